What follows belongs to an exercise in optimizing a design on an open flow for small area, a short achievable clock period and few clock cycles; a production flow would make more cautious choices. Function was checked by simulation only, so behaviour that the tests miss may differ from the original. Runs are listed by start time; runs that overlapped did not see each other's results, and the first one shown may already differ from the original design. The series may have gaps, and a smaller design here may also do less where the tests do not look. No activity file was given, so power comes from the tool's default toggle rates.

## design/flow/constraint.sdc

```tcl
create_clock -name core_clock -period 12.0 [get_ports {CLK}]
set_input_delay 2.4000 -clock core_clock [delete_from_list [all_inputs] [get_ports {CLK}]]
set_output_delay 2.4000 -clock core_clock [all_outputs]
set_load 0.01 [all_outputs]
```

## design/flow/config.mk

```make
export PLATFORM = sky130hd
export DESIGN_NAME = pipeline
export DESIGN_NICKNAME = pipeline
export VERILOG_FILES = /design/flow/design.v
export SDC_FILE = /design/flow/constraint.sdc
export NUM_CORES = 4
export LEC_CHECK = 0
export CAP_MARGIN = 20
export CORE_MARGIN = 2
export CORE_UTILIZATION = 40
export PLACE_DENSITY = 0.6
export SLEW_MARGIN = 20
```

## design/flow/run.sh

```bash
#!/bin/bash
# synth_recipe.tcl (not shown) runs the flow's synth.tcl, then flattens the netlist and writes it again
# the make line also repeats each setting of config.mk as NAME=value (left out here)
make -C /OpenROAD-flow-scripts/flow DESIGN_CONFIG=/design/flow/config.mk WORK_HOME=/design/flow/orfs CLKGATE_MAP_FILE= SYNTH_SCRIPT=/design/flow/synth_recipe.tcl finish
```

## design/flow/design.v

```verilog
package cpu_types_pkg;
  parameter WORD_W    = 32;
  parameter WBYTES    = WORD_W/8;
  parameter OP_W      = 6;
  parameter REG_W     = 5;
  parameter SHAM_W    = REG_W;
  parameter FUNC_W    = OP_W;
  parameter IMM_W     = 16;
  parameter ADDR_W    = 26;
  parameter AOP_W     = 4;
  parameter ITAG_W    = 26;
  parameter IIDX_W    = 4;
  parameter IBLK_W    = 0;  
  parameter IBYT_W    = 2;
  parameter DTAG_W    = 26;
  parameter DIDX_W    = 3;
  parameter DBLK_W    = 1;
  parameter DBYT_W    = 2;
  parameter DWAY_ASS  = 2;
  typedef enum logic [OP_W-1:0] {
    RTYPE   = 6'b000000,
    J       = 6'b000010,
    JAL     = 6'b000011,
    BEQ     = 6'b000100,
    BNE     = 6'b000101,
    ADDI    = 6'b001000,
    ADDIU   = 6'b001001,
    SLTI    = 6'b001010,
    SLTIU   = 6'b001011,
    ANDI    = 6'b001100,
    ORI     = 6'b001101,
    XORI    = 6'b001110,
    LUI     = 6'b001111,
    LW      = 6'b100011,
    LBU     = 6'b100100,
    LHU     = 6'b100101,
    SB      = 6'b101000,
    SH      = 6'b101001,
    SW      = 6'b101011,
    LL      = 6'b110000,
    SC      = 6'b111000,
    HALT    = 6'b111111
  } opcode_t;
  typedef enum logic [FUNC_W-1:0] {
    SLLV    = 6'b000100,
    SRLV    = 6'b000110,
    JR      = 6'b001000,
    ADD     = 6'b100000,
    ADDU    = 6'b100001,
    SUB     = 6'b100010,
    SUBU    = 6'b100011,
    AND     = 6'b100100,
    OR      = 6'b100101,
    XOR     = 6'b100110,
    NOR     = 6'b100111,
    SLT     = 6'b101010,
    SLTU    = 6'b101011
  } funct_t;
  typedef enum logic [AOP_W-1:0] {
    ALU_SLL     = 4'b0000,
    ALU_SRL     = 4'b0001,
    ALU_ADD     = 4'b0010,
    ALU_SUB     = 4'b0011,
    ALU_AND     = 4'b0100,
    ALU_OR      = 4'b0101,
    ALU_XOR     = 4'b0110,
    ALU_NOR     = 4'b0111,
    ALU_SLT     = 4'b1010,
    ALU_SLTU    = 4'b1011
  } aluop_t;
  typedef logic [REG_W-1:0] regbits_t;
  typedef struct packed {
    opcode_t            opcode;
    logic [ADDR_W-1:0]  addr;
  } j_t;
  typedef struct packed {
    opcode_t            opcode;
    regbits_t           rs;
    regbits_t           rt;
    logic [IMM_W-1:0]   imm;
  } i_t;
  typedef struct packed {
    opcode_t            opcode;
    regbits_t           rs;
    regbits_t           rt;
    regbits_t           rd;
    logic [SHAM_W-1:0]  shamt;
    funct_t             funct;
  } r_t;
  typedef struct packed {
    logic [ITAG_W-1:0]  tag;
    logic [IIDX_W-1:0]  idx;
    logic [IBYT_W-1:0]  bytoff;
  } icachef_t;
  typedef struct packed {
    logic [DTAG_W-1:0]  tag;
    logic [DIDX_W-1:0]  idx;
    logic [DBLK_W-1:0]  blkoff;
    logic [DBYT_W-1:0]  bytoff;
  } dcachef_t;
  typedef logic [WORD_W-1:0] word_t;
  typedef enum logic [1:0] {
    FREE,
    BUSY,
    ACCESS,
    ERROR
  } ramstate_t;
  typedef struct packed {
	logic valid;
	logic dirty;
	logic [DTAG_W - 1:0] tag;
	word_t [1:0] data;
  } dcache_frame;
  typedef struct packed {
	logic valid;
	logic [ITAG_W - 1:0] tag;
	word_t data;
  } icache_frame;
endpackage
module alu (
  input logic [31:0] aluif_port_a,
  input logic [31:0] aluif_port_b,
  input logic [3:0] aluif_aluop,
  output logic [31:0] aluif_port_o,
  output logic aluif_zero,
  output logic aluif_ov,
  output logic aluif_neg
);
  always_comb begin
    aluif_zero = '0;
    aluif_ov = '0;
    aluif_neg = '0;
    aluif_port_o = '0;
    casez(aluif_aluop)
      cpu_types_pkg::ALU_SLL:begin
        aluif_port_o = aluif_port_b << aluif_port_a[4:0];
      end
      cpu_types_pkg::ALU_SRL:begin
        aluif_port_o = aluif_port_b >> aluif_port_a[4:0];
      end
      cpu_types_pkg::ALU_ADD:begin
        aluif_port_o = $signed(aluif_port_a) + $signed(aluif_port_b);
        if((aluif_port_o[31] ^ aluif_port_a[31]) && (aluif_port_a[31] ~^ aluif_port_b[31]))begin
          aluif_ov = 1'b1;
        end
      end
      cpu_types_pkg::ALU_SUB:begin
        aluif_port_o = $signed(aluif_port_a) - $signed(aluif_port_b);
        if(aluif_port_a[31] == 1'b1 && aluif_port_o[31] == 1'b0 || aluif_port_a[31] == 1'b0 && aluif_port_o[31] == 1'b1) begin
          aluif_ov = 1'b1;
        end
      end
      cpu_types_pkg::ALU_AND:begin
        aluif_port_o = aluif_port_a & aluif_port_b;
      end
      cpu_types_pkg::ALU_OR:begin
        aluif_port_o = aluif_port_a | aluif_port_b;
      end
      cpu_types_pkg::ALU_XOR:begin
        aluif_port_o = aluif_port_a ^ aluif_port_b;
      end
      cpu_types_pkg::ALU_NOR:begin
        aluif_port_o = ~(aluif_port_a | aluif_port_b);
      end
      cpu_types_pkg::ALU_SLT:begin
        aluif_port_o = $signed(aluif_port_a) < $signed(aluif_port_b);
      end
      cpu_types_pkg::ALU_SLTU:begin
        aluif_port_o = aluif_port_a < aluif_port_b;
      end
      default:begin
        aluif_port_o = '0;
      end
    endcase
    if(aluif_port_o == 0)begin
      aluif_zero = 1'b1;
    end
    if(aluif_port_o[31] == 1'b1)begin
      aluif_neg = 1'b1;
    end
  end
endmodule
module control_unit (
  input logic [31:0] cuif_instr,
  output logic cuif_brn,
  output logic cuif_bne,
  output logic cuif_jmp,
  output logic cuif_jr,
  output logic [25:0] cuif_jmpaddr,
  output logic [3:0] cuif_aluop,
  output logic cuif_WEN,
  output logic [4:0] cuif_wsel,
  output logic [4:0] cuif_rsel1,
  output logic [4:0] cuif_rsel2,
  output logic cuif_luipad,
  output logic cuif_extsel,
  output logic [1:0] cuif_memreg,
  output logic cuif_rdat2sel,
  output logic cuif_dWEN,
  output logic cuif_dREN,
  output logic cuif_halt,
  output logic [15:0] cuif_imm16,
  output logic [5:0] cuif_opcode
);
cpu_types_pkg::r_t rtype;
cpu_types_pkg::i_t itype;
cpu_types_pkg::j_t jtype;
assign rtype = cuif_instr;
assign itype = cuif_instr;
assign jtype = cuif_instr;
always_comb begin
  cuif_brn = '0;
  cuif_bne = '0;
  cuif_jmp = '0;
  cuif_jr = '0;
  cuif_jmpaddr = '0;
  cuif_aluop = cpu_types_pkg::ALU_ADD;
  cuif_WEN = '0;
  cuif_wsel = '0;
  cuif_rsel1 = '0;
  cuif_rsel2 = '0;
  cuif_luipad = '0;
  cuif_extsel = '0;
  cuif_memreg = '0;
  cuif_rdat2sel = '0;
  cuif_dWEN = '0;
  cuif_dREN = '0;
  cuif_halt = '0;
  cuif_imm16 = '0;
  cuif_opcode = itype.opcode;
  casez(itype.opcode)
    cpu_types_pkg::BEQ:begin
      cuif_aluop = cpu_types_pkg::ALU_SUB;
      cuif_brn = 1;
      cuif_rsel1 = itype.rs;
      cuif_rsel2 = itype.rt;
      cuif_imm16 = itype.imm;
      cuif_extsel = 1;
    end
    cpu_types_pkg::BNE:begin
      cuif_aluop = cpu_types_pkg::ALU_SUB;
      cuif_bne = 1;
      cuif_rsel1 = itype.rs;
      cuif_rsel2 = itype.rt;
      cuif_imm16 = itype.imm;
      cuif_extsel = 1;
    end
    cpu_types_pkg::ADDI:begin
      cuif_aluop = cpu_types_pkg::ALU_ADD;
      cuif_rsel1 = itype.rs;
      cuif_wsel = itype.rt;
      cuif_rdat2sel = 1;  
      cuif_imm16 = itype.imm;
      cuif_WEN = 1;
      cuif_extsel = 1;  
    end
    cpu_types_pkg::ADDIU:begin
      cuif_aluop = cpu_types_pkg::ALU_ADD;
      cuif_rsel1 = itype.rs;
      cuif_wsel = itype.rt;
      cuif_rdat2sel = 1;  
      cuif_imm16 = itype.imm;
      cuif_WEN = 1;
      cuif_extsel = 1;  
    end
    cpu_types_pkg::SLTI:begin
      cuif_aluop = cpu_types_pkg::ALU_SLT;
      cuif_rsel1 = itype.rs;
      cuif_wsel = itype.rt;
      cuif_rdat2sel = 1;  
      cuif_imm16 = itype.imm;
      cuif_WEN = 1;
      cuif_extsel = 1;  
    end
    cpu_types_pkg::SLTIU:begin
      cuif_aluop = cpu_types_pkg::ALU_SLTU;
      cuif_rsel1 = itype.rs;
      cuif_wsel = itype.rt;
      cuif_rdat2sel = 1;  
      cuif_imm16 = itype.imm;
      cuif_WEN = 1;
    end
    cpu_types_pkg::ANDI:begin
      cuif_aluop = cpu_types_pkg::ALU_AND;
      cuif_rsel1 = itype.rs;
      cuif_wsel = itype.rt;
      cuif_rdat2sel = 1;  
      cuif_imm16 = itype.imm;
      cuif_WEN = 1;
    end
    cpu_types_pkg::ORI:begin
      cuif_aluop = cpu_types_pkg::ALU_OR;
      cuif_rsel1 = itype.rs;
      cuif_wsel = itype.rt;
      cuif_rdat2sel = 1;  
      cuif_imm16 = itype.imm;
      cuif_WEN = 1;
    end
    cpu_types_pkg::XORI:begin
      cuif_aluop = cpu_types_pkg::ALU_XOR;
      cuif_rsel1 = itype.rs;
      cuif_wsel = itype.rt;
      cuif_rdat2sel = 1;  
      cuif_imm16 = itype.imm;
      cuif_WEN = 1;
    end
    cpu_types_pkg::LUI:begin
      cuif_aluop = cpu_types_pkg::ALU_OR;
      cuif_rsel1 = '0;  
      cuif_wsel = itype.rt;
      cuif_rdat2sel = 1;  
      cuif_imm16 = itype.imm;
      cuif_WEN = 1;
      cuif_luipad = 1;  
    end
    cpu_types_pkg::LW:begin
      cuif_aluop = cpu_types_pkg::ALU_ADD;
      cuif_rsel1 = itype.rs;
      cuif_wsel = itype.rt;
      cuif_memreg = 1;  
      cuif_rdat2sel = 1;  
      cuif_imm16 = itype.imm;
      cuif_WEN = 1;
      cuif_extsel = 1;  
      cuif_dREN = 1;  
    end
    cpu_types_pkg::SW:begin
      cuif_aluop = cpu_types_pkg::ALU_ADD;
      cuif_rsel1 = itype.rs;
      cuif_rsel2 = itype.rt;
      cuif_rdat2sel = 1;  
      cuif_imm16 = itype.imm;
      cuif_extsel = 1;  
      cuif_dWEN = 1;  
    end
    cpu_types_pkg::HALT:begin
      cuif_halt = 1;
    end
    cpu_types_pkg::J:begin
      cuif_jmp = 1;
      cuif_aluop = cpu_types_pkg::ALU_ADD;
      cuif_jmpaddr = jtype.addr;
    end
    cpu_types_pkg::JAL:begin
      cuif_jmp = 1;
      cuif_aluop = cpu_types_pkg::ALU_ADD;
      cuif_memreg = 2;  
      cuif_wsel = 31;  
      cuif_WEN = 1;  
      cuif_jmpaddr = jtype.addr;
    end
    cpu_types_pkg::RTYPE:begin
      cuif_brn = '0;
      cuif_bne = '0;
      cuif_jmp = '0;
      cuif_jr = '0;
      cuif_jmpaddr = '0;
      cuif_aluop = cpu_types_pkg::ALU_ADD;
      cuif_WEN = '0;
      cuif_wsel = '0;
      cuif_rsel1 = '0;
      cuif_rsel2 = '0;
      cuif_luipad = '0;
      cuif_extsel = '0;
      cuif_memreg = '0;
      cuif_rdat2sel = '0;
      cuif_dWEN = '0;
      cuif_dREN = '0;
      cuif_halt = '0;
      cuif_imm16 = '0;
      cuif_opcode = itype.opcode;
      casez(rtype.funct)
        cpu_types_pkg::SLLV:begin
          cuif_aluop = cpu_types_pkg::ALU_SLL;
          cuif_WEN = 1;
          cuif_rdat2sel = 0;  
          cuif_rsel1 = rtype.rs;
          cuif_rsel2 = rtype.rt;
          cuif_wsel = rtype.rd;
        end
        cpu_types_pkg::SRLV:begin
          cuif_aluop = cpu_types_pkg::ALU_SRL;
          cuif_WEN = 1;
          cuif_rdat2sel = 0;  
          cuif_rsel1 = rtype.rs;
          cuif_rsel2 = rtype.rt;
          cuif_wsel = rtype.rd;
        end
        cpu_types_pkg::JR:begin
          cuif_jr = 1;
          cuif_rsel1 = rtype.rs;
          cuif_rsel2 = 0;  
          cuif_wsel = rtype.rd;
          cuif_aluop = cpu_types_pkg::ALU_OR;
        end
        cpu_types_pkg::ADD:begin
          cuif_aluop = cpu_types_pkg::ALU_ADD;
          cuif_WEN = 1;
          cuif_rsel1 = rtype.rs;
          cuif_rsel2 = rtype.rt;
          cuif_wsel = rtype.rd;
        end
        cpu_types_pkg::ADDU:begin
          cuif_aluop = cpu_types_pkg::ALU_ADD;
          cuif_WEN = 1;
          cuif_rsel1 = rtype.rs;
          cuif_rsel2 = rtype.rt;
          cuif_wsel = rtype.rd;
        end
        cpu_types_pkg::SUB:begin
          cuif_aluop = cpu_types_pkg::ALU_SUB;
          cuif_WEN = 1;
          cuif_rsel1 = rtype.rs;
          cuif_rsel2 = rtype.rt;
          cuif_wsel = rtype.rd;
        end
        cpu_types_pkg::SUBU:begin
          cuif_aluop = cpu_types_pkg::ALU_SUB;
          cuif_WEN = 1;
          cuif_rsel1 = rtype.rs;
          cuif_rsel2 = rtype.rt;
          cuif_wsel = rtype.rd;
        end
        cpu_types_pkg::AND:begin
          cuif_aluop = cpu_types_pkg::ALU_AND;
          cuif_WEN = 1;
          cuif_rsel1 = rtype.rs;
          cuif_rsel2 = rtype.rt;
          cuif_wsel = rtype.rd;
        end
        cpu_types_pkg::OR:begin
          cuif_aluop = cpu_types_pkg::ALU_OR;
          cuif_WEN = 1;
          cuif_rsel1 = rtype.rs;
          cuif_rsel2 = rtype.rt;
          cuif_wsel = rtype.rd;
        end
        cpu_types_pkg::XOR:begin
          cuif_aluop = cpu_types_pkg::ALU_XOR;
          cuif_WEN = 1;
          cuif_rsel1 = rtype.rs;
          cuif_rsel2 = rtype.rt;
          cuif_wsel = rtype.rd;
        end
        cpu_types_pkg::NOR:begin
          cuif_aluop = cpu_types_pkg::ALU_NOR;
          cuif_WEN = 1;
          cuif_rsel1 = rtype.rs;
          cuif_rsel2 = rtype.rt;
          cuif_wsel = rtype.rd;
        end
        cpu_types_pkg::SLT:begin
          cuif_aluop = cpu_types_pkg::ALU_SLT;
          cuif_WEN = 1;
          cuif_rsel1 = rtype.rs;
          cuif_rsel2 = rtype.rt;
          cuif_wsel = rtype.rd;
        end
        cpu_types_pkg::SLTU:begin
          cuif_aluop = cpu_types_pkg::ALU_SLTU;
          cuif_WEN = 1;
          cuif_rsel1 = rtype.rs;
          cuif_rsel2 = rtype.rt;
          cuif_wsel = rtype.rd;
        end
      endcase
    end
  endcase
end
endmodule
module register_file (
  input logic CLK,
  input logic nRST,
  input logic rfif_WEN,
  input logic [4:0] rfif_wsel,
  input logic [4:0] rfif_rsel1,
  input logic [4:0] rfif_rsel2,
  input logic [31:0] rfif_wdat,
  output logic [31:0] rfif_rdat1,
  output logic [31:0] rfif_rdat2
);
    cpu_types_pkg::word_t [31:0] val;
    always_ff @ (negedge CLK, negedge nRST) begin
        if(nRST == 1'b0)begin
            val[31:0] <= '0;
        end
        else if(rfif_WEN == 1'b1 && rfif_wsel != '0)begin
            val[rfif_wsel] <= rfif_wdat;
        end
    end
    always_comb begin
        rfif_rdat1 = val[rfif_rsel1];
        rfif_rdat2 = val[rfif_rsel2];
    end
endmodule
module forward_unit (
  input logic [4:0] fuif_memwsel,
  input logic [4:0] fuif_wbwsel,
  input logic fuif_memWEN,
  input logic fuif_wbWEN,
  input logic [4:0] fuif_rs,
  input logic [4:0] fuif_rt,
  input logic [31:0] fuif_exinstr,
  output logic [1:0] fuif_forwardb,
  output logic [1:0] fuif_forwarda
);
	cpu_types_pkg::r_t rtype;
	cpu_types_pkg::i_t itype;
	assign rtype = fuif_exinstr;
	assign itype = fuif_exinstr;
	always_comb begin
		fuif_forwarda = 0;
		fuif_forwardb = 0;
		if(fuif_memWEN && (fuif_memwsel != 0) && (fuif_memwsel == fuif_rs))begin
			fuif_forwarda = 2'b10;
		end
		else if(fuif_wbWEN && (fuif_wbwsel != 0) && fuif_wbwsel == fuif_rs)begin
			fuif_forwarda = 2'b01;
		end
		if(fuif_memWEN && (fuif_memwsel != 0) && (fuif_memwsel == fuif_rt))begin
			if(fuif_memwsel == fuif_rt && (itype.opcode == cpu_types_pkg::SW || itype.opcode == cpu_types_pkg::BEQ || itype.opcode == cpu_types_pkg::BNE || rtype.opcode == cpu_types_pkg::RTYPE))begin
				fuif_forwardb = 2'b10;
			end
		end
		else if(fuif_wbWEN && (fuif_wbwsel != 0) && fuif_wbwsel == fuif_rt)begin
			if(fuif_wbwsel == fuif_rt && (itype.opcode == cpu_types_pkg::SW || itype.opcode == cpu_types_pkg::BEQ || itype.opcode == cpu_types_pkg::BNE || rtype.opcode == cpu_types_pkg::RTYPE))begin
				fuif_forwardb = 2'b01;
			end
		end
	end
endmodule  
module hazard_unit (
  input logic huif_exbrn,
  input logic huif_exbne,
  input logic huif_exzero,
  input logic huif_exjmp,
  input logic huif_exjr,
  input logic huif_dhit,
  input logic huif_exWEN,
  input logic huif_memWEN,
  input logic huif_wbWEN,
  input logic [4:0] huif_exwsel,
  input logic [4:0] huif_memwsel,
  input logic [4:0] huif_wbwsel,
  input logic [4:0] huif_rs,
  input logic [4:0] huif_rt,
  input logic [31:0] huif_exinstr,
  output logic huif_ifidfreeze,
  output logic huif_idexfreeze,
  output logic huif_exmemfreeze,
  output logic huif_memwbfreeze,
  output logic huif_ifidflush,
  output logic huif_idexflush,
  output logic huif_exmemflush,
  output logic huif_memwbflush,
  output logic huif_stall
);
	cpu_types_pkg::r_t rtype;
	assign rtype = huif_exinstr;
	always_comb begin
		huif_stall = 0;
		huif_ifidfreeze = 0;
		huif_idexfreeze = 0;
		huif_exmemfreeze = 0;
		huif_memwbfreeze = 0;
		huif_ifidflush = 0;
		huif_idexflush = 0;
		huif_exmemflush = 0;
		huif_memwbflush = 0;
		if(huif_exbrn && huif_exzero || huif_exbne && ~huif_exzero || huif_exjmp || huif_exjr)begin
			huif_ifidflush = 1;
			huif_idexflush = 1;
		end
		else if(rtype.opcode == cpu_types_pkg::LW && (huif_exwsel == huif_rs || huif_exwsel == huif_rt) && huif_exwsel != 0 && huif_exWEN == 1) begin
			huif_ifidfreeze = 1;
			huif_idexflush = 1;
			huif_stall = 1;
		end
	end
endmodule  
module if_id (
  input logic CLK,
  input logic nRST,
  input logic [31:0] iiif_imemload_in,
  input logic [31:0] iiif_npc_in,
  input logic iiif_ihit,
  input logic iiif_flush,
  input logic iiif_freeze,
  output logic [31:0] iiif_imemload_out,
  output logic [31:0] iiif_npc_out
);
	always_ff @(posedge CLK, negedge nRST)
	begin
		if(!nRST)
		begin
			iiif_imemload_out <= 0;
			iiif_npc_out <= 0;
		end
	    else if (iiif_ihit && ~iiif_freeze) begin
	    	if(iiif_flush)begin
				iiif_imemload_out <= 0;
				iiif_npc_out <= 0;
			end
    		else begin
				iiif_imemload_out <= iiif_imemload_in;
				iiif_npc_out <= iiif_npc_in;
    		end  
	    end  
	end
endmodule
module id_ex (
  input logic CLK,
  input logic nRST,
  input logic ieif_ihit,
  input logic ieif_dREN_in,
  input logic [1:0] ieif_memreg_in,
  input logic ieif_halt_in,
  input logic ieif_dWEN_in,
  input logic ieif_luipad_in,
  input logic ieif_jr_in,
  input logic ieif_jmp_in,
  input logic ieif_brn_in,
  input logic ieif_bne_in,
  input logic ieif_rdat2sel_in,
  input logic ieif_WEN_in,
  input logic ieif_extsel_in,
  input logic [25:0] ieif_jmpaddr_in,
  input logic [4:0] ieif_rs_in,
  input logic [4:0] ieif_rt_in,
  input logic [4:0] ieif_wsel_in,
  input logic [15:0] ieif_imm16_in,
  input logic [31:0] ieif_rdat1_in,
  input logic [31:0] ieif_rdat2_in,
  input logic [31:0] ieif_npc_in,
  input logic [3:0] ieif_aluop_in,
  input logic ieif_freeze,
  input logic ieif_flush,
  input logic [31:0] ieif_instr_in,
  output logic ieif_dREN_out,
  output logic [1:0] ieif_memreg_out,
  output logic ieif_halt_out,
  output logic ieif_dWEN_out,
  output logic ieif_luipad_out,
  output logic ieif_jr_out,
  output logic ieif_jmp_out,
  output logic ieif_brn_out,
  output logic ieif_bne_out,
  output logic ieif_rdat2sel_out,
  output logic ieif_WEN_out,
  output logic ieif_extsel_out,
  output logic [25:0] ieif_jmpaddr_out,
  output logic [4:0] ieif_rs_out,
  output logic [4:0] ieif_rt_out,
  output logic [4:0] ieif_wsel_out,
  output logic [15:0] ieif_imm16_out,
  output logic [31:0] ieif_rdat1_out,
  output logic [31:0] ieif_rdat2_out,
  output logic [31:0] ieif_npc_out,
  output logic [3:0] ieif_aluop_out,
  output logic [31:0] ieif_instr_out
);
always_ff @(posedge CLK, negedge nRST) 
begin
	if(!nRST) begin
		ieif_dREN_out <= 0;
		ieif_memreg_out<=0;
		ieif_halt_out<=0;
		ieif_dWEN_out<=0;
		ieif_luipad_out<=0; 
		ieif_jr_out<=0;
		ieif_jmp_out<=0;
		ieif_brn_out<=0;
		ieif_bne_out<=0;
		ieif_rdat2sel_out<=0;
		ieif_WEN_out<=0;
		ieif_extsel_out<=0;
		ieif_jmpaddr_out<=0;
		ieif_rs_out<=0;
		ieif_rt_out<=0;
		ieif_wsel_out<=0;
		ieif_imm16_out<=0;
		ieif_rdat1_out<=0;
		ieif_rdat2_out<=0;
		ieif_npc_out<=0;
		ieif_aluop_out<=0;
		ieif_instr_out<='0;
	end 
	else if(ieif_ihit && ~ieif_freeze)begin
		if(ieif_flush)begin
			ieif_dREN_out <= 0;
			ieif_memreg_out<=0;
			ieif_halt_out<=0;
			ieif_dWEN_out<=0;
			ieif_luipad_out<=0; 
			ieif_jr_out<=0;
			ieif_jmp_out<=0;
			ieif_brn_out<=0;
			ieif_bne_out<=0;
			ieif_rdat2sel_out<=0;
			ieif_WEN_out<=0;
			ieif_extsel_out<=0;
			ieif_jmpaddr_out<=0;
			ieif_rs_out<=0;
			ieif_rt_out<=0;
			ieif_wsel_out<=0;
			ieif_imm16_out<=0;
			ieif_rdat1_out<=0;
			ieif_rdat2_out<=0;
			ieif_npc_out<=0;
			ieif_aluop_out<=0;
			ieif_instr_out<=0;
		end
		else begin
			ieif_dREN_out <= ieif_dREN_in;
			ieif_memreg_out<= ieif_memreg_in;
			ieif_halt_out <= ieif_halt_in;
			ieif_dWEN_out<= ieif_dWEN_in;
			ieif_luipad_out<= ieif_luipad_in;
			ieif_jr_out<=ieif_jr_in;
			ieif_jmp_out<=ieif_jmp_in;
			ieif_brn_out<=ieif_brn_in;
			ieif_bne_out<=ieif_bne_in;
			ieif_rdat2sel_out<=ieif_rdat2sel_in;
			ieif_WEN_out<=ieif_WEN_in;
			ieif_extsel_out<=ieif_extsel_in;
			ieif_jmpaddr_out<=ieif_jmpaddr_in;
			ieif_rs_out<=ieif_rs_in;
			ieif_rt_out<=ieif_rt_in;
			ieif_wsel_out<=ieif_wsel_in;
			ieif_imm16_out<=ieif_imm16_in;
			ieif_rdat1_out<=ieif_rdat1_in;
			ieif_rdat2_out<=ieif_rdat2_in;
			ieif_npc_out<=ieif_npc_in;
			ieif_aluop_out<=ieif_aluop_in;
			ieif_instr_out<=ieif_instr_in;
		end  
	end
end
endmodule
module ex_mem (
  input logic CLK,
  input logic nRST,
  input logic emif_ihit,
  input logic emif_dhit,
  input logic emif_jmp_in,
  input logic emif_brn_in,
  input logic emif_bne_in,
  input logic emif_jr_in,
  input logic emif_halt_in,
  input logic [1:0] emif_memreg_in,
  input logic emif_WEN_in,
  input logic emif_dREN_in,
  input logic emif_dWEN_in,
  input logic [25:0] emif_jmpaddr_in,
  input logic [31:0] emif_jraddr_in,
  input logic [31:0] emif_brnaddr_in,
  input logic [31:0] emif_npc_in,
  input logic [31:0] emif_rdat2_in,
  input logic [4:0] emif_wsel_in,
  input logic [31:0] emif_port_o_in,
  input logic emif_zero_in,
  input logic emif_ov_in,
  input logic emif_neg_in,
  input logic emif_freeze,
  input logic emif_flush,
  input logic [31:0] emif_instr_in,
  input logic [31:0] emif_dmemload_in,
  output logic emif_jmp_out,
  output logic emif_brn_out,
  output logic emif_bne_out,
  output logic emif_jr_out,
  output logic emif_halt_out,
  output logic [1:0] emif_memreg_out,
  output logic emif_WEN_out,
  output logic emif_dREN_out,
  output logic emif_dWEN_out,
  output logic [25:0] emif_jmpaddr_out,
  output logic [31:0] emif_jraddr_out,
  output logic [31:0] emif_brnaddr_out,
  output logic [31:0] emif_npc_out,
  output logic [31:0] emif_rdat2_out,
  output logic [4:0] emif_wsel_out,
  output logic [31:0] emif_port_o_out,
  output logic emif_zero_out,
  output logic emif_ov_out,
  output logic emif_neg_out,
  output logic [31:0] emif_instr_out,
  output logic [31:0] emif_dmemload_out
);
	always_ff @(posedge CLK, negedge nRST)begin
		if(~nRST)begin
			emif_jmp_out <= '0;
			emif_brn_out <= '0;
			emif_bne_out <= '0;
			emif_jr_out <= '0;
			emif_memreg_out <= '0;
			emif_halt_out <= '0;
			emif_WEN_out <= '0;
			emif_dREN_out <= '0;
			emif_dWEN_out <= '0;
			emif_jmpaddr_out <= '0;
			emif_npc_out <= '0;
			emif_jraddr_out <= '0;
			emif_brnaddr_out <= '0;
			emif_wsel_out <= '0;
			emif_rdat2_out <= '0;
			emif_port_o_out <= '0;
			emif_zero_out <= '0;
			emif_ov_out <= '0;
			emif_neg_out <= '0;
			emif_instr_out <= '0;
		end
		else if((emif_ihit) && ~emif_freeze)begin
			if(emif_flush)begin
				emif_jmp_out <= '0;
				emif_brn_out <= '0;
				emif_bne_out <= '0;
				emif_jr_out <= '0;
				emif_memreg_out <= '0;
				emif_halt_out <= '0;
				emif_WEN_out <= '0;
				emif_dREN_out <= '0;
				emif_dWEN_out <= '0;
				emif_jmpaddr_out <= '0;
				emif_npc_out <= '0;
				emif_jraddr_out <= '0;
				emif_brnaddr_out <= '0;
				emif_wsel_out <= '0;
				emif_rdat2_out <= '0;
				emif_port_o_out <= '0;
				emif_zero_out <= '0;
				emif_ov_out <= '0;
				emif_neg_out <= '0;
				emif_instr_out <= '0;
				emif_dmemload_out <= 0;
			end
			else begin
				emif_jmp_out <= emif_jmp_in;
				emif_brn_out <= emif_brn_in;
				emif_bne_out <= emif_bne_in;
				emif_jr_out <= emif_jr_in;
				emif_memreg_out <= emif_memreg_in;
				emif_halt_out <= emif_halt_in;
				emif_WEN_out <= emif_WEN_in;
				emif_dREN_out <= emif_dREN_in;
				emif_dWEN_out <= emif_dWEN_in;
				emif_jmpaddr_out <= emif_jmp_in;
				emif_npc_out <= emif_npc_in;
				emif_jraddr_out <= emif_jraddr_in;
				emif_brnaddr_out <= emif_brnaddr_in;
				emif_wsel_out <= emif_wsel_in;
				emif_rdat2_out <= emif_rdat2_in;
				emif_port_o_out <= emif_port_o_in;
				emif_zero_out <= emif_zero_in;
				emif_ov_out <= emif_ov_in;
				emif_neg_out <= emif_neg_in;
				emif_instr_out <= emif_instr_in;
				emif_dmemload_out <= emif_dmemload_in;
			end  
		end
		else if(emif_dhit)begin  
			emif_dREN_out <= '0;
			emif_dWEN_out <= '0;
			emif_dmemload_out <= emif_dmemload_in;
		end
	end
endmodule
module mem_wb (
  input logic CLK,
  input logic nRST,
  input logic [31:0] mwif_dmemload_in,
  input logic [31:0] mwif_jraddr_in,
  input logic [31:0] mwif_brnaddr_in,
  input logic [31:0] mwif_npc_in,
  input logic [31:0] mwif_port_o_in,
  input logic mwif_ihit,
  input logic mwif_dhit,
  input logic mwif_halt_in,
  input logic [25:0] mwif_jmpaddr_in,
  input logic mwif_zero_in,
  input logic mwif_neg_in,
  input logic mwif_ov_in,
  input logic mwif_WEN_in,
  input logic [1:0] mwif_memreg_in,
  input logic mwif_brn_in,
  input logic mwif_bne_in,
  input logic mwif_jmp_in,
  input logic mwif_jr_in,
  input logic [4:0] mwif_wsel_in,
  input logic mwif_freeze,
  input logic mwif_flush,
  output logic [31:0] mwif_dmemload_out,
  output logic [31:0] mwif_jraddr_out,
  output logic [31:0] mwif_brnaddr_out,
  output logic [31:0] mwif_npc_out,
  output logic [31:0] mwif_port_o_out,
  output logic mwif_halt_out,
  output logic [25:0] mwif_jmpaddr_out,
  output logic mwif_zero_out,
  output logic mwif_neg_out,
  output logic mwif_ov_out,
  output logic mwif_WEN_out,
  output logic [1:0] mwif_memreg_out,
  output logic mwif_brn_out,
  output logic mwif_bne_out,
  output logic mwif_jmp_out,
  output logic mwif_jr_out,
  output logic [4:0] mwif_wsel_out
);
always_ff @(posedge CLK, negedge nRST) begin
	if(~nRST) begin
		mwif_dmemload_out <= '0;
		mwif_jraddr_out <= '0;
		mwif_brnaddr_out <= '0;
		mwif_npc_out <= '0;
		mwif_port_o_out <= '0;
		mwif_halt_out <= '0;
		mwif_jmpaddr_out <= '0;
		mwif_zero_out <= '0;
		mwif_neg_out <= '0;
		mwif_ov_out <= '0;
		mwif_WEN_out <= '0;
		mwif_memreg_out <= '0;
		mwif_brn_out <= '0;
		mwif_bne_out <= '0;
		mwif_jmp_out <= '0;
		mwif_jr_out <= '0;
		mwif_wsel_out <= '0;
	end 
	else if((mwif_ihit) && ~mwif_freeze)begin
		if(mwif_flush)begin
			mwif_dmemload_out <= '0;
			mwif_jraddr_out <= '0;
			mwif_brnaddr_out <= '0;
			mwif_npc_out <= '0;
			mwif_port_o_out <= '0;
			mwif_halt_out <= '0;
			mwif_jmpaddr_out <= '0;
			mwif_zero_out <= '0;
			mwif_neg_out <= '0;
			mwif_ov_out <= '0;
			mwif_WEN_out <= '0;
			mwif_memreg_out <= '0;
			mwif_brn_out <= '0;
			mwif_bne_out <= '0;
			mwif_jmp_out <= '0;
			mwif_jr_out <= '0;
			mwif_wsel_out <= '0;
		end  
		else begin
			mwif_dmemload_out <= mwif_dmemload_in;
			mwif_jraddr_out <= mwif_jraddr_in;
			mwif_brnaddr_out <= mwif_brnaddr_in;
			mwif_npc_out <= mwif_npc_in;
			mwif_port_o_out <= mwif_port_o_in;
			mwif_halt_out <= mwif_halt_in;
			mwif_jmpaddr_out <= mwif_jmpaddr_in;
			mwif_zero_out <= mwif_zero_in;
			mwif_neg_out <= mwif_neg_in;
			mwif_ov_out <= mwif_ov_in;
			mwif_WEN_out <= mwif_WEN_in;
			mwif_memreg_out <= mwif_memreg_in;
			mwif_brn_out <= mwif_brn_in;
			mwif_bne_out <= mwif_bne_in;
			mwif_jmp_out <= mwif_jmp_in;
			mwif_jr_out <= mwif_jr_in;
			mwif_wsel_out <= mwif_wsel_in;
		end
	end
end
endmodule
module datapath (
  input logic CLK,
  input logic nRST,
  input logic dpif_ihit,
  input logic [31:0] dpif_imemload,
  input logic dpif_dhit,
  input logic [31:0] dpif_dmemload,
  output logic dpif_halt,
  output logic dpif_imemREN,
  output logic [31:0] dpif_imemaddr,
  output logic dpif_dmemREN,
  output logic dpif_dmemWEN,
  output logic dpif_datomic,
  output logic [31:0] dpif_dmemstore,
  output logic [31:0] dpif_dmemaddr
);
  parameter PC_INIT = 0;
  logic rfif_WEN;
  logic [4:0] rfif_wsel;
  logic [4:0] rfif_rsel1;
  logic [4:0] rfif_rsel2;
  logic [31:0] rfif_wdat;
  logic [31:0] rfif_rdat1;
  logic [31:0] rfif_rdat2;
  logic [31:0] aluif_port_a;
  logic [31:0] aluif_port_b;
  logic [31:0] aluif_port_o;
  logic aluif_zero;
  logic aluif_ov;
  logic aluif_neg;
  logic [3:0] aluif_aluop;
  logic cuif_brn;
  logic cuif_bne;
  logic cuif_jmp;
  logic cuif_jr;
  logic [25:0] cuif_jmpaddr;
  logic [3:0] cuif_aluop;
  logic [5:0] cuif_opcode;
  logic cuif_WEN;
  logic [4:0] cuif_wsel;
  logic [4:0] cuif_rsel1;
  logic [4:0] cuif_rsel2;
  logic cuif_extsel;
  logic cuif_luipad;
  logic [1:0] cuif_memreg;
  logic cuif_rdat2sel;
  logic [15:0] cuif_imm16;
  logic cuif_dWEN;
  logic cuif_dREN;
  logic cuif_halt;
  logic [31:0] cuif_instr;
  logic [31:0] iiif_imemload_in;
  logic [31:0] iiif_npc_in;
  logic [31:0] iiif_imemload_out;
  logic [31:0] iiif_npc_out;
  logic iiif_ihit;
  logic iiif_flush;
  logic iiif_freeze;
  logic ieif_ihit;
  logic ieif_dREN_in;
  logic ieif_halt_in;
  logic ieif_dWEN_in;
  logic ieif_luipad_in;
  logic ieif_jr_in;
  logic ieif_jmp_in;
  logic ieif_brn_in;
  logic ieif_bne_in;
  logic ieif_rdat2sel_in;
  logic ieif_WEN_in;
  logic ieif_extsel_in;
  logic [1:0] ieif_memreg_in;
  logic [25:0] ieif_jmpaddr_in;
  logic [31:0] ieif_rdat1_in;
  logic [31:0] ieif_rdat2_in;
  logic [31:0] ieif_npc_in;
  logic [3:0] ieif_aluop_in;
  logic [4:0] ieif_rs_in;
  logic [4:0] ieif_rt_in;
  logic [4:0] ieif_wsel_in;
  logic [15:0] ieif_imm16_in;
  logic ieif_flush;
  logic ieif_freeze;
  logic [31:0] ieif_instr_in;
  logic ieif_dREN_out;
  logic ieif_halt_out;
  logic ieif_dWEN_out;
  logic ieif_luipad_out;
  logic ieif_jr_out;
  logic ieif_jmp_out;
  logic ieif_brn_out;
  logic ieif_bne_out;
  logic ieif_rdat2sel_out;
  logic ieif_WEN_out;
  logic ieif_extsel_out;
  logic [1:0] ieif_memreg_out;
  logic [25:0] ieif_jmpaddr_out;
  logic [31:0] ieif_rdat1_out;
  logic [31:0] ieif_rdat2_out;
  logic [31:0] ieif_npc_out;
  logic [3:0] ieif_aluop_out;
  logic [4:0] ieif_rs_out;
  logic [4:0] ieif_rt_out;
  logic [4:0] ieif_wsel_out;
  logic [15:0] ieif_imm16_out;
  logic [31:0] ieif_instr_out;
  logic emif_ihit;
  logic emif_dhit;
  logic [1:0] emif_memreg_in;
  logic emif_jmp_in;
  logic emif_brn_in;
  logic emif_bne_in;
  logic emif_jr_in;
  logic emif_halt_in;
  logic emif_WEN_in;
  logic emif_dREN_in;
  logic emif_dWEN_in;
  logic [25:0] emif_jmpaddr_in;
  logic [31:0] emif_npc_in;
  logic [31:0] emif_jraddr_in;
  logic [31:0] emif_brnaddr_in;
  logic [4:0] emif_wsel_in;
  logic [31:0] emif_rdat2_in;
  logic [31:0] emif_port_o_in;
  logic emif_zero_in;
  logic emif_ov_in;
  logic emif_neg_in;
  logic emif_freeze;
  logic emif_flush;
  logic [31:0] emif_instr_in;
  logic [31:0] emif_dmemload_in;
  logic emif_jmp_out;
  logic emif_brn_out;
  logic emif_bne_out;
  logic emif_jr_out;
  logic [1:0] emif_memreg_out;
  logic emif_halt_out;
  logic emif_WEN_out;
  logic emif_dREN_out;
  logic emif_dWEN_out;
  logic [25:0] emif_jmpaddr_out;
  logic [31:0] emif_npc_out;
  logic [31:0] emif_jraddr_out;
  logic [31:0] emif_brnaddr_out;
  logic [4:0] emif_wsel_out;
  logic [31:0] emif_rdat2_out;
  logic [31:0] emif_port_o_out;
  logic emif_zero_out;
  logic emif_ov_out;
  logic emif_neg_out;
  logic [31:0] emif_instr_out;
  logic [31:0] emif_dmemload_out;
  logic [31:0] mwif_dmemload_in;
  logic [31:0] mwif_jraddr_in;
  logic [31:0] mwif_brnaddr_in;
  logic [31:0] mwif_npc_in;
  logic [31:0] mwif_port_o_in;
  logic mwif_ihit;
  logic mwif_dhit;
  logic mwif_halt_in;
  logic [25:0] mwif_jmpaddr_in;
  logic mwif_zero_in;
  logic mwif_neg_in;
  logic mwif_ov_in;
  logic mwif_WEN_in;
  logic [1:0] mwif_memreg_in;
  logic mwif_brn_in;
  logic mwif_bne_in;
  logic mwif_jmp_in;
  logic mwif_jr_in;
  logic [4:0] mwif_wsel_in;
  logic mwif_freeze;
  logic mwif_flush;
  logic [31:0] mwif_dmemload_out;
  logic [31:0] mwif_jraddr_out;
  logic [31:0] mwif_brnaddr_out;
  logic [31:0] mwif_npc_out;
  logic [31:0] mwif_port_o_out;
  logic mwif_halt_out;
  logic [25:0] mwif_jmpaddr_out;
  logic mwif_zero_out;
  logic mwif_neg_out;
  logic mwif_ov_out;
  logic mwif_WEN_out;
  logic [1:0] mwif_memreg_out;
  logic mwif_brn_out;
  logic mwif_bne_out;
  logic mwif_jmp_out;
  logic mwif_jr_out;
  logic [4:0] mwif_wsel_out;
  logic huif_exWEN;
  logic huif_memWEN;
  logic huif_wbWEN;
  logic huif_exbrn;
  logic huif_exbne;
  logic huif_exzero;
  logic huif_exjmp;
  logic huif_exjr;
  logic huif_dhit;
  logic [4:0] huif_exwsel;
  logic [4:0] huif_memwsel;
  logic [4:0] huif_wbwsel;
  logic [4:0] huif_rs;
  logic [4:0] huif_rt;
  logic [31:0] huif_exinstr;
  logic huif_stall;
  logic huif_ifidfreeze;
  logic huif_idexfreeze;
  logic huif_exmemfreeze;
  logic huif_memwbfreeze;
  logic huif_ifidflush;
  logic huif_idexflush;
  logic huif_exmemflush;
  logic huif_memwbflush;
  logic [4:0] fuif_rs;
  logic [4:0] fuif_rt;
  logic [4:0] fuif_memwsel;
  logic [4:0] fuif_wbwsel;
  logic fuif_memWEN;
  logic fuif_wbWEN;
  logic [31:0] fuif_exinstr;
  logic [1:0] fuif_forwarda;
  logic [1:0] fuif_forwardb;
  register_file RF (
    .CLK(CLK),
    .nRST(nRST),
    .rfif_WEN(rfif_WEN),
    .rfif_wsel(rfif_wsel),
    .rfif_rsel1(rfif_rsel1),
    .rfif_rsel2(rfif_rsel2),
    .rfif_wdat(rfif_wdat),
    .rfif_rdat1(rfif_rdat1),
    .rfif_rdat2(rfif_rdat2)
  );
  alu ALU (
    .aluif_port_a(aluif_port_a),
    .aluif_port_b(aluif_port_b),
    .aluif_aluop(aluif_aluop),
    .aluif_port_o(aluif_port_o),
    .aluif_zero(aluif_zero),
    .aluif_ov(aluif_ov),
    .aluif_neg(aluif_neg)
  );
  control_unit CU (
    .cuif_instr(cuif_instr),
    .cuif_brn(cuif_brn),
    .cuif_bne(cuif_bne),
    .cuif_jmp(cuif_jmp),
    .cuif_jr(cuif_jr),
    .cuif_jmpaddr(cuif_jmpaddr),
    .cuif_aluop(cuif_aluop),
    .cuif_WEN(cuif_WEN),
    .cuif_wsel(cuif_wsel),
    .cuif_rsel1(cuif_rsel1),
    .cuif_rsel2(cuif_rsel2),
    .cuif_luipad(cuif_luipad),
    .cuif_extsel(cuif_extsel),
    .cuif_memreg(cuif_memreg),
    .cuif_rdat2sel(cuif_rdat2sel),
    .cuif_dWEN(cuif_dWEN),
    .cuif_dREN(cuif_dREN),
    .cuif_halt(cuif_halt),
    .cuif_imm16(cuif_imm16),
    .cuif_opcode(cuif_opcode)
  );
  if_id IFID (
    .CLK(CLK),
    .nRST(nRST),
    .iiif_imemload_in(iiif_imemload_in),
    .iiif_npc_in(iiif_npc_in),
    .iiif_ihit(iiif_ihit),
    .iiif_flush(iiif_flush),
    .iiif_freeze(iiif_freeze),
    .iiif_imemload_out(iiif_imemload_out),
    .iiif_npc_out(iiif_npc_out)
  );
  id_ex IDEX (
    .CLK(CLK),
    .nRST(nRST),
    .ieif_ihit(ieif_ihit),
    .ieif_dREN_in(ieif_dREN_in),
    .ieif_memreg_in(ieif_memreg_in),
    .ieif_halt_in(ieif_halt_in),
    .ieif_dWEN_in(ieif_dWEN_in),
    .ieif_luipad_in(ieif_luipad_in),
    .ieif_jr_in(ieif_jr_in),
    .ieif_jmp_in(ieif_jmp_in),
    .ieif_brn_in(ieif_brn_in),
    .ieif_bne_in(ieif_bne_in),
    .ieif_rdat2sel_in(ieif_rdat2sel_in),
    .ieif_WEN_in(ieif_WEN_in),
    .ieif_extsel_in(ieif_extsel_in),
    .ieif_jmpaddr_in(ieif_jmpaddr_in),
    .ieif_rs_in(ieif_rs_in),
    .ieif_rt_in(ieif_rt_in),
    .ieif_wsel_in(ieif_wsel_in),
    .ieif_imm16_in(ieif_imm16_in),
    .ieif_rdat1_in(ieif_rdat1_in),
    .ieif_rdat2_in(ieif_rdat2_in),
    .ieif_npc_in(ieif_npc_in),
    .ieif_aluop_in(ieif_aluop_in),
    .ieif_freeze(ieif_freeze),
    .ieif_flush(ieif_flush),
    .ieif_instr_in(ieif_instr_in),
    .ieif_dREN_out(ieif_dREN_out),
    .ieif_memreg_out(ieif_memreg_out),
    .ieif_halt_out(ieif_halt_out),
    .ieif_dWEN_out(ieif_dWEN_out),
    .ieif_luipad_out(ieif_luipad_out),
    .ieif_jr_out(ieif_jr_out),
    .ieif_jmp_out(ieif_jmp_out),
    .ieif_brn_out(ieif_brn_out),
    .ieif_bne_out(ieif_bne_out),
    .ieif_rdat2sel_out(ieif_rdat2sel_out),
    .ieif_WEN_out(ieif_WEN_out),
    .ieif_extsel_out(ieif_extsel_out),
    .ieif_jmpaddr_out(ieif_jmpaddr_out),
    .ieif_rs_out(ieif_rs_out),
    .ieif_rt_out(ieif_rt_out),
    .ieif_wsel_out(ieif_wsel_out),
    .ieif_imm16_out(ieif_imm16_out),
    .ieif_rdat1_out(ieif_rdat1_out),
    .ieif_rdat2_out(ieif_rdat2_out),
    .ieif_npc_out(ieif_npc_out),
    .ieif_aluop_out(ieif_aluop_out),
    .ieif_instr_out(ieif_instr_out)
  );
  ex_mem EXMEM (
    .CLK(CLK),
    .nRST(nRST),
    .emif_ihit(emif_ihit),
    .emif_dhit(emif_dhit),
    .emif_jmp_in(emif_jmp_in),
    .emif_brn_in(emif_brn_in),
    .emif_bne_in(emif_bne_in),
    .emif_jr_in(emif_jr_in),
    .emif_halt_in(emif_halt_in),
    .emif_memreg_in(emif_memreg_in),
    .emif_WEN_in(emif_WEN_in),
    .emif_dREN_in(emif_dREN_in),
    .emif_dWEN_in(emif_dWEN_in),
    .emif_jmpaddr_in(emif_jmpaddr_in),
    .emif_jraddr_in(emif_jraddr_in),
    .emif_brnaddr_in(emif_brnaddr_in),
    .emif_npc_in(emif_npc_in),
    .emif_rdat2_in(emif_rdat2_in),
    .emif_wsel_in(emif_wsel_in),
    .emif_port_o_in(emif_port_o_in),
    .emif_zero_in(emif_zero_in),
    .emif_ov_in(emif_ov_in),
    .emif_neg_in(emif_neg_in),
    .emif_freeze(emif_freeze),
    .emif_flush(emif_flush),
    .emif_instr_in(emif_instr_in),
    .emif_dmemload_in(emif_dmemload_in),
    .emif_jmp_out(emif_jmp_out),
    .emif_brn_out(emif_brn_out),
    .emif_bne_out(emif_bne_out),
    .emif_jr_out(emif_jr_out),
    .emif_halt_out(emif_halt_out),
    .emif_memreg_out(emif_memreg_out),
    .emif_WEN_out(emif_WEN_out),
    .emif_dREN_out(emif_dREN_out),
    .emif_dWEN_out(emif_dWEN_out),
    .emif_jmpaddr_out(emif_jmpaddr_out),
    .emif_jraddr_out(emif_jraddr_out),
    .emif_brnaddr_out(emif_brnaddr_out),
    .emif_npc_out(emif_npc_out),
    .emif_rdat2_out(emif_rdat2_out),
    .emif_wsel_out(emif_wsel_out),
    .emif_port_o_out(emif_port_o_out),
    .emif_zero_out(emif_zero_out),
    .emif_ov_out(emif_ov_out),
    .emif_neg_out(emif_neg_out),
    .emif_instr_out(emif_instr_out),
    .emif_dmemload_out(emif_dmemload_out)
  );
  mem_wb MEMWB (
    .CLK(CLK),
    .nRST(nRST),
    .mwif_dmemload_in(mwif_dmemload_in),
    .mwif_jraddr_in(mwif_jraddr_in),
    .mwif_brnaddr_in(mwif_brnaddr_in),
    .mwif_npc_in(mwif_npc_in),
    .mwif_port_o_in(mwif_port_o_in),
    .mwif_ihit(mwif_ihit),
    .mwif_dhit(mwif_dhit),
    .mwif_halt_in(mwif_halt_in),
    .mwif_jmpaddr_in(mwif_jmpaddr_in),
    .mwif_zero_in(mwif_zero_in),
    .mwif_neg_in(mwif_neg_in),
    .mwif_ov_in(mwif_ov_in),
    .mwif_WEN_in(mwif_WEN_in),
    .mwif_memreg_in(mwif_memreg_in),
    .mwif_brn_in(mwif_brn_in),
    .mwif_bne_in(mwif_bne_in),
    .mwif_jmp_in(mwif_jmp_in),
    .mwif_jr_in(mwif_jr_in),
    .mwif_wsel_in(mwif_wsel_in),
    .mwif_freeze(mwif_freeze),
    .mwif_flush(mwif_flush),
    .mwif_dmemload_out(mwif_dmemload_out),
    .mwif_jraddr_out(mwif_jraddr_out),
    .mwif_brnaddr_out(mwif_brnaddr_out),
    .mwif_npc_out(mwif_npc_out),
    .mwif_port_o_out(mwif_port_o_out),
    .mwif_halt_out(mwif_halt_out),
    .mwif_jmpaddr_out(mwif_jmpaddr_out),
    .mwif_zero_out(mwif_zero_out),
    .mwif_neg_out(mwif_neg_out),
    .mwif_ov_out(mwif_ov_out),
    .mwif_WEN_out(mwif_WEN_out),
    .mwif_memreg_out(mwif_memreg_out),
    .mwif_brn_out(mwif_brn_out),
    .mwif_bne_out(mwif_bne_out),
    .mwif_jmp_out(mwif_jmp_out),
    .mwif_jr_out(mwif_jr_out),
    .mwif_wsel_out(mwif_wsel_out)
  );
  hazard_unit HU (
    .huif_exbrn(huif_exbrn),
    .huif_exbne(huif_exbne),
    .huif_exzero(huif_exzero),
    .huif_exjmp(huif_exjmp),
    .huif_exjr(huif_exjr),
    .huif_dhit(huif_dhit),
    .huif_exWEN(huif_exWEN),
    .huif_memWEN(huif_memWEN),
    .huif_wbWEN(huif_wbWEN),
    .huif_exwsel(huif_exwsel),
    .huif_memwsel(huif_memwsel),
    .huif_wbwsel(huif_wbwsel),
    .huif_rs(huif_rs),
    .huif_rt(huif_rt),
    .huif_exinstr(huif_exinstr),
    .huif_ifidfreeze(huif_ifidfreeze),
    .huif_idexfreeze(huif_idexfreeze),
    .huif_exmemfreeze(huif_exmemfreeze),
    .huif_memwbfreeze(huif_memwbfreeze),
    .huif_ifidflush(huif_ifidflush),
    .huif_idexflush(huif_idexflush),
    .huif_exmemflush(huif_exmemflush),
    .huif_memwbflush(huif_memwbflush),
    .huif_stall(huif_stall)
  );
  forward_unit FU (
    .fuif_memwsel(fuif_memwsel),
    .fuif_wbwsel(fuif_wbwsel),
    .fuif_memWEN(fuif_memWEN),
    .fuif_wbWEN(fuif_wbWEN),
    .fuif_rs(fuif_rs),
    .fuif_rt(fuif_rt),
    .fuif_exinstr(fuif_exinstr),
    .fuif_forwardb(fuif_forwardb),
    .fuif_forwarda(fuif_forwarda)
  );
  cpu_types_pkg::word_t imm32, lui32, brnaddr, wdat;
  cpu_types_pkg::word_t cpcr, npcr, pcradd;
  always_ff @ (posedge CLK, negedge nRST) begin
    if(!nRST)
      cpcr <= '0;
    else
      if(dpif_ihit && ~huif_stall)
        cpcr <= npcr;
      else
        cpcr <= cpcr;
  end
  assign pcradd = cpcr + 4;
  always_comb begin
    if(ieif_brn_out && aluif_zero || ieif_bne_out && ~aluif_zero)begin
      npcr = brnaddr;
    end  
    else if(ieif_jmp_out)begin
      npcr = {pcradd[31:28], ieif_jmpaddr_out, 2'b0};
    end  
    else if(ieif_jr_out)begin
      npcr = aluif_port_o;  
    end  
    else begin
      npcr = pcradd;
    end
  end  
  assign iiif_freeze = huif_ifidfreeze;
  assign ieif_freeze = huif_idexfreeze;
  assign iiif_flush = huif_ifidflush;
  assign ieif_flush = huif_idexflush;
  assign emif_freeze = huif_exmemfreeze;
  assign emif_flush = huif_exmemflush;
  assign mwif_freeze = huif_memwbfreeze;
  assign mwif_flush = huif_memwbflush;
  assign huif_rs = cuif_rsel1;
  assign huif_rt = cuif_rsel2;
  assign huif_dhit = dpif_dhit;
  assign huif_exinstr = ieif_instr_out;
  assign huif_exwsel = ieif_wsel_out;
  assign huif_exWEN = ieif_WEN_out;
  assign huif_memwsel = emif_wsel_out;
  assign huif_memWEN = emif_WEN_out;
  assign huif_wbwsel = mwif_wsel_out;
  assign huif_wbWEN = mwif_WEN_out;
  assign huif_exbrn = ieif_brn_out;
  assign huif_exbne = ieif_bne_out;
  assign huif_exjmp = ieif_jmp_out;
  assign huif_exjr = ieif_jr_out;
  assign huif_exzero = aluif_zero;
  assign fuif_rs = ieif_rs_out;
  assign fuif_rt = ieif_rt_out;
  assign fuif_exinstr = ieif_instr_out;
  assign fuif_memwsel = emif_wsel_out;
  assign fuif_wbwsel = mwif_wsel_out;
  assign fuif_memWEN = emif_WEN_out;
  assign fuif_wbWEN = mwif_WEN_out;
  assign iiif_ihit = dpif_ihit;
  assign iiif_npc_in = npcr;
  assign iiif_imemload_in = dpif_imemload;
  assign cuif_instr = iiif_imemload_out;
  assign rfif_rsel1 = cuif_rsel1;
  assign rfif_rsel2 = cuif_rsel2;
  assign ieif_ihit = dpif_ihit;
  assign ieif_npc_in = iiif_npc_out;
  assign ieif_brn_in = cuif_brn;
  assign ieif_bne_in = cuif_bne;
  assign ieif_jmpaddr_in = cuif_jmpaddr;
  assign ieif_jmp_in = cuif_jmp;
  assign ieif_jr_in = cuif_jr;
  assign ieif_dREN_in = cuif_dREN;
  assign ieif_dWEN_in = cuif_dWEN;
  assign ieif_WEN_in = cuif_WEN;
  assign ieif_memreg_in = cuif_memreg;
  assign ieif_halt_in = cuif_halt;
  assign ieif_wsel_in = cuif_wsel;
  assign ieif_aluop_in = cuif_aluop;
  assign ieif_rdat2sel_in = cuif_rdat2sel;
  assign ieif_luipad_in = cuif_luipad;
  assign ieif_extsel_in = cuif_extsel;
  assign ieif_rdat1_in = rfif_rdat1;
  assign ieif_rdat2_in = rfif_rdat2;
  assign ieif_imm16_in = cuif_imm16;
  assign ieif_rs_in = cuif_rsel1;
  assign ieif_rt_in = cuif_rsel2;
  assign ieif_instr_in = cuif_instr;
  always_comb begin 
    lui32 = '0;
    imm32 = {16'h0, ieif_imm16_out};
    if(ieif_luipad_out)begin
      lui32 = {ieif_imm16_out, 16'h0};
    end  
    else if(ieif_extsel_out)begin
      imm32 = (ieif_imm16_out[15] == 0) ? {16'h0, ieif_imm16_out} : {16'hffff, ieif_imm16_out};
    end  
    else begin
      imm32 = {16'h0, ieif_imm16_out};
    end  
  end  
  always_comb begin
    if(ieif_luipad_out)begin
      aluif_port_b = lui32;
    end  
    else if(ieif_rdat2sel_out)begin
      aluif_port_b = imm32;
    end  
    else begin
      if(fuif_forwardb == 2'b00)begin
        aluif_port_b = ieif_rdat2_out;
      end
      else if(fuif_forwardb == 2'b01)begin
        aluif_port_b = wdat;
      end
      else begin
        aluif_port_b = emif_port_o_out;
      end  
    end  
  end  
  always_comb begin
    if(fuif_forwarda == 2'b00)begin
      aluif_port_a = ieif_rdat1_out;
    end
    else if(fuif_forwarda == 2'b01)begin
      aluif_port_a = wdat;
    end
    else begin
      aluif_port_a = emif_port_o_out;
    end  
  end  
  assign brnaddr = ieif_npc_out + {imm32[29:0], 2'b00};
  assign emif_ihit = dpif_ihit;
  assign emif_dhit = dpif_dhit;
  assign emif_npc_in = ieif_npc_out;
  assign emif_brnaddr_in = brnaddr;
  assign emif_brn_in = ieif_brn_out;
  assign emif_bne_in = ieif_bne_out;
  assign emif_jmpaddr_in = ieif_jmpaddr_out;
  assign emif_jmp_in = ieif_jmp_out;
  assign emif_jraddr_in = aluif_port_o;
  assign emif_jr_in = ieif_jr_out;
  assign emif_dREN_in = ieif_dREN_out;
  assign emif_dWEN_in = ieif_dWEN_out;
  assign emif_WEN_in = ieif_WEN_out;
  assign emif_memreg_in = ieif_memreg_out;
  assign emif_halt_in = ieif_halt_out;
  assign emif_wsel_in = ieif_wsel_out;
  always_comb begin
      if(fuif_forwardb == 2'b00)begin
        emif_rdat2_in = ieif_rdat2_out;
      end
      else if(fuif_forwardb == 2'b01)begin
        emif_rdat2_in = wdat;
      end
      else begin
        emif_rdat2_in = emif_port_o_out;
      end  
  end
  assign emif_port_o_in = aluif_port_o;
  assign emif_zero_in = aluif_zero;
  assign emif_ov_in = aluif_ov;
  assign emif_neg_in = aluif_neg;
  assign aluif_aluop = ieif_aluop_out;
  assign dpif_dmemstore = emif_rdat2_out;
  assign emif_instr_in = ieif_instr_out;
  assign emif_dmemload_in = dpif_dmemload;
  assign dpif_imemREN = 1'b1;
  assign dpif_dmemREN = emif_dREN_out;
  assign dpif_dmemWEN = emif_dWEN_out;
  assign dpif_dmemaddr = emif_port_o_out;
  assign dpif_imemaddr = cpcr;
  assign mwif_ihit = dpif_ihit;
  assign mwif_dhit = dpif_dhit;
  assign mwif_npc_in = emif_npc_out;
  assign mwif_brnaddr_in = emif_brnaddr_out;
  assign mwif_brn_in = emif_brn_out;
  assign mwif_bne_in = emif_bne_out;
  assign mwif_jmpaddr_in = emif_jmpaddr_out;
  assign mwif_jmp_in = emif_jmp_out;
  assign mwif_jraddr_in = emif_jraddr_out;
  assign mwif_jr_in = emif_jr_out;
  assign mwif_WEN_in = emif_WEN_out;
  assign mwif_memreg_in = emif_memreg_out;
  assign mwif_halt_in = emif_halt_out;
  assign mwif_wsel_in = emif_wsel_out;
  assign mwif_port_o_in = emif_port_o_out;
  assign mwif_dmemload_in = emif_dmemload_out;
  assign mwif_zero_in = emif_zero_out;
  assign mwif_ov_in = emif_ov_out;
  assign mwif_neg_in = emif_neg_out;
  assign rfif_WEN = mwif_WEN_out;
  assign rfif_wsel = mwif_wsel_out;
  assign rfif_wdat = wdat;
  always_comb begin
    if(mwif_memreg_out == 2)begin
      wdat = mwif_npc_out;
    end  
    else if(mwif_memreg_out == 1)begin
      wdat = mwif_dmemload_out;
    end
    else begin
      wdat = mwif_port_o_out;
    end
  end
  always_ff @(posedge CLK ,negedge nRST) begin
    if(!nRST) begin
       dpif_halt <= 0;
    end else if(mwif_halt_out)begin
      dpif_halt <= 1;
    end
    else begin
      dpif_halt <= dpif_halt;
    end
  end
endmodule
module caches (
  input logic CLK, nRST,
  input  logic        dcif_halt, dcif_imemREN, dcif_dmemREN, dcif_dmemWEN,
  input  logic [31:0] dcif_dmemstore, dcif_dmemaddr, dcif_imemaddr,
  output logic        dcif_ihit, dcif_dhit, dcif_flushed,
  output logic [31:0] dcif_imemload, dcif_dmemload,
  input  logic        cif_iwait, cif_dwait,
  input  logic [31:0] cif_iload, cif_dload,
  output logic        cif_iREN, cif_dREN, cif_dWEN,
  output logic [31:0] cif_dstore, cif_iaddr, cif_daddr
);
  assign dcif_flushed = dcif_halt;
  assign dcif_ihit = (dcif_imemREN) ? ~cif_iwait : 0;
  assign dcif_dhit = (dcif_dmemREN|dcif_dmemWEN) ? ~cif_dwait : 0;
  assign dcif_imemload = cif_iload;
  assign dcif_dmemload = cif_dload;
  assign cif_iREN = dcif_imemREN;
  assign cif_dREN = dcif_dmemREN;
  assign cif_dWEN = dcif_dmemWEN;
  assign cif_dstore = dcif_dmemstore;
  assign cif_iaddr = dcif_imemaddr;
  assign cif_daddr = dcif_dmemaddr;
endmodule
module memory_control (
  input logic CLK, nRST,
  input  logic        ccif_iREN, ccif_dREN, ccif_dWEN,
  input  logic [31:0] ccif_dstore, ccif_iaddr, ccif_daddr,
  output logic        ccif_iwait, ccif_dwait,
  output logic [31:0] ccif_iload, ccif_dload,
  input  logic [31:0] ccif_ramload,
  input  logic [1:0]  ccif_ramstate,
  output logic        ccif_ramREN, ccif_ramWEN,
  output logic [31:0] ccif_ramaddr, ccif_ramstore
);
  parameter CPUS = 1;
  assign ccif_iload = ccif_ramload;
  assign ccif_dload = ccif_ramload;
  assign ccif_ramstore = ccif_dstore;
  assign ccif_ramWEN = ccif_dWEN;
  assign ccif_ramREN = ccif_dREN != 1'b0 ? ccif_dREN : ccif_iREN;
  assign ccif_ramaddr = (ccif_dREN || ccif_dWEN) ? ccif_daddr : ccif_iaddr;
  always_comb begin
    ccif_iwait = 1'b1;
    ccif_dwait = 1'b1;
    casez(ccif_ramstate)
      cpu_types_pkg::FREE,
      cpu_types_pkg::BUSY,
      cpu_types_pkg::ERROR:begin
        ccif_iwait = 1'b1;
        ccif_dwait = 1'b1;
      end
      cpu_types_pkg::ACCESS:begin
        if(ccif_dREN || ccif_dWEN)begin
          ccif_dwait = 1'b0;
          ccif_iwait = 1'b1;
        end
        else if(ccif_iREN)begin
          ccif_dwait = 1'b1;
          ccif_iwait = 1'b0;
        end
      end
    endcase
  end
endmodule
module pipeline (
  input  logic        CLK, nRST,
  output logic        halt,
  input  logic [1:0]  ramstate,
  input  logic [31:0] ramload,
  output logic [31:0] memaddr,
  output logic        memREN,
  output logic        memWEN,
  output logic [31:0] memstore
);
parameter PC0 = 0;
  logic        dcif_halt, dcif_ihit, dcif_imemREN, dcif_dhit, dcif_datomic;
  logic        dcif_dmemREN, dcif_dmemWEN, dcif_flushed;
  logic [31:0] dcif_imemload, dcif_imemaddr, dcif_dmemload, dcif_dmemstore, dcif_dmemaddr;
  logic        cif0_iwait, cif0_dwait, cif0_iREN, cif0_dREN, cif0_dWEN;
  logic [31:0] cif0_iload, cif0_dload, cif0_dstore, cif0_iaddr, cif0_daddr;
  datapath #(.PC_INIT(PC0)) DP (
    .CLK(CLK), .nRST(nRST),
    .dpif_ihit(dcif_ihit), .dpif_imemload(dcif_imemload),
    .dpif_dhit(dcif_dhit), .dpif_dmemload(dcif_dmemload),
    .dpif_halt(dcif_halt), .dpif_imemREN(dcif_imemREN), .dpif_imemaddr(dcif_imemaddr),
    .dpif_dmemREN(dcif_dmemREN), .dpif_dmemWEN(dcif_dmemWEN), .dpif_datomic(dcif_datomic),
    .dpif_dmemstore(dcif_dmemstore), .dpif_dmemaddr(dcif_dmemaddr)
  );
  caches CM (
    .CLK(CLK), .nRST(nRST),
    .dcif_halt(dcif_halt), .dcif_imemREN(dcif_imemREN), .dcif_dmemREN(dcif_dmemREN),
    .dcif_dmemWEN(dcif_dmemWEN), .dcif_dmemstore(dcif_dmemstore), .dcif_dmemaddr(dcif_dmemaddr),
    .dcif_imemaddr(dcif_imemaddr), .dcif_ihit(dcif_ihit), .dcif_dhit(dcif_dhit),
    .dcif_flushed(dcif_flushed), .dcif_imemload(dcif_imemload), .dcif_dmemload(dcif_dmemload),
    .cif_iwait(cif0_iwait), .cif_dwait(cif0_dwait), .cif_iload(cif0_iload), .cif_dload(cif0_dload),
    .cif_iREN(cif0_iREN), .cif_dREN(cif0_dREN), .cif_dWEN(cif0_dWEN),
    .cif_dstore(cif0_dstore), .cif_iaddr(cif0_iaddr), .cif_daddr(cif0_daddr)
  );
  memory_control CC (
    .CLK(CLK), .nRST(nRST),
    .ccif_iREN(cif0_iREN), .ccif_dREN(cif0_dREN), .ccif_dWEN(cif0_dWEN),
    .ccif_dstore(cif0_dstore), .ccif_iaddr(cif0_iaddr), .ccif_daddr(cif0_daddr),
    .ccif_iwait(cif0_iwait), .ccif_dwait(cif0_dwait), .ccif_iload(cif0_iload), .ccif_dload(cif0_dload),
    .ccif_ramload(ramload), .ccif_ramstate(ramstate),
    .ccif_ramREN(memREN), .ccif_ramWEN(memWEN), .ccif_ramaddr(memaddr), .ccif_ramstore(memstore)
  );
  assign halt = dcif_flushed;
endmodule
```

==> results of run 1 <==
## stage by stage
stage	area [um2]	setup slack, ns
6_report	98400	1.47
5_1_grt	98300	1.27
4_1_cts	98300	1.64
3_5_place_dp	92000	1.76
3_3_place_gp	91800	1.89
2_1_floorplan	87600	3.22
## routing by layer
metal | track usage | vias up | wire (um)
met1 | 0.456 | 40400 | 153000
li1 | - | 32900 | -
met2 | 0.511 | 5673 | 170000
met4 | 0.229 | 8 | 31400
met3 | 0.104 | 1389 | 47300
met5 | 0 | - | 53
## critical path, cell delays in order (launching register included)
cell and delay [ns]:
dfrtp_1 0.63, inv_1 0.19, ha_1 0.30, nor3b_1 0.18, ha_1 0.22, nor2b_1 0.35
nand2_1 0.17, nor2_1 0.73, nand3_2 0.70, buf_4 0.51, a22o_1 0.24
## final cells by class
type	instances	share of cell area
antenna	19	0.000483
clock buffer	242	0.0516
clock inverter	83	0.0120
inverter	209	0.00797
multi-input combinational	6231	0.459
sequential	1541	0.394
tap	2854	0.0363
timing repair buffer	417	0.0387
## cell families after synthesis
logic type | Yosys count | synth area share
AOI/OAI and AO/OA | 3045 | 0.258
and+or+nand+nor | 2363 | 0.113
DFF | 1541 | 0.442
buffers and inverters | 1120 | 0.0497
muxes | 574 | 0.107
adders and majority gates | 144 | 0.0208
xor gates and xnor gates | 104 | 0.0104
other | 1 | 0.0000428
## worst paths after layout
path,endpoint,slack [ns],cells after the start,startpoint
worst min-delay path,DP.RF.val[19],0.34,0,DP.RF.val[19]
max in group asynchronous,DP.RF.val[683],3.17,2,nRST
worst max-delay path,DP.RF.val[52],1.47,10,DP.MEMWB.mwif_wsel_out[0]
worst max register to register,DP.RF.val[52],1.47,10,DP.MEMWB.mwif_wsel_out[0]
worst min register to register,DP.RF.val[19],0.34,0,DP.RF.val[19]
min in group asynchronous,DP.EXMEM.emif_npc_out[9],1.43,1,nRST
## sequential cells by signal (all words and copies together), names as in the netlist, 5 cells and up
signal                      flops
DP.RF.val                    1024
DP.EXMEM.emif_dmemload_out     32
DP.EXMEM.emif_npc_out          32
DP.EXMEM.emif_port_o_out       32
DP.EXMEM.emif_rdat2_out        32
DP.IDEX.ieif_npc_out           32
DP.IDEX.ieif_rdat1_out         32
DP.IDEX.ieif_rdat2_out         32
DP.IFID.iiif_imemload_out      32
DP.IFID.iiif_npc_out           32
DP.MEMWB.mwif_dmemload_out     32
DP.MEMWB.mwif_npc_out          32
DP.MEMWB.mwif_port_o_out       32
DP.cpcr                        32
DP.IDEX.ieif_jmpaddr_out       26
DP.IDEX.ieif_imm16_out         16
DP.IDEX.ieif_instr_out          6
DP.EXMEM.emif_wsel_out          5
DP.IDEX.ieif_rs_out             5
DP.IDEX.ieif_rt_out             5
DP.IDEX.ieif_wsel_out           5
DP.MEMWB.mwif_wsel_out          5
## power by group through the flow
stage | clock (uW) | combinational [uW] | sequential (uW)
3_5_place_dp | 0 | 6510 | 6160
2_1_floorplan | 0 | 3550 | 5920
3_3_place_gp | 0 | 6490 | 6150
6_report | 5850 | 6820 | 6090
4_1_cts | 5870 | 6540 | 6080
5_1_grt | 6100 | 7010 | 6120
## cells in the mapped netlist (22+ instances only)
cell type / n
dfrtp_1: 485
a22o_1: 843
nor3_1: 176
o21ai_0: 646
ha_1: 141
o22ai_1: 57
clkbuf_1: 755
nand4_1: 25
and2_1: 22
a222oi_1: 131
nor2_1: 354
o21a_1: 22
inv_1: 205
mux2i_1: 133
mux2_4: 28
o311ai_0: 73
buf_2: 45
and3_1: 27
a31oi_1: 88
a21oi_1: 282
nand3_1: 106
edfxtp_1: 32
a32oi_1: 28
nand2_1: 1505
buf_1: 95
a221oi_1: 282
o21ai_1: 25
dfrtn_1: 1024
xnor2_1: 75
o211ai_1: 131
mux4_2: 260
mux2_2: 149
o221ai_1: 47
o31ai_1: 24
xor2_1: 29
a21o_1: 38
nand2b_1: 30
o2bb2ai_1: 32
a211oi_1: 134
==> flow_summary_export.csv, run 1 <==
group,metric,value,unit
run_status,status,"complete, no violations",
yosys,synthArstFlopShare,0.979,
yosys,synth_area_leaders,"dfrtn_1, dfrtp_1, a22o_1, mux4_2, nand2_1",
place,place_inst,11300,
finish,fin_util,0.453,
worst_setup_path,critPathMaxFanout,18,
finish,multi_input_area,0.0452,mm2
yosys,synth_largest_area_cell,"dfrtn_1",
global_route,grt_pass1_vias,77300,
timing,rsz0062_at_grt,"no",
floorplan,initial_core_util,0.403,
clock_tree,post_cts_buffers,0,
pwr,power.density,191,mW/mm2
clock_tree,cts_hold_buf,0,
clock_tree,cts_resized,0,
finish,fin_cells,11600,
finish,drive_gt1_frac,0.139,
pwr,comb_power_share,0.364,
clock_tree,cts_htree_levels,4,
floorplan,num_rows,171,
yosys,synth_top_area_share,0.293,
place,dp_hpwl,263000,um
worst_setup_path,cp_data_arrival_time,5.14,ns
yosys,ys_warn_count,11,
clock_tree,cts_tree,"done",
floorplan,die_w,472,um
finish,layout_commonest_cell,"nand2_1",
floorplan,die_y,472,um
drt,antenna_left,0,
drt,via_per_inst,6.93,
pwr,p_sw,7800,uW
worst_setup_path,criticalPathCategory,"reg2reg",
finish,final_cell_mix,"nand2_1, dfrtn_1, a22o_1",
global_route,grt_usage,0.352,
place,gp_congestion,1.04,
pwr,swShare,0.416,
timing,slew_violations,0,
yosys,avgSynthCellArea,9.85,um2
yosys,synth_cells,8892,
clock_tree,clock_sinks,1541,
timing,slew_headroom,0.108,
timing,setup_viol,0,
drt,vias,80300,
yosys,syn-cell-area,0.0876,mm2
drt,first_pass_iters,10,
clock_tree,clk_pin_slew,0.06,ns
timing,whs,0.339,ns
worst_setup_path,required,6.61,ns
yosys,ys_seq_elements,1541,
drt,totalWireLength,401000,um
timing,hold_viol,0,
hold_path,hp-class,"reg2reg",
pwr,p_leak,0.0419,uW
clock_tree,cts-root-buf,"clkbuf_16",
pwr,clkPwrFrac,0.312,
clock_tree,clkLatencyLatePin,0.86,ns
timing,worst_slew_pin_slew,1.34,ns
finish,fillers,20300,
clock_tree,clock_path_buffers,3,
pwr,power,18800,uW
yosys,synth_cell_type_count,102,
drt,remaining_drc_errors,0,
yosys,synth_ff_type,"dfrtn_1",
global_route,antenna_found_initial,22,
finish,seqCellArea,0.0387,mm2
drt,drtIter0Drc,11900,
finish,syn_to_final_growth,12.3,%
worst_setup_path,start_kind,"flip-flop",
place,portBuffers,101,
clock_tree,cts_made_buffers,173,
floorplan,core_area,0.217,mm2
floorplan,die_area,0.223,mm2
global_route,overflow,0,
global_route,grt_max_degree,238,
pwr,seqPwrFrac,0.325,
finish,num-nets-final,8753,
yosys,synth-edff-count,32,
floorplan,ios,103,
yosys,ys_seq_area_frac,0.442,
flow_run,cap_violations,0,
worst_setup_path,worstSetupEndpointType,"flip-flop",
timing,fin_setup_tns,0,ns
timing,fin_skew,0.115,ns
pwr,internal-power,11000,uW
drt,avgRoutedWirePerCell,34.6,um
pwr,ir_worst_vdd,0.151,mV
global_route,grt_pass1_wl,574000,um
Testbench counts, summed over its fixed seeds: cycles 122,512.
==> run 2, diff against run 1 <==
==> design/flow/design.v (replaced) <==
module pipeline (
  input  logic        CLK, nRST,
  output logic        halt,
  input  logic [1:0]  ramstate,
  input  logic [31:0] ramload,
  output logic [31:0] memaddr,
  output logic        memREN,
  output logic        memWEN,
  output logic [31:0] memstore
);
  logic [31:2] npc;        
  logic [31:0] ir;
  logic        dv;         
  logic        dph;        
  logic        dm;         
  logic        dwr;        
  logic [15:2] daddr;
  logic [31:0] a, b;
  logic        ev;         
  logic [3:0]  eop;
  logic [4:0]  ewsel;
  logic        halt_r;
  logic [31:0] rf [1:31];
  logic [31:1] rvalid;
  logic [5:0]  op, fn;
  logic [4:0]  rs, rt, rd;
  logic [15:0] imm;
  assign op  = ir[31:26];
  assign fn  = ir[5:0];
  assign rs  = ir[25:21];
  assign rt  = ir[20:16];
  assign rd  = ir[15:11];
  assign imm = ir[15:0];
  localparam logic [3:0] A_ADD = 4'd0, A_SUB = 4'd1, A_SLT = 4'd2, A_SLTU = 4'd3,
                         A_AND = 4'd4, A_OR = 4'd5, A_XOR = 4'd6, A_NOR = 4'd7,
                         A_SLL = 4'd8, A_SRL = 4'd9, A_PASSB = 4'd10;
  logic is_r, is_jr, is_j, is_jal, is_beq, is_bne, is_br, is_immop, is_lui,
        is_lw, is_sw, is_halt, r_alu;
  logic [3:0] r_op;
  always_comb begin
    is_r     = (op == 6'b000000);
    is_jr    = is_r && (fn == 6'b001000);
    is_j     = (op == 6'b000010);
    is_jal   = (op == 6'b000011);
    is_beq   = (op == 6'b000100);
    is_bne   = (op == 6'b000101);
    is_br    = is_beq || is_bne;
    is_immop = (op[5:3] == 3'b001) && (op[2:0] != 3'b111);
    is_lui   = (op == 6'b001111);
    is_lw    = (op == 6'b100011);
    is_sw    = (op == 6'b101011);
    is_halt  = (op == 6'b111111);
    r_alu    = 1'b1;
    case (fn)
      6'b100000, 6'b100001: r_op = A_ADD;
      6'b100010, 6'b100011: r_op = A_SUB;
      6'b100100:            r_op = A_AND;
      6'b100101:            r_op = A_OR;
      6'b100110:            r_op = A_XOR;
      6'b100111:            r_op = A_NOR;
      6'b101010:            r_op = A_SLT;
      6'b101011:            r_op = A_SLTU;
      6'b000100:            r_op = A_SLL;
      6'b000110:            r_op = A_SRL;
      default: begin        r_op = A_ADD; r_alu = 1'b0; end
    endcase
    r_alu = r_alu && is_r;
  end
  logic [3:0] i_op;
  always_comb
    case (op[2:0])
      3'b010:  i_op = A_SLT;
      3'b011:  i_op = A_SLTU;
      3'b100:  i_op = A_AND;
      3'b101:  i_op = A_OR;
      3'b110:  i_op = A_XOR;
      default: i_op = A_ADD;
    endcase
  logic        sext;
  logic [31:0] immx;
  assign sext = ~op[2] & ~(op[1] & op[0]);
  assign immx = {{16{sext & imm[15]}}, imm};
  logic two;
  assign two = r_alu || is_br || is_sw;
  logic rd_now;
  assign rd_now = dph ? 1'b1 : (is_r || is_br || is_immop || is_lw || is_sw);
  logic [4:0]  raddr;
  logic [31:0] rdata;
  assign raddr = dph ? rt : rs;
  logic [31:0] rfa [0:31];
  logic [31:0] rva;
  always_comb begin
    rfa[0] = '0;
    for (int i = 1; i < 32; i++) rfa[i] = rf[i];
  end
  assign rva   = {rvalid, 1'b0};
  assign rdata = rva[raddr] ? rfa[raddr] : 32'd0;
  logic stall_rd;
  assign stall_rd = rd_now && ev && (ewsel != 5'd0) && (ewsel == raddr);
  logic dstep;     
  assign dstep = dv && !dm && !halt_r && !stall_rd;
  logic last;      
  assign last = dph || !two;
  logic taken;
  assign taken = is_br && ((a == rdata) ^ is_bne);
  logic redirect;
  assign redirect = dstep && ((!dph && (is_j || is_jal || is_jr)) || (dph && taken));
  logic [31:2] target;
  always_comb begin
    if (dph)           target = npc + {{14{imm[15]}}, imm};
    else if (is_jr)    target = rdata[31:2];
    else               target = {npc[31:28], ir[25:0]};
  end
  logic fetch_en, acc, fdone, daccept;
  assign fetch_en = !halt_r && !(dv && is_halt);
  assign acc      = ramstate[1];                  
  assign fdone    = acc && !dm && fetch_en;
  assign daccept  = !dv || (dstep && last);
  assign memaddr  = {16'h0, dm ? daddr : npc[15:2], 2'b00};
  assign memREN   = dm ? !dwr : fetch_en;
  assign memWEN   = dm && dwr;
  assign memstore = b;
  assign halt     = halt_r;
  logic        sub;
  logic [31:0] bx, res;
  logic [32:0] sum;
  logic        slt, sltu;
  logic        left;
  logic [31:0] shin, shr, sh;
  assign sub  = (eop == A_SUB) || (eop == A_SLT) || (eop == A_SLTU);
  assign bx   = sub ? ~b : b;
  assign sum  = {1'b0, a} + {1'b0, bx} + {32'd0, sub};
  assign sltu = ~sum[32];
  assign slt  = (a[31] ^ b[31]) ? a[31] : sum[31];
  assign left = (eop == A_SLL);
  always_comb
    for (int i = 0; i < 32; i++) shin[i] = left ? b[31-i] : b[i];
  assign shr = shin >> a[4:0];
  always_comb
    for (int i = 0; i < 32; i++) sh[i] = left ? shr[31-i] : shr[i];
  always_comb
    case (eop)
      A_ADD, A_SUB: res = sum[31:0];
      A_SLT:        res = {31'd0, slt};
      A_SLTU:       res = {31'd0, sltu};
      A_AND:        res = a & b;
      A_OR:         res = a | b;
      A_XOR:        res = a ^ b;
      A_NOR:        res = ~(a | b);
      A_SLL, A_SRL: res = sh;
      default:      res = b;
    endcase
  always_ff @(posedge CLK)
    for (int i = 1; i < 32; i++)
      if (ev && ewsel == 5'(i)) rf[i] <= res;
  always_ff @(posedge CLK, negedge nRST)
    if (!nRST) rvalid <= '0;
    else
      for (int i = 1; i < 32; i++)
        if (ev && ewsel == 5'(i)) rvalid[i] <= 1'b1;
  always_ff @(posedge CLK, negedge nRST) begin
    if (!nRST) begin
      npc    <= '0;
      dv     <= 1'b0;
      dph    <= 1'b0;
      dm     <= 1'b0;
      ev     <= 1'b0;
      halt_r <= 1'b0;
    end else begin
      if (redirect)
        npc <= target;
      else if (fdone && daccept)
        npc <= npc + 30'd1;
      if (daccept)
        dv <= fdone && !redirect;
      if (dstep)
        dph <= two && !dph;
      if (dm) begin
        if (acc) dm <= 1'b0;
      end else if (dstep && ((is_lw && !dph) || (is_sw && dph)))
        dm <= 1'b1;
      ev <= (dm && !dwr && acc) ||
            (dstep && last && ((r_alu && dph) || (!dph && (is_immop || is_lui || is_jal))));
      if (dstep && is_halt)
        halt_r <= 1'b1;
    end
  end
  always_ff @(posedge CLK) begin
    if (fdone && daccept)
      ir <= ramload;
    if (dstep && !dph) begin
      daddr <= rdata[15:2] + imm[15:2];
      dwr   <= is_sw;
    end
    if (dstep && !dph)
      a <= rdata;
    if (dm && !dwr)
      b <= ramload;
    else if (dstep) begin
      if (dph)          b <= rdata;
      else if (is_lui)  b <= {imm, 16'h0};
      else if (is_jal)  b <= {npc, 2'b00};
      else              b <= immx;
    end
    if (dstep && last) begin
      if (dph)          begin eop <= r_op;    ewsel <= rd;     end
      else if (is_jal)  begin eop <= A_PASSB; ewsel <= 5'd31;  end
      else if (is_lui)  begin eop <= A_PASSB; ewsel <= rt;     end
      else if (is_lw)   begin eop <= A_PASSB; ewsel <= rt;     end
      else              begin eop <= i_op;    ewsel <= rt;     end
    end
  end
endmodule
==> run 2 against run 1 <==
  * Largest cell class is now sequential cells
  * Setup slack better by 2.4 ns
  * Critical endpoint is now daddr[15]
  * Largest power group unchanged
  * Final cell count down 43%
  * Die area decreased by 35%
  * Global-route usage shrank 3.1 points
==> flow_summary_export.csv, run 2 <==
group,metric,value,unit
run_status,status,"complete, no violations",
global_route,antenna_found_initial,12,
clock_tree,cts_hold_buf,0,
clock_tree,cts_made_buffers,118,
floorplan,die_y,381,um
timing,setup_viol,0,
floorplan,die_area,0.145,mm2
global_route,overflow,0,
pwr,ir_worst_vdd,0.192,mV
finish,top_register,"rf",
drt,vias,44900,
timing,fin_skew,0.0902,ns
clock_tree,clk_pin_slew,0.06,ns
yosys,avgSynthCellArea,12.6,um2
clock_tree,cts_htree_levels,3,
clock_tree,cts_tree,"done",
yosys,synth_cell_type_count,105,
yosys,synth_ff_type,"edfxtp_1",
yosys,synth-edff-count,1112,
floorplan,core_area,0.141,mm2
drt,first_pass_iters,6,
finish,layout_commonest_cell,"edfxtp_1",
floorplan,initial_core_util,0.402,
drt,drtIter0Drc,7309,
timing,hold_viol,0,
finish,fillers,12600,
global_route,grt_max_degree,91,
clock_tree,clkLatencyLatePin,0.79,ns
global_route,grt_pass1_vias,41200,
finish,drive_gt1_frac,0.135,
yosys,synthArstFlopShare,0.0560,
yosys,syn-cell-area,0.0569,mm2
finish,num-nets-final,4818,
worst_setup_path,cp_slowest_stage_delay,0.91,ns
timing,fin_setup_tns,0,ns
drt,remaining_drc_errors,0,
yosys,synthTopCellsByCount,"edfxtp_1, a21oi_1, nand2_1, nor2_1, a22oi_1",
yosys,ys_seq_elements,1178,
yosys,synth_top_area_share,0.587,
worst_setup_path,cpMostUsedCell,"a21oi_1",
clock_tree,post_cts_buffers,0,
yosys,synth_area_leaders,"edfxtp_1, a22oi_1, a21oi_1, ha_1, dfrtp_1",
timing,slew_headroom,0.0878,
worst_setup_path,cp_data_arrival_time,8.64,ns
worst_setup_path,required,12.49,ns
hold_path,hp-class,"reg2reg",
worst_setup_path,criticalPathCategory,"reg2reg",
clock_tree,cts_resized,0,
clock_tree,clock_path_buffers,3,
yosys,yosysMostFrequentCell,"edfxtp_1",
global_route,grt_pass1_wl,329000,um
timing,fin_crit,8.15,ns
worst_setup_path,start_kind,"flip-flop",
timing,final.period_utilization,0.679,
clock_tree,clock_sinks,1178,
floorplan,num_rows,138,
place,portBuffers,83,
drt,avgRoutedWirePerCell,36.2,um
drt,totalWireLength,241000,um
yosys,synth_cells,4526,
finish,syn_to_final_growth,14.5,%
timing,fmax,123,MHz
finish,final_cell_mix,"edfxtp_1, a21oi_1, nand2_1",
drt,antenna_left,0,
place,dp_hpwl,147000,um
finish,seqCellArea,0.0350,mm2
finish,largest_register_ffs,992,
pwr,p_leak,0.0222,uW
yosys,synth_largest_area_cell,"edfxtp_1",
place,place_inst,6411,
pwr,power.density,322,mW/mm2
floorplan,ios,103,
finish,fin_cells,6640,
yosys,ys_warn_count,3,
worst_setup_path,worstSetupEndpointType,"flip-flop",
drt,via_per_inst,6.77,
worst_setup_path,slowest_stage,"o22a_1",
yosys,ys_seq_area_frac,0.616,
place,gp_congestion,0.938,
clock_tree,cts-root-buf,"clkbuf_16",
timing,slew_violations,0,
worst_setup_path,crit_chain,"buf_4 -> and3_2 -> buf_4 -> o22a_1 -> buf_4 -> a22oi_1 -> and4_1 -> nand4_1 -> and2_1 -> ha_1 -> a21oi_1 -> o21bai_1 -> a21oi_1 -> o21bai_1 -> a21oi_1 -> nor2b_1 -> o21a_1 -> o21ai_0 -> nand2b_1 -> a21oi_1 -> o21ai_0 -> xnor2_1",
global_route,grt_usage,0.321,
timing,worst_slew_pin_slew,1.36,ns
finish,multi_input_area,0.0206,mm2
floorplan,die_w,381,um
flow_run,cap_violations,0,
timing,rsz0062_at_grt,"no",
worst_setup_path,critPathMaxFanout,78,
-- run 2: cell count changes after synthesis, sizes merged, moves of 419 or more --
cell    previous run  this run
a22o             843        50
clkbuf           756       204
dfrtn           1024         0
dfrtp            485        66
edfxtp            32      1112
nand2           1505       261
o21ai            672       224
-- run 2: path summary, 6_finish.rpt --
kind                            start         end  slack [ns]  cells past startpoint
max                               dph   daddr[15]        3.85                     22
min                        rvalid[16]  rvalid[16]        0.46                      1
max reg2reg                       dph   daddr[15]        3.85                     22
min reg2reg                rvalid[16]  rvalid[16]        0.46                      1
max in group asynchronous        nRST         dph        9.08                      2
min in group asynchronous        nRST     npc[24]        1.61                      1
-- run 2: through the flow --
step,util,total power (uW),hold slack [ns],cell area [um2],setup WS [ns]
CTS,0.461,20600,0.462,65100,4.25
detailed placement,0.431,16600,0.445,61000,4.22
floorplan,-,12300,0.432,56900,6.56
global route,0.461,21600,0.472,65100,3.76
finish,0.461,21000,0.460,65200,3.85
global placement,0.431,16500,0.442,60900,4.19
-- run 2: final cells by class --
type,instances,share of cell area
clock buffers,156,0.0498
flip-flops and latches,1178,0.538
diodes,8,0.000307
clock inverters,65,0.0140
well taps,1890,0.0363
inverters,114,0.00657
multi-input cells,2922,0.317
repair buffers,307,0.0385
-- run 2: critical path, delay by kind of cell (launching register included) --
family	cells	cell delay [ns]
flops	1	0.79
simple gates	6	2.03
compound gates	11	2.69
buf+inv	3	1.82
fa+ha+maj	1	0.34
xor+xnor	1	0.16
-- run 2: routing by layer --
metal	global-route usage	vias up	wire (um)
met5	0	-	83
met4	0.194	12	17400
met3	0.0870	769	31500
met2	0.472	3562	102000
met1	0.424	22500	89300
li1	-	18100	-
-- run 2: cells by family after synthesis --
kind of cell / share of synthesized area
compound gates: 0.180
mux: 0.0243
buf+inv: 0.0330
other cells: 0.0000659
fa+ha+maj: 0.0314
xor+xnor: 0.0243
flops: 0.616
simple gates: 0.0910
-- run 2: power breakdown --
group | total (uW) | switching, uW | internal, uW | leakage, uW
clock | 3970 | 1670 | 2300 | 0.00200
sequential | 6990 | 566 | 6420 | 0.0110
combinational | 10000 | 7090 | 2900 | 0.00918
total | 21000 | 9330 | 11600 | 0.0222
Testbench counts for the RTL of run 2, summed over its fixed seeds: cycles 110,112.
==> run 3, diff against run 2 <==
==> design/flow/design.v (replaced) <==
module pipeline (
  input  logic        CLK, nRST,
  output logic        halt,
  input  logic [1:0]  ramstate,
  input  logic [31:0] ramload,
  output logic [31:0] memaddr,
  output logic        memREN,
  output logic        memWEN,
  output logic [31:0] memstore
);
  logic [31:2] npc;        
  logic [31:0] ir;
  logic        dv;         
  logic        dph;        
  logic [4:0]  raddr;      
  logic [31:1] rse;        
  logic [15:2] daddr;      
  logic        dm;         
  logic [4:0]  lrt;        
  logic        halt_r;
  logic        ev;
  logic [4:0]  ewsel;
  logic [31:0] a, b;       
  logic [4:0]  sa;         
  logic        e_sub, e_left;
  logic        e_sum, e_slt, e_sltu, e_and, e_or, e_xor, e_nor, e_sh, e_b;
  logic [31:0] rf [1:31];
  logic [31:1] rvalid;
  logic [5:0]  op, fn;
  logic [4:0]  rs, rt, rd;
  logic [15:0] imm;
  assign op  = ir[31:26];
  assign fn  = ir[5:0];
  assign rs  = ir[25:21];
  assign rt  = ir[20:16];
  assign rd  = ir[15:11];
  assign imm = ir[15:0];
  logic is_r, is_jr, is_jal, is_beq, is_bne, is_br, is_immop, is_lui,
        is_lw, is_sw, is_halt, r_alu;
  logic f_add, f_sub, f_and, f_or, f_xor, f_nor, f_slt, f_sltu, f_sll, f_srl;
  always_comb begin
    is_r     = (op == 6'b000000);
    is_jr    = is_r && (fn == 6'b001000);
    is_jal   = (op == 6'b000011);
    is_beq   = (op == 6'b000100);
    is_bne   = (op == 6'b000101);
    is_br    = is_beq || is_bne;
    is_immop = (op[5:3] == 3'b001);           
    is_lui   = (op == 6'b001111);
    is_lw    = (op == 6'b100011);
    is_sw    = (op == 6'b101011);
    is_halt  = (op == 6'b111111);
    if (is_r) begin
      f_add  = (fn[5:1] == 5'b10000);
      f_sub  = (fn[5:1] == 5'b10001);
      f_and  = (fn == 6'b100100);
      f_or   = (fn == 6'b100101);
      f_xor  = (fn == 6'b100110);
      f_nor  = (fn == 6'b100111);
      f_slt  = (fn == 6'b101010);
      f_sltu = (fn == 6'b101011);
      f_sll  = (fn == 6'b000100);
      f_srl  = (fn == 6'b000110);
    end else begin
      f_add  = is_immop && (op[2:1] == 2'b00);
      f_sub  = 1'b0;
      f_and  = is_immop && (op[2:0] == 3'b100);
      f_or   = is_immop && (op[2:0] == 3'b101);
      f_xor  = is_immop && (op[2:0] == 3'b110);
      f_nor  = 1'b0;
      f_slt  = is_immop && (op[2:0] == 3'b010);
      f_sltu = is_immop && (op[2:0] == 3'b011);
      f_sll  = 1'b0;
      f_srl  = 1'b0;
    end
    r_alu = is_r && (f_add || f_sub || f_and || f_or || f_xor || f_nor ||
                     f_slt || f_sltu || f_sll || f_srl);
  end
  logic        sext;
  logic [31:0] immy;
  assign sext = ~op[2] & ~(op[1] & op[0]);
  assign immy = is_lui ? {imm, 16'h0} : {{16{sext & imm[15]}}, imm};
  logic two;
  assign two = r_alu || (is_br && rt != 5'd0) || is_sw;
  logic [31:0] rdata;
  always_comb begin
    rdata = '0;
    for (int i = 1; i < 32; i++)
      rdata = rdata | ({32{rse[i]}} & rf[i]);
  end
  logic acc, st, fetch_en, fdone;
  logic rq_d, rq_w, rq_f;
  assign acc      = ramstate[1];                  
  assign st       = rq_w;                         
  assign fetch_en = rq_f;                         
  assign fdone    = acc && !rq_d && fetch_en;
  assign memaddr  = {16'h0, rq_d ? daddr : npc[15:2], 2'b00};
  assign memREN   = rq_d ? !rq_w : rq_f;
  assign memWEN   = rq_w;
  assign memstore = rdata;
  assign halt     = halt_r;
  logic rd_now, stall, dstep, last, leave, taken, redirect;
  assign rd_now = dph || is_r || is_br || is_immop || is_lw || is_sw;
  assign stall  = rd_now && ev && (ewsel == raddr);
  assign dstep  = dv && !dm && !halt_r && !stall;
  assign last   = dph || !two;
  assign leave  = dstep && last && !(st && !acc);
  assign taken  = is_br && (((dph ? b : 32'd0) == rdata) ^ is_bne);
  assign redirect = dstep && last && (is_jal || is_jr || taken);
  logic [31:2] target;
  always_comb begin
    if (is_br)      target = npc + {{14{imm[15]}}, imm};
    else if (is_jr) target = rdata[31:2];
    else            target = {npc[31:28], ir[25:0]};
  end
  logic daccept;
  assign daccept = !dv || leave;
  logic [31:2] npc1;
  logic        fj;
  assign npc1 = npc + 30'd1;
  assign fj   = (ramload[31:26] == 6'b000010);
  logic [4:0] fra;
  logic       f_rt;
  assign f_rt = (ramload[31:26] == 6'b000000 && ramload[5:0] != 6'b001000) ||
                (ramload[31:27] == 5'b00010 && ramload[20:16] != 5'd0);
  assign fra  = f_rt ? ramload[20:16] : ramload[25:21];
  logic [4:0] sra;
  assign sra = is_sw ? rt : rs;
  logic [4:0] raddr_n;
  logic       raddr_ld;
  always_comb begin
    raddr_ld = 1'b1;
    raddr_n  = fra;
    if (fdone && daccept) raddr_n = fra;
    else if (dstep && !dph && two) raddr_n = sra;
    else raddr_ld = 1'b0;
  end
  logic [31:0] brev;
  always_comb
    for (int i = 0; i < 32; i++) brev[i] = b[31-i];
  logic [32:0] sum;
  logic        slt, sltu;
  logic [31:0] shr, sh, res;
  assign sum  = {1'b0, a} + {1'b0, b} + {32'd0, e_sub};
  assign sltu = ~sum[32];
  assign slt  = (a[31] ^ b[31] ^ e_sub) ? a[31] : sum[31];
  assign shr  = b >> sa;
  always_comb
    for (int i = 0; i < 32; i++) sh[i] = e_left ? shr[31-i] : shr[i];
  assign res = ({32{e_sum}}  & sum[31:0]) |
               ({32{e_slt}}  & {31'd0, slt}) |
               ({32{e_sltu}} & {31'd0, sltu}) |
               ({32{e_and}}  & (a & b)) |
               ({32{e_or}}   & (a | b)) |
               ({32{e_xor}}  & (a ^ b)) |
               ({32{e_nor}}  & ~(a | b)) |
               ({32{e_sh}}   & sh) |
               ({32{e_b}}    & b);
  logic        wen;
  logic [4:0]  wsel;
  logic [31:0] wdata;
  assign wen   = dm ? acc : ev;
  assign wsel  = dm ? lrt : ewsel;
  assign wdata = dm ? ramload : res;
  always_ff @(posedge CLK)
    for (int i = 1; i < 32; i++)
      if (wen && wsel == 5'(i)) rf[i] <= wdata;
  logic [31:1] rvalid_n;
  always_comb
    for (int i = 1; i < 32; i++)
      rvalid_n[i] = rvalid[i] || (wen && wsel == 5'(i));
  always_ff @(posedge CLK, negedge nRST)
    if (!nRST) rvalid <= '0;
    else       rvalid <= rvalid_n;
  logic [4:0] raddr_nx;
  assign raddr_nx = raddr_ld ? raddr_n : raddr;
  always_ff @(posedge CLK) begin
    raddr <= raddr_nx;
    for (int i = 1; i < 32; i++) rse[i] <= (raddr_nx == 5'(i)) && rvalid_n[i];
  end
  logic dm_nx, st_nx, halt_nx, dv_nx, halt_ir_nx;
  assign dm_nx      = dm ? !acc : (dstep && !dph && is_lw);
  assign st_nx      = (dstep && !dph && is_sw) || (st && !acc);
  assign halt_nx    = halt_r || (dstep && is_halt);
  assign dv_nx      = daccept ? (fdone && !redirect && !fj) : dv;
  assign halt_ir_nx = (fdone && daccept) ? (ramload[31:26] == 6'b111111) : is_halt;
  logic e_go;    
  assign e_go = dstep && ((dph && r_alu) || (!dph && (is_immop || is_jal)));
  always_ff @(posedge CLK, negedge nRST) begin
    if (!nRST) begin
      npc    <= '0;
      dv     <= 1'b0;
      dph    <= 1'b0;
      dm     <= 1'b0;
      ev     <= 1'b0;
      halt_r <= 1'b0;
      rq_d   <= 1'b0;
      rq_w   <= 1'b0;
      rq_f   <= 1'b1;
    end else begin
      if (redirect)
        npc <= target;
      else if (fdone && daccept)
        npc <= fj ? {npc1[31:28], ramload[25:0]} : npc1;
      if (daccept)
        dv <= fdone && !redirect && !fj;
      if (leave)
        dph <= 1'b0;
      else if (dstep && !dph && two)
        dph <= 1'b1;
      if (dm) begin
        if (acc) dm <= 1'b0;
      end else if (dstep && !dph && is_lw)
        dm <= 1'b1;
      ev <= e_go;
      rq_d <= dm_nx || st_nx;
      rq_w <= st_nx;
      rq_f <= !halt_nx && !(dv_nx && halt_ir_nx);
      if (dstep && is_halt)
        halt_r <= 1'b1;
    end
  end
  always_ff @(posedge CLK) begin
    if (fdone && daccept)
      ir <= ramload;
    if (dstep && !dph) begin
      daddr <= rdata[15:2] + imm[15:2];
      lrt   <= rt;
    end
    if (dstep) begin
      a  <= rdata;
      sa <= rdata[4:0];
      if (dph)
        b <= {32{f_sub | f_slt | f_sltu}} ^ (f_sll ? brev : b);
      else if (two)
        b <= rdata;                        
      else if (is_jal)
        b <= {npc, 2'b00};
      else
        b <= {32{f_slt | f_sltu}} ^ immy;
    end
    if (e_go) begin
      ewsel  <= dph ? rd : (is_jal ? 5'd31 : rt);
      e_sub  <= f_sub | f_slt | f_sltu;
      e_left <= f_sll;
      e_sum  <= f_add | f_sub;
      e_slt  <= f_slt;
      e_sltu <= f_sltu;
      e_and  <= f_and;
      e_or   <= f_or;
      e_xor  <= f_xor;
      e_nor  <= f_nor;
      e_sh   <= f_sll | f_srl;
      e_b    <= is_jal || is_lui;
    end
  end
endmodule
--- a/design/flow/config.mk
+++ b/design/flow/config.mk
@@ -5,8 +5,9 @@
 export SDC_FILE = /design/flow/constraint.sdc
 export NUM_CORES = 4
 export LEC_CHECK = 0
-export CAP_MARGIN = 20
+export CAP_MARGIN = 50
 export CORE_MARGIN = 2
 export CORE_UTILIZATION = 40
 export PLACE_DENSITY = 0.6
-export SLEW_MARGIN = 20
+export SETUP_SLACK_MARGIN = 5
+export SLEW_MARGIN = 70
==> run 3 against run 2 <==
  * Synthesized cell count is 6.8% lower
  * Register-to-register slack better by 3.1 ns
  * Utilization increased by 2.0 points
  * Flip-flop and latch count up 50
  * Largest cell class unchanged
  * Largest power group unchanged
  * Highest routed layer unchanged
==> flow_summary_export.csv, run 3 <==
group,metric,value,unit
floorplan,initial_core_util,0.403,
yosys,ys_warn_count,2,
yosys,synth_cells,4218,
drt,drtIter0Drc,6666,
clock_tree,cts_resized,0,
clock_tree,cts_made_buffers,131,
floorplan,die_w,376,um
pwr,seqPwrFrac,0.366,
drt,totalWireLength,218000,um
finish,final_cell_mix,"edfxtp_1, a22oi_1, nand2_1",
yosys,synth-edff-count,1123,
yosys,synth_top_area_share,0.610,
floorplan,core_area,0.137,mm2
worst_setup_path,slowest_stage,"or4_2",
yosys,synthTopCellsByCount,"edfxtp_1, a22oi_1, nand2_1, a21oi_1, nor2_1",
clock_tree,clock_sinks,1228,
floorplan,num_rows,136,
floorplan,ios,103,
clock_tree,cts_htree_levels,4,
run_status,status,"complete, no violations",
yosys,avgSynthCellArea,13.1,um2
place,dp_hpwl,140000,um
worst_setup_path,rrSetupSlack,6.97,ns
finish,top_register,"rf",
timing,hold_viol,0,
pwr,p_sw,6760,uW
drt,via_per_inst,6.59,
finish,syn_to_final_growth,19.4,%
drt,antenna_left,0,
timing,final.period_utilization,0.516,
timing,slew_violations,0,
yosys,synth_ff_type,"edfxtp_1",
global_route,grt_pass1_vias,38600,
finish,drive_gt1_frac,0.166,
place,portBuffers,83,
timing,fin_skew,0.0466,ns
timing,rsz0062_at_grt,"no",
hold_path,whs_path_depth,1,
pwr,ir_worst_vdd,0.148,mV
clock_tree,post_cts_buffers,0,
place,gp_congestion,0.990,
timing,worst_slack,5.81,ns
pwr,comb_power_share,0.400,
worst_setup_path,criticalPathCategory,"reg2out",
worst_setup_path,worst_r2r_path_depth,17,
global_route,grt_usage,0.301,
yosys,synthArstFlopShare,0.0562,
global_route,antenna_found_initial,9,
yosys,ys_seq_area_frac,0.654,
drt,vias,41900,
timing,setup_viol,0,
clock_tree,clk_pin_slew,0.06,ns
pwr,swShare,0.391,
global_route,grt_pass1_wl,300000,um
finish,layout_commonest_cell,"edfxtp_1",
floorplan,die_area,0.141,mm2
worst_setup_path,critPathMaxFanout,16,
finish,fillers,11800,
pwr,clkPwrFrac,0.235,
clock_tree,cts-root-buf,"clkbuf_16",
drt,remaining_drc_errors,0,
worst_setup_path,cp_slowest_stage_delay,0.95,ns
hold_path,hp-class,"reg2reg",
finish,num-nets-final,4600,
pwr,p_leak,0.0225,uW
timing,worst_slew_pin_slew,0.533,ns
yosys,syn-cell-area,0.0553,mm2
worst_setup_path,required,9.60,ns
yosys,yosysMostFrequentCell,"edfxtp_1",
place,place_ws,6.38,ns
yosys,synth_cell_type_count,91,
worst_setup_path,worstSetupEndpointType,"output pin",
floorplan,die_y,376,um
flow_run,cap_violations,0,
drt,avgRoutedWirePerCell,34.2,um
global_route,overflow,0,
timing,fin_crit,6.19,ns
drt,wl_met3,25900,um
worst_setup_path,crit_chain,"buf_6 -> buf_12 -> a222oi_1 -> nand3_1 -> or4_2 -> clkdlybuf4s50_1",
clock_tree,clock_path_buffers,3,
drt,wl_met2,98500,um
pwr,power.density,262,mW/mm2
clock_tree,cts_hold_buf,0,
finish,largest_register_ffs,992,
worst_setup_path,start_kind,"flip-flop",
drt,routedLengthMet1,81200,um
clock_tree,clkLatencyLatePin,0.79,ns
timing,whs,0.450,ns
drt,first_pass_iters,6,
clock_tree,cts_tree,"done",
timing,slew_headroom,0.640,
worst_setup_path,cp_data_arrival_time,3.79,ns
timing,fin_setup_tns,0,ns
timing,fmax,161,MHz
yosys,ys_seq_elements,1228,
yosys,synth_largest_area_cell,"edfxtp_1",
yosys,synth_area_leaders,"edfxtp_1, a22oi_1, dfrtp_1, ha_1, a21oi_1",
pwr,internal-power,10500,uW
drt,top_layer_used,"met5",
global_route,grt_max_degree,61,
run 3: cell count changes after synthesis, sizes merged, moves of 33 or more:
cell / previous run / this run
a21oi: 367 / 256
a221oi: 45 / 88
a22oi: 255 / 358
dfxtp: 0 / 36
nand3: 70 / 107
nand4: 45 / 80
nor3: 68 / 35
o21ai: 224 / 161
o221ai: 91 / 10
run 3: final cells by class:
| type | instances | area [um2] | area share |
|---|---|---|---|
| Sequential cell | 1228 | 36200 | 0.549 |
| Multi-Input combinational cell | 2599 | 18500 | 0.280 |
| Timing Repair Buffer | 361 | 4260 | 0.0644 |
| Clock buffer | 167 | 3510 | 0.0531 |
| Tap cell | 1794 | 2240 | 0.0340 |
| Clock inverter | 71 | 792 | 0.0120 |
| Inverter | 132 | 499 | 0.00756 |
| Antenna cell | 3 | 7.51 | 0.000114 |
run 3: layer usage:
metal | up-vias | global-route usage
li1 | 17100 | -
met1 | 21200 | 0.402
met2 | 3059 | 0.472
met3 | 529 | 0.0609
met4 | 2 | 0.143
met5 | - | 0
run 3: cell families after synthesis:
family                     synth area share
AOI/OAI and AO/OA                     0.159
muxes                                0.0243
xor gates and xnor gates             0.0187
and+or+nand+nor                      0.0882
DFF                                   0.654
adders and majority gates            0.0257
other                             0.0000678
buffers and inverters                0.0302
run 3: critical path, delay by kind of cell (launching register included):
| family | cells | cell delay [ns] |
|---|---|---|
| buffers and inverters | 3 | 1.10 |
| AND/OR/NAND/NOR | 2 | 1.06 |
| flip-flops | 1 | 0.42 |
| AO/OA/AOI/OAI | 1 | 0.38 |
run 3: metrics by stage:
step	cell area [um2]	std cells	utilization	power [uW]
after floorplan	55400	4235	-	10100
after global placement	58800	5983	0.429	12600
after detailed placement	61500	6104	0.448	13000
after CTS	65800	6342	0.479	17000
after global routing	66100	6352	0.481	17900
final	66100	6355	0.481	17300
run 3: final timing paths:
kind                             from            to
max reg2reg                      b[0]     rf[7][28]
max in group asynchronous        nRST            dm
min in group asynchronous        nRST        npc[5]
min                        rvalid[20]    rvalid[20]
max                           rse[11]  memstore[19]
min reg2reg                rvalid[20]    rvalid[20]
run 3: power by group through the flow:
stage	Clock (uW)	Combinational, uW	Sequential (uW)
after floorplan	0	3810	6280
after global placement	0	6090	6530
after detailed placement	0	6600	6400
after CTS	4090	6630	6320
after global routing	4250	7290	6350
final	4060	6910	6320
Testbench counts for the RTL of run 3, summed over its fixed seeds: cycles 106,576.
==> run 4, diff against run 3 <==
--- a/design/flow/design.v
+++ b/design/flow/design.v
@@ -97,14 +97,14 @@
   assign memaddr  = {16'h0, rq_d ? daddr : npc[15:2], 2'b00};
   assign memREN   = rq_d ? !rq_w : rq_f;
   assign memWEN   = rq_w;
-  assign memstore = rdata;
+  assign memstore = b;
   assign halt     = halt_r;
   logic rd_now, stall, dstep, last, leave, taken, redirect;
   assign rd_now = dph || is_r || is_br || is_immop || is_lw || is_sw;
   assign stall  = rd_now && ev && (ewsel == raddr);
   assign dstep  = dv && !dm && !halt_r && !stall;
   assign last   = dph || !two;
-  assign leave  = dstep && last && !(st && !acc);
+  assign leave  = dstep && last && !(is_sw && !(st && acc));
   assign taken  = is_br && (((dph ? b : 32'd0) == rdata) ^ is_bne);
   assign redirect = dstep && last && (is_jal || is_jr || taken);
   logic [31:2] target;
@@ -180,7 +180,7 @@
   end
   logic dm_nx, st_nx, halt_nx, dv_nx, halt_ir_nx;
   assign dm_nx      = dm ? !acc : (dstep && !dph && is_lw);
-  assign st_nx      = (dstep && !dph && is_sw) || (st && !acc);
+  assign st_nx      = (dstep && dph && is_sw && !st) || (st && !acc);
   assign halt_nx    = halt_r || (dstep && is_halt);
   assign dv_nx      = daccept ? (fdone && !redirect && !fj) : dv;
   assign halt_ir_nx = (fdone && daccept) ? (ramload[31:26] == 6'b111111) : is_halt;
@@ -230,7 +230,9 @@
     if (dstep) begin
       a  <= rdata;
       sa <= rdata[4:0];
-      if (dph)
+      if (dph && is_sw) begin
+        if (!st) b <= rdata;               
+      end else if (dph)
         b <= {32{f_sub | f_slt | f_sltu}} ^ (f_sll ? brev : b);
       else if (two)
         b <= rdata;                        
--- a/design/flow/config.mk
+++ b/design/flow/config.mk
@@ -7,7 +7,7 @@
 export LEC_CHECK = 0
 export CAP_MARGIN = 50
 export CORE_MARGIN = 2
-export CORE_UTILIZATION = 40
-export PLACE_DENSITY = 0.6
+export CORE_UTILIZATION = 55
+export PLACE_DENSITY = 0.7
 export SETUP_SLACK_MARGIN = 5
 export SLEW_MARGIN = 70
==> run 4 against run 3 <==
  * Worst hold slack worse by 0.0026 ns
  * Critical path depth is 12 higher
  * Via count rose by 0.37%
  * Sequential share of layout area grew 1.2 points
  * Non-clock buffer count down 5
  * Sequential power grew 2%
  * Critical endpoint is now daddr[15]
  * Largest cell class unchanged
  * Largest power group unchanged
==> flow_summary_export.csv, run 4 <==
group,metric,value,unit
yosys,syn-cell-area,0.0555,mm2
timing,fin_crit,5.41,ns
hold_path,whs_endpoint,"rvalid[18]",
finish,largest_register_ffs,992,
yosys,synth-edff-count,1123,
drt,antenna_left,0,
pwr,p_leak,0.0222,uW
worst_setup_path,worstSetupEndpointType,"flip-flop",
timing,worst_slew_pin_slew,0.501,ns
global_route,grt_pass1_wl,289000,um
finish,layout_commonest_cell,"edfxtp_1",
global_route,grt_util_met3,0.0957,
hold_path,whs_path_depth,1,
timing,fin_setup_tns,0,ns
drt,totalWireLength,207000,um
global_route,grt_use_met2,0.599,
global_route,grt_pass1_vias,39200,
clock_tree,post_cts_buffers,0,
timing,slew_violations,0,
worst_setup_path,reg2reg_from,"rse[19]",
timing,fmax,185,MHz
place,gp_congestion,0.997,
worst_setup_path,required,12.45,ns
global_route,antenna_found_initial,4,
yosys,synth_ff_type,"edfxtp_1",
worst_setup_path,worst_r2r_path_depth,18,
timing,setup_viol,0,
yosys,avgSynthCellArea,13.1,um2
flow_run,cap_violations,0,
yosys,synth_cells,4250,
finish,syn_to_final_growth,16.4,%
worst_setup_path,criticalPathCategory,"reg2reg",
clock_tree,cts_resized,0,
worst_setup_path,r2r_end,"daddr[15]",
worst_setup_path,rrSetupSlack,6.59,ns
finish,fillers,7216,
yosys,ys_warn_count,2,
hold_path,hp-class,"reg2reg",
finish,final_cell_mix,"edfxtp_1, a22oi_1, nand2_1",
worst_setup_path,slowest_stage,"or4_2",
hold_path,min-delay-start,"rvalid[18]",
clock_tree,clock_path_buffers,3,
clock_tree,clkLatencyLatePin,0.75,ns
clock_tree,cts_htree_levels,3,
timing,fin_skew,0.0702,ns
global_route,grt_max_degree,65,
yosys,yosysMostFrequentCell,"edfxtp_1",
timing,whs,0.448,ns
timing,hold_viol,0,
pwr,ir_worst_vdd,0.195,mV
global_route,grt_usage,0.396,
yosys,synth_top_area_share,0.607,
floorplan,die_area,0.104,mm2
drt,avgRoutedWirePerCell,35.4,um
timing,final.period_utilization,0.451,
clock_tree,cts-root-buf,"clkbuf_16",
floorplan,initial_core_util,0.555,
place,dp_hpwl,130000,um
drt,drtIter0Drc,6971,
drt,remaining_drc_errors,0,
worst_setup_path,cp_slowest_stage_delay,0.95,ns
worst_setup_path,critPathMaxFanout,19,
worst_setup_path,cp_data_arrival_time,5.87,ns
clock_tree,cts_hold_buf,0,
finish,top_register,"rf",
yosys,synth_area_leaders,"edfxtp_1, a22oi_1, dfrtp_1, ha_1, a21oi_1",
clock_tree,clk_pin_slew,0.06,ns
drt,first_pass_iters,7,
run_status,status,"complete, no violations",
finish,num-nets-final,4593,
floorplan,die_w,322,um
global_route,met1_usage,0.518,
worst_setup_path,cpMostUsedCell,"a21oi_1",
yosys,ys_seq_area_frac,0.651,
place,portBuffers,83,
floorplan,num_rows,116,
drt,via_per_inst,7.19,
clock_tree,cts_made_buffers,119,
clock_tree,cts_tree,"done",
yosys,ys_seq_elements,1228,
clock_tree,clock_sinks,1228,
worst_setup_path,start_kind,"flip-flop",
finish,drive_gt1_frac,0.163,
timing,slew_headroom,0.664,
yosys,synth_cell_type_count,84,
floorplan,die_y,322,um
global_route,grt.busiest_layer,"met2",
worst_setup_path,crit_chain,"buf_4 -> buf_4 -> a222oi_1 -> nand3_1 -> or4_2 -> ha_1 -> a21o_1 -> a21oi_1 -> o21ai_0 -> a21oi_1 -> o21ai_0 -> a21oi_1 -> nand2b_1 -> a21boi_0 -> or4_1 -> a31o_2 -> a21oi_1 -> xnor2_1",
yosys,synth_largest_area_cell,"edfxtp_1",
drt,vias,42000,
floorplan,ios,103,
yosys,synthTopCellsByCount,"edfxtp_1, a22oi_1, a21oi_1, nand2_1, nor2_1",
pwr,power.density,273,mW/mm2
yosys,synthArstFlopShare,0.0562,
global_route,overflow,0,
floorplan,core_area,0.100,mm2
timing,rsz0062_at_grt,"no",
## run 4: cell count changes after synthesis, sizes merged, moves of 16 or more
cell    change
o21a       +16
a211oi     +31
o211ai     -18
mux2i      -16
nand2      -30
xnor2      +19
a221oi     +22
## run 4: power breakdown
part	switching (uW)	internal [uW]	total, uW	leakage (uW)
registers	434	6010	6450	0.0112
logic	4860	2460	7320	0.00908
clock network	1660	2240	3900	0.00197
## run 4: how the worst max path moves through the flow
stage                startpoint         to  slack [ns]  cells after the start
floorplan           ramstate[1]    npc[14]        7.01                     11
finish                  rse[19]  daddr[15]        6.59                     18
global route            rse[19]  daddr[15]        6.31                     18
detailed placement  ramload[28]    rse[17]        6.41                     11
CTS                     rse[19]  daddr[15]        6.67                     18
global placement     ramload[3]    rse[19]        6.15                     11
## run 4: per-stage QoR
| step | cell area [um2] | std cells | util | setup slack (ns) | total power (uW) |
|---|---|---|---|---|---|
| finish | 64600 | 5850 | 0.646 | 6.59 | 17700 |
| global route | 64600 | 5848 | 0.645 | 6.31 | 18300 |
| CTS | 64400 | 5837 | 0.643 | 6.67 | 17400 |
| detailed placement | 60300 | 5612 | 0.603 | 6.41 | 13500 |
| global placement | 58300 | 5488 | 0.582 | 6.15 | 13000 |
| floorplan | 55600 | 4267 | - | 7.01 | 10500 |
## run 4: cells by family after synthesis
group           Yosys count  share of synthesized area
compound gates         1295                      0.163
simple gates            962                     0.0854
flops                  1228                      0.651
fa+ha+maj               111                     0.0255
mux                      93                     0.0216
buf+inv                 427                     0.0316
xor+xnor                133                     0.0210
other cells               1                  0.0000675
## run 4: per-layer routing
| metal | vias to the layer above | wire, um |
|---|---|---|
| met5 | - | 26 |
| met4 | 4 | 16000 |
| met3 | 785 | 28600 |
| met2 | 3565 | 90900 |
| met1 | 20600 | 71500 |
| li1 | 17100 | - |
## run 4: final cells by class
class	instances	area, um2	area share
Antenna cell	2	5.00	0.0000774
Clock inverter	81	960	0.0148
Tap cell	1298	1620	0.0251
Sequential cell	1228	36300	0.561
Multi-Input combinational cell	2612	18700	0.289
Inverter	129	485	0.00751
Clock buffer	144	3100	0.0480
Timing Repair Buffer	356	3500	0.0541
## run 4: critical path, delay by kind of cell, from the launching register on
family | cells | cell delay, ns
compound gates | 10 | 2.12
simple gates | 4 | 1.66
buf+inv | 2 | 0.57
fa+ha+maj | 1 | 0.33
flops | 1 | 0.31
xor+xnor | 1 | 0.08
Testbench counts for the RTL of run 4, summed over its fixed seeds: cycles 110,240.
==> run 5, diff against run 4 <==
--- a/design/flow/design.v
+++ b/design/flow/design.v
@@ -1,3 +1,30 @@
+module ksadd #(parameter int W = 32, parameter int L = 5) (   
+  input  logic [W-1:0] x, y,
+  input  logic         cin,
+  output logic [W-1:0] s,
+  output logic         cout
+);
+  logic [W-1:0] p;
+  logic [W-1:0] g [0:L];
+  logic [W-1:0] q [0:L];
+  assign p = x ^ y;
+  always_comb begin
+    g[0] = x & y;
+    g[0][0] = g[0][0] | (p[0] & cin);
+    q[0] = p;
+    for (int k = 0; k < L; k++)
+      for (int i = 0; i < W; i++)
+        if (i >= (1 << k)) begin
+          g[k+1][i] = g[k][i] | (q[k][i] & g[k][i - (1 << k)]);
+          q[k+1][i] = q[k][i] & q[k][i - (1 << k)];
+        end else begin
+          g[k+1][i] = g[k][i];
+          q[k+1][i] = q[k][i];
+        end
+  end
+  assign s    = p ^ {g[L][W-2:0], cin};
+  assign cout = g[L][W-1];
+endmodule
 module pipeline (
   input  logic        CLK, nRST,
   output logic        halt,
@@ -104,7 +131,7 @@
   assign stall  = rd_now && ev && (ewsel == raddr);
   assign dstep  = dv && !dm && !halt_r && !stall;
   assign last   = dph || !two;
-  assign leave  = dstep && last && !(is_sw && !(st && acc));
+  assign leave  = dstep && last;
   assign taken  = is_br && (((dph ? b : 32'd0) == rdata) ^ is_bne);
   assign redirect = dstep && last && (is_jal || is_jr || taken);
   logic [31:2] target;
@@ -113,6 +140,9 @@
     else if (is_jr) target = rdata[31:2];
     else            target = {npc[31:28], ir[25:0]};
   end
+  logic [15:2] dsum;
+  logic        dsum_co;
+  ksadd #(.W(14), .L(4)) u_dadd (.x(rdata[15:2]), .y(imm[15:2]), .cin(1'b0), .s(dsum), .cout(dsum_co));
   logic daccept;
   assign daccept = !dv || leave;
   logic [31:2] npc1;
@@ -141,7 +171,7 @@
   logic [32:0] sum;
   logic        slt, sltu;
   logic [31:0] shr, sh, res;
-  assign sum  = {1'b0, a} + {1'b0, b} + {32'd0, e_sub};
+  ksadd #(.W(32), .L(5)) u_add (.x(a), .y(b), .cin(e_sub), .s(sum[31:0]), .cout(sum[32]));
   assign sltu = ~sum[32];
   assign slt  = (a[31] ^ b[31] ^ e_sub) ? a[31] : sum[31];
   assign shr  = b >> sa;
@@ -159,7 +189,7 @@
   logic        wen;
   logic [4:0]  wsel;
   logic [31:0] wdata;
-  assign wen   = dm ? acc : ev;
+  assign wen   = dm ? (acc && !st) : ev;
   assign wsel  = dm ? lrt : ewsel;
   assign wdata = dm ? ramload : res;
   always_ff @(posedge CLK)
@@ -174,13 +204,22 @@
     else       rvalid <= rvalid_n;
   logic [4:0] raddr_nx;
   assign raddr_nx = raddr_ld ? raddr_n : raddr;
+  logic [31:1] rsel_nx;
+  always_comb
+    for (int i = 1; i < 32; i++)
+      if (fdone && daccept)
+        rsel_nx[i] = f_rt ? (ramload[20:16] == 5'(i)) : (ramload[25:21] == 5'(i));
+      else if (dstep && !dph && two)
+        rsel_nx[i] = (sra == 5'(i));
+      else
+        rsel_nx[i] = (raddr == 5'(i));
   always_ff @(posedge CLK) begin
     raddr <= raddr_nx;
-    for (int i = 1; i < 32; i++) rse[i] <= (raddr_nx == 5'(i)) && rvalid_n[i];
+    for (int i = 1; i < 32; i++) rse[i] <= rsel_nx[i] && rvalid_n[i];
   end
   logic dm_nx, st_nx, halt_nx, dv_nx, halt_ir_nx;
-  assign dm_nx      = dm ? !acc : (dstep && !dph && is_lw);
-  assign st_nx      = (dstep && dph && is_sw && !st) || (st && !acc);
+  assign dm_nx      = dm ? !acc : (dstep && ((!dph && is_lw) || (dph && is_sw)));
+  assign st_nx      = dm ? (st && !acc) : (dstep && dph && is_sw);
   assign halt_nx    = halt_r || (dstep && is_halt);
   assign dv_nx      = daccept ? (fdone && !redirect && !fj) : dv;
   assign halt_ir_nx = (fdone && daccept) ? (ramload[31:26] == 6'b111111) : is_halt;
@@ -208,10 +247,7 @@
         dph <= 1'b0;
       else if (dstep && !dph && two)
         dph <= 1'b1;
-      if (dm) begin
-        if (acc) dm <= 1'b0;
-      end else if (dstep && !dph && is_lw)
-        dm <= 1'b1;
+      dm <= dm_nx;
       ev <= e_go;
       rq_d <= dm_nx || st_nx;
       rq_w <= st_nx;
@@ -224,15 +260,15 @@
     if (fdone && daccept)
       ir <= ramload;
     if (dstep && !dph) begin
-      daddr <= rdata[15:2] + imm[15:2];
+      daddr <= dsum;
       lrt   <= rt;
     end
     if (dstep) begin
       a  <= rdata;
       sa <= rdata[4:0];
-      if (dph && is_sw) begin
-        if (!st) b <= rdata;               
-      end else if (dph)
+      if (dph && is_sw)
+        b <= rdata;                        
+      else if (dph)
         b <= {32{f_sub | f_slt | f_sltu}} ^ (f_sll ? brev : b);
       else if (two)
         b <= rdata;                        
--- a/design/flow/config.mk
+++ b/design/flow/config.mk
@@ -8,6 +8,8 @@
 export CAP_MARGIN = 50
 export CORE_MARGIN = 2
 export CORE_UTILIZATION = 55
+export CTS_CLUSTER_DIAMETER = 80
+export CTS_CLUSTER_SIZE = 20
 export PLACE_DENSITY = 0.7
 export SETUP_SLACK_MARGIN = 5
 export SLEW_MARGIN = 70
==> run 5 against run 4 <==
  * Via count decreased by 1.2%
  * Sequential power decreased by 3%
  * Combinational power decreased by 12%
  * Register-to-register slack improved by 0.07 ns
  * Utilization decreased by 1.4 points
  * Clock power decreased by 32%
  * Worst hold slack improved by 0.0074 ns
  * First-iteration DRC count decreased by 1.3%
==> flow_summary_export.csv, run 5 <==
group,metric,value,unit
place,gp_congestion,0.994,
yosys,ys_warn_count,8,
floorplan,num_rows,116,
floorplan,initial_core_util,0.555,
timing,worst_slack,6.66,ns
yosys,synth_largest_area_cell,"edfxtp_1",
timing,fin_skew,0.0303,ns
worst_setup_path,worstSetupEndpointType,"flip-flop",
place,dp_hpwl,131000,um
timing,final.period_utilization,0.445,
finish,num-nets-final,4540,
run_status,status,"complete, no violations",
global_route,overflow,0,
drt,vias,41600,
pwr,ir_worst_vdd,0.160,mV
timing,fin_crit,5.34,ns
finish,fin_area,0.0631,mm2
timing,setup_viol,0,
worst_setup_path,criticalPathCategory,"reg2reg",
yosys,synth_cells,4240,
yosys,yosysMostFrequentCell,"edfxtp_1",
hold_path,hp-class,"reg2reg",
place,place_ws,6.25,ns
clock_tree,post_cts_buffers,0,
drt,via_per_inst,7.26,
clock_tree,clock_path_buffers,3,
drt,drtIter0Drc,6878,
finish,drive_gt1_frac,0.145,
yosys,synth-edff-count,1128,
yosys,avgSynthCellArea,13.1,um2
place,portBuffers,83,
clock_tree,cts_made_buffers,76,
worst_setup_path,rrSetupSlack,6.66,ns
timing,slew_violations,0,
flow_run,cap_violations,0,
floorplan,core_area,0.100,mm2
global_route,grt_max_degree,66,
floorplan,die_y,322,um
floorplan,ios,103,
finish,final_cell_mix,"edfxtp_1, a22oi_1, nand2_1",
global_route,grt_pass1_wl,284000,um
yosys,ys_seq_elements,1228,
drt,totalWireLength,205000,um
finish,largest_register_ffs,992,
global_route,antenna_found_initial,5,
worst_setup_path,crit_chain,"buf_4 -> buf_4 -> a22o_1 -> a221oi_2 -> nand3_1 -> or4_1 -> buf_4 -> or4_1 -> o31a_1 -> a2111oi_4 -> nand4_1 -> mux2i_2 -> nand2_2 -> buf_8 -> mux2i_1 -> a211o_1",
finish,fillers,7388,
global_route,grt_usage,0.390,
finish,top_register,"rf",
worst_setup_path,required,12.56,ns
yosys,syn-cell-area,0.0555,mm2
timing,fmax,187,MHz
floorplan,die_w,322,um
drt,antenna_left,0,
worst_setup_path,critPathMaxFanout,48,
global_route,grt_pass1_vias,38400,
yosys,synth_ff_type,"edfxtp_1",
clock_tree,cts_tree,"done",
clock_tree,cts_resized,0,
clock_tree,clk_pin_slew,0.08,ns
yosys,synth_cell_type_count,84,
yosys,synth_top_area_share,0.610,
worst_setup_path,slowest_stage,"or4_1",
place,post_dp_cell_area,0.0606,mm2
clock_tree,clkLatencyLatePin,0.69,ns
drt,first_pass_iters,6,
pwr,p_leak,0.0215,uW
worst_setup_path,start_kind,"flip-flop",
finish,syn_to_final_growth,13.8,%
worst_setup_path,cp_data_arrival_time,5.90,ns
yosys,ys_seq_area_frac,0.653,
drt,avgRoutedWirePerCell,35.9,um
drt,remaining_drc_errors,0,
yosys,synth_area_leaders,"edfxtp_1, a22oi_1, dfrtp_1, ha_1, a21oi_1",
worst_setup_path,cp_slowest_stage_delay,0.70,ns
timing,hold_viol,0,
timing,fin_setup_tns,0,ns
clock_tree,cts_htree_levels,3,
yosys,synthArstFlopShare,0.0562,
clock_tree,cts-root-buf,"clkbuf_16",
floorplan,die_area,0.103,mm2
pwr,power.density,243,mW/mm2
finish,layout_commonest_cell,"edfxtp_1",
clock_tree,cts_hold_buf,0,
timing,rsz0062_at_grt,"no",
pwr,power,15400,uW
clock_tree,clock_sinks,1228,
worst_setup_path,cpMostUsedCell,"buf_4",
yosys,synthTopCellsByCount,"edfxtp_1, a22oi_1, nand2_1, a21oi_1, nor2_1",
[run 5: final timing paths]
kind,start,to,cells after the start
max,rse[3],npc[31],16
min,rvalid[15],rvalid[15],1
max reg2reg,rse[3],npc[31],16
min reg2reg,rvalid[15],rvalid[15],1
max in group asynchronous,nRST,rvalid[1],3
min in group asynchronous,nRST,npc[10],1
[run 5: metal layers]
layer,global-route usage,wire length [um],vias to the layer above
met5,0,12,-
met4,0.261,16700,2
met3,0.0961,27600,835
met2,0.597,91400,3445
met1,0.494,69700,20300
li1,-,-,16900
[run 5: logic make-up after synthesis]
group,synth area share
compound gates,0.162
flops,0.653
simple gates,0.0833
buf+inv,0.0306
xor+xnor,0.0207
mux,0.0254
fa+ha+maj,0.0256
other cells,0.0000676
[run 5: per-stage QoR]
stage | util | hold WS (ns) | instances
6_report | 0.631 | 0.455 | 5721
2_1_floorplan | - | 0.422 | 4257
4_1_cts | 0.629 | 0.454 | 5709
3_3_place_gp | 0.583 | 0.431 | 5481
3_5_place_dp | 0.606 | 0.433 | 5604
5_1_grt | 0.631 | 0.466 | 5719
[run 5: power breakdown]
group          internal [uW]  switching (uW)
Clock                   1210            1440
Combinational           2180            4260
Sequential              5890             370
Total                   9280            6070
[run 5: layout make-up]
type | instances | area (um2) | share of cell area
repair buffers | 351 | 3770 | 0.0597
inverters | 129 | 488 | 0.00773
flip-flops and latches | 1228 | 36300 | 0.575
diodes | 3 | 7.51 | 0.000119
well taps | 1298 | 1620 | 0.0257
clock buffers | 89 | 1990 | 0.0316
multi-input cells | 2607 | 18700 | 0.296
clock inverters | 16 | 239 | 0.00378
[run 5: critical path, delay by kind of cell, from the launching register on]
family          cells  cell delay (ns)
mux                 2             0.40
flops               1             0.47
simple gates        5             1.76
compound gates      5             1.36
buf+inv             4             1.18
Testbench counts for the RTL of run 5, summed over its fixed seeds: cycles 104,983.
==> run 6, diff against run 5 <==
--- a/design/flow/design.v
+++ b/design/flow/design.v
@@ -263,9 +263,9 @@
       daddr <= dsum;
       lrt   <= rt;
     end
+    a  <= rdata;
+    sa <= rdata[4:0];
     if (dstep) begin
-      a  <= rdata;
-      sa <= rdata[4:0];
       if (dph && is_sw)
         b <= rdata;                        
       else if (dph)
@@ -277,7 +277,7 @@
       else
         b <= {32{f_slt | f_sltu}} ^ immy;
     end
-    if (e_go) begin
+    begin
       ewsel  <= dph ? rd : (is_jal ? 5'd31 : rt);
       e_sub  <= f_sub | f_slt | f_sltu;
       e_left <= f_sll;
==> run 6 against run 5 <==
  * Final area shrank 0.31%
  * Setup slack gained 0.22 ns
  * Via count shrank 1.2%
  * Sequential share of layout area shrank 0.60 points
  * Combinational power shrank 17%
  * Non-clock buffer count grew 5
  * Utilization is essentially flat
  * Global-route usage shrank 0.27 points
  * Sequential power shrank about 10%
  * Synthesized area shrank 0.64%
  * Die area shrank 0.63%
  * Final cell count is essentially flat
  * Critical endpoint is now npc[16]
  * Largest cell class unchanged
==> flow_summary_export.csv, run 6 <==
group,metric,value,unit
yosys,syn-cell-area,0.0551,mm2
timing,hold_viol,0,
worst_setup_path,reg2reg_from,"rse[29]",
finish,final_cell_mix,"edfxtp_1, a22oi_1, nand2_1",
drt,drtIter0Drc,6713,
clock_tree,cts-root-buf,"clkbuf_16",
yosys,synth_cells,4218,
clock_tree,cts_tree,"done",
clock_tree,cts_htree_levels,3,
finish,fillers,7391,
drt,vias,41100,
floorplan,die_area,0.103,mm2
floorplan,ios,103,
yosys,ys_warn_count,8,
drt,remaining_drc_errors,0,
timing,fmax,195,MHz
floorplan,core_area,0.0997,mm2
clock_tree,cts_hold_buf,0,
worst_setup_path,rrSetupSlack,6.87,ns
hold_path,whs_endpoint,"rvalid[13]",
pwr,clkPwrFrac,0.199,
yosys,synthArstFlopShare,0.0562,
drt,first_pass_iters,8,
drt,avgRoutedWirePerCell,35.4,um
floorplan,num_rows,116,
clock_tree,clkLatencyLatePin,0.71,ns
timing,setup_viol,0,
run_status,status,"complete, no violations",
finish,drive_gt1_frac,0.150,
place,place_inst,5578,
finish,num-nets-final,4516,
drt,totalWireLength,202000,um
global_route,grt_usage,0.387,
timing,slew_violations,0,
clock_tree,clk_pin_slew,0.08,ns
yosys,synth_cell_type_count,91,
worst_setup_path,worst_r2r_path_depth,12,
yosys,synth-edff-count,1080,
worst_setup_path,criticalPathCategory,"reg2reg",
timing,slew_headroom,0.662,
clock_tree,clock_path_buffers,3,
worst_setup_path,cp_data_arrival_time,5.69,ns
floorplan,die_y,321,um
timing,worst_slack,6.87,ns
global_route,overflow,0,
clock_tree,cts_resized,0,
pwr,swShare,0.384,
timing,fin_crit,5.13,ns
worst_setup_path,r2r_end,"npc[16]",
global_route,grt_pass1_wl,281000,um
hold_path,whs_path_depth,1,
pwr,p_leak,0.0221,uW
yosys,synthTopCellsByCount,"edfxtp_1, a22oi_1, nand2_1, a21oi_1, nor2_1",
floorplan,initial_core_util,0.553,
timing,fin_skew,0.0501,ns
yosys,ys_seq_elements,1228,
finish,seqCellArea,0.0358,mm2
floorplan,die_w,321,um
place,place_ws,6.47,ns
global_route,grt_pass1_vias,38200,
yosys,synth_area_leaders,"edfxtp_1, a22oi_1, dfrtp_1, dfxtp_1, ha_1",
finish,largest_register_ffs,992,
yosys,synth_top_area_share,0.588,
worst_setup_path,critPathMaxFanout,24,
finish,top_register,"rf",
finish,syn_to_final_growth,14.2,%
worst_setup_path,start_kind,"flip-flop",
drt,antenna_left,0,
finish,multi_input_area,0.0187,mm2
clock_tree,cts_made_buffers,77,
global_route,grt_max_degree,82,
pwr,power.density,217,mW/mm2
timing,worst_slew_pin_slew,0.505,ns
timing,final.period_utilization,0.427,
timing,fin_setup_tns,0,ns
hold_path,min-delay-start,"rvalid[13]",
pwr,power,13700,uW
pwr,seqPwrFrac,0.411,
place,portBuffers,83,
yosys,avgSynthCellArea,13.1,um2
clock_tree,post_cts_buffers,0,
finish,layout_commonest_cell,"edfxtp_1",
flow_run,cap_violations,0,
yosys,ys_seq_area_frac,0.648,
finish,top_regs,"rf (992), b (32), ir (32)",
place,gp_congestion,1.01,
finish,fin_cells,5716,
pwr,p_sw,5240,uW
hold_path,hp-class,"reg2reg",
worst_setup_path,worstSetupEndpointType,"flip-flop",
global_route,antenna_found_initial,3,
yosys,synth_ff_type,"edfxtp_1",
clock_tree,clock_sinks,1228,
timing,rsz0062_at_grt,"no",
yosys,synth_largest_area_cell,"edfxtp_1",
worst_setup_path,required,12.56,ns
drt,via_per_inst,7.18,
pwr,internal-power,8410,uW
pwr,ir_worst_vdd,0.180,mV
place,dp_hpwl,128000,um
pwr,comb_power_share,0.390,
yosys,yosysMostFrequentCell,"edfxtp_1",
run 6: metal layers:
| metal | global-route usage | wire, um | part of all wire | vias to the layer above |
|---|---|---|---|---|
| li1 | - | - | - | 16800 |
| met1 | 0.499 | 70300 | 0.35 | 20200 |
| met2 | 0.595 | 89500 | 0.44 | 3298 |
| met3 | 0.0866 | 26100 | 0.13 | 759 |
| met4 | 0.250 | 16400 | 0.081 | 0 |
| met5 | 0 | 0 | 0 | - |
run 6: worst max-delay path by stage:
| stage | start | slack (ns) | endpoint |
|---|---|---|---|
| floorplan | ramstate[1] | 7.18 | npc[16] |
| global placement | sa[3] | 6.25 | rf[7][0] |
| detailed placement | ramload[2] | 6.47 | rse[14] |
| CTS | rse[3] | 7.00 | daddr[15] |
| global route | rse[3] | 6.74 | daddr[15] |
| finish | rse[29] | 6.87 | npc[16] |
run 6: kinds of logic after synthesis:
logic type,synth area share
XOR/XNOR,0.0226
multiplexers,0.0270
buffers and inverters,0.0328
adder cells (fa/ha/maj),0.0257
AO/OA/AOI/OAI,0.163
AND/OR/NAND/NOR,0.0806
flip-flops,0.648
other,0.0000680
run 6: cell type report:
type | instances | share of cell area
antenna | 2 | 0.0000795
sequential | 1228 | 0.569
multi-input combinational | 2572 | 0.297
tap | 1298 | 0.0258
clock inverter | 19 | 0.00397
clock buffer | 107 | 0.0331
inverter | 134 | 0.00815
timing repair buffer | 356 | 0.0633
run 6: worst max-delay path, cell delays in order, from the launching register on:
cell	delay [ns]
dfxtp_2	0.47
buf_6	0.31
a222oi_1	0.36
clkdlybuf4s50_1	0.59
nand3_1	0.09
or4_2	0.95
nor4_2	0.32
a32oi_1	0.13
a2111oi_4	0.39
nor3b_2	0.38
mux2i_1	0.20
a31oi_4	0.45
mux2_4	0.34
run 6: power groups by stage:
stage / clock network, uW / logic [uW] / registers (uW)
final: 2720 / 5330 / 5610
after global routing: 2850 / 5640 / 5630
after CTS: 2710 / 5130 / 5600
after detailed placement: 0 / 5100 / 5690
after global placement: 0 / 4660 / 5810
after floorplan: 0 / 3090 / 5600
run 6: per-stage QoR:
step / hold WS, ns / utilization / cell area, um2
5_1_grt: 0.459 / 0.631 / 62900
2_1_floorplan: 0.422 / - / 55200
4_1_cts: 0.452 / 0.629 / 62700
6_report: 0.454 / 0.631 / 63000
3_3_place_gp: 0.431 / 0.580 / 57800
3_5_place_dp: 0.433 / 0.605 / 60400
Testbench counts for the RTL of run 6, summed over its fixed seeds: cycles 104,983.
==> run 7, diff against run 6 <==
==> design/flow/config.mk (replaced) <==
export PLATFORM = sky130hd
export DESIGN_NAME = pipeline
export DESIGN_NICKNAME = pipeline
export VERILOG_FILES = /design/flow/design.v
export SDC_FILE = /design/flow/constraint.sdc
export NUM_CORES = 4
export LEC_CHECK = 0
export CAP_MARGIN = 50
export CORE_MARGIN = 2
export CORE_UTILIZATION = 65
export CTS_CLUSTER_DIAMETER = 90
export CTS_CLUSTER_SIZE = 25
export PLACE_DENSITY = 0.8
export SETUP_SLACK_MARGIN = 5
export SLEW_MARGIN = 70
==> run 7 against run 6 <==
  * Still clean
  * Clock skew decreased by 0.0078 ns
  * Die area decreased by 15%
  * Final cell count decreased by 3.6%
  * Clock power decreased by 15%
  * Flip-flop and latch count unchanged
  * Combinational power about the same
  * Critical path type unchanged
  * Critical endpoint is now daddr[15]
==> flow_summary_export.csv, run 7 <==
group,metric,value,unit
worst_setup_path,cp_data_arrival_time,5.57,ns
clock_tree,clk_pin_slew,0.09,ns
place,place_ws,6.41,ns
floorplan,num_rows,106,
place,gp_congestion,1.03,
finish,top_regs,"rf (992), b (32), ir (32)",
clock_tree,cts_made_buffers,58,
run_status,status,"complete, no violations",
global_route,grt_pass1_wl,279000,um
global_route,antenna_found_initial,2,
drt,remaining_drc_errors,0,
drt,drtIter0Drc,7521,
drt,first_pass_iters,6,
timing,rsz0062_at_grt,"no",
drt,totalWireLength,198000,um
pwr,comb_power_share,0.402,
timing,fmax,195,MHz
pwr,swShare,0.388,
worst_setup_path,cp_top_family,"compound AO/OA/AOI/OAI gates",
drt,avgRoutedWirePerCell,35.9,um
pwr,p_sw,5160,uW
clock_tree,cts_hold_buf,0,
place,portBuffers,83,
global_route,grt_max_degree,66,
clock_tree,cts-root-buf,"clkbuf_16",
drt,antenna_left,0,
finish,top_register,"rf",
finish,final_cell_mix,"edfxtp_1, a22oi_1, nand2_1",
timing,final.period_utilization,0.428,
pwr,internal-power,8130,uW
global_route,overflow,0,
worst_setup_path,crit_chain,"buf_4 -> a221oi_1 -> clkbuf_1 -> nand3_1 -> or4_2 -> ha_1 -> a21o_1 -> a21oi_1 -> o21ai_0 -> a21oi_1 -> o21ai_0 -> a21oi_1 -> o21bai_1 -> a2111oi_2 -> o31ai_1 -> a21oi_1 -> xnor2_1",
finish,syn_to_final_growth,12.4,%
place,dp_hpwl,121000,um
clock_tree,post_cts_buffers,0,
pwr,p_leak,0.0218,uW
clock_tree,clkLatencyLatePin,0.72,ns
yosys,synth_ff_type,"edfxtp_1",
clock_tree,cts_resized,0,
yosys,yosysMostFrequentCell,"edfxtp_1",
pwr,clkPwrFrac,0.174,
timing,fin_crit,5.13,ns
worst_setup_path,required,12.43,ns
yosys,avgSynthCellArea,13.1,um2
yosys,ys_seq_elements,1228,
worst_setup_path,slowest_stage,"or4_2",
yosys,synth_cell_type_count,91,
finish,drive_gt1_frac,0.143,
yosys,ys_warn_count,8,
finish,largest_register_ffs,992,
worst_setup_path,critPathMaxFanout,18,
global_route,grt_pass1_vias,39400,
clock_tree,cts_htree_levels,2,
worst_setup_path,path_buf_inv,2,
clock_tree,cts_tree,"done",
finish,num-nets-final,4485,
yosys,synth_cells,4218,
clock_tree,clock_path_buffers,3,
worst_setup_path,start_kind,"flip-flop",
yosys,synth-edff-count,1080,
timing,fin_skew,0.0423,ns
timing,hold_viol,0,
worst_setup_path,criticalPathCategory,"reg2reg",
yosys,synth_largest_area_cell,"edfxtp_1",
timing,fin_setup_tns,0,ns
clock_tree,clock_sinks,1228,
worst_setup_path,worstSetupEndpointType,"flip-flop",
floorplan,core_area,0.0838,mm2
timing,slew_violations,0,
pwr,ir_worst_vdd,0.163,mV
timing,slew_headroom,0.659,
timing,setup_viol,0,
pwr,seqPwrFrac,0.424,
flow_run,cap_violations,0,
global_route,grt_usage,0.452,
finish,layout_commonest_cell,"edfxtp_1",
timing,worst_slew_pin_slew,0.510,ns
yosys,synth_top_area_share,0.588,
pwr,power.density,214,mW/mm2
floorplan,die_y,295,um
floorplan,initial_core_util,0.658,
timing,worst_slack,6.87,ns
drt,via_per_inst,7.60,
yosys,synthTopCellsByCount,"edfxtp_1, a22oi_1, nand2_1, a21oi_1, nor2_1",
hold_path,hp-class,"reg2reg",
finish,fin_cells,5509,
yosys,synthArstFlopShare,0.0562,
worst_setup_path,cpMostUsedCell,"a21oi_1",
drt,vias,41900,
finish,fillers,5229,
yosys,synth_area_leaders,"edfxtp_1, a22oi_1, dfrtp_1, dfxtp_1, ha_1",
yosys,syn-cell-area,0.0551,mm2
floorplan,die_w,295,um
floorplan,die_area,0.0872,mm2
worst_setup_path,cp_slowest_stage_delay,0.88,ns
floorplan,ios,103,
yosys,ys_seq_area_frac,0.648,
place,place_inst,5401,
[run 7: cell counts after synthesis]
Identical to the previous run, type by type.
[run 7: final cells by class]
type,count,area (um2),share of cell area
tap,1134,1420,0.0229
sequential,1228,35800,0.578
clock inverter,12,243,0.00392
timing repair buffer,344,3730,0.0601
multi-input combinational,2572,18700,0.302
clock buffer,82,1540,0.0249
antenna,3,7.51,0.000121
inverter,134,517,0.00834
[run 7: worst reg2reg max path, stage by stage, from the launching register on]
cell and delay, ns:
dfxtp_4 0.50, buf_4 0.35, a221oi_1 0.32, clkbuf_1 0.19
nand3_1 0.12, or4_2 0.88, ha_1 0.39, a21o_1 0.18
a21oi_1 0.21, o21ai_0 0.10, a21oi_1 0.23, o21ai_0 0.11
a21oi_1 0.25, o21bai_1 0.14, a2111oi_2 0.46, o31ai_1 0.15
a21oi_1 0.19, xnor2_1 0.08
[run 7: stage by stage]
stage	hold slack [ns]	util	power, uW	area (um2)
detailed placement	0.434	0.715	10800	59900
finish	0.457	0.739	13300	62000
CTS	0.456	0.736	13000	61700
global route	0.468	0.739	13700	62000
global placement	0.431	0.687	10400	57600
floorplan	0.422	-	8690	55200
[run 7: logic make-up (layout without fill, tap and decap cells)]
family | Yosys count | in the layout | share of synthesized area
and+or+nand+nor | 907 | 907 | 0.0806
AOI/OAI and AO/OA | 1268 | 1268 | 0.163
buffers and inverters | 435 | 572 | 0.0328
xor gates and xnor gates | 142 | 142 | 0.0226
muxes | 126 | 126 | 0.0270
adders and majority gates | 111 | 111 | 0.0257
DFF | 1228 | 1228 | 0.648
other | 1 | 21 | 0.0000680
[run 7: per-layer routing]
layer,vias to the layer above,routed length [um],GRT usage
li1,16700,-,-
met1,20100,62800,0.563
met2,4113,86300,0.673
met3,987,30200,0.129
met4,0,18600,0.347
met5,-,0,0
[run 7: worst paths after layout]
check	start	to	slack [ns]	cells after the start
min in group asynchronous	nRST	npc[8]	1.50	1
max in group asynchronous	nRST	rq_f	9.78	3
max	rse[5]	daddr[15]	6.87	17
max reg2reg	rse[5]	daddr[15]	6.87	17
min reg2reg	rvalid[6]	rvalid[6]	0.46	1
min	rvalid[6]	rvalid[6]	0.46	1
[run 7: power by group through the flow]
stage	sequential [uW]	combinational (uW)	clock, uW
4_1_cts	5610	5090	2290
3_3_place_gp	5820	4560	0
2_1_floorplan	5600	3090	0
5_1_grt	5650	5640	2420
3_5_place_dp	5700	5050	0
6_report	5640	5350	2310
==> run 8, diff against run 7 <==
--- a/design/flow/design.v
+++ b/design/flow/design.v
@@ -52,7 +52,6 @@
   logic        e_sub, e_left;
   logic        e_sum, e_slt, e_sltu, e_and, e_or, e_xor, e_nor, e_sh, e_b;
   logic [31:0] rf [1:31];
-  logic [31:1] rvalid;
   logic [5:0]  op, fn;
   logic [4:0]  rs, rt, rd;
   logic [15:0] imm;
@@ -192,16 +191,14 @@
   assign wen   = dm ? (acc && !st) : ev;
   assign wsel  = dm ? lrt : ewsel;
   assign wdata = dm ? ramload : res;
+  logic        clr;
+  logic [31:0] wdata_c;
+  assign clr     = !nRST;
+  assign wdata_c = wdata & {32{nRST}};
   always_ff @(posedge CLK)
     for (int i = 1; i < 32; i++)
-      if (wen && wsel == 5'(i)) rf[i] <= wdata;
-  logic [31:1] rvalid_n;
-  always_comb
-    for (int i = 1; i < 32; i++)
-      rvalid_n[i] = rvalid[i] || (wen && wsel == 5'(i));
-  always_ff @(posedge CLK, negedge nRST)
-    if (!nRST) rvalid <= '0;
-    else       rvalid <= rvalid_n;
+      if (clr || (wen && wsel == 5'(i)))
+        rf[i] <= wdata_c;
   logic [4:0] raddr_nx;
   assign raddr_nx = raddr_ld ? raddr_n : raddr;
   logic [31:1] rsel_nx;
@@ -215,7 +212,7 @@
         rsel_nx[i] = (raddr == 5'(i));
   always_ff @(posedge CLK) begin
     raddr <= raddr_nx;
-    for (int i = 1; i < 32; i++) rse[i] <= rsel_nx[i] && rvalid_n[i];
+    rse <= rsel_nx;
   end
   logic dm_nx, st_nx, halt_nx, dv_nx, halt_ir_nx;
   assign dm_nx      = dm ? !acc : (dstep && ((!dph && is_lw) || (dph && is_sw)));
==> design/flow/config.mk (replaced) <==
export PLATFORM = sky130hd
export DESIGN_NAME = pipeline
export DESIGN_NICKNAME = pipeline
export VERILOG_FILES = /design/flow/design.v
export SDC_FILE = /design/flow/constraint.sdc
export NUM_CORES = 4
export LEC_CHECK = 0
export CAP_MARGIN = 50
export CORE_MARGIN = 2
export CORE_UTILIZATION = 55
export CTS_CLUSTER_DIAMETER = 80
export CTS_CLUSTER_SIZE = 20
export PLACE_DENSITY = 0.7
export SETUP_SLACK_MARGIN = 5
export SLEW_MARGIN = 70
==> run 8 against run 7 <==
  * Clock power rose by 13%
  * Routed wire length rose by 0.19%
  * Flip-flop and latch count down 31
  * Non-clock buffer count increased by 22
  * Worst hold slack improved by 0.13 ns
  * Highest routed layer unchanged
  * Still clean on timing, DRC and antenna
  * Global-route usage shrank 6.2 points
==> flow_summary_export.csv, run 8 <==
group,metric,value,unit
clock_tree,cts-root-buf,"clkbuf_16",
run_status,status,"complete, no violations",
worst_setup_path,crit_start,"rse[24]",
worst_setup_path,reg2reg_from,"rse[24]",
finish,largest_register_ffs,992,
clock_tree,clk_pin_slew,0.09,ns
global_route,antenna_found_initial,6,
drt,drtIter0Drc,7112,
timing,fin_skew,0.0405,ns
timing,worst_slack,6.66,ns
floorplan,die_area,0.101,mm2
yosys,synthTopCellsByCount,"edfxtp_1, a22oi_1, clkbuf_1, nand2_1, a21oi_1",
clock_tree,cts_made_buffers,75,
yosys,synth_cell_type_count,85,
clock_tree,cts_hold_buf,0,
hold_path,whs_path_depth,0,
worst_setup_path,cp_data_arrival_time,5.91,ns
worst_setup_path,start_kind,"flip-flop",
drt,first_pass_iters,7,
worst_setup_path,critPathMaxFanout,20,
yosys,avgSynthCellArea,13.0,um2
finish,drive_gt1_frac,0.145,
finish,top_regs,"rf (992), b (32), ir (32)",
pwr,p_leak,0.0223,uW
place,dp_hpwl,123000,um
finish,layout_commonest_cell,"edfxtp_1",
hold_path,hp-class,"reg2reg",
yosys,synth_cells,4167,
clock_tree,cts_resized,0,
floorplan,die_w,317,um
clock_tree,clock_path_buffers,3,
global_route,grt_use_met2,0.592,
clock_tree,cts_tree,"done",
yosys,synth-edff-count,1080,
drt,antenna_left,0,
global_route,grt_pass1_wl,276000,um
drt,totalWireLength,198000,um
worst_setup_path,worst_r2r_path_depth,15,
yosys,synth_ff_type,"edfxtp_1",
global_route,met1_usage,0.507,
yosys,synthArstFlopShare,0.0317,
drt,avgRoutedWirePerCell,35.2,um
finish,fin_cells,5628,
clock_tree,cts_htree_levels,3,
worst_setup_path,criticalPathCategory,"reg2reg",
clock_tree,post_cts_buffers,0,
finish,top_register,"rf",
drt,remaining_drc_errors,0,
global_route,overflow,0,
place,gp_congestion,0.983,
worst_setup_path,crit_chain,"buf_4 -> buf_4 -> a222oi_1 -> nand3_1 -> or4_1 -> buf_4 -> or4_1 -> or4_1 -> a211oi_2 -> nand4_1 -> mux2i_2 -> or2_2 -> buf_4 -> mux2i_1 -> a31o_2",
timing,fin_setup_tns,0,ns
worst_setup_path,slowest_stage,"or4_1",
timing,slew_violations,0,
worst_setup_path,cpMostUsedCell,"buf_4",
hold_path,whs_endpoint,"lrt[2]",
pwr,ir_worst_vdd,0.160,mV
global_route,grt_util_met3,0.100,
timing,fmax,187,MHz
place,place_ws,6.71,ns
yosys,ys_seq_area_frac,0.648,
finish,num-nets-final,4458,
clock_tree,clock_sinks,1197,
flow_run,cap_violations,0,
worst_setup_path,rrSetupSlack,6.66,ns
clock_tree,clkLatencyLatePin,0.69,ns
yosys,synth_area_leaders,"edfxtp_1, a22oi_1, dfxtp_1, ha_1, a21oi_1",
yosys,ys_warn_count,8,
worst_setup_path,cp_top_family,"simple AND/OR/NAND/NOR gates",
worst_setup_path,required,12.57,ns
yosys,syn-cell-area,0.0540,mm2
global_route,grt_pass1_vias,37400,
finish,fin_area,0.0616,mm2
place,portBuffers,83,
hold_path,min-delay-start,"ir[18]",
worst_setup_path,worstSetupEndpointType,"flip-flop",
pwr,power.density,249,mW/mm2
yosys,ys_seq_elements,1197,
timing,rsz0062_at_grt,"no",
worst_setup_path,cp_slowest_stage_delay,0.51,ns
place,post_dp_cell_area,0.0591,mm2
floorplan,initial_core_util,0.557,
timing,hold_viol,0,
global_route,grt_max_degree,69,
drt,via_per_inst,7.22,
finish,final_cell_mix,"edfxtp_1, a22oi_1, nand2_1",
yosys,synth_top_area_share,0.601,
place,place_inst,5496,
floorplan,ios,103,
yosys,synth_largest_area_cell,"edfxtp_1",
global_route,grt.busiest_layer,"met2",
timing,final.period_utilization,0.445,
timing,setup_viol,0,
worst_setup_path,path_buf_inv,4,
timing,fin_crit,5.34,ns
finish,syn_to_final_growth,14.1,%
floorplan,die_y,317,um
global_route,grt_usage,0.390,
drt,vias,40700,
worst_setup_path,r2r_end,"npc[20]",
floorplan,core_area,0.0970,mm2
yosys,yosysMostFrequentCell,"edfxtp_1",
floorplan,num_rows,114,
-- run 8: changes by cell type in the layout (fill, tap and decap cells not counted), moves of 29 or more --
cell	delta
nor3b_1	-29
dfrtp_1	-31
o21ai_4	+32
nor2_1	+34
xor2_1	-31
a22o_1	-29
a22oi_1	+45
or2_2	-37
-- run 8: metal layers --
| metal | share of wire | routed length, um |
|---|---|---|
| met2 | 0.44 | 87900 |
| met3 | 0.13 | 26700 |
| met4 | 0.077 | 15300 |
| met5 | 0 | 0 |
| met1 | 0.34 | 68400 |
-- run 8: layout make-up --
cell class,instances,area [um2]
Multi-Input combinational cell,2556,18500
Antenna cell,4,10.0
Clock buffer,100,2010
Sequential cell,1197,35000
Fill cell,7150,35400
Timing Repair Buffer,366,3870
Clock inverter,14,161
Tap cell,1276,1600
Inverter,115,434
-- run 8: through the flow --
stage,hold slack (ns),util,total power [uW]
after floorplan,0.482,-,9600
after global placement,0.553,0.585,12000
after detailed placement,0.551,0.610,12500
after CTS,0.578,0.632,15000
after global routing,0.595,0.635,15800
final,0.589,0.635,15300
-- run 8: worst max-delay path by stage --
stage                     slack, ns   endpoint  cells after the start
after floorplan                6.16     npc[2]                     15
after global placement         6.28  rf[14][5]                      6
after detailed placement       6.71  rf[16][4]                      8
after CTS                      6.74  rf[1][30]                     18
after global routing           6.51    npc[20]                     15
final                          6.66    npc[20]                     15
-- run 8: cells by family after synthesis --
group,synth area share
AND/OR/NAND/NOR,0.0750
adder cells (fa/ha/maj),0.0263
XOR/XNOR,0.0221
multiplexers,0.0313
flip-flops,0.648
AO/OA/AOI/OAI,0.166
other,0.0000695
buffers and inverters,0.0316
-- run 8: power by group --
part	internal [uW]	leakage [uW]	switching (uW)
clock network	1200	0.00105	1400
registers	5460	0.0122	526
logic	2300	0.00901	4460
total	8950	0.0223	6390
Testbench counts for the RTL of run 8, summed over its fixed seeds: cycles 104,983.
==> run 9, diff against run 8 <==
--- a/design/flow/design.v
+++ b/design/flow/design.v
@@ -214,12 +214,10 @@
     raddr <= raddr_nx;
     rse <= rsel_nx;
   end
-  logic dm_nx, st_nx, halt_nx, dv_nx, halt_ir_nx;
+  logic dm_nx, st_nx, halt_nx;
   assign dm_nx      = dm ? !acc : (dstep && ((!dph && is_lw) || (dph && is_sw)));
   assign st_nx      = dm ? (st && !acc) : (dstep && dph && is_sw);
   assign halt_nx    = halt_r || (dstep && is_halt);
-  assign dv_nx      = daccept ? (fdone && !redirect && !fj) : dv;
-  assign halt_ir_nx = (fdone && daccept) ? (ramload[31:26] == 6'b111111) : is_halt;
   logic e_go;    
   assign e_go = dstep && ((dph && r_alu) || (!dph && (is_immop || is_jal)));
   always_ff @(posedge CLK, negedge nRST) begin
@@ -248,7 +246,7 @@
       ev <= e_go;
       rq_d <= dm_nx || st_nx;
       rq_w <= st_nx;
-      rq_f <= !halt_nx && !(dv_nx && halt_ir_nx);
+      rq_f <= !halt_nx;            
       if (dstep && is_halt)
         halt_r <= 1'b1;
     end
--- a/design/flow/config.mk
+++ b/design/flow/config.mk
@@ -7,9 +7,9 @@
 export LEC_CHECK = 0
 export CAP_MARGIN = 50
 export CORE_MARGIN = 2
-export CORE_UTILIZATION = 55
+export CORE_UTILIZATION = 65
 export CTS_CLUSTER_DIAMETER = 80
 export CTS_CLUSTER_SIZE = 20
-export PLACE_DENSITY = 0.7
+export PLACE_DENSITY = 0.8
 export SETUP_SLACK_MARGIN = 5
 export SLEW_MARGIN = 70
==> run 9 against run 8 <==
  * Final cell count down 0.92%
  * Power up 3.2%
  * Utilization up 11 points
  * Combinational power up 7.0%
  * Synthesized cell count up 3.4%
  * Critical path depth unchanged
  * Via count up 6.0%
  * Final area up 0.60%
  * Highest routed layer is now met5
==> flow_summary_export.csv, run 9 <==
group,metric,value,unit
run_status,status,"complete, no violations",
worst_setup_path,cpMostUsedCell,"buf_16",
timing,slew_headroom,0.653,
yosys,syn-cell-area,0.0546,mm2
yosys,synthTopCellsByCount,"edfxtp_1, a22oi_1, nand2_1, o21ai_0, a21oi_1",
drt,avgRoutedWirePerCell,37.4,um
pwr,ir_worst_vdd,0.156,mV
timing,rsz0062_at_grt,"no",
yosys,synth_cells,4307,
global_route,overflow,0,
clock_tree,cts_tree,"done",
yosys,synth_largest_area_cell,"edfxtp_1",
global_route,grt_util_met3,0.150,
place,portBuffers,83,
yosys,ys_seq_elements,1197,
yosys,synth_ff_type,"edfxtp_1",
drt,vias,43100,
pwr,power.density,255,mW/mm2
drt,totalWireLength,209000,um
global_route,grt_pass1_wl,290000,um
worst_setup_path,cp_slowest_stage_delay,0.63,ns
global_route,grt.busiest_layer,"met2",
finish,top_register,"rf",
global_route,grt_use_met2,0.723,
finish,fin_util,0.743,
global_route,grt_usage,0.479,
hold_path,hp-class,"reg2reg",
worst_setup_path,criticalPathCategory,"reg2reg",
timing,slew_violations,0,
finish,largest_register_ffs,992,
floorplan,initial_core_util,0.655,
timing,setup_viol,0,
finish,drive_gt1_frac,0.145,
yosys,avgSynthCellArea,12.7,um2
global_route,grt_pass1_vias,40700,
yosys,synth_area_leaders,"edfxtp_1, a22oi_1, dfxtp_1, ha_1, o21ai_0",
global_route,met1_usage,0.585,
drt,drtIter0Drc,8297,
worst_setup_path,slowest_stage,"or4_1",
clock_tree,clock_sinks,1197,
yosys,ys_warn_count,8,
timing,final.period_utilization,0.434,
worst_setup_path,cp_data_arrival_time,5.75,ns
floorplan,core_area,0.0834,mm2
clock_tree,cts_resized,0,
floorplan,die_w,294,um
floorplan,num_rows,106,
timing,hold_viol,0,
clock_tree,cts_made_buffers,76,
worst_setup_path,required,12.54,ns
floorplan,die_y,294,um
place,dp_hpwl,129000,um
clock_tree,cts-root-buf,"clkbuf_16",
yosys,synthArstFlopShare,0.0317,
clock_tree,clk_pin_slew,0.08,ns
worst_setup_path,crit_chain,"buf_4 -> buf_16 -> a222oi_1 -> nand3_1 -> nor3_2 -> nand2_1 -> o22ai_1 -> o32ai_4 -> clkbuf_4 -> or4_1 -> o21ai_2 -> nand3_4 -> buf_16 -> a2111oi_1 -> a21oi_1",
timing,worst_slew_pin_slew,0.520,ns
yosys,synth_top_area_share,0.594,
yosys,ys_seq_area_frac,0.640,
finish,top_regs,"rf (992), b (32), ir (32)",
drt,first_pass_iters,10,
clock_tree,post_cts_buffers,0,
timing,fin_skew,0.0875,ns
clock_tree,cts_htree_levels,3,
worst_setup_path,critPathMaxFanout,20,
yosys,synth-edff-count,1080,
global_route,antenna_found_initial,2,
yosys,synth_cell_type_count,88,
timing,fin_crit,5.21,ns
drt,via_per_inst,7.73,
drt,antenna_left,0,
floorplan,die_area,0.0863,mm2
place,gp_congestion,1.02,
finish,layout_commonest_cell,"edfxtp_1",
global_route,grt_max_degree,71,
timing,fin_setup_tns,0,ns
worst_setup_path,cp_top_family,"simple AND/OR/NAND/NOR gates",
finish,fillers,5227,
clock_tree,cts_hold_buf,0,
yosys,yosysMostFrequentCell,"edfxtp_1",
finish,syn_to_final_growth,13.5,%
clock_tree,clkLatencyLatePin,0.71,ns
finish,num-nets-final,4606,
flow_run,cap_violations,0,
worst_setup_path,path_buf_inv,4,
pwr,p_leak,0.0225,uW
timing,fmax,192,MHz
finish,final_cell_mix,"edfxtp_1, a22oi_1, nand2_1",
worst_setup_path,worstSetupEndpointType,"flip-flop",
worst_setup_path,start_kind,"flip-flop",
floorplan,ios,103,
clock_tree,clock_path_buffers,3,
drt,remaining_drc_errors,0,
-- run 9: through the flow --
| step | total power [uW] | hold slack [ns] | worst slack (ns) | instances | area, um2 |
|---|---|---|---|---|---|
| finish | 15800 | 0.537 | 6.79 | 5576 | 62000 |
| global route | 16200 | 0.573 | 6.84 | 5574 | 62000 |
| CTS | 15300 | 0.534 | 6.95 | 5561 | 61600 |
| detailed placement | 12700 | 0.510 | 6.28 | 5448 | 59300 |
| global placement | 12300 | 0.499 | 6.12 | 5329 | 57100 |
| floorplan | 9680 | 0.463 | 6.04 | 4324 | 54700 |
-- run 9: path summary, 6_finish.rpt --
kind                            endpoint  slack (ns)    start  cells past startpoint
worst max-delay path              npc[2]        6.79  rse[25]                     15
worst min-delay path                  dv        0.54       dv                      2
worst max register to register    npc[2]        6.79  rse[25]                     15
worst min register to register        dv        0.54       dv                      2
max in group asynchronous            dph        9.57     nRST                      3
min in group asynchronous        npc[14]        1.56     nRST                      1
-- run 9: area by class of cell --
type	count	area, um2	share of cell area
Sequential cell	1197	35000	0.565
Multi-Input combinational cell	2723	19200	0.309
Timing Repair Buffer	357	3750	0.0605
Clock buffer	92	1980	0.0320
Tap cell	1080	1350	0.0218
Inverter	104	398	0.00642
Clock inverter	21	299	0.00482
Antenna cell	2	5.00	0.0000808
-- run 9: where the power goes --
group	switching (uW)	internal [uW]	total (uW)	leakage, uW
sequential	487	5450	5940	0.0122
clock	1430	1220	2650	0.00109
combinational	4890	2350	7230	0.00919
total	6810	9020	15800	0.0225
-- run 9: per-layer routing --
layer,part of all wire,wire length (um)
met2,0.44,91800
met1,0.31,65100
met3,0.16,33400
met4,0.088,18300
met5,0.000043,9
-- run 9: worst register-to-register path, cell delays in order (launching register included) --
cell and delay [ns]:
dfxtp_4 0.49, buf_4 0.26, buf_16 0.19, a222oi_1 0.41, nand3_1 0.23, nor3_2 0.33, nand2_1 0.41, o22ai_1 0.38
o32ai_4 0.15, clkbuf_4 0.21, or4_1 0.63, o21ai_2 0.27, nand3_4 0.28, buf_16 0.26, a2111oi_1 0.46, a21oi_1 0.09
-- run 9: kinds of logic after synthesis --
group / count (synthesis) / synth area share
compound gates: 1370 / 0.171
simple gates: 978 / 0.0856
mux: 132 / 0.0278
other cells: 1 / 0.0000687
fa+ha+maj: 111 / 0.0260
xor+xnor: 114 / 0.0183
buf+inv: 404 / 0.0307
flops: 1197 / 0.640
Testbench counts for the RTL of run 9, summed over its fixed seeds: cycles 104,625.
==> run 10, diff against run 9 <==
--- a/design/flow/design.v
+++ b/design/flow/design.v
@@ -192,13 +192,11 @@
   assign wsel  = dm ? lrt : ewsel;
   assign wdata = dm ? ramload : res;
   logic        clr;
-  logic [31:0] wdata_c;
   assign clr     = !nRST;
-  assign wdata_c = wdata & {32{nRST}};
   always_ff @(posedge CLK)
     for (int i = 1; i < 32; i++)
       if (clr || (wen && wsel == 5'(i)))
-        rf[i] <= wdata_c;
+        rf[i] <= wdata;
   logic [4:0] raddr_nx;
   assign raddr_nx = raddr_ld ? raddr_n : raddr;
   logic [31:1] rsel_nx;
@@ -228,6 +226,7 @@
       dm     <= 1'b0;
       ev     <= 1'b0;
       halt_r <= 1'b0;
+      {e_sum, e_slt, e_sltu, e_and, e_or, e_xor, e_nor, e_sh, e_b} <= '0;
       rq_d   <= 1'b0;
       rq_w   <= 1'b0;
       rq_f   <= 1'b1;
@@ -244,6 +243,15 @@
         dph <= 1'b1;
       dm <= dm_nx;
       ev <= e_go;
+      e_sum  <= f_add | f_sub;
+      e_slt  <= f_slt;
+      e_sltu <= f_sltu;
+      e_and  <= f_and;
+      e_or   <= f_or;
+      e_xor  <= f_xor;
+      e_nor  <= f_nor;
+      e_sh   <= f_sll | f_srl;
+      e_b    <= is_jal || is_lui;
       rq_d <= dm_nx || st_nx;
       rq_w <= st_nx;
       rq_f <= !halt_nx;            
@@ -276,15 +284,6 @@
       ewsel  <= dph ? rd : (is_jal ? 5'd31 : rt);
       e_sub  <= f_sub | f_slt | f_sltu;
       e_left <= f_sll;
-      e_sum  <= f_add | f_sub;
-      e_slt  <= f_slt;
-      e_sltu <= f_sltu;
-      e_and  <= f_and;
-      e_or   <= f_or;
-      e_xor  <= f_xor;
-      e_nor  <= f_nor;
-      e_sh   <= f_sll | f_srl;
-      e_b    <= is_jal || is_lui;
     end
   end
 endmodule
==> run 10 against run 9 <==
  * Critical path depth up 2
  * Via count down 2.5%
  * Non-clock buffer count up 3
  * Setup slack better by 0.30 ns
  * Final area down 0.22%
  * Register-to-register slack better by 0.30 ns
  * Power up 3.8%
  * First-iteration DRC count up 0.83%
  * Still clean
  * Largest cell class unchanged
  * Sequential share of layout area up 0.20 points
  * Flip-flop and latch count unchanged
  * Sequential power up 8.4%
==> flow_summary_export.csv, run 10 <==
group,metric,value,unit
timing,fmax,204,MHz
yosys,synth_area_leaders,"edfxtp_1, a22oi_1, dfxtp_1, ha_1, a21oi_1",
floorplan,ios,103,
global_route,grt_pass1_vias,39400,
place,dp_hpwl,120000,um
clock_tree,cts_resized,0,
worst_setup_path,crit_chain,"buf_6 -> a222oi_1 -> nand3_1 -> or4_4 -> ha_1 -> a21o_1 -> a21oi_1 -> o21bai_1 -> a21oi_1 -> o21bai_1 -> a21oi_1 -> o21bai_1 -> a21oi_1 -> o21ai_0 -> a21o_1 -> a21oi_1 -> xnor2_1",
timing,fin_crit,4.91,ns
yosys,synth_cells,4181,
finish,syn_to_final_growth,13.7,%
finish,multi_input_area,0.0188,mm2
yosys,ys_seq_area_frac,0.644,
worst_setup_path,cp_data_arrival_time,5.32,ns
global_route,grt_pass1_wl,278000,um
pwr,seqPwrFrac,0.392,
drt,via_per_inst,7.69,
clock_tree,cts_made_buffers,73,
drt,totalWireLength,198000,um
clock_tree,clkLatencyLatePin,0.69,ns
pwr,p_leak,0.0224,uW
finish,top_register,"rf",
timing,worst_slew_pin_slew,0.511,ns
worst_setup_path,worstSetupEndpointType,"flip-flop",
worst_setup_path,criticalPathCategory,"reg2reg",
global_route,overflow,0,
timing,rsz0062_at_grt,"no",
worst_setup_path,path_buf_inv,1,
clock_tree,clock_sinks,1197,
pwr,p_sw,6980,uW
place,post_dp_cell_area,0.0591,mm2
global_route,grt_usage,0.456,
run_status,status,"complete, no violations",
drt,remaining_drc_errors,0,
finish,drive_gt1_frac,0.154,
worst_setup_path,cp_top_family,"compound AO/OA/AOI/OAI gates",
worst_setup_path,slowest_stage,"or4_4",
finish,fillers,5136,
worst_setup_path,cp_slowest_stage_delay,0.74,ns
finish,top_regs,"rf (992), b (32), ir (32)",
floorplan,core_area,0.0833,mm2
floorplan,die_y,293,um
yosys,ys_warn_count,8,
place,gp_congestion,1.02,
floorplan,die_w,293,um
pwr,ir_worst_vdd,0.183,mV
finish,num-nets-final,4486,
finish,final_cell_mix,"edfxtp_1, a22oi_1, nand2_1",
timing,final.period_utilization,0.409,
finish,layout_commonest_cell,"edfxtp_1",
floorplan,initial_core_util,0.653,
drt,vias,42000,
pwr,swShare,0.425,
yosys,synth_largest_area_cell,"edfxtp_1",
clock_tree,cts_tree,"done",
hold_path,hp-class,"reg2reg",
worst_setup_path,cpMostUsedCell,"a21oi_1",
clock_tree,post_cts_buffers,0,
finish,seqCellArea,0.0351,mm2
yosys,synth-edff-count,1080,
timing,slew_violations,0,
drt,first_pass_iters,8,
clock_tree,clock_path_buffers,3,
global_route,antenna_found_initial,8,
timing,hold_viol,0,
pwr,power.density,266,mW/mm2
yosys,syn-cell-area,0.0544,mm2
clock_tree,cts_htree_levels,3,
global_route,grt_max_degree,73,
timing,whs,0.542,ns
timing,slew_headroom,0.659,
timing,fin_setup_tns,0,ns
yosys,synth_top_area_share,0.596,
place,portBuffers,83,
yosys,ys_seq_elements,1197,
pwr,clkPwrFrac,0.160,
timing,fin_skew,0.0384,ns
floorplan,num_rows,106,
floorplan,die_area,0.0860,mm2
worst_setup_path,start_kind,"flip-flop",
yosys,avgSynthCellArea,13.0,um2
clock_tree,clk_pin_slew,0.10,ns
finish,fin_area,0.0618,mm2
pwr,internal-power,9450,uW
drt,drtIter0Drc,8366,
timing,setup_viol,0,
yosys,yosysMostFrequentCell,"edfxtp_1",
yosys,synth_ff_type,"edfxtp_1",
clock_tree,cts_hold_buf,0,
drt,antenna_left,0,
clock_tree,cts-root-buf,"clkbuf_16",
yosys,synthArstFlopShare,0.0393,
yosys,synthTopCellsByCount,"edfxtp_1, a22oi_1, nand2_1, a21oi_1, nor2_1",
pwr,comb_power_share,0.448,
worst_setup_path,required,12.41,ns
finish,largest_register_ffs,992,
drt,avgRoutedWirePerCell,36.3,um
yosys,synth_cell_type_count,97,
flow_run,cap_violations,0,
worst_setup_path,critPathMaxFanout,21,
-- run 10: cell count changes in the layout (fill, tap and decap cells not counted), moves of 14 or more --
cell,delta
nor3_1,-32
nand2_1,-30
inv_1,+29
o21ai_2,-14
a21oi_4,+14
mux2i_1,-29
xor2_1,+18
o21ai_0,-63
or3_1,-18
nand3_1,+14
-- run 10: per-stage QoR --
stage	power, uW	util	setup slack (ns)	instances
finish	16400	0.743	7.09	5462
global route	16800	0.742	6.99	5455
CTS	15900	0.736	7.24	5432
detailed placement	13300	0.710	6.85	5321
global placement	12800	0.682	6.19	5198
floorplan	10300	-	6.24	4198
-- run 10: power by group through the flow --
stage / clock (uW) / combinational (uW) / sequential, uW
global route: 2740 / 7610 / 6480
floorplan: 0 / 3960 / 6310
CTS: 2600 / 6890 / 6390
finish: 2630 / 7370 / 6440
detailed placement: 0 / 6850 / 6470
global placement: 0 / 6240 / 6510
-- run 10: layout make-up --
class / instances / share of cell area
Sequential cell: 1197 / 0.567
Multi-Input combinational cell: 2568 / 0.304
Timing Repair Buffer: 360 / 0.0623
Clock buffer: 96 / 0.0319
Tap cell: 1080 / 0.0219
Inverter: 139 / 0.00856
Clock inverter: 15 / 0.00421
Antenna cell: 7 / 0.000283
-- run 10: cell families after synthesis --
kind of cell / after synthesis / synth area share
other: 1 / 0.0000690
AOI/OAI and AO/OA: 1316 / 0.170
DFF: 1197 / 0.644
muxes: 106 / 0.0243
buffers and inverters: 433 / 0.0354
and+or+nand+nor: 884 / 0.0784
adders and majority gates: 111 / 0.0261
xor gates and xnor gates: 133 / 0.0216
-- run 10: worst reg2reg max path, stage by stage, from the launching register on --
cell,delay [ns]
dfxtp_4,0.46
buf_6,0.29
a222oi_1,0.44
nand3_1,0.18
or4_4,0.74
ha_1,0.32
a21o_1,0.19
a21oi_1,0.24
o21bai_1,0.13
a21oi_1,0.25
o21bai_1,0.10
a21oi_1,0.24
o21bai_1,0.09
a21oi_1,0.27
o21ai_0,0.21
a21o_1,0.22
a21oi_1,0.20
xnor2_1,0.09
-- run 10: path summary, 6_finish.rpt --
check	depth (start not counted)	slack (ns)	from	endpoint
max reg2reg	17	7.09	rse[10]	daddr[15]
min reg2reg	2	0.54	dv	dv
min	2	0.54	dv	dv
max in group asynchronous	2	9.78	nRST	ev
min in group asynchronous	1	1.63	nRST	rq_d
max	17	7.09	rse[10]	daddr[15]
-- run 10: layer usage --
| layer | up-vias | track usage | part of all wire |
|---|---|---|---|
| met5 | - | 0 | 0.00020 |
| met3 | 1111 | 0.154 | 0.16 |
| met1 | 19900 | 0.556 | 0.31 |
| met4 | 6 | 0.356 | 0.094 |
| li1 | 16700 | - | - |
| met2 | 4321 | 0.672 | 0.43 |
Testbench counts for the RTL of run 10, summed over its fixed seeds: cycles 104,625.

-- afterwards: timing with drivers on the ports --
The flow's constraints put no driver on any port. The routed layouts listed below were extracted and timed again, unchanged, in two steps.
Step 1: set_driving_cell puts a clkbuf_16 on CLK and a buf_2 on each other input, an assumption about the parent block.
Step 2 times the ports against the registers' clock, not the clock port: input delays grow and output delays shrink by t, the midpoint of the rising clock arrivals with the driver on.
Three values: no drivers, after step 1, after step 2; two values: the first two.
run | t, ns | slack for setup (ns) | cell pins on the clock port's net
run 2 | 0.823 | 3.853 / 3.853 / 3.853 | 1
run 3 | 0.839 | 5.806 / 5.734 / 6.351 | 1
run 4 | 0.793 | 6.587 / 6.587 / 6.327 | 1
run 5 | 0.745 | 6.656 / 6.656 / 6.340 | 1
run 6 | 0.757 | 6.872 / 6.872 / 6.512 | 1
run 7 | 0.765 | 6.868 / 6.868 / 6.398 | 1
run 8 | 0.740 | 6.661 / 6.661 / 6.661 | 1
run 9 | 0.736 | 6.793 / 6.793 / 6.155 | 1
run 10 | 0.738 | 7.090 / 7.090 / 6.623 | 1
After both steps setup and hold are still met in every run listed. The setup slack of run 9, which loses most, moves by 0.000 ns with the drivers and by -0.638 ns with both steps.
